Context: an optimization exercise on an open-source flow, tuned for small area and a short achievable clock period. The choices shown serve that exercise and are no tape-out recipe.
In this exercise RTL edits were held to simulation tests only and were not proved equivalent to the original.
Runs are listed by start time; runs that overlapped did not see each other's results, and the first one shown may already differ from the original design.
Not every run is shown, and edits may drop behaviour that the tests do not exercise.
Power is estimated from default activity; no workload was simulated.

==> flow/config.mk <==
export PLATFORM = sky130hd
export DESIGN_NAME = piano_top
export DESIGN_NICKNAME = piano_top
export VERILOG_FILES = /design/flow/design.v
export SDC_FILE = /design/flow/constraint.sdc
export NUM_CORES = 4
export LEC_CHECK = 0
export CAP_MARGIN = 20
export CORE_MARGIN = 2
export CORE_UTILIZATION = 40
export SLEW_MARGIN = 20
==> flow/constraint.sdc <==
create_clock -name core_clock -period 100.0 [get_ports {CP}]
set_input_delay 20.0000 -clock core_clock [delete_from_list [all_inputs] [get_ports {CP}]]
set_output_delay 20.0000 -clock core_clock [all_outputs]
set_load 0.01 [all_outputs]
==> flow/design.v <==
module Clkdiv (
    input CP_100MHz,
    input clr,
    output CP_25MHz,       
    output reg CP_20ms,    
    output reg CP_rhythm,  
    output CP_381Hz        
);
    parameter N20=1999;       
    parameter NRHY=3333;      
    reg[1:0] count1;
    reg[31:0] count2;
    reg[31:0] count3;
    reg[23:0] count4;
    always @(posedge CP_100MHz, posedge clr) begin
        if(clr==1)
            count1<=0;
        else count1<=count1+1;
    end
    assign CP_25MHz=(count1==2'b01);
    always @(posedge CP_100MHz, posedge clr) begin
        if(clr==1) begin
            count2<=0;
            CP_20ms<=0;
        end
        else begin
            CP_20ms<=0;
            if(count2<N20)
                count2<=count2+1;
            else begin
                count2<=0;
                CP_20ms<=1;
            end
        end
    end
    always @(posedge CP_100MHz, posedge clr) begin
        if(clr==1) begin
            count3<=0;
            CP_rhythm<=0;
        end
        else begin
            CP_rhythm<=0;
            if(count3<NRHY)
                count3<=count3+1;
            else begin
                count3<=0;
                CP_rhythm<=1;
            end
        end
    end
    always@(posedge CP_100MHz, posedge clr) begin
        if(clr==1)
            count4<=0;
        else
            count4<=count4+1;
    end
    assign CP_381Hz=(count4[17:0]==18'h1ffff);
endmodule
module Key_dejitter (
    input CP,
    input clr,
    input[4:0] Button,
    input CP_20ms,
    output reg[4:0] X
);
    wire[2:0] invalid;
    assign invalid=Button[4]+Button[3]+Button[2]+Button[1]+Button[0];  
    always @(posedge CP, posedge clr) begin
        if(clr==1) X<=5'b00000;
        else if(CP_20ms) begin
            if(invalid>1) X<=5'b00000;  
            else X<=Button;
        end
    end
endmodule
module Free_play (
    input CP,
    input clr,
    input CP_20ms,
    input[2:0] sw,  
    input[4:0] Button,
    output reg[10:0] frequency
);
    parameter key_do=5'b10000, re=5'b01000, mi=5'b00100, so=5'b00010, la=5'b00001;  
    parameter low_origin=3'b100, low_up=3'b101,
                middle_origin=3'b000, middle_up=3'b001,
                high_origin=3'b010, high_up=3'b011;
    parameter low_do=262, middle_do=523, high_do=1046,
              low_re=294, middle_re=587, high_re=1175,
              low_mi=330, middle_mi=659, high_mi=1318,
              low_fa=349, middle_fa=699, high_fa=1398,
              low_so=392, middle_so=784, high_so=1569,
              low_la=440, middle_la=880, high_la=1762,
              low_xi=494, middle_xi=988, high_xi=1977,
              silence=1;
    wire[4:0] key;
    Key_dejitter U(.CP(CP),
                   .clr(clr),
                   .CP_20ms(CP_20ms),
                   .Button(Button),
                   .X(key));
    always @(*) begin
        case (key)
            key_do: case (sw)
                low_origin: frequency=low_do;
                low_up: frequency=low_do;
                middle_origin: frequency=middle_do;
                middle_up: frequency=middle_do;
                high_origin: frequency=high_do;
                high_up: frequency=high_do;
                default: frequency=middle_do;
            endcase
            re: case (sw)
                low_origin: frequency=low_re;
                low_up: frequency=low_re;
                middle_origin: frequency=middle_re;
                middle_up: frequency=middle_re;
                high_origin: frequency=high_re;
                high_up: frequency=high_re;
                default: frequency=middle_re;
            endcase
            mi: case (sw)
                low_origin: frequency=low_mi;
                low_up: frequency=low_fa;
                middle_origin: frequency=middle_mi;
                middle_up: frequency=middle_fa;
                high_origin: frequency=high_mi;
                high_up: frequency=high_fa;
                default: frequency=middle_mi;
            endcase
            so: case (sw)
                low_origin: frequency=low_so;
                low_up: frequency=low_so;
                middle_origin: frequency=middle_so;
                middle_up: frequency=middle_so;
                high_origin: frequency=high_so;
                high_up: frequency=high_so;
                default: frequency=middle_so;
            endcase
            la: case (sw)
                low_origin: frequency=low_la;
                low_up: frequency=low_xi;
                middle_origin: frequency=middle_la;
                middle_up: frequency=middle_xi;
                high_origin: frequency=high_la;
                high_up: frequency=high_xi;
                default: frequency=middle_la;
            endcase
            default: frequency=silence;
            endcase
    end
endmodule
module Auto_play (
    input CP,
    input clr,
    input CP_rhythm,
    input[1:0] sw,
    output reg[10:0] frequency
);
    reg[10:0] rhythm;
    parameter low_do=262, middle_do=523, high_do=1046,
              low_re=294, middle_re=587, high_re=1175,
              low_mi=330, middle_mi=659, high_mi=1318,
              low_fa=349, middle_fa=699, high_fa=1398,
              low_so=392, middle_so=784, high_so=1569,
              low_la=440, middle_la=880, high_la=1762,
              low_xi=494, middle_xi=988, high_xi=1977,
              silence=1;
    always @(posedge CP, posedge clr) begin
        if(clr==1) begin
            rhythm<=0;
            frequency<=silence;
        end
        else if(CP_rhythm) case (sw)
            2'b10: begin
               rhythm<=rhythm+1;
               case(rhythm)
               0: frequency<=silence;
               1: frequency<=middle_do;
               3: frequency<=middle_fa;
               6: frequency<=silence;
               7: frequency<=middle_so;
               8: frequency<=middle_la;
               9: frequency<=middle_xi;
               12: frequency<=silence;
               13: frequency<=middle_la;
               14: frequency<=middle_so;
               15: frequency<=middle_la;
               18: frequency<=silence;
               19: frequency<=middle_so;
               20: frequency<=middle_fa;
               21: frequency<=middle_so;
               23: frequency<=middle_re;
               26:frequency<=silence;
               27: frequency<=middle_fa;
               30: frequency<=silence;
               31: frequency<=middle_fa;
               32: frequency<=middle_so;
               33: frequency<=middle_mi;
               35: frequency<=middle_re;
               38: frequency<=middle_do;
               39: frequency<=middle_re;
               41: frequency<=middle_la;
               48: frequency<=silence;
               1+48: frequency<=middle_do;
               3+48: frequency<=middle_fa;
               6+48: frequency<=silence;
               7+48: frequency<=middle_so;
               8+48: frequency<=middle_la;
               9+48: frequency<=middle_xi;
               12+48: frequency<=silence;
               13+48: frequency<=middle_la;
               14+48: frequency<=middle_so;
               15+48: frequency<=middle_la;
               18+48: frequency<=silence;
               19+48: frequency<=middle_so;
               20+48: frequency<=middle_fa;
               21+48: frequency<=middle_so;
               23+48: frequency<=middle_re;
               26+48: frequency<=silence;
               27+48: frequency<=middle_fa;
               30+48: frequency<=silence;
               31+48: frequency<=middle_fa;
               32+48: frequency<=middle_so;
               33+48: frequency<=middle_mi;
               35+48: frequency<=middle_re;
               38+48: frequency<=middle_do;
               39+48: frequency<=middle_re;
               96: frequency<=silence;
               97: frequency<=middle_la;
               98: frequency<=middle_xi;
               99: frequency<=high_do;
               102: frequency<=silence;
               103: frequency<=high_do;
               104: frequency<=high_re;
               105: frequency<=middle_xi;
               107: frequency<=middle_la;
               109: frequency<=middle_so;
               111: frequency<=middle_la;
               114: frequency<=silence;
               115: frequency<=high_mi;
               117: frequency<=middle_xi;
               119: frequency<=middle_la;
               122: frequency<=middle_so;
               123: frequency<=middle_la;
               127: frequency<=middle_so;
               128: frequency<=middle_fa;
               129: frequency<=middle_mi;
               133: frequency<=middle_re;
               134: frequency<=middle_do;
               135: frequency<=middle_re;
               137: frequency<=middle_la;
               95+51: frequency<=silence;
               96+51: frequency<=silence;
               97+51: frequency<=middle_la;
               98+51: frequency<=middle_xi;
               99+51: frequency<=high_do;
               102+51: frequency<=silence;
               103+51: frequency<=high_do;
               104+51: frequency<=high_re;
               105+51: frequency<=middle_xi;
               107+51: frequency<=middle_la;
               109+51: frequency<=middle_so;
               111+51: frequency<=middle_la;
               114+51: frequency<=silence;
               115+51: frequency<=high_mi;
               117+51: frequency<=middle_xi;
               119+51: frequency<=middle_la;
               122+51: frequency<=middle_so;
               123+51: frequency<=middle_la;
               127+51: frequency<=middle_so;
               128+51: frequency<=middle_fa;
               129+51: frequency<=middle_mi;
               133+51: frequency<=middle_re;
               134+51: frequency<=middle_do;
               135+51: frequency<=middle_re;
               145+51: frequency<=silence;
               default :frequency<=frequency;
               endcase
            end
            2'b01: begin
                rhythm<=rhythm+1;
                case(rhythm)
                0: frequency<=silence;
                2: frequency<=middle_mi;
                4: frequency<=middle_re;
                5: frequency<=middle_do;
                7: frequency<=middle_re;
                8: frequency<=middle_mi;
                10: frequency<=middle_fa;
                11: frequency<=middle_so;
                13: frequency<=silence;
                14: frequency<=middle_mi;
                15: frequency<=middle_re;
                16: frequency<=middle_do;
                17: frequency<=low_xi;
                19: frequency<=low_la;
                20: frequency<=low_xi;
                22: frequency<=middle_do;
                23: frequency<=low_so;
                25: frequency<=silence;
                26: frequency<=low_la;
                27: frequency<=low_so;
                28: frequency<=low_fa;
                29: frequency<=low_mi;
                31: frequency<=low_so;
                32: frequency<=middle_do;
                34: frequency<=middle_mi;
                35: frequency<=middle_re;
                37: frequency<=middle_do;
                38: frequency<=middle_re;
                40: frequency<=low_la;
                41: frequency<=middle_do;
                43: frequency<=low_xi;
                44: frequency<=low_xi;
                46: frequency<=middle_do;
                47: frequency<=middle_re;
                49: frequency<=silence;
                default :frequency<=frequency;
            endcase
            end
            default: begin
                frequency<=1999;
                rhythm<=0;
            end
        endcase
    end
endmodule
module Select_frequency (
    input[1:0] sw,
    input[10:0] frequency1,frequency2,
    output reg[10:0] frequency
);
    always @(*) begin
        if((sw==0)||(sw==3))  
            frequency=frequency1;
        else  
            frequency=frequency2;
    end
endmodule
module Generate_melody (
    input CP,
    input clr,
    input[10:0] frequency,
    output reg melody
);
    reg[30:0] count;
    reg[30:0] flag;
    reg change;
    parameter N=9999_9999;
    always @(*) begin
        if(frequency==1)
            flag=1;  
        else flag=N/(2*frequency);
    end
    always @(posedge CP, posedge clr) begin
        if(clr==1) begin
            count<=0;
            change<=0;
        end
        else if(count<flag) begin
            count<=count+1;
            change<=0;
        end
        else begin
            change<=1;
            count<=0;
        end
    end
    always@(posedge CP, posedge clr) begin
        if(clr==1)
            melody<=0;
        else if(change)
            melody<=~melody;
    end
endmodule
module Display_melody (
    input[10:0] frequency,
    input[1:0] sw,
    input CP,
    input clr,
    input CP_381Hz,
    output reg[6:0] a_to_g,
    output reg[3:0] an
);
    reg s;
    reg[3:0] digit;
    reg[7:0] x;
    parameter low=2'b10, middle=2'b00, high=2'b01;
    parameter low_do=262, middle_do=523, high_do=1046,
              low_re=294, middle_re=587, high_re=1175,
              low_mi=330, middle_mi=659, high_mi=1318,
              low_fa=349, middle_fa=699, high_fa=1398,
              low_so=392, middle_so=784, high_so=1569,
              low_la=440, middle_la=880, high_la=1762,
              low_xi=494, middle_xi=988, high_xi=1977,
              silence=1;
    always @(*) begin
        case (frequency)
            low_do: x=8'b1010_0001;
            middle_do: x=8'b1011_0001;
            high_do: x=8'b1100_0001;
            low_re: x=8'b1010_0010;
            middle_re: x=8'b1011_0010;
            high_re: x=8'b1100_0010;
            low_mi: x=8'b1010_0011;
            middle_mi: x=8'b1011_0011;
            high_mi: x=8'b1100_0011;
            low_fa: x=8'b1010_0100;
            middle_fa: x=8'b1011_0100;
            high_fa: x=8'b1100_0100;
            low_so: x=8'b1010_0101;
            middle_so: x=8'b1011_0101;
            high_so: x=8'b1100_0101;
            low_la: x=8'b1010_0110;
            middle_la: x=8'b1011_0110;
            high_la: x=8'b1100_0110;
            low_xi: x=8'b1010_0111;
            middle_xi: x=8'b1011_0111;
            high_xi: x=8'b1100_0111;
            default: case (sw)
                low: x=8'b1010_0000;
                middle: x=8'b1011_0000;
                high: x=8'b1100_0000;
                default: x=8'b1011_0000;
            endcase
        endcase
    end
    always@(posedge CP, posedge clr) begin
        if(clr==1)
            s<=0;
        else if(CP_381Hz)
            s<=s+1;
    end
    always @(*)
        case(s)
        0: digit=x[3:0];
        1: digit=x[7:4];
        default digit=x[3:0];
        endcase
    always @(*) begin
        an=4'b1111;
        an[s]=0;
    end
    always @(*)
        case(digit)
            0:a_to_g=7'b000_0001;
            1:a_to_g=7'b100_1111;
            2:a_to_g=7'b001_0010;
            3:a_to_g=7'b000_0110;
            4:a_to_g=7'b100_1100;
            5:a_to_g=7'b010_0100;
            6:a_to_g=7'b010_0000;
            7:a_to_g=7'b000_1111;
            'hA:a_to_g=7'b111_0111;
            'hB:a_to_g=7'b111_1110;
            'hC:a_to_g=7'b011_1111;
            default:a_to_g=7'b000_0001;  
        endcase
endmodule
module VGA_640x480 (
    input CP,
    input clr,
    input CP_25MHz,
    output reg hsync,
    output reg vsync,
    output reg[9:0] hc,
    output reg[9:0] vc,
    output reg vidon
);
    parameter hpixels=10'b11001_00000,
              vlines=10'b10000_01001,
              hbp=10'b00100_10000,
              hfp=10'b1100010000,
              vbp=10'b00000_11111,
              vfp=10'b01111_11111;
    reg vsenable;
    always @(posedge CP, posedge clr) begin
        if(clr==1) begin
            hc<=0;
            vsenable<=0;
        end
        else if(CP_25MHz) begin
            if(hc==hpixels-1) begin
                hc<=0;
                vsenable<=1;
            end
            else begin
                hc<=hc+1;
                vsenable<=0;
            end
        end
    end
    always @(*) begin
        if(hc<96)
            hsync=0;
        else
            hsync=1;
    end
    always @(posedge CP, posedge clr) begin
        if(clr==1)
            vc<=0;
        else if(CP_25MHz)
            if(vsenable==1) begin
                if(vc==vlines-1)
                    vc<=0;
                else
                    vc<=vc+1;
            end
    end
    always @(*) begin
        if(vc<2)
            vsync=0;
        else
            vsync=1;
    end
    always @(*) begin
        if((hc<hfp)&&(hc>=hbp)&&(vc<vfp-40)&&(vc>=vbp))
            vidon=1;
        else
            vidon=0;
    end
endmodule
module Press_signal (
    input[10:0] frequency,
    output reg[9:0] press_left,
    output[9:0] press_right
);
    parameter low_do=262, middle_do=523, high_do=1046,
              low_re=294, middle_re=587, high_re=1175,
              low_mi=330, middle_mi=659, high_mi=1318,
              low_fa=349, middle_fa=699, high_fa=1398,
              low_so=392, middle_so=784, high_so=1569,
              low_la=440, middle_la=880, high_la=1762,
              low_xi=494, middle_xi=988, high_xi=1977,
              silence=1;
    parameter hbp=10'b00100_10000, hfp=10'b1100010000;
    parameter vbp=10'b00000_11111, vfp=10'b01111_11111;
    assign press_right=press_left+20;
    always @(*) begin
        case (frequency)
            low_do: press_left=149;
            middle_do: press_left=362;
            high_do: press_left=575;
            low_re: press_left=180;
            middle_re: press_left=395;
            high_re:  press_left=606;
            low_mi: press_left=210;
            middle_mi:  press_left=423;
            high_mi:  press_left=637;
            low_fa: press_left=241;
            middle_fa: press_left=454;
            high_fa: press_left=667;
            low_so: press_left=271;
            middle_so: press_left=484;
            high_so: press_left=697;
            low_la: press_left=301;
            middle_la:press_left=515;
            high_la: press_left=728;
            low_xi: press_left=332;
            middle_xi: press_left=545;
            high_xi: press_left=758;
            default: press_left=hfp;
        endcase
    end
endmodule
module Bar (
    input CP,
    input clr,
    input CP_rhythm,
    input[1:0] sw,
    input[9:0] hc,
    input[9:0] vc,
    output reg[3:0] red,green,blue
);
    reg[10:0] rhythm;
    reg[9:0] bar_bottom[28:0],bar_right[28:0];
    wire[9:0] bar_left[28:0],bar_top[28:0];
    parameter move_length=25;
    parameter vbp=10'b00000_11111, vfp=10'b01111_11111;
    integer i;
    reg[28:0] in_bar;
    parameter low_do=149, middle_do=362, high_do=575,
              low_re=180, middle_re=395, high_re=606,
              low_mi=210, middle_mi=423, high_mi=637,
              low_fa=241, middle_fa=454, high_fa=667,
              low_so=271, middle_so=484, high_so=697,
              low_la=301, middle_la=515, high_la=728,
              low_xi=332, middle_xi=545, high_xi=758;
    assign bar_left[0]=middle_so;
    assign bar_left[1]=high_mi;
    assign bar_left[2]=high_mi;
    assign bar_left[3]=high_fa;
    assign bar_left[4]=high_mi;
    assign bar_left[5]=high_re;
    assign bar_left[6]=high_do;
    assign bar_left[7]=high_do;
    assign bar_left[8]=high_do;
    assign bar_left[9]=high_fa;
    assign bar_left[10]=high_mi;
    assign bar_left[11]=high_re;
    assign bar_left[12]=high_do;
    assign bar_left[13]=high_re;
    assign bar_left[14]=middle_so;
    assign bar_left[15]=high_do;
    assign bar_left[16]=middle_so;
    assign bar_left[17]=high_do;
    assign bar_left[18]=middle_xi;
    assign bar_left[19]=middle_la;
    assign bar_left[20]=middle_xi;
    assign bar_left[21]=high_do;
    assign bar_left[22]=high_re;
    assign bar_left[23]=high_re;
    assign bar_left[24]=high_re;
    assign bar_left[25]=middle_xi;
    assign bar_left[26]=high_do;
    assign bar_left[27]=middle_la;
    assign bar_left[28]=middle_so;
    always @(*) begin
        for(i=0;i<=28;i=i+1)
            bar_right[i]=bar_left[i]+20;
    end
    assign bar_top[0]=bar_bottom[0]-move_length*2;
    assign bar_top[1]=bar_bottom[1]-move_length*3;
    assign bar_top[2]=bar_bottom[2]-move_length;
    assign bar_top[3]=bar_bottom[3]-move_length*2;
    assign bar_top[4]=bar_bottom[4]-move_length*2;
    assign bar_top[5]=bar_bottom[5]-move_length*4;
    assign bar_top[6]=bar_bottom[6]-move_length*2;
    assign bar_top[7]=bar_bottom[7]-move_length;
    assign bar_top[8]=bar_bottom[8]-move_length;
    assign bar_top[9]=bar_bottom[9]-move_length*2;
    assign bar_top[10]=bar_bottom[10]-move_length*2;
    assign bar_top[11]=bar_bottom[11]-move_length*2;
    assign bar_top[12]=bar_bottom[12]-move_length*2;
    assign bar_top[13]=bar_bottom[13]-move_length*6;
    assign bar_top[14]=bar_bottom[14]-move_length*2;
    assign bar_top[15]=bar_bottom[15]-move_length*2;
    assign bar_top[16]=bar_bottom[16]-move_length*2;
    assign bar_top[17]=bar_bottom[17]-move_length*2;
    assign bar_top[18]=bar_bottom[18]-move_length*2;
    assign bar_top[19]=bar_bottom[19]-move_length*3;
    assign bar_top[20]=bar_bottom[20]-move_length;
    assign bar_top[21]=bar_bottom[21]-move_length*2;
    assign bar_top[22]=bar_bottom[22]-move_length;
    assign bar_top[23]=bar_bottom[23]-move_length;
    assign bar_top[24]=bar_bottom[24]-move_length*3;
    assign bar_top[25]=bar_bottom[25]-move_length;
    assign bar_top[26]=bar_bottom[26]-move_length*2;
    assign bar_top[27]=bar_bottom[27]-move_length*2;
    assign bar_top[28]=bar_bottom[28]-move_length*6;
    always @(posedge CP, posedge clr) begin
        if(clr==1) begin
            rhythm<=0;
            for(i=0;i<=28;i=i+1)
                bar_bottom[i]<=0;
        end
        else if(CP_rhythm) case (sw)
            2'b11: begin
                rhythm<=rhythm+1;
                case (rhythm)
                    2: begin
                        bar_bottom[0]<=vbp;
                    end
                    4: begin
                        bar_bottom[0]<=bar_bottom[0]+move_length;
                        bar_bottom[1]<=vbp;
                    end
                    7: begin
                        for(i=0;i<=1;i=i+1)
                            if(bar_bottom[i])
                                bar_bottom[i]<=bar_bottom[i]+move_length;
                            else bar_bottom[i]<=0;
                        bar_bottom[2]<=vbp;
                    end
                    8: begin
                        for(i=0;i<=2;i=i+1)
                            if(bar_bottom[i])
                                bar_bottom[i]<=bar_bottom[i]+move_length;
                            else bar_bottom[i]<=0;
                        bar_bottom[3]<=vbp;
                    end
                    10: begin
                        for(i=0;i<=3;i=i+1)
                            if(bar_bottom[i])
                                bar_bottom[i]<=bar_bottom[i]+move_length;
                            else bar_bottom[i]<=0;
                        bar_bottom[4]<=vbp;
                    end
                    12: begin
                        for(i=0;i<=4;i=i+1)
                            if(bar_bottom[i])
                                bar_bottom[i]<=bar_bottom[i]+move_length;
                            else bar_bottom[i]<=0;
                        bar_bottom[5]<=vbp;
                    end
                    16: begin
                        for(i=0;i<=5;i=i+1)
                            if(bar_bottom[i])
                                bar_bottom[i]<=bar_bottom[i]+move_length;
                            else bar_bottom[i]<=0;
                        bar_bottom[6]<=vbp;
                    end
                    18: begin
                        for(i=0;i<=6;i=i+1)
                            if(bar_bottom[i])
                                bar_bottom[i]<=bar_bottom[i]+move_length;
                            else bar_bottom[i]<=0;
                        bar_bottom[7]<=vbp;
                    end
                    19: begin
                        for(i=0;i<=7;i=i+1)
                            if(bar_bottom[i])
                                bar_bottom[i]<=bar_bottom[i]+move_length;
                            else bar_bottom[i]<=0;
                        bar_bottom[8]<=vbp;
                    end
                    20: begin
                        for(i=0;i<=8;i=i+1)
                            if(bar_bottom[i])
                                bar_bottom[i]<=bar_bottom[i]+move_length;
                            else bar_bottom[i]<=0;
                        bar_bottom[9]<=vbp;
                    end
                    22: begin
                        for(i=0;i<=9;i=i+1)
                            if(bar_bottom[i])
                                bar_bottom[i]<=bar_bottom[i]+move_length;
                            else bar_bottom[i]<=0;
                        bar_bottom[10]<=vbp;
                    end
                    24: begin
                        for(i=0;i<=10;i=i+1)
                            if(bar_bottom[i])
                                bar_bottom[i]<=bar_bottom[i]+move_length;
                            else bar_bottom[i]<=0;
                        bar_bottom[11]<=vbp;
                    end
                    26: begin
                        for(i=0;i<=11;i=i+1)
                            if(bar_bottom[i])
                                bar_bottom[i]<=bar_bottom[i]+move_length;
                            else bar_bottom[i]<=0;
                        bar_bottom[12]<=vbp;
                    end
                    28: begin
                        for(i=0;i<=12;i=i+1)
                            if(bar_bottom[i])
                                bar_bottom[i]<=bar_bottom[i]+move_length;
                            else bar_bottom[i]<=0;
                        bar_bottom[13]<=vbp;
                    end
                    34: begin
                        for(i=0;i<=13;i=i+1)
                            if(bar_bottom[i])
                                bar_bottom[i]<=bar_bottom[i]+move_length;
                            else bar_bottom[i]<=0;
                        bar_bottom[14]<=vbp;
                    end
                    36: begin
                        for(i=0;i<=14;i=i+1)
                            if(bar_bottom[i])
                                bar_bottom[i]<=bar_bottom[i]+move_length;
                            else bar_bottom[i]<=0;
                        bar_bottom[15]<=vbp;
                    end
                    38: begin
                        for(i=0;i<=15;i=i+1)
                            if(bar_bottom[i])
                                bar_bottom[i]<=bar_bottom[i]+move_length;
                            else bar_bottom[i]<=0;
                        bar_bottom[16]<=vbp;
                    end
                    40: begin
                        for(i=0;i<=16;i=i+1)
                            if(bar_bottom[i])
                                bar_bottom[i]<=bar_bottom[i]+move_length;
                            else bar_bottom[i]<=0;
                        bar_bottom[17]<=vbp;
                    end
                    42: begin
                        for(i=0;i<=17;i=i+1)
                            if(bar_bottom[i])
                                bar_bottom[i]<=bar_bottom[i]+move_length;
                            else bar_bottom[i]<=0;
                        bar_bottom[18]<=vbp;
                    end
                    44: begin
                        for(i=0;i<=18;i=i+1)
                            if(bar_bottom[i])
                                bar_bottom[i]<=bar_bottom[i]+move_length;
                            else bar_bottom[i]<=0;
                        bar_bottom[19]<=vbp;
                    end
                    47: begin
                        for(i=0;i<=19;i=i+1)
                            if(bar_bottom[i])
                                bar_bottom[i]<=bar_bottom[i]+move_length;
                            else bar_bottom[i]<=0;
                        bar_bottom[20]<=vbp;
                    end
                    48: begin
                        for(i=0;i<=20;i=i+1)
                            if(bar_bottom[i])
                                bar_bottom[i]<=bar_bottom[i]+move_length;
                            else bar_bottom[i]<=0;
                        bar_bottom[21]<=vbp;
                    end
                    50: begin
                        for(i=0;i<=21;i=i+1)
                            if(bar_bottom[i])
                                bar_bottom[i]<=bar_bottom[i]+move_length;
                            else bar_bottom[i]<=0;
                        bar_bottom[22]<=vbp;
                    end
                    51: begin
                        for(i=0;i<=22;i=i+1)
                            if(bar_bottom[i])
                                bar_bottom[i]<=bar_bottom[i]+move_length;
                            else bar_bottom[i]<=0;
                        bar_bottom[23]<=vbp;
                    end
                    52: begin
                        for(i=0;i<=23;i=i+1)
                            if(bar_bottom[i])
                                bar_bottom[i]<=bar_bottom[i]+move_length;
                            else bar_bottom[i]<=0;
                        bar_bottom[24]<=vbp;
                    end
                    55: begin
                        for(i=0;i<=24;i=i+1)
                            if(bar_bottom[i])
                                bar_bottom[i]<=bar_bottom[i]+move_length;
                            else bar_bottom[i]<=0;
                        bar_bottom[25]<=vbp;
                    end
                    56: begin
                        for(i=0;i<=25;i=i+1)
                            if(bar_bottom[i])
                                bar_bottom[i]<=bar_bottom[i]+move_length;
                            else bar_bottom[i]<=0;
                        bar_bottom[26]<=vbp;
                    end
                    58: begin
                        for(i=0;i<=26;i=i+1)
                            if(bar_bottom[i])
                                bar_bottom[i]<=bar_bottom[i]+move_length;
                            else bar_bottom[i]<=0;
                        bar_bottom[27]<=vbp;
                    end
                    60: begin
                        for(i=0;i<=27;i=i+1)
                            if(bar_bottom[i])
                                bar_bottom[i]<=bar_bottom[i]+move_length;
                            else bar_bottom[i]<=0;
                        bar_bottom[28]<=vbp;
                    end
                    default: begin
                        for(i=0;i<=28;i=i+1)
                            if((bar_bottom[i]>0)&&(bar_bottom[i]<=vfp))
                                bar_bottom[i]<=bar_bottom[i]+move_length;
                            else bar_bottom[i]<=0;
                    end
                endcase
            end
            default: begin
                rhythm<=0;
                for(i=0;i<=28;i=i+1)
                    bar_bottom[i]<=0;
            end
        endcase
    end
    always @(*) begin
        for(i=0;i<=28;i=i+1)
            in_bar[i]=(hc<bar_right[i])&(hc>bar_left[i])&(vc>bar_top[i])&(vc<bar_bottom[i]);
    end
    always @(*) begin
        red=0; green=0; blue=0;
        if(in_bar) begin
            red=4'b1001;
            green=4'b1111;
            blue=4'b1111;
        end
    end
endmodule
module VGA_picture (
    input CP,
    input clr,
    input vidon,
    input CP_rhythm,
    input CP_25MHz,
    input[11:0] rom_data,
    output[16:0] rom_addr,
    input[1:0] sw,
    input[9:0] hc,
    input[9:0] vc,
    input[10:0] frequency,
    output reg[3:0] red,green,blue
);
    parameter hbp=10'b00100_10000, hfp=10'b1100010000;
    parameter vbp=10'b00000_11111, vfp=10'b01111_11111;
    parameter W=640, H=189;
    wire[10:0] xpix,ypix;
    wire[18:0] rom_addr1, rom_addr2;
    wire[16:0] rom_addr17;
    reg sprite_on,R,G,B;
    wire[11:0] M;
    wire[9:0] press_left;
    wire[9:0] press_right;
    parameter press_top=vfp-80, press_bottom=vfp-60;
    wire[3:0] red_bar,green_bar,blue_bar;
    reg[11:0] M_q;
    assign ypix=vc-(vfp-H-40);
    assign xpix=hc-hbp;
    assign rom_addr17=ypix*640+xpix;
    assign rom_addr=rom_addr17;
    always @(posedge CP, posedge clr) begin
        if(clr==1)
            M_q<=0;
        else if(CP_25MHz)
            M_q<=rom_data;
    end
    assign M=M_q;
    always @(*) begin
        if((hc>=hbp)&&(hc<hbp+W)&&
           (vc>=vfp-H-40)&&(vc<vfp-40))
           sprite_on=1;
        else
           sprite_on=0;
    end
    Press_signal U2(.frequency(frequency),
                    .press_left(press_left),
                    .press_right(press_right));
    Bar U3(.CP(CP),
          .clr(clr),
          .CP_rhythm(CP_rhythm),
          .sw(sw),
          .hc(hc),
          .vc(vc),
          .red(red_bar),
          .green(green_bar),
          .blue(blue_bar));
    always @(*) begin
        red=0; green=0; blue=0;
        if(sprite_on==1) begin
            if((hc>=press_left)&&(hc<press_right)&&
                (vc>=press_top)&&(vc<press_bottom)) begin
                    red=4'b1111;
                    green=0;
                    blue=0;
                end
            else begin
            red=M[11:8];
            green=M[7:4];
            blue=M[3:0];
            end
        end
        else if(vidon==1) begin
            red=red_bar;
            green=green_bar;
            blue=blue_bar;
        end
        else begin
            red=0;
            green=0;
            blue=0;
        end
    end
endmodule
module piano_top (
    input CP,
    input clr,
    input[4:0] sw,
    input[4:0] Button,
    input[11:0] rom_data,
    output[16:0] rom_addr,
    output melody,
    output[4:0] led,
    output[6:0] a_to_g,
    output[3:0] an,
    output hsync,vsync,
    output[3:0] red,green,blue
);
    wire[10:0] frequency1, frequency2, frequency;
    wire CP_25MHz, CP_20ms,CP_rhythm,CP_381Hz;
    wire vidon;
    wire[9:0] hc,vc;
    assign led=sw;
    Clkdiv U1(.CP_100MHz(CP),
              .clr(clr),
              .CP_25MHz(CP_25MHz),
              .CP_rhythm(CP_rhythm),
              .CP_20ms(CP_20ms),
              .CP_381Hz(CP_381Hz));
    Free_play U2(.CP(CP),
                 .clr(clr),
                 .CP_20ms(CP_20ms),
                 .sw(sw[4:2]),
                 .Button(Button),
                 .frequency(frequency1));
    Auto_play U3(.CP(CP),
                 .clr(clr),
                 .CP_rhythm(CP_rhythm),
                 .sw(sw[1:0]),
                 .frequency(frequency2));
    Select_frequency U4(.sw(sw[1:0]),
              .frequency1(frequency1),
              .frequency2(frequency2),
              .frequency(frequency));
    Generate_melody U5(.CP(CP),
                       .clr(clr),
                       .frequency(frequency),
                       .melody(melody));
    Display_melody U6(.CP(CP),
                      .clr(clr),
                      .CP_381Hz(CP_381Hz),
                      .frequency(frequency),
                      .sw(sw[4:3]),
                      .a_to_g(a_to_g),
                      .an(an));
    VGA_640x480 U7(.CP(CP),
                   .clr(clr),
                   .CP_25MHz(CP_25MHz),
                   .hsync(hsync),
                   .vsync(vsync),
                   .hc(hc),
                   .vc(vc),
                   .vidon(vidon));
    VGA_picture U8(.CP(CP),
                   .clr(clr),
                   .vidon(vidon),
                   .CP_25MHz(CP_25MHz),
                   .CP_rhythm(CP_rhythm),
                   .rom_data(rom_data),
                   .rom_addr(rom_addr),
                   .sw(sw[1:0]),
                   .hc(hc),
                   .vc(vc),
                   .frequency(frequency),
                   .red(red),
                   .green(green),
                   .blue(blue));
endmodule
==> flow/run.sh <==
#!/bin/bash
# synth_recipe.tcl (not shown) runs the flow's synth.tcl, then flattens the netlist and writes it again
# the make line also repeats each setting of config.mk as NAME=value (left out here)
make -C /OpenROAD-flow-scripts/flow DESIGN_CONFIG=/design/flow/config.mk WORK_HOME=/design/flow/orfs CLKGATE_MAP_FILE= SYNTH_SCRIPT=/design/flow/synth_recipe.tcl finish
==> impl_metrics.yaml, run 1 <==
die:
  dieWidth_um: 418
  die_h_um: 418
  num_io_pins: 72
  start_util_pct: 40.1
  coreArea_sq_mm: 0.171
  die_area_sq_mm: 0.175
  row_count: 152
logic_synthesis:
  yosysSeqAreaShare_pct: 17.5
  syn_area_sq_mm: 0.0687
  ys_top_cells_by_count: "1016 x ha_1, 837 x nor2_1, 811 x nand2_1, 761 x o21ai_0, 690 x a21oi_1"
  syn-instance-count: 9095
  yosysMostFrequentCell: "ha_1"
  synthTopCellsByArea: "ha_1 19%, dfrtp_1 17%, xnor2_1 5.9%"
  synth-edff-count: 0
  yosys_warnings: 13
  ys_types: 142
  ys_seq_elements: 481
  synthArstFlopShare_pct: 100
  synth_top_area_share_pct: 18.5
  yosys.area.top_type: "ha_1"
  synth_ff_type: "dfrtp_1"
  avgSynthCellArea_sq_um: 7.55
place:
  postPlaceCellArea_sq_mm: 0.0721
  portBuffers: 69
  dp_hpwl_mm: 168
  place.gp.congestion: 0.963
critical_path:
  cp.required_ps: 100550
  rr_startpoint: "U2.U.X[3]"
  critPathMaxFanout: 28
  crit_type: "in2reg"
  cp_common_cell: "o21a_1"
  r2r-end: "U5.count[25]"
  cp_top_family: "compound AO/OA/AOI/OAI gates"
  critPathBufInv: 24
  crit_path_start_kind: "input port"
  reg2regPathDepth: 400
  slowest_stage: "a2111o_2"
  r2r_slack_ps: 24650
  critPathMaxStageDelay_ps: 490
  cp-end-kind: "register"
  worstPathArrival_ps: 94960
finish:
  multiInputGateArea_sq_mm: 0.0541
  final-seq-area_sq_mm: 0.0121
  area_delta_synth_final_pct: 9.42
  fillCellCount: 17321
  final_area_sq_mm: 0.0751
  num-nets-final: 10208
  drive_gt1_share_pct: 6.84
  final_core_util_pct: 43.9
timing:
  skew_ps: 39.6
  fin_crit_ps: 94400
  setup_viol: 0
  timing.hold.ws_ps: 432
  worst_pin_slew_ps: 1230
  slew_headroom_pct: 17.5
  period_share_pct: 94.4
  hold_viol: 0
  report.final.slew_viol_count: 0
  max_freq_mhz: 10.6
global_route:
  grt-ovfl-total: 0
  grt_pass1_vias: 65547
  grt_max_degree: 142
  grt_pass1_wl_mm: 356
  antenna_found_initial: 6
  grt_usage_pct: 24.6
cts:
  numCtsBuffers: 61
  h-tree-depth: 2
  cts_hold_buf: 0
  clock_path_buffers: 3
  cts_tree: "done"
  clockRootBuffer: "clkbuf_16"
  clk_latency_ps: 700
  cts_sinks: 481
  cts.clk_slew.worst_paths_ps: 60
route:
  drt-vias-per-instance: 6.04
  firstDrtPassIters: 6
  drt_iter0_drc: 5801
  wire_per_inst_um: 19.6
  ant_nets: 0
  vias: 69131
  wl_mm: 224
  post-route-drc-count: 0
worst_hold_path:
  min_from: "U1.count1[0]"
  hp-class: "reg2reg"
  hold_path_end: "U1.count1[0]"
  holdPathStages: 1
outcome:
  outcome: "finished clean"
run:
  maxCapViolCount: 0
-- state kept, by name (all words and copies together) (netlist names), 2 cells and up --
register          cells
U3.frequency         11
U7.hc                10
U8.U3.rhythm         11
U1.count1             2
U1.count3            32
U7.vc                10
U2.U.X                5
U1.count4            18
U8.M_q               12
U8.U3.bar_bottom    290
U5.count             31
U1.count2            32
U3.rhythm            11
-- worst register-to-register path, delay by kind of cell (launching register included) --
| family | cells | cell delay (ps) |
|---|---|---|
| DFF | 1 | 560 |
| buffers and inverters | 20 | 3540 |
| xor gates and xnor gates | 1 | 220 |
| adders and majority gates | 29 | 9140 |
| AOI/OAI and AO/OA | 210 | 37610 |
| and+or+nand+nor | 132 | 21740 |
| muxes | 8 | 2390 |
-- per-stage QoR --
| stage | cells | setup WS [ps] | setup TNS, ps |
|---|---|---|---|
| finish | 11448 | 5600 | 0 |
| global placement | 11280 | 1410 | 0 |
| CTS | 11393 | 210 | 0 |
| global route | 11446 | -269 | -7680 |
| floorplan | 9137 | 3590 | 0 |
| detailed placement | 11281 | -581 | -17690 |
-- cell usage in the layout, fill, tap and decap left out, types with 29 or more instances in the layout --
cell,instances
nor2b_1,171
o21ai_1,63
o22ai_1,44
clkbuf_16,63
nor3b_1,30
a21o_1,178
mux2i_1,32
and3_1,95
o21bai_1,38
nand2b_1,228
and2_1,70
a21oi_1,673
or3_1,77
conb_1,44
inv_1,465
o31ai_1,104
clkdlybuf4s50_1,65
mux2_2,66
a2111oi_0,32
nor4_1,105
a31oi_1,147
nand2_1,805
nor2_1,827
ha_1,1012
xor2_1,133
nand3_1,286
nand4_1,167
o41ai_1,29
o21a_1,158
a211oi_1,58
nor3_1,261
dfrtp_1,470
buf_4,177
o211ai_1,81
xnor2_1,460
or2_2,36
o21ai_0,740
-- timing repair --
item,in CTS,in global routing
resized for setup,3,123
pin swaps,0,25
hold endpoints to repair,0,0
setup endpoints to repair,32,32
gates cloned,0,3
setup buffers,0,49
-- worst max path at each step --
stage,end,slack [ps],start,depth (start not counted)
2_1_floorplan,U5.count[19],3590,sw[0],431
3_3_place_gp,U5.count[17],1410,sw[0],396
3_5_place_dp,U5.count[17],-580,sw[0],395
4_1_cts,U5.count[17],210,sw[0],396
5_1_grt,U5.count[25],-270,sw[1],405
6_report,U5.count[25],5600,sw[0],405
-- cell families (layout without fill, tap and decap cells) --
group / after synthesis / after routing / synth area share (%)
adder cells (fa/ha/maj): 1020 / 1020 / 18.6
AO/OA/AOI/OAI: 2726 / 2726 / 25.1
buffers and inverters: 771 / 846 / 4.65
AND/OR/NAND/NOR: 3394 / 3395 / 24.7
multiplexers: 104 / 104 / 1.67
flip-flops: 481 / 481 / 17.5
XOR/XNOR: 597 / 597 / 7.66
other: 2 / 46 / 0.0109
-- routing by layer --
metal	track usage [%]	share of wire (%)
met1	34.1	46
met2	39.6	45
met3	2.76	6.5
met4	8.06	3.3
met5	0	0.0062
-- area by class of cell --
class	count	share of cell area, %
Multi-Input combinational cell	7886	72.0
Sequential cell	481	16.1
Tap cell	2233	3.72
Timing Repair Buffer	258	2.89
Inverter	476	2.39
Clock buffer	82	2.34
Clock inverter	30	0.573
Antenna cell	2	0.00666
Power of run 1 is not shown: default switching activity piles up to over one toggle a cycle in this logic, so the estimate is an artifact.
==> inputs of run 2 (changes only) <==
==> flow/design.v (replaced) <==
module Clkdiv (
    input CP,
    input clr,
    output pix_en,    
    output s,         
    output key_en,    
    output beat       
);
    reg[18:0] c4;
    always @(posedge CP, posedge clr)
        if (clr) c4 <= 19'h20000;
        else c4 <= c4 + 1'b1;
    assign pix_en = (c4[1:0] == 2'b01);
    assign s = c4[18];
    reg[6:0] kd;
    wire kd_top = kd[6] & kd[5] & kd[4] & kd[3] & kd[2] & kd[0];  
    always @(posedge CP, posedge clr)
        if (clr) kd <= 0;
        else if (c4[3:0] == 4'hf) kd <= kd_top ? 7'd1 : kd + 1'b1;
    assign key_en = kd_top & (c4[3:0] == 4'h0);
    reg[10:0] bd;
    wire bd_top = bd[10] & bd[9] & bd[7] & bd[1] & bd[0];  
    always @(posedge CP, posedge clr)
        if (clr) bd <= 0;
        else if (c4[0]) bd <= bd_top ? 11'd1 : bd + 1'b1;
    assign beat = bd_top & ~c4[0];
endmodule
module Key_dejitter (
    input CP,
    input clr,
    input key_en,
    input[4:0] Button,
    output reg[2:0] k
);
    wire[2:0] nkeys = Button[4] + Button[3] + Button[2] + Button[1] + Button[0];
    always @(posedge CP, posedge clr)
        if (clr) k <= 0;
        else if (key_en) begin
            if (nkeys > 1) k <= 0;
            else k <= {Button[1] | Button[0], Button[3] | Button[2] | Button[0],
                       Button[4] | Button[2] | Button[1]};
        end
endmodule
module Free_play (
    input[2:0] sw,
    input[2:0] k,
    output[1:0] o,
    output[2:0] t
);
    wire up = sw[0] & ~(sw[2] & sw[1]);
    assign o = {sw[2] & ~sw[1], sw[1] & ~sw[2]};
    assign t = (up && (k == 3'd3)) ? 3'd4 : (up && (k == 3'd6)) ? 3'd7 : k;
endmodule
module Auto_play (
    input CP,
    input clr,
    input beat,
    input[1:0] sw,
    output reg[4:0] auto_note,
    output[10:0] rb         
);
    reg[10:0] rc;
    reg rm;
    wire[10:0] ar = rm ? rc : 11'd0;    
    assign rb = rm ? 11'd0 : rc;
    wire auto_sw = sw[1] ^ sw[0];
    always @(posedge CP, posedge clr)
        if (clr) begin
            rc <= 0;
            rm <= 0;
        end else if (beat) begin
            if (auto_sw) begin
                rc <= ar + 1'b1;
                rm <= 1'b1;
            end else if (sw[1]) begin
                rc <= rb + 1'b1;
                rm <= 1'b0;
            end else
                rc <= 0;
        end
    reg song1_set, song2_set;
    reg[4:0] song1_note, song2_note;
    always @(*) begin
        song1_set=1'b1; song1_note=5'd0;
        case (ar)
            11'd0: song1_note=5'd0;
            11'd1: song1_note=5'd1;
            11'd3: song1_note=5'd4;
            11'd6: song1_note=5'd0;
            11'd7: song1_note=5'd5;
            11'd8: song1_note=5'd6;
            11'd9: song1_note=5'd7;
            11'd12: song1_note=5'd0;
            11'd13: song1_note=5'd6;
            11'd14: song1_note=5'd5;
            11'd15: song1_note=5'd6;
            11'd18: song1_note=5'd0;
            11'd19: song1_note=5'd5;
            11'd20: song1_note=5'd4;
            11'd21: song1_note=5'd5;
            11'd23: song1_note=5'd2;
            11'd26: song1_note=5'd0;
            11'd27: song1_note=5'd4;
            11'd30: song1_note=5'd0;
            11'd31: song1_note=5'd4;
            11'd32: song1_note=5'd5;
            11'd33: song1_note=5'd3;
            11'd35: song1_note=5'd2;
            11'd38: song1_note=5'd1;
            11'd39: song1_note=5'd2;
            11'd41: song1_note=5'd6;
            11'd48: song1_note=5'd0;
            11'd49: song1_note=5'd1;
            11'd51: song1_note=5'd4;
            11'd54: song1_note=5'd0;
            11'd55: song1_note=5'd5;
            11'd56: song1_note=5'd6;
            11'd57: song1_note=5'd7;
            11'd60: song1_note=5'd0;
            11'd61: song1_note=5'd6;
            11'd62: song1_note=5'd5;
            11'd63: song1_note=5'd6;
            11'd66: song1_note=5'd0;
            11'd67: song1_note=5'd5;
            11'd68: song1_note=5'd4;
            11'd69: song1_note=5'd5;
            11'd71: song1_note=5'd2;
            11'd74: song1_note=5'd0;
            11'd75: song1_note=5'd4;
            11'd78: song1_note=5'd0;
            11'd79: song1_note=5'd4;
            11'd80: song1_note=5'd5;
            11'd81: song1_note=5'd3;
            11'd83: song1_note=5'd2;
            11'd86: song1_note=5'd1;
            11'd87: song1_note=5'd2;
            11'd96: song1_note=5'd0;
            11'd97: song1_note=5'd6;
            11'd98: song1_note=5'd7;
            11'd99: song1_note=5'd9;
            11'd102: song1_note=5'd0;
            11'd103: song1_note=5'd9;
            11'd104: song1_note=5'd10;
            11'd105: song1_note=5'd7;
            11'd107: song1_note=5'd6;
            11'd109: song1_note=5'd5;
            11'd111: song1_note=5'd6;
            11'd114: song1_note=5'd0;
            11'd115: song1_note=5'd11;
            11'd117: song1_note=5'd7;
            11'd119: song1_note=5'd6;
            11'd122: song1_note=5'd5;
            11'd123: song1_note=5'd6;
            11'd127: song1_note=5'd5;
            11'd128: song1_note=5'd4;
            11'd129: song1_note=5'd3;
            11'd133: song1_note=5'd2;
            11'd134: song1_note=5'd1;
            11'd135: song1_note=5'd2;
            11'd137: song1_note=5'd6;
            11'd146: song1_note=5'd0;
            11'd147: song1_note=5'd0;
            11'd148: song1_note=5'd6;
            11'd149: song1_note=5'd7;
            11'd150: song1_note=5'd9;
            11'd153: song1_note=5'd0;
            11'd154: song1_note=5'd9;
            11'd155: song1_note=5'd10;
            11'd156: song1_note=5'd7;
            11'd158: song1_note=5'd6;
            11'd160: song1_note=5'd5;
            11'd162: song1_note=5'd6;
            11'd165: song1_note=5'd0;
            11'd166: song1_note=5'd11;
            11'd168: song1_note=5'd7;
            11'd170: song1_note=5'd6;
            11'd173: song1_note=5'd5;
            11'd174: song1_note=5'd6;
            11'd178: song1_note=5'd5;
            11'd179: song1_note=5'd4;
            11'd180: song1_note=5'd3;
            11'd184: song1_note=5'd2;
            11'd185: song1_note=5'd1;
            11'd186: song1_note=5'd2;
            11'd196: song1_note=5'd0;
            default: song1_set=1'b0;
        endcase
    end
    always @(*) begin
        song2_set=1'b1; song2_note=5'd0;
        case (ar)
            11'd0: song2_note=5'd0;
            11'd2: song2_note=5'd3;
            11'd4: song2_note=5'd2;
            11'd5: song2_note=5'd1;
            11'd7: song2_note=5'd2;
            11'd8: song2_note=5'd3;
            11'd10: song2_note=5'd4;
            11'd11: song2_note=5'd5;
            11'd13: song2_note=5'd0;
            11'd14: song2_note=5'd3;
            11'd15: song2_note=5'd2;
            11'd16: song2_note=5'd1;
            11'd17: song2_note=5'd23;
            11'd19: song2_note=5'd22;
            11'd20: song2_note=5'd23;
            11'd22: song2_note=5'd1;
            11'd23: song2_note=5'd21;
            11'd25: song2_note=5'd0;
            11'd26: song2_note=5'd22;
            11'd27: song2_note=5'd21;
            11'd28: song2_note=5'd20;
            11'd29: song2_note=5'd19;
            11'd31: song2_note=5'd21;
            11'd32: song2_note=5'd1;
            11'd34: song2_note=5'd3;
            11'd35: song2_note=5'd2;
            11'd37: song2_note=5'd1;
            11'd38: song2_note=5'd2;
            11'd40: song2_note=5'd22;
            11'd41: song2_note=5'd1;
            11'd43: song2_note=5'd23;
            11'd44: song2_note=5'd23;
            11'd46: song2_note=5'd1;
            11'd47: song2_note=5'd2;
            11'd49: song2_note=5'd0;
            default: song2_set=1'b0;
        endcase
    end
    always @(posedge CP, posedge clr)
        if (clr) auto_note <= 0;
        else if (beat) begin
            if (sw == 2'b10) begin
                if (song1_set) auto_note <= song1_note;
            end else if (sw == 2'b01) begin
                if (song2_set) auto_note <= song2_note;
            end else
                auto_note <= 5'b11000;
        end
endmodule
module Select_frequency (
    input[1:0] sw,
    input[1:0] free_o,
    input[2:0] free_t,
    input[4:0] auto_note,
    output[1:0] o,
    output[2:0] t,
    output idle       
);
    wire auto_sw = sw[1] ^ sw[0];
    assign o = auto_sw ? auto_note[4:3] : free_o;
    assign t = auto_sw ? auto_note[2:0] : free_t;
    assign idle = auto_sw & (auto_note == 5'b11000);
endmodule
module Generate_melody (
    input CP,
    input clr,
    input[1:0] o,
    input[2:0] t,
    input idle,
    output reg melody
);
    reg[17:0] half;
    always @(*)
        case ({o, t})
            5'b10001: half = 190839;
            5'b10010: half = 170068;
            5'b10011: half = 151515;
            5'b10100: half = 143266;
            5'b10101: half = 127551;
            5'b10110: half = 113636;
            5'b10111: half = 101214;
            5'b00001: half = 95602;
            5'b00010: half = 85178;
            5'b00011: half = 75872;
            5'b00100: half = 71530;
            5'b00101: half = 63775;
            5'b00110: half = 56818;
            5'b00111: half = 50607;
            5'b01001: half = 47801;
            5'b01010: half = 42553;
            5'b01011: half = 37936;
            5'b01100: half = 35765;
            5'b01101: half = 31867;
            5'b01110: half = 28376;
            5'b01111: half = 25290;
            default: half = idle ? 18'd25012 : 18'd1;
        endcase
    reg[17:0] count;
    reg change;
    always @(posedge CP, posedge clr)
        if (clr) begin
            count <= 0;
            change <= 0;
        end else if (count < half) begin
            count <= count + 1'b1;
            change <= 0;
        end else begin
            count <= 0;
            change <= 1;
        end
    always @(posedge CP, posedge clr)
        if (clr) melody <= 0;
        else if (change) melody <= ~melody;
endmodule
module Display_melody (
    input s,
    input[1:0] sw,       
    input auto_sw,
    input[1:0] auto_o,
    input[2:0] t,
    output reg[6:0] a_to_g,
    output[3:0] an
);
    wire[1:0] dig_o = (auto_sw && t != 0) ? auto_o : sw;
    wire[3:0] digit = !s ? {1'b0, t} : (dig_o == 2'b01) ? 4'hC : (dig_o == 2'b10) ? 4'hA : 4'hB;
    assign an = s ? 4'b1101 : 4'b1110;
    always @(*)
        case (digit)
            4'h1: a_to_g = 7'b100_1111;
            4'h2: a_to_g = 7'b001_0010;
            4'h3: a_to_g = 7'b000_0110;
            4'h4: a_to_g = 7'b100_1100;
            4'h5: a_to_g = 7'b010_0100;
            4'h6: a_to_g = 7'b010_0000;
            4'h7: a_to_g = 7'b000_1111;
            4'hA: a_to_g = 7'b111_0111;
            4'hB: a_to_g = 7'b111_1110;
            4'hC: a_to_g = 7'b011_1111;
            default: a_to_g = 7'b000_0001;
        endcase
endmodule
module VGA_640x480 (
    input CP,
    input clr,
    input pix_en,
    output hsync,
    output vsync,
    output reg[9:0] hc,
    output reg[9:0] vc
);
    reg vsenable;
    always @(posedge CP, posedge clr)
        if (clr) begin
            hc <= 0;
            vsenable <= 0;
        end else if (pix_en) begin
            if (hc == 10'd799) begin
                hc <= 0;
                vsenable <= 1;
            end else begin
                hc <= hc + 1'b1;
                vsenable <= 0;
            end
        end
    always @(posedge CP, posedge clr)
        if (clr) vc <= 0;
        else if (pix_en && vsenable) vc <= (vc == 10'd520) ? 10'd0 : vc + 1'b1;
    assign hsync = (hc >= 10'd96);
    assign vsync = (vc >= 10'd2);
endmodule
module Press_signal (
    input[9:0] hc,
    output reg[4:0] pcol
);
    always @(*) begin
        if (hc >= 10'd149 && hc < 10'd169) pcol = 5'd17;
        else if (hc >= 10'd180 && hc < 10'd200) pcol = 5'd18;
        else if (hc >= 10'd210 && hc < 10'd230) pcol = 5'd19;
        else if (hc >= 10'd241 && hc < 10'd261) pcol = 5'd20;
        else if (hc >= 10'd271 && hc < 10'd291) pcol = 5'd21;
        else if (hc >= 10'd301 && hc < 10'd321) pcol = 5'd22;
        else if (hc >= 10'd332 && hc < 10'd352) pcol = 5'd23;
        else if (hc >= 10'd362 && hc < 10'd382) pcol = 5'd1;
        else if (hc >= 10'd395 && hc < 10'd415) pcol = 5'd2;
        else if (hc >= 10'd423 && hc < 10'd443) pcol = 5'd3;
        else if (hc >= 10'd454 && hc < 10'd474) pcol = 5'd4;
        else if (hc >= 10'd484 && hc < 10'd504) pcol = 5'd5;
        else if (hc >= 10'd515 && hc < 10'd535) pcol = 5'd6;
        else if (hc >= 10'd545 && hc < 10'd565) pcol = 5'd7;
        else if (hc >= 10'd575 && hc < 10'd595) pcol = 5'd9;
        else if (hc >= 10'd606 && hc < 10'd626) pcol = 5'd10;
        else if (hc >= 10'd637 && hc < 10'd657) pcol = 5'd11;
        else if (hc >= 10'd667 && hc < 10'd687) pcol = 5'd12;
        else if (hc >= 10'd697 && hc < 10'd717) pcol = 5'd13;
        else if (hc >= 10'd728 && hc < 10'd748) pcol = 5'd14;
        else if (hc >= 10'd758 && hc < 10'd778) pcol = 5'd15;
        else pcol = 5'b11111;
    end
endmodule
module Bar (
    input[10:0] rb,
    input[9:0] hc,
    input[9:0] vc,
    output in_bar
);
    reg[3:0] a;
    reg bf;
    always @(*) begin
        if (vc >= 10'd281) a = 11;
        else if (vc >= 10'd256) a = 10;
        else if (vc >= 10'd231) a = 9;
        else if (vc >= 10'd206) a = 8;
        else if (vc >= 10'd181) a = 7;
        else if (vc >= 10'd156) a = 6;
        else if (vc >= 10'd131) a = 5;
        else if (vc >= 10'd106) a = 4;
        else if (vc >= 10'd81) a = 3;
        else if (vc >= 10'd56) a = 2;
        else a = 1;
        bf = !(vc == 10'd31 || vc == 10'd56 || vc == 10'd81 || vc == 10'd106 ||
               vc == 10'd131 || vc == 10'd156 || vc == 10'd181 || vc == 10'd206 ||
               vc == 10'd231 || vc == 10'd256 || vc == 10'd281);
    end
    wire[10:0] tau = rb - a;
    wire[6:0] cov, bcol;
    assign cov[0] = ((tau >= 11'd3) && (tau <= (bf ? 11'd4 : 11'd3))) ||
                      ((tau >= 11'd35) && (tau <= (bf ? 11'd36 : 11'd35))) ||
                      ((tau >= 11'd39) && (tau <= (bf ? 11'd40 : 11'd39))) ||
                      ((tau >= 11'd61) && (tau <= (bf ? 11'd66 : 11'd65)) && (rb >= 11'd66));
    assign cov[1] = ((tau >= 11'd45) && (tau <= (bf ? 11'd47 : 11'd46)) && (rb >= 11'd47)) ||
                      ((tau >= 11'd59) && (tau <= (bf ? 11'd60 : 11'd59)));
    assign cov[2] = ((tau >= 11'd43) && (tau <= (bf ? 11'd44 : 11'd43))) ||
                      ((tau >= 11'd48) && (tau <= (bf ? 11'd48 : 11'd47))) ||
                      ((tau >= 11'd56) && (tau <= (bf ? 11'd56 : 11'd55)));
    assign cov[3] = ((tau >= 11'd17) && (tau <= (bf ? 11'd18 : 11'd17))) ||
                      ((tau >= 11'd19) && (tau <= (bf ? 11'd19 : 11'd18))) ||
                      ((tau >= 11'd20) && (tau <= (bf ? 11'd20 : 11'd19))) ||
                      ((tau >= 11'd27) && (tau <= (bf ? 11'd28 : 11'd27))) ||
                      ((tau >= 11'd37) && (tau <= (bf ? 11'd38 : 11'd37))) ||
                      ((tau >= 11'd41) && (tau <= (bf ? 11'd42 : 11'd41))) ||
                      ((tau >= 11'd49) && (tau <= (bf ? 11'd50 : 11'd49))) ||
                      ((tau >= 11'd57) && (tau <= (bf ? 11'd58 : 11'd57)));
    assign cov[4] = ((tau >= 11'd13) && (tau <= (bf ? 11'd16 : 11'd15)) && (rb >= 11'd16)) ||
                      ((tau >= 11'd25) && (tau <= (bf ? 11'd26 : 11'd25))) ||
                      ((tau >= 11'd29) && (tau <= (bf ? 11'd34 : 11'd33)) && (rb >= 11'd34)) ||
                      ((tau >= 11'd51) && (tau <= (bf ? 11'd51 : 11'd50))) ||
                      ((tau >= 11'd52) && (tau <= (bf ? 11'd52 : 11'd51))) ||
                      ((tau >= 11'd53) && (tau <= (bf ? 11'd55 : 11'd54)) && (rb >= 11'd55));
    assign cov[5] = ((tau >= 11'd5) && (tau <= (bf ? 11'd7 : 11'd6)) && (rb >= 11'd7)) ||
                      ((tau >= 11'd8) && (tau <= (bf ? 11'd8 : 11'd7))) ||
                      ((tau >= 11'd11) && (tau <= (bf ? 11'd12 : 11'd11))) ||
                      ((tau >= 11'd23) && (tau <= (bf ? 11'd24 : 11'd23)));
    assign cov[6] = ((tau >= 11'd9) && (tau <= (bf ? 11'd10 : 11'd9))) ||
                      ((tau >= 11'd21) && (tau <= (bf ? 11'd22 : 11'd21)));
    assign bcol[0] = (hc > 10'd484) && (hc < 10'd504);
    assign bcol[1] = (hc > 10'd515) && (hc < 10'd535);
    assign bcol[2] = (hc > 10'd545) && (hc < 10'd565);
    assign bcol[3] = (hc > 10'd575) && (hc < 10'd595);
    assign bcol[4] = (hc > 10'd606) && (hc < 10'd626);
    assign bcol[5] = (hc > 10'd637) && (hc < 10'd657);
    assign bcol[6] = (hc > 10'd667) && (hc < 10'd687);
    assign in_bar = |(cov & bcol);
endmodule
module VGA_picture (
    input CP,
    input pix_en,
    input[9:0] hc,
    input[9:0] vc,
    input[11:0] rom_data,
    output[16:0] rom_addr,
    input[4:0] note,
    input[4:0] pcol,
    input in_bar,
    output reg[3:0] red,green,blue
);
    wire[10:0] xpix = {1'b0, hc} - 11'd144;
    assign rom_addr = {vc, 7'd0} + {vc, 9'd0} + {6'd0, xpix} + 17'd81664;
    reg[11:0] M;
    always @(posedge CP)
        if (pix_en) M <= rom_data;
    wire hvis = (hc >= 10'd144) && (hc < 10'd784);
    wire sprite_on = hvis && (vc >= 10'd282) && (vc < 10'd471);
    wire vidon = hvis && (vc >= 10'd31) && (vc < 10'd471);
    wire press = (note == pcol) && (vc >= 10'd431) && (vc < 10'd451);
    always @(*) begin
        if (sprite_on) begin
            if (press) begin
                red = 4'hf; green = 0; blue = 0;
            end else begin
                red = M[11:8]; green = M[7:4]; blue = M[3:0];
            end
        end else if (vidon && in_bar) begin
            red = 4'b1001; green = 4'hf; blue = 4'hf;
        end else begin
            red = 0; green = 0; blue = 0;
        end
    end
endmodule
module piano_top (
    input CP,
    input clr,
    input[4:0] sw,
    input[4:0] Button,
    input[11:0] rom_data,
    output[16:0] rom_addr,
    output melody,
    output[4:0] led,
    output[6:0] a_to_g,
    output[3:0] an,
    output hsync,vsync,
    output[3:0] red,green,blue
);
    wire pix_en, s, key_en, beat;
    wire[2:0] k;
    wire[1:0] free_o, o;
    wire[2:0] free_t, t;
    wire[4:0] auto_note, pcol;
    wire[10:0] rb;
    wire idle, in_bar;
    wire[9:0] hc, vc;
    assign led = sw;
    Clkdiv U1(.CP(CP), .clr(clr), .pix_en(pix_en), .s(s), .key_en(key_en), .beat(beat));
    Key_dejitter U2(.CP(CP), .clr(clr), .key_en(key_en), .Button(Button), .k(k));
    Free_play U3(.sw(sw[4:2]), .k(k), .o(free_o), .t(free_t));
    Auto_play U4(.CP(CP), .clr(clr), .beat(beat), .sw(sw[1:0]), .auto_note(auto_note), .rb(rb));
    Select_frequency U5(.sw(sw[1:0]), .free_o(free_o), .free_t(free_t), .auto_note(auto_note),
                        .o(o), .t(t), .idle(idle));
    Generate_melody U6(.CP(CP), .clr(clr), .o(o), .t(t), .idle(idle), .melody(melody));
    Display_melody U7(.s(s), .sw(sw[4:3]), .auto_sw(sw[1] ^ sw[0]), .auto_o(auto_note[4:3]),
                      .t(t), .a_to_g(a_to_g), .an(an));
    VGA_640x480 U8(.CP(CP), .clr(clr), .pix_en(pix_en), .hsync(hsync), .vsync(vsync),
                   .hc(hc), .vc(vc));
    Press_signal U9(.hc(hc), .pcol(pcol));
    Bar U10(.rb(rb), .hc(hc), .vc(vc), .in_bar(in_bar));
    VGA_picture U11(.CP(CP), .pix_en(pix_en), .hc(hc), .vc(vc), .rom_data(rom_data),
                    .rom_addr(rom_addr), .note({o, t}), .pcol(pcol), .in_bar(in_bar),
                    .red(red), .green(green), .blue(blue));
endmodule
==> run 2 against run 1 <==
  * Synthesized area decreased by 81%
  * Cell count decreased by 82%
  * Via count decreased by 81%
  * Global-route usage about the same
  * First-iteration DRC count decreased by 67%
  * Die area decreased by 81%
  * Clock-buffer cell count decreased by 71
  * Hold slack improved by 34 ps
==> impl_metrics.yaml, run 2 <==
outcome:
  outcome: "finished clean"
die:
  start_util_pct: 40.7
  coreArea_sq_mm: 0.0316
  dieWidth_um: 183
  row_count: 65
  num_io_pins: 72
  die_area_sq_mm: 0.0336
  die_h_um: 183
finish:
  num-nets-final: 1823
  fillCellCount: 3133
  regMostFlops: "U1.c4"
  instances_no_fill: 2106
  layout_commonest_cell: "nand2_1"
  multiInputGateArea_sq_mm: 0.00919
  largest_reg_flops: 19
  final-seq-area_sq_mm: 0.00281
  area_delta_synth_final_pct: 8.41
  layout_common_cells: "202 x nand2_1, 155 x nor2_1, 128 x o21ai_0, 97 x dfrtp_1, 95 x a21oi_1"
  antenna_cells: 0
  reg_top3: "U1.c4 x19, U6.count x18, U11.M x12"
  drive_gt1_share_pct: 5.99
critical_path:
  r2r-end: "U6.count[13]"
  endpoint: "red[3]"
  critPathMaxFanout: 21
  reg2regPathDepth: 18
  crit_path_start_kind: "input port"
  worstPathArrival_ps: 24500
  cp-end-kind: "output port"
  cp-startpoint: "sw[1]"
  rr_startpoint: "U2.k[1]"
  r2r_slack_ps: 95260
  cp.required_ps: 80000
  crit_type: "in2out"
place:
  place_inst: 2090
  dp_hpwl_mm: 30.2
  portBuffers: 69
  pre_cts_slack_ps: 55420
  place.gp.congestion: 0.957
route:
  wire_per_inst_um: 19.9
  drt-vias-per-instance: 6.35
  drt_iter0_drc: 1940
  post-route-drc-count: 0
  wl_mm: 41.8
  vias: 13375
  met3WireLength_mm: 3.46
  routedLengthMet1_mm: 18.4
  ant_nets: 0
  routed.top_layer: "met4"
  firstDrtPassIters: 8
  met2WireLength_mm: 19.2
timing:
  worst_slack_ps: 55500
  setup_viol: 0
  skew_ps: 7.51
  max_freq_mhz: 22.5
  fin_tns_setup_ps: 0
  worst_pin_slew_ps: 1080
  slew_headroom_pct: 27.4
  period_share_pct: 44.5
  hold_viol: 0
  rsz0062_at_grt: "false"
  report.final.slew_viol_count: 0
  fin_crit_ps: 44500
logic_synthesis:
  yosysSeqAreaShare_pct: 21.9
  synth-edff-count: 12
  syn-instance-count: 1723
  syn_area_sq_mm: 0.0129
  ys_top_cells_by_count: "202 x nand2_1, 155 x nor2_1, 128 x o21ai_0, 97 x dfrtp_1, 95 x a21oi_1"
  avgSynthCellArea_sq_um: 7.47
  synth_ff_type: "dfrtp_1"
  synth_top_area_share_pct: 18.9
  yosysMostFrequentCell: "nand2_1"
  synthTopCellsByArea: "dfrtp_1 19%, ha_1 9.1%, nand2_1 5.9%"
  ys_types: 100
  yosys.area.top_type: "dfrtp_1"
  synthArstFlopShare_pct: 89.1
  ys_seq_elements: 110
  yosys_warnings: 9
cts:
  cts_hold_buf: 0
  numCtsBuffers: 9
  clockRootBuffer: "clkbuf_16"
  h-tree-depth: 3
  cts_tree: "done"
  cts.clk_slew.worst_paths_ps: 80
  cts_setup_buffers: 0
  ctsResizeCount: 0
  clock_path_buffers: 2
  cts_sinks: 110
  clk_latency_ps: 370
global_route:
  grt-ovfl-total: 0
  antenna_found_initial: 0
  grt_pass1_vias: 12358
  grt_max_degree: 63
  grt_usage_pct: 24.6
  grt_pass1_wl_mm: 67.5
worst_hold_path:
  hp-class: "reg2reg"
  min_from: "U6.change"
run:
  maxCapViolCount: 0
power_and_ir_drop:
  power.leakage_nw: 5.56
  peakVddDrop_mv: 0.00954
  p_per_area_mw_per_mm2: 10.1
## run 2: final cells by class
cell class	instances	area share, %
multi-input cells	1413	65.9
flip-flops and latches	110	20.2
repair buffers	90	6.08
well taps	402	3.61
inverters	75	2.04
clock buffers	11	1.82
clock inverters	5	0.422
## run 2: worst min path at each step
| stage | endpoint | slack, ps | cells after the start |
|---|---|---|---|
| 6_report | U6.melody | 470 | 1 |
| 5_1_grt | U6.melody | 490 | 1 |
| 4_1_cts | U1.c4[16] | 470 | 1 |
| 3_5_place_dp | U1.c4[16] | 460 | 1 |
| 3_3_place_gp | U1.c4[16] | 450 | 1 |
| 2_1_floorplan | U6.melody | 420 | 1 |
## run 2: critical path: stages
cell	delay (ps)
clkdlybuf4s50_1	530
inv_1	100
ha_1	740
clkinv_1	470
mux2_2	550
and3_1	210
mux2_2	260
nor4_1	790
o21ai_0	190
nand2_1	120
clkdlybuf4s50_1	530
## run 2: report_power, final
group	total (mW)	internal (mW)	switching (mW)
logic	0.0535	0.0198	0.0337
registers	0.0489	0.0469	0.00206
clock network	0.0381	0.0193	0.0189
total	0.141	0.0859	0.0547
## run 2: metrics by stage
step / hold slack (ps) / power, mW / area [sq um] / util, %
finish: 466 / 0.141 / 13900 / 44.1
global placement: 455 / 0.102 / 13600 / 43.1
global route: 488 / 0.149 / 13900 / 44.1
CTS: 473 / 0.141 / 13900 / 44.1
floorplan: 417 / 0.0880 / 12900 / -
detailed placement: 458 / 0.102 / 13600 / 43.1
## run 2: cell families (layout without fill, tap and decap cells)
family | Yosys count | after routing | synth area share [%]
muxes | 21 | 21 | 1.94
adders and majority gates | 100 | 100 | 10.1
xor gates and xnor gates | 88 | 88 | 6.11
AOI/OAI and AO/OA | 508 | 508 | 26.8
other | 1 | 2 | 0.0291
buffers and inverters | 201 | 181 | 6.81
and+or+nand+nor | 694 | 694 | 26.3
DFF | 110 | 110 | 21.9
## run 2: routing by layer
metal | track usage (%) | up-vias
li1 | - | 6274
met4 | 7.33 | 0
met3 | 4.05 | 84
met1 | 34.6 | 6340
met5 | 0 | -
met2 | 38.7 | 677
==> inputs of run 3 (changes only) <==
--- a/flow/design.v
+++ b/flow/design.v
@@ -2,28 +2,33 @@
     input CP,
     input clr,
     output pix_en,    
-    output s,         
+    output reg s,     
     output key_en,    
     output beat       
 );
-    reg[18:0] c4;
+    reg[1:0] p;
     always @(posedge CP, posedge clr)
-        if (clr) c4 <= 19'h20000;
-        else c4 <= c4 + 1'b1;
-    assign pix_en = (c4[1:0] == 2'b01);
-    assign s = c4[18];
-    reg[6:0] kd;
-    wire kd_top = kd[6] & kd[5] & kd[4] & kd[3] & kd[2] & kd[0];  
-    always @(posedge CP, posedge clr)
-        if (clr) kd <= 0;
-        else if (c4[3:0] == 4'hf) kd <= kd_top ? 7'd1 : kd + 1'b1;
-    assign key_en = kd_top & (c4[3:0] == 4'h0);
-    reg[10:0] bd;
-    wire bd_top = bd[10] & bd[9] & bd[7] & bd[1] & bd[0];  
-    always @(posedge CP, posedge clr)
-        if (clr) bd <= 0;
-        else if (c4[0]) bd <= bd_top ? 11'd1 : bd + 1'b1;
-    assign beat = bd_top & ~c4[0];
+        if (clr) p <= 0;
+        else p <= p + 1'b1;
+    assign pix_en = (p == 2'b01);
+    reg[10:0] kq;
+    assign key_en = (kq == 11'h4ff);
+    always @(posedge CP, posedge clr)
+        if (clr) kq <= 11'h0ff;
+        else kq <= {kq[9:0], kq[10] ^ kq[8] ^ key_en};
+    reg[11:0] bq;
+    assign beat = (bq == 12'hf55);
+    always @(posedge CP, posedge clr)
+        if (clr) bq <= 12'h755;
+        else bq <= {bq[10:0], bq[11] ^ bq[10] ^ bq[9] ^ bq[3] ^ beat};
+    reg[18:0] sq;
+    wire s_flip = (sq == 19'h555fe);
+    always @(posedge CP, posedge clr)
+        if (clr) sq <= 19'h003e6;
+        else sq <= {sq[17:0], sq[18] ^ sq[17] ^ sq[16] ^ sq[13] ^ s_flip};
+    always @(posedge CP, posedge clr)
+        if (clr) s <= 0;
+        else if (s_flip) s <= ~s;
 endmodule
 module Key_dejitter (
     input CP,
@@ -305,30 +310,44 @@
 endmodule
 module Display_melody (
     input s,
-    input[1:0] sw,       
-    input auto_sw,
-    input[1:0] auto_o,
-    input[2:0] t,
-    output reg[6:0] a_to_g,
+    input[4:0] sw,
+    input[2:0] k,            
+    input[4:0] auto_note,
+    output[6:0] a_to_g,
     output[3:0] an
 );
-    wire[1:0] dig_o = (auto_sw && t != 0) ? auto_o : sw;
-    wire[3:0] digit = !s ? {1'b0, t} : (dig_o == 2'b01) ? 4'hC : (dig_o == 2'b10) ? 4'hA : 4'hB;
-    assign an = s ? 4'b1101 : 4'b1110;
-    always @(*)
-        case (digit)
-            4'h1: a_to_g = 7'b100_1111;
-            4'h2: a_to_g = 7'b001_0010;
-            4'h3: a_to_g = 7'b000_0110;
-            4'h4: a_to_g = 7'b100_1100;
-            4'h5: a_to_g = 7'b010_0100;
-            4'h6: a_to_g = 7'b010_0000;
-            4'h7: a_to_g = 7'b000_1111;
-            4'hA: a_to_g = 7'b111_0111;
-            4'hB: a_to_g = 7'b111_1110;
-            4'hC: a_to_g = 7'b011_1111;
-            default: a_to_g = 7'b000_0001;
+    function [6:0] seg;
+        input[3:0] d;
+        case (d)
+            4'h1: seg = 7'b100_1111;
+            4'h2: seg = 7'b001_0010;
+            4'h3: seg = 7'b000_0110;
+            4'h4: seg = 7'b100_1100;
+            4'h5: seg = 7'b010_0100;
+            4'h6: seg = 7'b010_0000;
+            4'h7: seg = 7'b000_1111;
+            4'hA: seg = 7'b111_0111;
+            4'hB: seg = 7'b111_1110;
+            4'hC: seg = 7'b011_1111;
+            default: seg = 7'b000_0001;
         endcase
+    endfunction
+    function [6:0] mark;
+        input[1:0] o;
+        mark = (o == 2'b01) ? seg(4'hC) : (o == 2'b10) ? seg(4'hA) : seg(4'hB);
+    endfunction
+    wire auto_sw = sw[1] ^ sw[0];
+    wire up = sw[2] & ~(sw[4] & sw[3]);
+    wire[2:0] kup = (k == 3'd3) ? 3'd4 : (k == 3'd6) ? 3'd7 : k;
+    wire[6:0] seg_k = seg({1'b0, k});
+    wire[6:0] seg_kup = seg({1'b0, kup});
+    wire[6:0] seg_auto = seg({1'b0, auto_note[2:0]});
+    wire[6:0] mark_auto = mark(auto_note[4:3]);
+    wire auto_tone = auto_note[2:0] != 3'd0;
+    wire[6:0] mark_sw = mark(sw[4:3]);
+    assign a_to_g = s ? ((auto_sw & auto_tone) ? mark_auto : mark_sw)
+                      : (auto_sw ? seg_auto : (up ? seg_kup : seg_k));
+    assign an = s ? 4'b1101 : 4'b1110;
 endmodule
 module VGA_640x480 (
     input CP,
@@ -413,36 +432,100 @@
                vc == 10'd231 || vc == 10'd256 || vc == 10'd281);
     end
     wire[10:0] tau = rb - a;
-    wire[6:0] cov, bcol;
-    assign cov[0] = ((tau >= 11'd3) && (tau <= (bf ? 11'd4 : 11'd3))) ||
-                      ((tau >= 11'd35) && (tau <= (bf ? 11'd36 : 11'd35))) ||
-                      ((tau >= 11'd39) && (tau <= (bf ? 11'd40 : 11'd39))) ||
-                      ((tau >= 11'd61) && (tau <= (bf ? 11'd66 : 11'd65)) && (rb >= 11'd66));
-    assign cov[1] = ((tau >= 11'd45) && (tau <= (bf ? 11'd47 : 11'd46)) && (rb >= 11'd47)) ||
-                      ((tau >= 11'd59) && (tau <= (bf ? 11'd60 : 11'd59)));
-    assign cov[2] = ((tau >= 11'd43) && (tau <= (bf ? 11'd44 : 11'd43))) ||
-                      ((tau >= 11'd48) && (tau <= (bf ? 11'd48 : 11'd47))) ||
-                      ((tau >= 11'd56) && (tau <= (bf ? 11'd56 : 11'd55)));
-    assign cov[3] = ((tau >= 11'd17) && (tau <= (bf ? 11'd18 : 11'd17))) ||
-                      ((tau >= 11'd19) && (tau <= (bf ? 11'd19 : 11'd18))) ||
-                      ((tau >= 11'd20) && (tau <= (bf ? 11'd20 : 11'd19))) ||
-                      ((tau >= 11'd27) && (tau <= (bf ? 11'd28 : 11'd27))) ||
-                      ((tau >= 11'd37) && (tau <= (bf ? 11'd38 : 11'd37))) ||
-                      ((tau >= 11'd41) && (tau <= (bf ? 11'd42 : 11'd41))) ||
-                      ((tau >= 11'd49) && (tau <= (bf ? 11'd50 : 11'd49))) ||
-                      ((tau >= 11'd57) && (tau <= (bf ? 11'd58 : 11'd57)));
-    assign cov[4] = ((tau >= 11'd13) && (tau <= (bf ? 11'd16 : 11'd15)) && (rb >= 11'd16)) ||
-                      ((tau >= 11'd25) && (tau <= (bf ? 11'd26 : 11'd25))) ||
-                      ((tau >= 11'd29) && (tau <= (bf ? 11'd34 : 11'd33)) && (rb >= 11'd34)) ||
-                      ((tau >= 11'd51) && (tau <= (bf ? 11'd51 : 11'd50))) ||
-                      ((tau >= 11'd52) && (tau <= (bf ? 11'd52 : 11'd51))) ||
-                      ((tau >= 11'd53) && (tau <= (bf ? 11'd55 : 11'd54)) && (rb >= 11'd55));
-    assign cov[5] = ((tau >= 11'd5) && (tau <= (bf ? 11'd7 : 11'd6)) && (rb >= 11'd7)) ||
-                      ((tau >= 11'd8) && (tau <= (bf ? 11'd8 : 11'd7))) ||
-                      ((tau >= 11'd11) && (tau <= (bf ? 11'd12 : 11'd11))) ||
-                      ((tau >= 11'd23) && (tau <= (bf ? 11'd24 : 11'd23)));
-    assign cov[6] = ((tau >= 11'd9) && (tau <= (bf ? 11'd10 : 11'd9))) ||
-                      ((tau >= 11'd21) && (tau <= (bf ? 11'd22 : 11'd21)));
+    wire[6:0] bcol;
+    reg[6:0] cov;
+    always @(*)
+        case (tau[6:0])
+            7'd3: cov[0] = 1'b1;
+            7'd4: cov[0] = (bf ? 1'b1 : 1'b0);
+            7'd35: cov[0] = 1'b1;
+            7'd36: cov[0] = (bf ? 1'b1 : 1'b0);
+            7'd39: cov[0] = 1'b1;
+            7'd40: cov[0] = (bf ? 1'b1 : 1'b0);
+            7'd61: cov[0] = (a >= 4'd5);
+            7'd62: cov[0] = (a >= 4'd4);
+            7'd63: cov[0] = (a >= 4'd3);
+            7'd64: cov[0] = (a >= 4'd2);
+            7'd65: cov[0] = 1'b1;
+            7'd66: cov[0] = (bf ? 1'b1 : 1'b0);
+            default: cov[0] = 1'b0;
+        endcase
+    always @(*)
+        case (tau[6:0])
+            7'd45: cov[1] = (a >= 4'd2);
+            7'd46: cov[1] = 1'b1;
+            7'd47: cov[1] = (bf ? 1'b1 : 1'b0);
+            7'd59: cov[1] = 1'b1;
+            7'd60: cov[1] = (bf ? 1'b1 : 1'b0);
+            default: cov[1] = 1'b0;
+        endcase
+    always @(*)
+        case (tau[6:0])
+            7'd43: cov[2] = 1'b1;
+            7'd44: cov[2] = (bf ? 1'b1 : 1'b0);
+            7'd48: cov[2] = (bf ? 1'b1 : 1'b0);
+            7'd56: cov[2] = (bf ? 1'b1 : 1'b0);
+            default: cov[2] = 1'b0;
+        endcase
+    always @(*)
+        case (tau[6:0])
+            7'd17: cov[3] = 1'b1;
+            7'd18: cov[3] = (bf ? 1'b1 : 1'b0);
+            7'd19: cov[3] = (bf ? 1'b1 : 1'b0);
+            7'd20: cov[3] = (bf ? 1'b1 : 1'b0);
+            7'd27: cov[3] = 1'b1;
+            7'd28: cov[3] = (bf ? 1'b1 : 1'b0);
+            7'd37: cov[3] = 1'b1;
+            7'd38: cov[3] = (bf ? 1'b1 : 1'b0);
+            7'd41: cov[3] = 1'b1;
+            7'd42: cov[3] = (bf ? 1'b1 : 1'b0);
+            7'd49: cov[3] = 1'b1;
+            7'd50: cov[3] = (bf ? 1'b1 : 1'b0);
+            7'd57: cov[3] = 1'b1;
+            7'd58: cov[3] = (bf ? 1'b1 : 1'b0);
+            default: cov[3] = 1'b0;
+        endcase
+    always @(*)
+        case (tau[6:0])
+            7'd13: cov[4] = (a >= 4'd3);
+            7'd14: cov[4] = (a >= 4'd2);
+            7'd15: cov[4] = 1'b1;
+            7'd16: cov[4] = (bf ? 1'b1 : 1'b0);
+            7'd25: cov[4] = 1'b1;
+            7'd26: cov[4] = (bf ? 1'b1 : 1'b0);
+            7'd29: cov[4] = (a >= 4'd5);
+            7'd30: cov[4] = (a >= 4'd4);
+            7'd31: cov[4] = (a >= 4'd3);
+            7'd32: cov[4] = (a >= 4'd2);
+            7'd33: cov[4] = 1'b1;
+            7'd34: cov[4] = (bf ? 1'b1 : 1'b0);
+            7'd51: cov[4] = (bf ? 1'b1 : 1'b0);
+            7'd52: cov[4] = (bf ? 1'b1 : 1'b0);
+            7'd53: cov[4] = (a >= 4'd2);
+            7'd54: cov[4] = 1'b1;
+            7'd55: cov[4] = (bf ? 1'b1 : 1'b0);
+            default: cov[4] = 1'b0;
+        endcase
+    always @(*)
+        case (tau[6:0])
+            7'd5: cov[5] = (a >= 4'd2);
+            7'd6: cov[5] = 1'b1;
+            7'd7: cov[5] = (bf ? 1'b1 : 1'b0);
+            7'd8: cov[5] = (bf ? 1'b1 : 1'b0);
+            7'd11: cov[5] = 1'b1;
+            7'd12: cov[5] = (bf ? 1'b1 : 1'b0);
+            7'd23: cov[5] = 1'b1;
+            7'd24: cov[5] = (bf ? 1'b1 : 1'b0);
+            default: cov[5] = 1'b0;
+        endcase
+    always @(*)
+        case (tau[6:0])
+            7'd9: cov[6] = 1'b1;
+            7'd10: cov[6] = (bf ? 1'b1 : 1'b0);
+            7'd21: cov[6] = 1'b1;
+            7'd22: cov[6] = (bf ? 1'b1 : 1'b0);
+            default: cov[6] = 1'b0;
+        endcase
     assign bcol[0] = (hc > 10'd484) && (hc < 10'd504);
     assign bcol[1] = (hc > 10'd515) && (hc < 10'd535);
     assign bcol[2] = (hc > 10'd545) && (hc < 10'd565);
@@ -450,7 +533,7 @@
     assign bcol[4] = (hc > 10'd606) && (hc < 10'd626);
     assign bcol[5] = (hc > 10'd637) && (hc < 10'd657);
     assign bcol[6] = (hc > 10'd667) && (hc < 10'd687);
-    assign in_bar = |(cov & bcol);
+    assign in_bar = (tau[10:7] == 0) && |(cov & bcol);
 endmodule
 module VGA_picture (
     input CP,
@@ -459,10 +542,12 @@
     input[9:0] vc,
     input[11:0] rom_data,
     output[16:0] rom_addr,
-    input[4:0] note,
-    input[4:0] pcol,
+    input[4:0] sw,
+    input[2:0] k,
+    input[4:0] auto_note,
+    input[4:0] pcol,         
     input in_bar,
-    output reg[3:0] red,green,blue
+    output[3:0] red,green,blue
 );
     wire[10:0] xpix = {1'b0, hc} - 11'd144;
     assign rom_addr = {vc, 7'd0} + {vc, 9'd0} + {6'd0, xpix} + 17'd81664;
@@ -472,20 +557,21 @@
     wire hvis = (hc >= 10'd144) && (hc < 10'd784);
     wire sprite_on = hvis && (vc >= 10'd282) && (vc < 10'd471);
     wire vidon = hvis && (vc >= 10'd31) && (vc < 10'd471);
-    wire press = (note == pcol) && (vc >= 10'd431) && (vc < 10'd451);
-    always @(*) begin
-        if (sprite_on) begin
-            if (press) begin
-                red = 4'hf; green = 0; blue = 0;
-            end else begin
-                red = M[11:8]; green = M[7:4]; blue = M[3:0];
-            end
-        end else if (vidon && in_bar) begin
-            red = 4'b1001; green = 4'hf; blue = 4'hf;
-        end else begin
-            red = 0; green = 0; blue = 0;
-        end
-    end
+    wire mark_row = sprite_on && (vc >= 10'd431) && (vc < 10'd451);
+    wire[11:0] base = sprite_on ? M : (vidon && in_bar) ? 12'h9ff : 12'h000;
+    wire auto_sw = sw[1] ^ sw[0];
+    wire up = sw[2] & ~(sw[4] & sw[3]);
+    wire[2:0] kup = (k == 3'd3) ? 3'd4 : (k == 3'd6) ? 3'd7 : k;
+    wire hit_auto = (auto_note == pcol);
+    wire hit_k = (k == pcol[2:0]);
+    wire hit_kup = (kup == pcol[2:0]);
+    wire oct_ok = (sw[4:3] == 2'b10) ? (pcol[4:3] == 2'b10) :
+                  (sw[4:3] == 2'b01) ? (pcol[4:3] == 2'b01) : (pcol[4:3] == 2'b00);
+    wire hit = auto_sw ? hit_auto : (oct_ok & (up ? hit_kup : hit_k));
+    wire mark = mark_row & hit;
+    assign red = base[11:8] | {4{mark}};
+    assign green = base[7:4] & ~{4{mark}};
+    assign blue = base[3:0] & ~{4{mark}};
 endmodule
 module piano_top (
     input CP,
@@ -517,13 +603,12 @@
     Select_frequency U5(.sw(sw[1:0]), .free_o(free_o), .free_t(free_t), .auto_note(auto_note),
                         .o(o), .t(t), .idle(idle));
     Generate_melody U6(.CP(CP), .clr(clr), .o(o), .t(t), .idle(idle), .melody(melody));
-    Display_melody U7(.s(s), .sw(sw[4:3]), .auto_sw(sw[1] ^ sw[0]), .auto_o(auto_note[4:3]),
-                      .t(t), .a_to_g(a_to_g), .an(an));
+    Display_melody U7(.s(s), .sw(sw), .k(k), .auto_note(auto_note), .a_to_g(a_to_g), .an(an));
     VGA_640x480 U8(.CP(CP), .clr(clr), .pix_en(pix_en), .hsync(hsync), .vsync(vsync),
                    .hc(hc), .vc(vc));
     Press_signal U9(.hc(hc), .pcol(pcol));
     Bar U10(.rb(rb), .hc(hc), .vc(vc), .in_bar(in_bar));
     VGA_picture U11(.CP(CP), .pix_en(pix_en), .hc(hc), .vc(vc), .rom_data(rom_data),
-                    .rom_addr(rom_addr), .note({o, t}), .pcol(pcol), .in_bar(in_bar),
-                    .red(red), .green(green), .blue(blue));
+                    .rom_addr(rom_addr), .sw(sw), .k(k), .auto_note(auto_note), .pcol(pcol),
+                    .in_bar(in_bar), .red(red), .green(green), .blue(blue));
 endmodule
==> flow/flow/run.sh (new file) <==
#!/bin/bash
# The standard layout, with two changes: synthesis maps arithmetic to plain
# gates (no Kogge-Stone carry map, no full-adder cells) with an area-oriented ABC
# script (flow/my_synth.tcl), and the
# port buffers are the smallest buffer cell. Output goes to standard.log.
set -euo pipefail
here=$(pwd)
bash standard.sh SYNTH_SCRIPT=$here/flow/my_synth.tcl \
  "BUFFER_PORTS_ARGS=-buffer_cell sky130_fd_sc_hd__buf_1" ADDER_MAP_FILE= \
  finish > standard.log 2>&1
==> flow/flow/area.abc (new file) <==
strash; ifraig; dc2; dc2; dc2; &get -n; &st; &dch -f; &nf -a -R 1000; &put; topo
==> flow/flow/my_synth.tcl (new file) <==
# The standard flow's synthesis (ORFS synth.tcl, without Yosys's fsm and share passes), with
# ripple arithmetic instead of the Kogge-Stone carry map and an area-oriented
# ABC script.
set my_dir [file dirname [file normalize [info script]]]
proc synth {args} {
  set out {}
  set skip 0
  foreach a $args {
    if {$skip} { set skip 0; continue }
    if {$a eq "-extra-map"} { set skip 1; continue }
    lappend out $a
  }
  yosys synth -nofsm -noshare {*}$out
}
proc abc {args} {
  global my_dir
  set out {}
  set skip 0
  foreach a $args {
    if {$skip} { set skip 0; continue }
    if {$a eq "-script"} { set skip 1; continue }
    lappend out $a
  }
  yosys abc -script $my_dir/area.abc {*}$out
}
source $::env(SCRIPTS_DIR)/synth.tcl
# left out here: clear keep_hierarchy, flatten, clean up, hide names made inside functions, write 1_2_yosys.v
==> flow/standard.sh (new file) <==
#!/bin/bash
# synth_recipe.tcl (not shown) runs the flow's synth.tcl, then flattens the netlist and writes it again
# the make line also repeats each setting of config.mk as NAME=value (left out here)
make -C /OpenROAD-flow-scripts/flow DESIGN_CONFIG=/design/flow/config.mk WORK_HOME=/design/flow/orfs CLKGATE_MAP_FILE= SYNTH_SCRIPT=/design/flow/synth_recipe.tcl "${@:-finish}"
removed: flow/run.sh
==> run 3 against run 2 <==
  * Via count fell by 25%
  * Hold slack got worse by 100 ps
  * Wire length shrank 29%
  * Largest cell class unchanged
  * Largest power group is now the clock network
  * Highest routed layer unchanged
==> impl_metrics.yaml, run 3 <==
outcome:
  outcome: "finished clean"
critical_path:
  rr_startpoint: "U2.k[2]"
  critPathMaxFanout: 11
  r2r-end: "U6.count[13]"
  reg2regPathDepth: 24
  r2r_slack_ps: 94440
  crit_path_start_kind: "input port"
  cp.required_ps: 80000
  worstPathArrival_ps: 22850
  crit_type: "in2out"
  cp-end-kind: "output port"
timing:
  worst_pin_slew_ps: 951
  period_share_pct: 42.8
  timing.hold.ws_ps: 364
  fin_crit_ps: 42850
  fin_tns_setup_ps: 0
  hold_viol: 0
  report.final.slew_viol_count: 0
  worst_slack_ps: 57150
  slew_headroom_pct: 35.7
  max_freq_mhz: 23.3
  skew_ps: 10.0
  rsz0062_at_grt: "false"
  setup_viol: 0
logic_synthesis:
  synth_top_area_share_pct: 22.7
  yosysSeqAreaShare_pct: 32.8
  synthArstFlopShare_pct: 89.8
  yosys.area.top_type: "dfrtp_1"
  syn-instance-count: 1223
  synthTopCellsByArea: "dfrtp_1 23%, nor2_1 7.8%, nand2_1 6.3%"
  ys_types: 63
  yosysMostFrequentCell: "nor2_1"
  ys_top_cells_by_count: "192 x nor2_1, 155 x nand2_1, 97 x a21oi_1, 84 x dfrtp_1, 74 x o21ai_0"
  yosys_warnings: 9
  synth-edff-count: 12
  synth_ff_type: "dfrtp_1"
  ys_seq_elements: 118
  avgSynthCellArea_sq_um: 7.57
  syn_area_sq_mm: 0.00926
cts:
  clk_latency_ps: 430
  ctsResizeCount: 0
  cts.clk_slew.worst_paths_ps: 60
  h-tree-depth: 4
  cts_tree: "done"
  clock_path_buffers: 2
  cts_sinks: 118
  numCtsBuffers: 17
  cts_setup_buffers: 0
  cts_hold_buf: 0
  clockRootBuffer: "clkbuf_16"
worst_hold_path:
  hold_path_end: "U1.kq[1]"
  min_from: "U1.kq[0]"
  holdPathStages: 0
  hp-class: "reg2reg"
die:
  die_area_sq_mm: 0.0244
  dieWidth_um: 156
  coreArea_sq_mm: 0.0227
  die_h_um: 156
  row_count: 55
  start_util_pct: 40.8
  num_io_pins: 72
global_route:
  grt_pass1_wl_mm: 47.6
  grt_usage_pct: 24.1
  grt-ovfl-total: 0
  grt_max_degree: 59
  grt_pass1_vias: 9091
  antenna_found_initial: 0
finish:
  instances_no_fill: 1608
  drive_gt1_share_pct: 4.99
  area_delta_synth_final_pct: 12.9
  layout_common_cells: "192 x nor2_1, 155 x nand2_1, 97 x a21oi_1, 84 x dfrtp_1, 74 x o21ai_0"
  layout_commonest_cell: "nor2_1"
  num-nets-final: 1334
  reg_top3: "U1.sq x19, U6.count x18"
  largest_reg_flops: 19
  fillCellCount: 2279
  antenna_cells: 0
  regMostFlops: "U1.sq"
route:
  wire_per_inst_um: 18.4
  ant_nets: 0
  wl_mm: 29.5
  drt_iter0_drc: 1268
  vias: 10077
  drt-vias-per-instance: 6.27
  firstDrtPassIters: 7
  post-route-drc-count: 0
power_and_ir_drop:
  p_switching_mw: 0.0404
  peakVddDrop_mv: 0.00901
  combPwrFrac_pct: 13.5
  p_per_area_mw_per_mm2: 12.5
  p_clk_share_pct: 45.8
  p_int_mw: 0.0905
  pwr-share-seq_pct: 40.6
  power.leakage_nw: 4.16
  finalPower_mw: 0.131
  swShare_pct: 30.9
run:
  maxCapViolCount: 0
place:
  place.gp.congestion: 0.967
  pre_cts_slack_ps: 57300
  dp_hpwl_mm: 21.4
  place_inst: 1576
  portBuffers: 69
run 3: routing by layer:
| metal | global-route usage [%] | wire length, um |
|---|---|---|
| met1 | 35.3 | 13500 |
| met2 | 35.9 | 12700 |
| met3 | 3.58 | 2420 |
| met4 | 8.74 | 933 |
| met5 | 0 | 0 |
run 3: layout make-up:
cell class / instances / area (sq um) / area share [%]
Tap cell: 285 / 357 / 3.41
Clock buffer: 17 / 425 / 4.07
Clock inverter: 15 / 155 / 1.48
Timing Repair Buffer: 79 / 334 / 3.19
Multi-Input combinational cell: 1077 / 6080 / 58.1
Sequential cell: 118 / 3040 / 29.1
Inverter: 17 / 66.3 / 0.634
run 3: worst max path at each step:
stage	cells after the start	from	end	slack, ps
after global placement	9	sw[0]	red[0]	57350
after global routing	9	sw[0]	red[3]	57090
after CTS	9	sw[0]	red[3]	57290
after detailed placement	9	sw[0]	red[3]	57300
after floorplan	9	sw[3]	red[0]	58420
final	9	sw[0]	red[3]	57150
run 3: cell families (layout without fill, tap and decap cells):
group,count (synthesis),after routing,share of synthesized area (%)
simple gates,639,639,33.0
flops,118,118,32.8
buf+inv,29,128,1.66
mux,3,3,0.338
compound gates,347,347,23.9
other cells,1,2,0.0405
xor+xnor,78,78,7.37
fa+ha+maj,8,8,0.864
run 3: power groups by stage:
stage	clock network [mW]	registers [mW]	logic (mW)
after floorplan	0	0.0534	0.0131
after global placement	0	0.0541	0.0174
after detailed placement	0	0.0540	0.0174
after CTS	0.0613	0.0532	0.0175
after global routing	0.0636	0.0538	0.0203
final	0.0600	0.0532	0.0177
run 3: stage by stage:
stage,utilization [%],area [sq um]
2_1_floorplan,-,9270
6_report,46.0,10500
3_5_place_dp,43.5,9870
4_1_cts,46.0,10500
5_1_grt,46.0,10500
3_3_place_gp,43.5,9870
run 3: critical path, cell delays in order:
cell      delay [ps]
buf_1            180
nand2b_1         220
and2_0           560
o211ai_1         170
o41ai_1          800
and3_1           490
nand2b_1         180
a21o_1           100
buf_1            140
==> inputs of run 4 (changes only) <==
--- a/flow/design.v
+++ b/flow/design.v
@@ -62,183 +62,507 @@
     input beat,
     input[1:0] sw,
     output reg[4:0] auto_note,
-    output[10:0] rb         
+    output reg[10:0] rc,
+    output reg rm
 );
-    reg[10:0] rc;
-    reg rm;
-    wire[10:0] ar = rm ? rc : 11'd0;    
-    assign rb = rm ? 11'd0 : rc;
     wire auto_sw = sw[1] ^ sw[0];
+    wire[10:0] base = (auto_sw == rm) ? rc : 11'd0;
     always @(posedge CP, posedge clr)
         if (clr) begin
             rc <= 0;
             rm <= 0;
         end else if (beat) begin
-            if (auto_sw) begin
-                rc <= ar + 1'b1;
-                rm <= 1'b1;
-            end else if (sw[1]) begin
-                rc <= rb + 1'b1;
-                rm <= 1'b0;
-            end else
-                rc <= 0;
+            rc <= (sw == 2'b00) ? 11'd0 : base + 1'b1;
+            rm <= auto_sw;
         end
     reg song1_set, song2_set;
     reg[4:0] song1_note, song2_note;
+    reg song1_hit;
     always @(*) begin
-        song1_set=1'b1; song1_note=5'd0;
-        case (ar)
-            11'd0: song1_note=5'd0;
-            11'd1: song1_note=5'd1;
-            11'd3: song1_note=5'd4;
-            11'd6: song1_note=5'd0;
-            11'd7: song1_note=5'd5;
-            11'd8: song1_note=5'd6;
-            11'd9: song1_note=5'd7;
-            11'd12: song1_note=5'd0;
-            11'd13: song1_note=5'd6;
-            11'd14: song1_note=5'd5;
-            11'd15: song1_note=5'd6;
-            11'd18: song1_note=5'd0;
-            11'd19: song1_note=5'd5;
-            11'd20: song1_note=5'd4;
-            11'd21: song1_note=5'd5;
-            11'd23: song1_note=5'd2;
-            11'd26: song1_note=5'd0;
-            11'd27: song1_note=5'd4;
-            11'd30: song1_note=5'd0;
-            11'd31: song1_note=5'd4;
-            11'd32: song1_note=5'd5;
-            11'd33: song1_note=5'd3;
-            11'd35: song1_note=5'd2;
-            11'd38: song1_note=5'd1;
-            11'd39: song1_note=5'd2;
-            11'd41: song1_note=5'd6;
-            11'd48: song1_note=5'd0;
-            11'd49: song1_note=5'd1;
-            11'd51: song1_note=5'd4;
-            11'd54: song1_note=5'd0;
-            11'd55: song1_note=5'd5;
-            11'd56: song1_note=5'd6;
-            11'd57: song1_note=5'd7;
-            11'd60: song1_note=5'd0;
-            11'd61: song1_note=5'd6;
-            11'd62: song1_note=5'd5;
-            11'd63: song1_note=5'd6;
-            11'd66: song1_note=5'd0;
-            11'd67: song1_note=5'd5;
-            11'd68: song1_note=5'd4;
-            11'd69: song1_note=5'd5;
-            11'd71: song1_note=5'd2;
-            11'd74: song1_note=5'd0;
-            11'd75: song1_note=5'd4;
-            11'd78: song1_note=5'd0;
-            11'd79: song1_note=5'd4;
-            11'd80: song1_note=5'd5;
-            11'd81: song1_note=5'd3;
-            11'd83: song1_note=5'd2;
-            11'd86: song1_note=5'd1;
-            11'd87: song1_note=5'd2;
-            11'd96: song1_note=5'd0;
-            11'd97: song1_note=5'd6;
-            11'd98: song1_note=5'd7;
-            11'd99: song1_note=5'd9;
-            11'd102: song1_note=5'd0;
-            11'd103: song1_note=5'd9;
-            11'd104: song1_note=5'd10;
-            11'd105: song1_note=5'd7;
-            11'd107: song1_note=5'd6;
-            11'd109: song1_note=5'd5;
-            11'd111: song1_note=5'd6;
-            11'd114: song1_note=5'd0;
-            11'd115: song1_note=5'd11;
-            11'd117: song1_note=5'd7;
-            11'd119: song1_note=5'd6;
-            11'd122: song1_note=5'd5;
-            11'd123: song1_note=5'd6;
-            11'd127: song1_note=5'd5;
-            11'd128: song1_note=5'd4;
-            11'd129: song1_note=5'd3;
-            11'd133: song1_note=5'd2;
-            11'd134: song1_note=5'd1;
-            11'd135: song1_note=5'd2;
-            11'd137: song1_note=5'd6;
-            11'd146: song1_note=5'd0;
-            11'd147: song1_note=5'd0;
-            11'd148: song1_note=5'd6;
-            11'd149: song1_note=5'd7;
-            11'd150: song1_note=5'd9;
-            11'd153: song1_note=5'd0;
-            11'd154: song1_note=5'd9;
-            11'd155: song1_note=5'd10;
-            11'd156: song1_note=5'd7;
-            11'd158: song1_note=5'd6;
-            11'd160: song1_note=5'd5;
-            11'd162: song1_note=5'd6;
-            11'd165: song1_note=5'd0;
-            11'd166: song1_note=5'd11;
-            11'd168: song1_note=5'd7;
-            11'd170: song1_note=5'd6;
-            11'd173: song1_note=5'd5;
-            11'd174: song1_note=5'd6;
-            11'd178: song1_note=5'd5;
-            11'd179: song1_note=5'd4;
-            11'd180: song1_note=5'd3;
-            11'd184: song1_note=5'd2;
-            11'd185: song1_note=5'd1;
-            11'd186: song1_note=5'd2;
-            11'd196: song1_note=5'd0;
-            default: song1_set=1'b0;
+        song1_hit = 1'b1;
+        case (rc[7:0])
+            8'd0: ;
+            8'd1: ;
+            8'd3: ;
+            8'd6: ;
+            8'd7: ;
+            8'd8: ;
+            8'd9: ;
+            8'd12: ;
+            8'd13: ;
+            8'd14: ;
+            8'd15: ;
+            8'd18: ;
+            8'd19: ;
+            8'd20: ;
+            8'd21: ;
+            8'd23: ;
+            8'd26: ;
+            8'd27: ;
+            8'd30: ;
+            8'd31: ;
+            8'd32: ;
+            8'd33: ;
+            8'd35: ;
+            8'd38: ;
+            8'd39: ;
+            8'd41: ;
+            8'd48: ;
+            8'd49: ;
+            8'd51: ;
+            8'd54: ;
+            8'd55: ;
+            8'd56: ;
+            8'd57: ;
+            8'd60: ;
+            8'd61: ;
+            8'd62: ;
+            8'd63: ;
+            8'd66: ;
+            8'd67: ;
+            8'd68: ;
+            8'd69: ;
+            8'd71: ;
+            8'd74: ;
+            8'd75: ;
+            8'd78: ;
+            8'd79: ;
+            8'd80: ;
+            8'd81: ;
+            8'd83: ;
+            8'd86: ;
+            8'd87: ;
+            8'd96: ;
+            8'd97: ;
+            8'd98: ;
+            8'd99: ;
+            8'd102: ;
+            8'd103: ;
+            8'd104: ;
+            8'd105: ;
+            8'd107: ;
+            8'd109: ;
+            8'd111: ;
+            8'd114: ;
+            8'd115: ;
+            8'd117: ;
+            8'd119: ;
+            8'd122: ;
+            8'd123: ;
+            8'd127: ;
+            8'd128: ;
+            8'd129: ;
+            8'd133: ;
+            8'd134: ;
+            8'd135: ;
+            8'd137: ;
+            8'd146: ;
+            8'd147: ;
+            8'd148: ;
+            8'd149: ;
+            8'd150: ;
+            8'd153: ;
+            8'd154: ;
+            8'd155: ;
+            8'd156: ;
+            8'd158: ;
+            8'd160: ;
+            8'd162: ;
+            8'd165: ;
+            8'd166: ;
+            8'd168: ;
+            8'd170: ;
+            8'd173: ;
+            8'd174: ;
+            8'd178: ;
+            8'd179: ;
+            8'd180: ;
+            8'd184: ;
+            8'd185: ;
+            8'd186: ;
+            8'd196: ;
+            default: song1_hit = 1'b0;
         endcase
     end
+    always @(*)
+        case (rc[7:0])
+            8'd0: song1_note = 5'd0;
+            8'd1: song1_note = 5'd1;
+            8'd2: song1_note = 5'd1;
+            8'd3: song1_note = 5'd4;
+            8'd4: song1_note = 5'd4;
+            8'd5: song1_note = 5'd4;
+            8'd6: song1_note = 5'd0;
+            8'd7: song1_note = 5'd5;
+            8'd8: song1_note = 5'd6;
+            8'd9: song1_note = 5'd7;
+            8'd10: song1_note = 5'd7;
+            8'd11: song1_note = 5'd7;
+            8'd12: song1_note = 5'd0;
+            8'd13: song1_note = 5'd6;
+            8'd14: song1_note = 5'd5;
+            8'd15: song1_note = 5'd6;
+            8'd16: song1_note = 5'd6;
+            8'd17: song1_note = 5'd6;
+            8'd18: song1_note = 5'd0;
+            8'd19: song1_note = 5'd5;
+            8'd20: song1_note = 5'd4;
+            8'd21: song1_note = 5'd5;
+            8'd22: song1_note = 5'd5;
+            8'd23: song1_note = 5'd2;
+            8'd24: song1_note = 5'd2;
+            8'd25: song1_note = 5'd2;
+            8'd26: song1_note = 5'd0;
+            8'd27: song1_note = 5'd4;
+            8'd28: song1_note = 5'd4;
+            8'd29: song1_note = 5'd4;
+            8'd30: song1_note = 5'd0;
+            8'd31: song1_note = 5'd4;
+            8'd32: song1_note = 5'd5;
+            8'd33: song1_note = 5'd3;
+            8'd34: song1_note = 5'd3;
+            8'd35: song1_note = 5'd2;
+            8'd36: song1_note = 5'd2;
+            8'd37: song1_note = 5'd2;
+            8'd38: song1_note = 5'd1;
+            8'd39: song1_note = 5'd2;
+            8'd40: song1_note = 5'd2;
+            8'd41: song1_note = 5'd6;
+            8'd42: song1_note = 5'd6;
+            8'd43: song1_note = 5'd6;
+            8'd44: song1_note = 5'd6;
+            8'd45: song1_note = 5'd6;
+            8'd46: song1_note = 5'd6;
+            8'd47: song1_note = 5'd6;
+            8'd48: song1_note = 5'd0;
+            8'd49: song1_note = 5'd1;
+            8'd50: song1_note = 5'd1;
+            8'd51: song1_note = 5'd4;
+            8'd52: song1_note = 5'd4;
+            8'd53: song1_note = 5'd4;
+            8'd54: song1_note = 5'd0;
+            8'd55: song1_note = 5'd5;
+            8'd56: song1_note = 5'd6;
+            8'd57: song1_note = 5'd7;
+            8'd58: song1_note = 5'd7;
+            8'd59: song1_note = 5'd7;
+            8'd60: song1_note = 5'd0;
+            8'd61: song1_note = 5'd6;
+            8'd62: song1_note = 5'd5;
+            8'd63: song1_note = 5'd6;
+            8'd64: song1_note = 5'd6;
+            8'd65: song1_note = 5'd6;
+            8'd66: song1_note = 5'd0;
+            8'd67: song1_note = 5'd5;
+            8'd68: song1_note = 5'd4;
+            8'd69: song1_note = 5'd5;
+            8'd70: song1_note = 5'd5;
+            8'd71: song1_note = 5'd2;
+            8'd72: song1_note = 5'd2;
+            8'd73: song1_note = 5'd2;
+            8'd74: song1_note = 5'd0;
+            8'd75: song1_note = 5'd4;
+            8'd76: song1_note = 5'd4;
+            8'd77: song1_note = 5'd4;
+            8'd78: song1_note = 5'd0;
+            8'd79: song1_note = 5'd4;
+            8'd80: song1_note = 5'd5;
+            8'd81: song1_note = 5'd3;
+            8'd82: song1_note = 5'd3;
+            8'd83: song1_note = 5'd2;
+            8'd84: song1_note = 5'd2;
+            8'd85: song1_note = 5'd2;
+            8'd86: song1_note = 5'd1;
+            8'd87: song1_note = 5'd2;
+            8'd88: song1_note = 5'd2;
+            8'd89: song1_note = 5'd2;
+            8'd90: song1_note = 5'd2;
+            8'd91: song1_note = 5'd2;
+            8'd92: song1_note = 5'd2;
+            8'd93: song1_note = 5'd2;
+            8'd94: song1_note = 5'd2;
+            8'd95: song1_note = 5'd2;
+            8'd96: song1_note = 5'd0;
+            8'd97: song1_note = 5'd6;
+            8'd98: song1_note = 5'd7;
+            8'd99: song1_note = 5'd9;
+            8'd100: song1_note = 5'd9;
+            8'd101: song1_note = 5'd9;
+            8'd102: song1_note = 5'd0;
+            8'd103: song1_note = 5'd9;
+            8'd104: song1_note = 5'd10;
+            8'd105: song1_note = 5'd7;
+            8'd106: song1_note = 5'd7;
+            8'd107: song1_note = 5'd6;
+            8'd108: song1_note = 5'd6;
+            8'd109: song1_note = 5'd5;
+            8'd110: song1_note = 5'd5;
+            8'd111: song1_note = 5'd6;
+            8'd112: song1_note = 5'd6;
+            8'd113: song1_note = 5'd6;
+            8'd114: song1_note = 5'd0;
+            8'd115: song1_note = 5'd11;
+            8'd116: song1_note = 5'd11;
+            8'd117: song1_note = 5'd7;
+            8'd118: song1_note = 5'd7;
+            8'd119: song1_note = 5'd6;
+            8'd120: song1_note = 5'd6;
+            8'd121: song1_note = 5'd6;
+            8'd122: song1_note = 5'd5;
+            8'd123: song1_note = 5'd6;
+            8'd124: song1_note = 5'd6;
+            8'd125: song1_note = 5'd6;
+            8'd126: song1_note = 5'd6;
+            8'd127: song1_note = 5'd5;
+            8'd128: song1_note = 5'd4;
+            8'd129: song1_note = 5'd3;
+            8'd130: song1_note = 5'd3;
+            8'd131: song1_note = 5'd3;
+            8'd132: song1_note = 5'd3;
+            8'd133: song1_note = 5'd2;
+            8'd134: song1_note = 5'd1;
+            8'd135: song1_note = 5'd2;
+            8'd136: song1_note = 5'd2;
+            8'd137: song1_note = 5'd6;
+            8'd138: song1_note = 5'd6;
+            8'd139: song1_note = 5'd6;
+            8'd140: song1_note = 5'd6;
+            8'd141: song1_note = 5'd6;
+            8'd142: song1_note = 5'd6;
+            8'd143: song1_note = 5'd6;
+            8'd144: song1_note = 5'd6;
+            8'd145: song1_note = 5'd6;
+            8'd146: song1_note = 5'd0;
+            8'd147: song1_note = 5'd0;
+            8'd148: song1_note = 5'd6;
+            8'd149: song1_note = 5'd7;
+            8'd150: song1_note = 5'd9;
+            8'd151: song1_note = 5'd9;
+            8'd152: song1_note = 5'd9;
+            8'd153: song1_note = 5'd0;
+            8'd154: song1_note = 5'd9;
+            8'd155: song1_note = 5'd10;
+            8'd156: song1_note = 5'd7;
+            8'd157: song1_note = 5'd7;
+            8'd158: song1_note = 5'd6;
+            8'd159: song1_note = 5'd6;
+            8'd160: song1_note = 5'd5;
+            8'd161: song1_note = 5'd5;
+            8'd162: song1_note = 5'd6;
+            8'd163: song1_note = 5'd6;
+            8'd164: song1_note = 5'd6;
+            8'd165: song1_note = 5'd0;
+            8'd166: song1_note = 5'd11;
+            8'd167: song1_note = 5'd11;
+            8'd168: song1_note = 5'd7;
+            8'd169: song1_note = 5'd7;
+            8'd170: song1_note = 5'd6;
+            8'd171: song1_note = 5'd6;
+            8'd172: song1_note = 5'd6;
+            8'd173: song1_note = 5'd5;
+            8'd174: song1_note = 5'd6;
+            8'd175: song1_note = 5'd6;
+            8'd176: song1_note = 5'd6;
+            8'd177: song1_note = 5'd6;
+            8'd178: song1_note = 5'd5;
+            8'd179: song1_note = 5'd4;
+            8'd180: song1_note = 5'd3;
+            8'd181: song1_note = 5'd3;
+            8'd182: song1_note = 5'd3;
+            8'd183: song1_note = 5'd3;
+            8'd184: song1_note = 5'd2;
+            8'd185: song1_note = 5'd1;
+            8'd186: song1_note = 5'd2;
+            8'd187: song1_note = 5'd2;
+            8'd188: song1_note = 5'd2;
+            8'd189: song1_note = 5'd2;
+            8'd190: song1_note = 5'd2;
+            8'd191: song1_note = 5'd2;
+            8'd192: song1_note = 5'd2;
+            8'd193: song1_note = 5'd2;
+            8'd194: song1_note = 5'd2;
+            8'd195: song1_note = 5'd2;
+            8'd196: song1_note = 5'd0;
+            8'd197: song1_note = 5'd0;
+            8'd198: song1_note = 5'd0;
+            8'd199: song1_note = 5'd0;
+            8'd200: song1_note = 5'd0;
+            8'd201: song1_note = 5'd0;
+            8'd202: song1_note = 5'd0;
+            8'd203: song1_note = 5'd0;
+            8'd204: song1_note = 5'd0;
+            8'd205: song1_note = 5'd0;
+            8'd206: song1_note = 5'd0;
+            8'd207: song1_note = 5'd0;
+            8'd208: song1_note = 5'd0;
+            8'd209: song1_note = 5'd0;
+            8'd210: song1_note = 5'd0;
+            8'd211: song1_note = 5'd0;
+            8'd212: song1_note = 5'd0;
+            8'd213: song1_note = 5'd0;
+            8'd214: song1_note = 5'd0;
+            8'd215: song1_note = 5'd0;
+            8'd216: song1_note = 5'd0;
+            8'd217: song1_note = 5'd0;
+            8'd218: song1_note = 5'd0;
+            8'd219: song1_note = 5'd0;
+            8'd220: song1_note = 5'd0;
+            8'd221: song1_note = 5'd0;
+            8'd222: song1_note = 5'd0;
+            8'd223: song1_note = 5'd0;
+            8'd224: song1_note = 5'd0;
+            8'd225: song1_note = 5'd0;
+            8'd226: song1_note = 5'd0;
+            8'd227: song1_note = 5'd0;
+            8'd228: song1_note = 5'd0;
+            8'd229: song1_note = 5'd0;
+            8'd230: song1_note = 5'd0;
+            8'd231: song1_note = 5'd0;
+            8'd232: song1_note = 5'd0;
+            8'd233: song1_note = 5'd0;
+            8'd234: song1_note = 5'd0;
+            8'd235: song1_note = 5'd0;
+            8'd236: song1_note = 5'd0;
+            8'd237: song1_note = 5'd0;
+            8'd238: song1_note = 5'd0;
+            8'd239: song1_note = 5'd0;
+            8'd240: song1_note = 5'd0;
+            8'd241: song1_note = 5'd0;
+            8'd242: song1_note = 5'd0;
+            8'd243: song1_note = 5'd0;
+            8'd244: song1_note = 5'd0;
+            8'd245: song1_note = 5'd0;
+            8'd246: song1_note = 5'd0;
+            8'd247: song1_note = 5'd0;
+            8'd248: song1_note = 5'd0;
+            8'd249: song1_note = 5'd0;
+            8'd250: song1_note = 5'd0;
+            8'd251: song1_note = 5'd0;
+            8'd252: song1_note = 5'd0;
+            8'd253: song1_note = 5'd0;
+            8'd254: song1_note = 5'd0;
+            8'd255: song1_note = 5'd0;
+        endcase
+    always @(*) song1_set = song1_hit && rc[10:8] == 0;
+    reg song2_hit;
     always @(*) begin
-        song2_set=1'b1; song2_note=5'd0;
-        case (ar)
-            11'd0: song2_note=5'd0;
-            11'd2: song2_note=5'd3;
-            11'd4: song2_note=5'd2;
-            11'd5: song2_note=5'd1;
-            11'd7: song2_note=5'd2;
-            11'd8: song2_note=5'd3;
-            11'd10: song2_note=5'd4;
-            11'd11: song2_note=5'd5;
-            11'd13: song2_note=5'd0;
-            11'd14: song2_note=5'd3;
-            11'd15: song2_note=5'd2;
-            11'd16: song2_note=5'd1;
-            11'd17: song2_note=5'd23;
-            11'd19: song2_note=5'd22;
-            11'd20: song2_note=5'd23;
-            11'd22: song2_note=5'd1;
-            11'd23: song2_note=5'd21;
-            11'd25: song2_note=5'd0;
-            11'd26: song2_note=5'd22;
-            11'd27: song2_note=5'd21;
-            11'd28: song2_note=5'd20;
-            11'd29: song2_note=5'd19;
-            11'd31: song2_note=5'd21;
-            11'd32: song2_note=5'd1;
-            11'd34: song2_note=5'd3;
-            11'd35: song2_note=5'd2;
-            11'd37: song2_note=5'd1;
-            11'd38: song2_note=5'd2;
-            11'd40: song2_note=5'd22;
-            11'd41: song2_note=5'd1;
-            11'd43: song2_note=5'd23;
-            11'd44: song2_note=5'd23;
-            11'd46: song2_note=5'd1;
-            11'd47: song2_note=5'd2;
-            11'd49: song2_note=5'd0;
-            default: song2_set=1'b0;
+        song2_hit = 1'b1;
+        case (rc[5:0])
+            6'd0: ;
+            6'd2: ;
+            6'd4: ;
+            6'd5: ;
+            6'd7: ;
+            6'd8: ;
+            6'd10: ;
+            6'd11: ;
+            6'd13: ;
+            6'd14: ;
+            6'd15: ;
+            6'd16: ;
+            6'd17: ;
+            6'd19: ;
+            6'd20: ;
+            6'd22: ;
+            6'd23: ;
+            6'd25: ;
+            6'd26: ;
+            6'd27: ;
+            6'd28: ;
+            6'd29: ;
+            6'd31: ;
+            6'd32: ;
+            6'd34: ;
+            6'd35: ;
+            6'd37: ;
+            6'd38: ;
+            6'd40: ;
+            6'd41: ;
+            6'd43: ;
+            6'd44: ;
+            6'd46: ;
+            6'd47: ;
+            6'd49: ;
+            default: song2_hit = 1'b0;
         endcase
     end
+    always @(*)
+        case (rc[5:0])
+            6'd0: song2_note = 5'd0;
+            6'd1: song2_note = 5'd0;
+            6'd2: song2_note = 5'd3;
+            6'd3: song2_note = 5'd3;
+            6'd4: song2_note = 5'd2;
+            6'd5: song2_note = 5'd1;
+            6'd6: song2_note = 5'd1;
+            6'd7: song2_note = 5'd2;
+            6'd8: song2_note = 5'd3;
+            6'd9: song2_note = 5'd3;
+            6'd10: song2_note = 5'd4;
+            6'd11: song2_note = 5'd5;
+            6'd12: song2_note = 5'd5;
+            6'd13: song2_note = 5'd0;
+            6'd14: song2_note = 5'd3;
+            6'd15: song2_note = 5'd2;
+            6'd16: song2_note = 5'd1;
+            6'd17: song2_note = 5'd23;
+            6'd18: song2_note = 5'd23;
+            6'd19: song2_note = 5'd22;
+            6'd20: song2_note = 5'd23;
+            6'd21: song2_note = 5'd23;
+            6'd22: song2_note = 5'd1;
+            6'd23: song2_note = 5'd21;
+            6'd24: song2_note = 5'd21;
+            6'd25: song2_note = 5'd0;
+            6'd26: song2_note = 5'd22;
+            6'd27: song2_note = 5'd21;
+            6'd28: song2_note = 5'd20;
+            6'd29: song2_note = 5'd19;
+            6'd30: song2_note = 5'd19;
+            6'd31: song2_note = 5'd21;
+            6'd32: song2_note = 5'd1;
+            6'd33: song2_note = 5'd1;
+            6'd34: song2_note = 5'd3;
+            6'd35: song2_note = 5'd2;
+            6'd36: song2_note = 5'd2;
+            6'd37: song2_note = 5'd1;
+            6'd38: song2_note = 5'd2;
+            6'd39: song2_note = 5'd2;
+            6'd40: song2_note = 5'd22;
+            6'd41: song2_note = 5'd1;
+            6'd42: song2_note = 5'd1;
+            6'd43: song2_note = 5'd23;
+            6'd44: song2_note = 5'd23;
+            6'd45: song2_note = 5'd23;
+            6'd46: song2_note = 5'd1;
+            6'd47: song2_note = 5'd2;
+            6'd48: song2_note = 5'd2;
+            6'd49: song2_note = 5'd0;
+            6'd50: song2_note = 5'd0;
+            6'd51: song2_note = 5'd0;
+            6'd52: song2_note = 5'd0;
+            6'd53: song2_note = 5'd0;
+            6'd54: song2_note = 5'd0;
+            6'd55: song2_note = 5'd0;
+            6'd56: song2_note = 5'd0;
+            6'd57: song2_note = 5'd0;
+            6'd58: song2_note = 5'd0;
+            6'd59: song2_note = 5'd0;
+            6'd60: song2_note = 5'd0;
+            6'd61: song2_note = 5'd0;
+            6'd62: song2_note = 5'd0;
+            6'd63: song2_note = 5'd0;
+        endcase
+    always @(*) song2_set = song2_hit && rc[10:6] == 0;
     always @(posedge CP, posedge clr)
         if (clr) auto_note <= 0;
         else if (beat) begin
             if (sw == 2'b10) begin
-                if (song1_set) auto_note <= song1_note;
+                if (!rm) auto_note <= 0;
+                else if (song1_set) auto_note <= song1_note;
             end else if (sw == 2'b01) begin
-                if (song2_set) auto_note <= song2_note;
+                if (!rm) auto_note <= 0;
+                else if (song2_set) auto_note <= song2_note;
             end else
                 auto_note <= 5'b11000;
         end
@@ -408,8 +732,10 @@
     end
 endmodule
 module Bar (
-    input[10:0] rb,
+    input[10:0] rc,      
+    input rm,            
     input[9:0] hc,
+    input[4:0] pcol,
     input[9:0] vc,
     output in_bar
 );
@@ -431,7 +757,7 @@
                vc == 10'd131 || vc == 10'd156 || vc == 10'd181 || vc == 10'd206 ||
                vc == 10'd231 || vc == 10'd256 || vc == 10'd281);
     end
-    wire[10:0] tau = rb - a;
+    wire[10:0] tau = rc - a;
     wire[6:0] bcol;
     reg[6:0] cov;
     always @(*)
@@ -526,14 +852,15 @@
             7'd22: cov[6] = (bf ? 1'b1 : 1'b0);
             default: cov[6] = 1'b0;
         endcase
-    assign bcol[0] = (hc > 10'd484) && (hc < 10'd504);
-    assign bcol[1] = (hc > 10'd515) && (hc < 10'd535);
-    assign bcol[2] = (hc > 10'd545) && (hc < 10'd565);
-    assign bcol[3] = (hc > 10'd575) && (hc < 10'd595);
-    assign bcol[4] = (hc > 10'd606) && (hc < 10'd626);
-    assign bcol[5] = (hc > 10'd637) && (hc < 10'd657);
-    assign bcol[6] = (hc > 10'd667) && (hc < 10'd687);
-    assign in_bar = (tau[10:7] == 0) && |(cov & bcol);
+    assign bcol[0] = (pcol == 5'd5);
+    assign bcol[1] = (pcol == 5'd6);
+    assign bcol[2] = (pcol == 5'd7);
+    assign bcol[3] = (pcol == 5'd9);
+    assign bcol[4] = (pcol == 5'd10);
+    assign bcol[5] = (pcol == 5'd11);
+    assign bcol[6] = (pcol == 5'd12);
+    wire first_px = (hc == 10'd484) || (hc == 10'd515) || (hc == 10'd545) || (hc == 10'd575) || (hc == 10'd606) || (hc == 10'd637) || (hc == 10'd667);
+    assign in_bar = !rm && (tau[10:7] == 0) && |(cov & bcol) && !first_px;
 endmodule
 module VGA_picture (
     input CP,
@@ -592,14 +919,15 @@
     wire[1:0] free_o, o;
     wire[2:0] free_t, t;
     wire[4:0] auto_note, pcol;
-    wire[10:0] rb;
+    wire[10:0] rc;
+    wire rm;
     wire idle, in_bar;
     wire[9:0] hc, vc;
     assign led = sw;
     Clkdiv U1(.CP(CP), .clr(clr), .pix_en(pix_en), .s(s), .key_en(key_en), .beat(beat));
     Key_dejitter U2(.CP(CP), .clr(clr), .key_en(key_en), .Button(Button), .k(k));
     Free_play U3(.sw(sw[4:2]), .k(k), .o(free_o), .t(free_t));
-    Auto_play U4(.CP(CP), .clr(clr), .beat(beat), .sw(sw[1:0]), .auto_note(auto_note), .rb(rb));
+    Auto_play U4(.CP(CP), .clr(clr), .beat(beat), .sw(sw[1:0]), .auto_note(auto_note), .rc(rc), .rm(rm));
     Select_frequency U5(.sw(sw[1:0]), .free_o(free_o), .free_t(free_t), .auto_note(auto_note),
                         .o(o), .t(t), .idle(idle));
     Generate_melody U6(.CP(CP), .clr(clr), .o(o), .t(t), .idle(idle), .melody(melody));
@@ -607,7 +935,7 @@
     VGA_640x480 U8(.CP(CP), .clr(clr), .pix_en(pix_en), .hsync(hsync), .vsync(vsync),
                    .hc(hc), .vc(vc));
     Press_signal U9(.hc(hc), .pcol(pcol));
-    Bar U10(.rb(rb), .hc(hc), .vc(vc), .in_bar(in_bar));
+    Bar U10(.rc(rc), .rm(rm), .hc(hc), .pcol(pcol), .vc(vc), .in_bar(in_bar));
     VGA_picture U11(.CP(CP), .pix_en(pix_en), .hc(hc), .vc(vc), .rom_data(rom_data),
                     .rom_addr(rom_addr), .sw(sw), .k(k), .auto_note(auto_note), .pcol(pcol),
                     .in_bar(in_bar), .red(red), .green(green), .blue(blue));
==> flow/flow/run.sh (replaced) <==
#!/bin/bash
# The standard layout (standard.sh), with these changes:
# - synthesis (flow/my_synth.tcl): arithmetic maps to plain gates (no
#   Kogge-Stone carry map, no full-adder cells) and ABC runs an area-oriented
#   script (flow/area.abc); registers and their names are as standard;
# - port buffers are the smallest buffer cell;
# - the clock tree uses clkbuf_4 cells and no dummy loads.
# make's output goes to standard.log; each step's log is under orfs/logs.
set -euo pipefail
here=$(pwd)
bash standard.sh SYNTH_SCRIPT=$here/flow/my_synth.tcl ADDER_MAP_FILE= \
  "BUFFER_PORTS_ARGS=-buffer_cell sky130_fd_sc_hd__buf_1" \
  "CTS_ARGS=-sink_clustering_enable -repair_clock_nets -buf_list sky130_fd_sc_hd__clkbuf_4 -sink_clustering_size 20 -sink_clustering_max_diameter 300 -sink_buffer_max_cap_derate 1.0 -dont_use_dummy_load" \
  finish > standard.log 2>&1
--- a/flow/config.mk
+++ b/flow/config.mk
@@ -7,5 +7,6 @@
 export LEC_CHECK = 0
 export CAP_MARGIN = 20
 export CORE_MARGIN = 2
-export CORE_UTILIZATION = 40
+export CORE_UTILIZATION = 65
+export PLACE_DENSITY = 0.75
 export SLEW_MARGIN = 20
==> run 4 against run 3 <==
  * Combinational power shrank 15%
  * Clock power shrank about 60%
  * Maximum frequency shrank 0.37%
  * Critical endpoint is now red[0]
  * Power shrank 30%
  * Synthesized cell count shrank 4.6%
  * Hold slack lost 32 ps
  * Die area shrank 40%
==> impl_metrics.yaml, run 4 <==
outcome:
  outcome: "finished clean"
finish:
  drive_gt1_share_pct: 3.92
  regMostFlops: "U1.sq"
  largest_reg_flops: 19
  layout_common_cells: "164 x nand2_1, 155 x nor2_1, 92 x a21oi_1, 84 x dfrtp_1, 76 x o21ai_0"
  final_area_sq_mm: 0.00953
  antenna_cells: 0
  layout_commonest_cell: "nand2_1"
  area_delta_synth_final_pct: 6.54
  fillCellCount: 1035
  num-nets-final: 1276
  reg_top3: "U1.sq x19, U6.count x18"
route:
  ant_nets: 0
  vias: 10043
  wire_per_inst_um: 19.7
  drt_iter0_drc: 1684
  post-route-drc-count: 0
  drt-vias-per-instance: 7.04
  firstDrtPassIters: 7
  wl_mm: 28.1
global_route:
  grt_usage_pct: 38.0
  use_met3_pct: 8.74
  grt-ovfl-total: 0
  grtUsageMet2_pct: 59.3
  grt_pass1_wl_mm: 44.9
  antenna_found_initial: 0
  grt_pass1_vias: 9063
  gr-usage-met1_pct: 51.0
  busiest_layer: "met2"
  grt_max_degree: 76
logic_synthesis:
  synth_ff_type: "dfrtp_1"
  yosysSeqAreaShare_pct: 34.0
  syn_area_sq_mm: 0.00895
  ys_types: 63
  synthTopCellsByArea: "dfrtp_1 23%, nand2_1 6.9%, nor2_1 6.5%"
  ys_top_cells_by_count: "164 x nand2_1, 156 x nor2_1, 92 x a21oi_1, 84 x dfrtp_1, 76 x o21ai_0"
  synth_top_area_share_pct: 23.5
  avgSynthCellArea_sq_um: 7.67
  yosys_warnings: 9
  syn-instance-count: 1167
  synthArstFlopShare_pct: 89.8
  yosysMostFrequentCell: "nand2_1"
  synth-edff-count: 12
  ys_seq_elements: 118
  yosys.area.top_type: "dfrtp_1"
power_and_ir_drop:
  finalPower_mw: 0.0912
  power.leakage_nw: 3.84
  p_per_area_mw_per_mm2: 9.57
  peakVddDrop_mv: 0.0119
die:
  row_count: 42
  dieWidth_um: 121
  die_area_sq_mm: 0.0147
  die_h_um: 121
  num_io_pins: 72
  coreArea_sq_mm: 0.0133
  start_util_pct: 67.0
cts:
  clock_path_buffers: 2
  cts_hold_buf: 0
  ctsResizeCount: 0
  numCtsBuffers: 17
  cts_sinks: 118
  cts_setup_buffers: 0
  cts_tree: "done"
  clockRootBuffer: "clkbuf_4"
  h-tree-depth: 4
  cts.clk_slew.worst_paths_ps: 120
  clk_latency_ps: 560
critical_path:
  crit_type: "in2out"
  worstPathArrival_ps: 23010
  crit_path_start_kind: "input port"
  rr_startpoint: "U2.k[2]"
  r2r-end: "U6.count[13]"
  slowest_stage: "o41ai_1"
  critPathMaxStageDelay_ps: 640
  critPathMaxFanout: 11
  reg2regPathDepth: 21
  cp.required_ps: 80000
  cp-end-kind: "output port"
  r2r_slack_ps: 93800
  cp_cell_sequence: "buf_1 -> a21boi_0 -> and3_1 -> o22a_1 -> xor2_1 -> o2111ai_1 -> o41ai_1 -> and3_1 -> nor2b_1 -> nand2_1 -> buf_1"
place:
  postPlaceCellArea_sq_mm: 0.00940
  place.gp.congestion: 1.00
  portBuffers: 69
  dp_hpwl_mm: 20.1
worst_hold_path:
  min_from: "U1.kq[0]"
  hold_path_end: "U1.kq[1]"
  holdPathStages: 0
  hp-class: "reg2reg"
timing:
  worst_pin_slew_ps: 1110
  max_freq_mhz: 23.3
  report.final.slew_viol_count: 0
  skew_ps: 31.3
  setup_viol: 0
  slew_headroom_pct: 25.1
  fin_crit_ps: 43010
  fin_tns_setup_ps: 0
  period_share_pct: 43.0
  hold_viol: 0
  rsz0062_at_grt: "false"
run:
  maxCapViolCount: 0
[run 4: changes by cell type after synthesis, sizes merged, moves of 9 or more]
cell and delta:
nand2 +9, nand3 -17, nand4 -15, and3 +16, nor2 -36
[run 4: logic make-up after synthesis]
logic type	count (synthesis)	share of synthesized area, %
buffers and inverters	33	1.89
AO/OA/AOI/OAI	334	23.6
XOR/XNOR	71	6.95
flip-flops	118	34.0
other	1	0.0419
AND/OR/NAND/NOR	601	32.5
multiplexers	3	0.364
adder cells (fa/ha/maj)	6	0.671
[run 4: through the flow]
| step | hold WS (ps) | utilization (%) | std cells | setup slack (ps) |
|---|---|---|---|---|
| 2_1_floorplan | 345 | - | 1168 | 58140 |
| 3_3_place_gp | 351 | 70.4 | 1408 | 57180 |
| 3_5_place_dp | 355 | 70.5 | 1409 | 57030 |
| 4_1_cts | 330 | 71.4 | 1426 | 57030 |
| 5_1_grt | 331 | 71.4 | 1426 | 56850 |
| 6_report | 332 | 71.4 | 1426 | 56990 |
[run 4: how the worst max path moves through the flow]
stage | endpoint | from | cells past startpoint
final | red[0] | sw[3] | 11
after global routing | red[0] | sw[3] | 11
after CTS | red[0] | sw[3] | 11
after detailed placement | red[0] | sw[3] | 11
after global placement | red[0] | sw[3] | 11
after floorplan | red[0] | sw[2] | 9
[run 4: power by group]
group          total, mW  internal [mW]  switching, mW
logic             0.0150        0.00555        0.00949
registers         0.0522         0.0501        0.00209
clock network     0.0240        0.00773         0.0163
total             0.0912         0.0634         0.0279
[run 4: routing by layer]
layer | up-vias | wire (um)
li1 | 4521 | -
met2 | 789 | 12600
met1 | 4590 | 11000
met3 | 143 | 3320
met4 | 0 | 1130
met5 | - | 0
[run 4: layout make-up]
| type | instances | area (sq um) | share of cell area (%) |
|---|---|---|---|
| multi-input combinational | 1017 | 5750 | 60.3 |
| sequential | 118 | 3040 | 31.9 |
| timing repair buffer | 77 | 319 | 3.35 |
| tap | 176 | 220 | 2.31 |
| clock buffer | 17 | 128 | 1.34 |
| inverter | 21 | 81.3 | 0.853 |
[run 4: worst max-delay path: cells and delay by family]
| kind | cells | cell delay, ps |
|---|---|---|
| AOI/OAI and AO/OA | 4 | 1600 |
| xor gates and xnor gates | 1 | 150 |
| buffers and inverters | 2 | 260 |
| and+or+nand+nor | 4 | 1010 |
==> inputs of run 5 (changes only) <==
--- a/flow/design.v
+++ b/flow/design.v
@@ -757,7 +757,7 @@
                vc == 10'd131 || vc == 10'd156 || vc == 10'd181 || vc == 10'd206 ||
                vc == 10'd231 || vc == 10'd256 || vc == 10'd281);
     end
-    wire[10:0] tau = rc - a;
+    wire[6:0] tau = rc[6:0] - {3'd0, a};
     wire[6:0] bcol;
     reg[6:0] cov;
     always @(*)
@@ -860,7 +860,7 @@
     assign bcol[5] = (pcol == 5'd11);
     assign bcol[6] = (pcol == 5'd12);
     wire first_px = (hc == 10'd484) || (hc == 10'd515) || (hc == 10'd545) || (hc == 10'd575) || (hc == 10'd606) || (hc == 10'd637) || (hc == 10'd667);
-    assign in_bar = !rm && (tau[10:7] == 0) && |(cov & bcol) && !first_px;
+    assign in_bar = !rm && (rc[10:7] == 0) && |(cov & bcol) && !first_px;
 endmodule
 module VGA_picture (
     input CP,
==> flow/flow/run.sh (replaced) <==
#!/bin/bash
# The standard layout (standard.sh), with these changes:
# - synthesis (flow/my_synth.tcl): arithmetic maps to plain gates (no
#   Kogge-Stone carry map, no full-adder cells) and ABC runs an area-oriented
#   script with deep logic resynthesis (flow/area.abc); registers and their
#   names are as in the standard synthesis;
# - port buffers are the smallest buffer cell;
# - the clock tree uses clkbuf_4 cells and no dummy loads;
# - repair_timing works on paths with less than 57.7 ns of slack: the paths
#   from the switch inputs to the outputs, which set the period reached.
# make's output goes to standard.log; each step's log is under orfs/logs.
set -euo pipefail
here=$(pwd)
bash standard.sh SYNTH_SCRIPT=$here/flow/my_synth.tcl ADDER_MAP_FILE= \
  "BUFFER_PORTS_ARGS=-buffer_cell sky130_fd_sc_hd__buf_1" \
  "CTS_ARGS=-sink_clustering_enable -repair_clock_nets -buf_list sky130_fd_sc_hd__clkbuf_4 -sink_clustering_size 20 -sink_clustering_max_diameter 300 -sink_buffer_max_cap_derate 1.0 -dont_use_dummy_load" \
  SETUP_SLACK_MARGIN=57.7 \
  finish > standard.log 2>&1
==> flow/flow/area.abc (replaced) <==
strash; ifraig; dc2; dc2; dc2; &get -n; &deepsyn -T 300; &put; strash; &get -n; &st; &dch -f; &nf -R 1000; &put; topo
--- a/flow/flow/my_synth.tcl
+++ b/flow/flow/my_synth.tcl
@@ -1,6 +1,6 @@
 # The standard flow's synthesis (ORFS synth.tcl, without Yosys's fsm and share passes), with
 # ripple arithmetic instead of the Kogge-Stone carry map and an area-oriented
-# ABC script.
+# ABC script (flow/area.abc).
 set my_dir [file dirname [file normalize [info script]]]
 proc synth {args} {
   set out {}
==> run 5 against run 4 <==
  * Power is 1.0% lower
  * Clock skew grew 6.7 ps
  * Clock power shrank 5%
  * Critical endpoint is now blue[2]
  * Sequential power about the same
  * Non-clock buffer count is 1 lower
  * First-iteration DRC count down 39%
==> impl_metrics.yaml, run 5 <==
outcome:
  outcome: "finished clean"
global_route:
  gr-usage-met1_pct: 46.3
  grt_usage_pct: 33.8
  grt_pass1_vias: 7500
  antenna_found_initial: 0
  grtUsageMet2_pct: 54.2
  grt_max_degree: 63
  grt_pass1_wl_mm: 36.3
  busiest_layer: "met2"
  use_met3_pct: 5.91
  grt-ovfl-total: 0
logic_synthesis:
  synthTopCellsByArea: "dfrtp_1 26%, nand2_1 7.4%, dfstp_2 7.2%"
  ys_types: 64
  yosys_warnings: 9
  yosys.area.top_type: "dfrtp_1"
  ys_seq_elements: 118
  yosysMostFrequentCell: "nand2_1"
  syn_area_sq_mm: 0.00808
  ys_top_cells_by_count: "159 x nand2_1, 130 x nor2_1, 84 x dfrtp_1, 83 x a21oi_1, 67 x o21ai_0"
  synthArstFlopShare_pct: 89.8
  synth-edff-count: 12
  synth_top_area_share_pct: 26.0
  synth_ff_type: "dfrtp_1"
  avgSynthCellArea_sq_um: 7.98
  yosysSeqAreaShare_pct: 37.6
  syn-instance-count: 1013
timing:
  rsz0062_at_grt: "false"
  max_freq_mhz: 23.7
  fin_tns_setup_ps: 0
  slew_headroom_pct: 36.3
  skew_ps: 38.0
  report.final.slew_viol_count: 0
  setup_viol: 0
  hold_viol: 0
  worst_pin_slew_ps: 947
  fin_crit_ps: 42180
  period_share_pct: 42.2
critical_path:
  critPathMaxFanout: 8
  cp_common_cell: "nand2_1"
  crit_type: "in2out"
  worstPathArrival_ps: 22180
  cp-end-kind: "output port"
  cp_cell_sequence: "buf_1 -> nand2_1 -> a21oi_2 -> mux2i_2 -> and2_1 -> nor3_1 -> a21oi_1 -> nand2_1 -> o21ai_1 -> o21ai_1 -> and2_2 -> nand2_1 -> nand2_1 -> buf_1"
  cp.required_ps: 80000
  crit_path_start_kind: "input port"
  critPathMaxStageDelay_ps: 310
  slowest_stage: "mux2i_2"
route:
  wl_mm: 22.1
  vias: 8247
  ant_nets: 0
  drt_iter0_drc: 1028
  wire_per_inst_um: 17.5
  post-route-drc-count: 0
  drt-vias-per-instance: 6.53
  firstDrtPassIters: 5
power_and_ir_drop:
  peakVddDrop_mv: 0.00945
  p_per_area_mw_per_mm2: 10.4
  power.leakage_nw: 3.51
place:
  place.gp.congestion: 1.01
  portBuffers: 69
  dp_hpwl_mm: 16.0
cts:
  cts.clk_slew.worst_paths_ps: 110
  clockRootBuffer: "clkbuf_4"
  cts_sinks: 118
  numCtsBuffers: 17
  clock_path_buffers: 2
  h-tree-depth: 4
  clk_latency_ps: 540
  cts_tree: "done"
finish:
  drive_gt1_share_pct: 5.11
  largest_reg_flops: 19
  layout_commonest_cell: "nand2_1"
  antenna_cells: 0
  final_core_util_pct: 72.0
  regMostFlops: "U1.sq"
  num-nets-final: 1121
  area_delta_synth_final_pct: 7.56
  fillCellCount: 992
  layout_common_cells: "159 x nand2_1, 130 x nor2_1, 84 x dfrtp_1, 81 x a21oi_1, 68 x buf_1"
  reg_top3: "U1.sq x19, U6.count x18"
die:
  die_h_um: 115
  start_util_pct: 67.0
  row_count: 40
  die_area_sq_mm: 0.0133
  dieWidth_um: 115
  num_io_pins: 72
  coreArea_sq_mm: 0.0121
run:
  maxCapViolCount: 0
worst_hold_path:
  hp-class: "reg2reg"
-- run 5: repair_timing --
item                       4_1_cts  5_1_grt
setup endpoints to repair       18       15
gates resized for setup          8        5
buffers inserted                 0        1
gates cloned                     0        0
hold buffers                     0        0
-- run 5: worst paths after layout --
path / startpoint / end / slack, ps / cells after the start
min in group asynchronous: clr / U1.sq[3] / 19480 / 2
setup / recovery: sw[2] / blue[2] / 57820 / 14
hold reg to reg: U1.kq[4] / U1.kq[5] / 350 / 0
hold / removal: U1.kq[4] / U1.kq[5] / 350 / 0
setup reg to reg: U2.k[1] / U6.count[4] / 94020 / 26
max in group asynchronous: clr / U6.count[7] / 79310 / 3
-- run 5: routing by layer --
metal  vias up  wire length [um]
li1       3879                 -
met5         -                 0
met4         0               669
met1      3851              9380
met3        71              1770
met2       446             10300
-- run 5: area by class of cell --
type,instances,area (sq um),area share (%)
Clock buffer,17,128,1.47
Inverter,23,88.8,1.02
Multi-Input combinational cell,861,4910,56.5
Sequential cell,118,3040,35.0
Tap cell,168,210,2.42
Timing Repair Buffer,76,313,3.60
-- run 5: critical path, delay by kind of cell --
kind	cells	cell delay (ps)
buf+inv	2	260
mux	1	310
compound gates	4	760
simple gates	7	850
-- run 5: per-stage QoR --
stage	std cells	power, mW	setup slack, ps	hold slack (ps)	cell area (sq um)
floorplan	1014	0.0638	58010	346	8080
global route	1263	0.0949	57710	354	8690
global placement	1245	0.0678	57270	353	8510
finish	1263	0.0903	57820	354	8690
detailed placement	1245	0.0681	57110	358	8510
CTS	1262	0.0903	57710	352	8660
-- run 5: kinds of logic (layout without fill, tap and decap cells) --
logic type,Yosys count,after routing,synth area share [%]
AND/OR/NAND/NOR,496,496,29.2
AO/OA/AOI/OAI,286,286,22.3
flip-flops,118,118,37.6
XOR/XNOR,63,63,6.83
buffers and inverters,35,116,2.18
adder cells (fa/ha/maj),7,7,0.867
multiplexers,7,7,0.929
other,1,2,0.0464
-- run 5: report_power, final --
part           switching (mW)  internal (mW)  leakage (nW)
clock                  0.0149        0.00774        0.0782
combinational         0.00955        0.00600          2.01
sequential            0.00191         0.0502          1.42
total                  0.0264         0.0639          3.51
==> inputs of run 6 (changes only) <==
--- a/flow/design.v
+++ b/flow/design.v
@@ -757,7 +757,7 @@
                vc == 10'd131 || vc == 10'd156 || vc == 10'd181 || vc == 10'd206 ||
                vc == 10'd231 || vc == 10'd256 || vc == 10'd281);
     end
-    wire[6:0] tau = rc[6:0] - {3'd0, a};
+    wire[10:0] tau = rc - a;
     wire[6:0] bcol;
     reg[6:0] cov;
     always @(*)
@@ -860,7 +860,7 @@
     assign bcol[5] = (pcol == 5'd11);
     assign bcol[6] = (pcol == 5'd12);
     wire first_px = (hc == 10'd484) || (hc == 10'd515) || (hc == 10'd545) || (hc == 10'd575) || (hc == 10'd606) || (hc == 10'd637) || (hc == 10'd667);
-    assign in_bar = !rm && (rc[10:7] == 0) && |(cov & bcol) && !first_px;
+    assign in_bar = !rm && (tau[10:7] == 0) && |(cov & bcol) && !first_px;
 endmodule
 module VGA_picture (
     input CP,
==> run 6 against run 5 <==
  * Critical path depth is the same
  * Non-clock buffer count grew 10
  * Critical endpoint is now green[2]
  * Die area shrank 3.1%
  * Maximum frequency is essentially flat
  * Worst setup slack lost 16 ps
==> impl_metrics.yaml, run 6 <==
power_and_ir_drop:
  p_switching_mw: 0.0222
  power.leakage_nw: 3.41
  finalPower_mw: 0.0833
  p_per_area_mw_per_mm2: 9.72
  p_int_mw: 0.0611
  p_clk_share_pct: 27.2
  pwr-share-seq_pct: 61.7
  peakVddDrop_mv: 0.00933
  combPwrFrac_pct: 11.0
  swShare_pct: 26.6
timing:
  fin_crit_ps: 42200
  report.final.slew_viol_count: 0
  setup_viol: 0
  skew_ps: 24.9
  period_share_pct: 42.2
  worst_pin_slew_ps: 922
  max_freq_mhz: 23.7
  fin_tns_setup_ps: 0
  hold_viol: 0
  slew_headroom_pct: 36.9
  worst_slack_ps: 57800
  rsz0062_at_grt: "true"
finish:
  layout_common_cells: "147 x nand2_1, 115 x nor2_1, 85 x a21oi_1, 84 x dfrtp_1, 80 x o21ai_0"
  regMostFlops: "U1.sq"
  largest_reg_flops: 19
  layout_commonest_cell: "nand2_1"
  num-nets-final: 1097
  reg_top3: "U1.sq x19, U6.count x18"
  area_delta_synth_final_pct: 9.55
  fillCellCount: 943
  multiInputGateArea_sq_mm: 0.00470
  drive_gt1_share_pct: 7.19
  instances_no_fill: 1219
  final-seq-area_sq_mm: 0.00304
critical_path:
  cp-end-kind: "output port"
  worstPathArrival_ps: 22200
  critPathMaxFanout: 9
  slowest_stage: "nor3_2"
  cp_top_family: "simple AND/OR/NAND/NOR gates"
  crit_path_start_kind: "input port"
  critPathMaxStageDelay_ps: 330
  cp_common_cell: "nand2_1"
  cp.required_ps: 80000
  cp_cell_sequence: "clkbuf_4 -> xor2_2 -> nor3_2 -> nand2_2 -> nand2_1 -> o21ai_0 -> buf_4 -> xnor2_2 -> a211oi_4 -> buf_4 -> nor2b_4 -> nand2_1 -> nand2_1 -> buf_1"
  critPathBufInv: 4
  crit_type: "in2out"
logic_synthesis:
  ys_seq_elements: 118
  yosys.area.top_type: "dfrtp_1"
  avgSynthCellArea_sq_um: 8.00
  synthArstFlopShare_pct: 89.8
  synth_top_area_share_pct: 26.9
  yosysSeqAreaShare_pct: 38.9
  yosys_warnings: 9
  syn_area_sq_mm: 0.00782
  yosysMostFrequentCell: "nand2_1"
  syn-instance-count: 978
  synthTopCellsByArea: "dfrtp_1 27%, dfstp_2 7.4%, nand2_1 7.1%"
  synth_ff_type: "dfrtp_1"
  synth-edff-count: 12
  ys_types: 64
  ys_top_cells_by_count: "148 x nand2_1, 115 x nor2_1, 86 x a21oi_1, 84 x dfrtp_1, 81 x o21ai_0"
run:
  maxCapViolCount: 0
route:
  met2WireLength_mm: 9.28
  routedLengthMet1_mm: 8.88
  wl_mm: 20.8
  firstDrtPassIters: 9
  ant_nets: 0
  post-route-drc-count: 0
  vias: 8113
  wire_per_inst_um: 17.1
  met3WireLength_mm: 1.97
  routed.top_layer: "met4"
  drt-vias-per-instance: 6.66
  drt_iter0_drc: 888
global_route:
  grt_pass1_wl_mm: 34.6
  grt_max_degree: 66
  grt-ovfl-total: 0
  grt_usage_pct: 32.7
  antenna_found_initial: 1
  grt_pass1_vias: 7298
die:
  dieWidth_um: 114
  die_area_sq_mm: 0.0129
  start_util_pct: 65.9
  num_io_pins: 72
  coreArea_sq_mm: 0.0119
  die_h_um: 114
  row_count: 40
cts:
  numCtsBuffers: 17
  cts_hold_buf: 0
  clk_latency_ps: 510
  clock_path_buffers: 2
  clockRootBuffer: "clkbuf_4"
  cts_tree: "done"
  h-tree-depth: 4
  cts_sinks: 118
  cts.clk_slew.worst_paths_ps: 100
place:
  dp_hpwl_mm: 14.6
  place.gp.congestion: 0.999
  pre_cts_slack_ps: 56590
  portBuffers: 69
  place_inst: 1191
worst_hold_path:
  hp-class: "reg2reg"
outcome:
  outcome: "finished clean"
## run 6: layout make-up
cell class / instances / area share [%]
sequential: 118 / 35.5
clock buffer: 17 / 1.49
inverter: 31 / 1.39
tap: 147 / 2.15
multi-input combinational: 819 / 54.9
antenna: 1 / 0.0292
timing repair buffer: 86 / 4.61
## run 6: routing by layer
layer,global-route usage (%),vias to the layer above
met5,0,-
met4,11.5,0
met3,7.60,82
met2,50.2,480
met1,45.9,3755
li1,-,3796
## run 6: path summary, 6_finish.rpt
| path | start | slack [ps] | depth (start not counted) | to |
|---|---|---|---|---|
| worst max-delay path | sw[0] | 57800 | 14 | green[2] |
| worst min-delay path | U1.kq[1] | 360 | 0 | U1.kq[2] |
| worst max register to register | U2.k[1] | 94990 | 24 | U6.count[2] |
| worst min register to register | U1.kq[1] | 360 | 0 | U1.kq[2] |
| max in group asynchronous | clr | 79310 | 3 | U8.vc[1] |
| min in group asynchronous | clr | 19510 | 2 | U1.bq[5] |
## run 6: cells by family (layout without fill, tap and decap cells)
group	count (synthesis)	after routing	synth area share, %
and+or+nand+nor	441	441	26.4
muxes	5	5	0.656
adders and majority gates	4	4	0.512
AOI/OAI and AO/OA	310	310	24.6
xor gates and xnor gates	56	57	6.27
buffers and inverters	43	134	2.64
DFF	118	118	38.9
other	1	3	0.0479
## run 6: power by group through the flow
stage | logic, mW | clock network (mW) | registers (mW)
after floorplan | 0.00641 | 0 | 0.0518
after global placement | 0.00843 | 0 | 0.0523
after detailed placement | 0.00859 | 0 | 0.0522
after CTS | 0.00886 | 0.0232 | 0.0514
after global routing | 0.0104 | 0.0253 | 0.0517
final | 0.00920 | 0.0227 | 0.0514
## run 6: per-stage QoR
| stage | utilization (%) | area (sq um) | hold WS, ps |
|---|---|---|---|
| 6_report | 72.2 | 8570 | 356 |
| 5_1_grt | 72.2 | 8570 | 356 |
| 2_1_floorplan | - | 7840 | 346 |
| 4_1_cts | 71.3 | 8450 | 354 |
| 3_5_place_dp | 69.6 | 8250 | 356 |
| 3_3_place_gp | 69.6 | 8250 | 351 |
## run 6: what timing repair did
item                                    CTS  global route
cloned                                    0             1
pin swaps                                 1             2
endpoints found under the setup margin   19            12
setup buffers                             4             5
gates resized for setup                  13            13
## run 6: worst reg2reg max path, cell delays in order, from the launching register on
cell and delay (ps):
dfrtp_1 380, nand3_1 160, nor3_2 280, buf_4 170, a211o_1 230, nand2_1 150
nand2_1 200, nor2_1 90, a2111oi_0 800, a21oi_1 130, a31o_1 220, a21oi_1 100
o21ai_0 80, o21ai_0 90, a21oi_1 90, a221oi_1 200, o21ai_0 150, o21ai_0 90
a21oi_1 80, a221oi_1 180, o21ai_0 130, a222oi_1 280, o22ai_1 190, buf_4 230
nor3_1 220
==> inputs of run 7 (changes only) <==
--- a/flow/flow/run.sh
+++ b/flow/flow/run.sh
@@ -2,7 +2,8 @@
 # The standard layout (standard.sh), with these changes:
 # - synthesis (flow/my_synth.tcl): arithmetic maps to plain gates (no
 #   Kogge-Stone carry map, no full-adder cells) and ABC runs an area-oriented
-#   script with deep logic resynthesis (flow/area.abc); registers and their
+#   script with two rounds of deep logic resynthesis (flow/area.abc);
+#   registers and their
 #   names are as in the standard synthesis;
 # - port buffers are the smallest buffer cell;
 # - the clock tree uses clkbuf_4 cells and no dummy loads;
==> flow/flow/area.abc (replaced) <==
strash; ifraig; dc2; dc2; dc2; &get -n; &deepsyn -T 300; &put; strash; dc2; &get -n; &deepsyn -T 200 -S 2; &put; strash; &get -n; &st; &dch -f; &nf -R 1000; &put; topo
==> run 7 against run 6 <==
  * Still clean
  * Sequential cell count unchanged
  * Critical path depth unchanged
  * Global-route usage up 1.6 points
  * Largest cell class unchanged
==> impl_metrics.yaml, run 7 <==
outcome:
  outcome: "finished clean"
power_and_ir_drop:
  finalPower_mw: 0.0950
  swShare_pct: 31.1
  p_clk_share_pct: 24.1
  p_per_area_mw_per_mm2: 11.1
  peakVddDrop_mv: 0.0106
  pwr-share-seq_pct: 56.5
  p_switching_mw: 0.0295
  power.leakage_nw: 3.39
  p_int_mw: 0.0655
  combPwrFrac_pct: 19.4
route:
  wire_per_inst_um: 18.3
  firstDrtPassIters: 7
  drt-vias-per-instance: 6.77
  wl_mm: 22.3
  vias: 8261
  post-route-drc-count: 0
  ant_nets: 0
  drt_iter0_drc: 1017
cts:
  cts.clk_slew.worst_paths_ps: 110
  cts_sinks: 118
  clk_latency_ps: 560
  clock_path_buffers: 2
  cts_hold_buf: 0
  cts_tree: "done"
  numCtsBuffers: 17
  h-tree-depth: 4
  clockRootBuffer: "clkbuf_4"
critical_path:
  cp-startpoint: "sw[0]"
  slowest_stage: "nor3_4"
  cp-end-kind: "output port"
  rr_startpoint: "U2.k[1]"
  worstSetupPathDepth: 14
  r2r_slack_ps: 95300
  critPathMaxFanout: 8
  endpoint: "blue[1]"
  r2r-end: "U6.count[7]"
  cp_top_family: "simple AND/OR/NAND/NOR gates"
  crit_path_start_kind: "input port"
  worstPathArrival_ps: 22200
  cp.required_ps: 80000
  crit_type: "in2out"
  cp_cell_sequence: "buf_12 -> nor2b_4 -> or2_4 -> buf_6 -> nor3_4 -> nand2_2 -> a22oi_2 -> xnor2_1 -> o211ai_1 -> nor3_4 -> nor2b_4 -> nand2_1 -> nand2_1 -> buf_1"
  critPathBufInv: 3
  critPathMaxStageDelay_ps: 300
  reg2regPathDepth: 24
die:
  row_count: 40
  start_util_pct: 65.9
  coreArea_sq_mm: 0.0119
  num_io_pins: 72
  die_h_um: 114
  die_area_sq_mm: 0.0129
  dieWidth_um: 114
timing:
  report.final.slew_viol_count: 0
  fin_crit_ps: 42200
  rsz0062_at_grt: "true"
  skew_ps: 41.3
  max_freq_mhz: 23.7
  hold_viol: 0
  fin_tns_setup_ps: 0
  period_share_pct: 42.2
  setup_viol: 0
  slew_headroom_pct: 37.6
  worst_slack_ps: 57800
  worst_pin_slew_ps: 936
logic_synthesis:
  syn_area_sq_mm: 0.00781
  ys_top_cells_by_count: "151 x nand2_1, 129 x nor2_1, 84 x dfrtp_1, 82 x o21ai_0, 76 x a21oi_1"
  ys_seq_elements: 118
  yosys.area.top_type: "dfrtp_1"
  synth-edff-count: 12
  yosysMostFrequentCell: "nand2_1"
  synth_ff_type: "dfrtp_1"
  syn-instance-count: 982
  synthArstFlopShare_pct: 89.8
  avgSynthCellArea_sq_um: 7.96
  synthTopCellsByArea: "dfrtp_1 27%, dfstp_2 7.4%, nand2_1 7.3%"
  synth_top_area_share_pct: 26.9
  yosys_warnings: 9
  yosysSeqAreaShare_pct: 38.9
  ys_types: 63
place:
  place_inst: 1192
  dp_hpwl_mm: 15.7
  portBuffers: 69
  pre_cts_slack_ps: 56890
  place.gp.congestion: 1.01
finish:
  regMostFlops: "U1.sq"
  multiInputGateArea_sq_mm: 0.00472
  layout_commonest_cell: "nand2_1"
  drive_gt1_share_pct: 7.18
  num-nets-final: 1098
  final-seq-area_sq_mm: 0.00304
  largest_reg_flops: 19
  reg_top3: "U1.sq x19, U6.count x18"
  area_delta_synth_final_pct: 9.58
  instances_no_fill: 1220
  layout_common_cells: "148 x nand2_1, 128 x nor2_1, 84 x dfrtp_1, 79 x o21ai_0, 75 x a21oi_1"
  final_core_util_pct: 72.2
  fillCellCount: 954
run:
  maxCapViolCount: 0
global_route:
  grt_usage_pct: 34.3
  grt_pass1_wl_mm: 35.5
  grt_max_degree: 62
  grt-ovfl-total: 0
  antenna_found_initial: 1
  grt_pass1_vias: 7390
worst_hold_path:
  hp-class: "reg2reg"
-- run 7: cell types whose count changed after synthesis, sizes merged, moves of 7 or more --
cell,before,now
a211oi,9,21
nor2,115,129
o21a,14,7
a31oi,28,15
a21oi,86,76
-- run 7: final cells by class --
type / count / area share (%)
inverters: 25 / 1.13
multi-input cells: 829 / 55.1
repair buffers: 83 / 4.60
well taps: 147 / 2.15
clock buffers: 17 / 1.49
flip-flops and latches: 118 / 35.5
diodes: 1 / 0.0292
-- run 7: power groups by stage --
| stage | clock network [mW] | logic, mW | registers, mW |
|---|---|---|---|
| after global placement | 0 | 0.0169 | 0.0543 |
| final | 0.0229 | 0.0184 | 0.0536 |
| after detailed placement | 0 | 0.0170 | 0.0544 |
| after CTS | 0.0233 | 0.0173 | 0.0535 |
| after global routing | 0.0251 | 0.0204 | 0.0539 |
| after floorplan | 0 | 0.0130 | 0.0537 |
-- run 7: worst min-delay path by stage --
stage,startpoint,end,slack [ps],depth (start not counted)
6_report,U1.sq[8],U1.sq[9],350,0
5_1_grt,U1.sq[8],U1.sq[9],340,0
4_1_cts,U1.sq[8],U1.sq[9],350,0
3_5_place_dp,U1.sq[1],U1.sq[2],360,0
2_1_floorplan,U1.bq[7],U1.bq[8],350,0
3_3_place_gp,U1.bq[7],U1.bq[8],350,0
-- run 7: through the flow --
| step | cell area (sq um) | hold slack [ps] |
|---|---|---|
| 3_5_place_dp | 8230 | 356 |
| 3_3_place_gp | 8230 | 349 |
| 4_1_cts | 8420 | 345 |
| 6_report | 8560 | 353 |
| 2_1_floorplan | 7830 | 346 |
| 5_1_grt | 8560 | 344 |
-- run 7: layer usage --
layer	GRT usage, %	vias up	part of all wire, %
met5	0	-	0
met4	14.1	0	3.3
met3	6.48	87	10
met2	53.3	573	45
met1	47.8	3810	41
li1	-	3791	-
-- run 7: cell families after synthesis --
kind of cell | Yosys count | share of synthesized area, %
mux | 4 | 0.544
other cells | 1 | 0.0480
simple gates | 474 | 28.4
fa+ha+maj | 1 | 0.128
xor+xnor | 54 | 6.05
compound gates | 293 | 23.6
buf+inv | 37 | 2.35
flops | 118 | 38.9
-- run 7: what timing repair did --
action,CTS,global route
endpoints found under the hold margin,0,0
pin swaps,2,10
cloned,0,1
endpoints found under the setup margin,19,16
buffers inserted,1,8
gates resized for setup,17,26
==> inputs of run 8 (changes only) <==
==> flow/flow/area.abc (replaced) <==
strash; ifraig; dc2; dc2; dc2; &get -n; &deepsyn -T 300; &put; strash; dc2; &get -n; &deepsyn -T 200 -S 2; &put; strash; dch -f; amap; topo
==> run 8 against run 7 <==
  * Largest cell class unchanged
  * Synthesized area increased by 0.21%
  * Non-clock buffer count grew 18
  * Via count rose by 5.8%
  * Die area is 0.20% higher
  * Power up 5.5%
  * Sequential power down 2%
  * Maximum frequency is 1.0% lower
  * Still clean on timing, DRC and antenna
  * Register-to-register slack got worse by 530 ps
  * Critical endpoint is now green[2]
==> impl_metrics.yaml, run 8 <==
outcome:
  outcome: "finished clean"
route:
  wire_per_inst_um: 17.6
  firstDrtPassIters: 10
  drt-vias-per-instance: 6.54
  ant_nets: 0
  wl_mm: 23.5
  post-route-drc-count: 0
  drt_iter0_drc: 1210
  vias: 8737
place:
  dp_hpwl_mm: 16.8
  pre_cts_slack_ps: 56450
  portBuffers: 69
  place.gp.congestion: 1.12
  place_inst: 1290
run:
  maxCapViolCount: 0
logic_synthesis:
  yosysSeqAreaShare_pct: 38.8
  syn_area_sq_mm: 0.00783
  avgSynthCellArea_sq_um: 7.24
  ys_top_cells_by_count: "260 x nor2_1, 147 x clkinv_1, 110 x o21ai_0, 101 x nand2_1, 84 x dfrtp_1"
  yosys.area.top_type: "dfrtp_1"
  syn-instance-count: 1081
  ys_seq_elements: 118
  synthArstFlopShare_pct: 89.8
  yosys_warnings: 9
  synth_ff_type: "dfrtp_1"
  synth_top_area_share_pct: 26.8
  synthTopCellsByArea: "dfrtp_1 27%, nor2_1 12%, dfstp_2 7.4%"
  synth-edff-count: 12
  yosysMostFrequentCell: "nor2_1"
  ys_types: 54
cts:
  numCtsBuffers: 17
  clk_latency_ps: 540
  cts_tree: "done"
  clockRootBuffer: "clkbuf_4"
  cts.clk_slew.worst_paths_ps: 120
  clock_path_buffers: 2
  h-tree-depth: 4
  cts_sinks: 118
finish:
  instances_no_fill: 1335
  antenna_cells: 0
  drive_gt1_share_pct: 10.9
  layout_common_cells: "244 x nor2_1, 137 x clkinv_1, 108 x o21ai_0, 101 x nand2_1, 84 x dfrtp_1"
  num-nets-final: 1214
  area_delta_synth_final_pct: 13.6
  reg_top3: "U1.sq x19, U6.count x18"
  regMostFlops: "U1.sq"
  largest_reg_flops: 19
  layout_commonest_cell: "nor2_1"
  fillCellCount: 928
  final_core_util_pct: 75.0
global_route:
  grt_usage_pct: 36.5
  grt_max_degree: 55
  antenna_found_initial: 0
  grt-ovfl-total: 0
  grt_pass1_wl_mm: 38.0
  grt_pass1_vias: 8075
timing:
  worst_pin_slew_ps: 1070
  fin_tns_setup_ps: 0
  worst_slack_ps: 57360
  report.final.slew_viol_count: 0
  rsz0062_at_grt: "true"
  period_share_pct: 42.6
  max_freq_mhz: 23.5
  hold_viol: 0
  slew_headroom_pct: 27.9
  skew_ps: 44.4
  timing.hold.ws_ps: 353
  setup_viol: 0
  fin_crit_ps: 42640
die:
  num_io_pins: 72
  start_util_pct: 66.0
  coreArea_sq_mm: 0.0119
  dieWidth_um: 114
  die_area_sq_mm: 0.0129
  die_h_um: 114
  row_count: 40
power_and_ir_drop:
  swShare_pct: 33.1
  power.leakage_nw: 3.41
  peakVddDrop_mv: 0.0121
  p_per_area_mw_per_mm2: 11.3
  p_int_mw: 0.0671
  pwr-share-seq_pct: 52.4
  p_switching_mw: 0.0331
  combPwrFrac_pct: 24.3
  p_clk_share_pct: 23.3
worst_hold_path:
  hp-class: "reg2reg"
critical_path:
  cp-end-kind: "output port"
  worstPathArrival_ps: 22640
  cp.required_ps: 80000
  critPathMaxFanout: 8
  crit_type: "in2out"
  crit_path_start_kind: "input port"
  r2r_slack_ps: 94770
[run 8: cell types whose count changed in the layout (fill, tap and decap cells not counted), sizes merged, moves of 14 or more]
cell    previous run  this run
and3              17         3
nand3             31         8
o21ai             82       110
clkinv            24       143
xnor2             38         0
o22ai             16        33
buf               83        97
nor3              52        38
a21oi             76        56
nand2            151       101
xor2              16         2
nor2             129       260
[run 8: worst max-delay path, stage by stage]
cell and delay [ps]:
buf_12 130, clkinv_16 40, nor2_4 30, nor2_4 200, clkinv_4 90, or3_4 370, nor2_4 160, o32ai_4 100
a2111oi_2 310, o21ai_1 170, a2111oi_4 480, or2_4 280, o22ai_2 90, buf_2 190
[run 8: final timing paths]
path	startpoint	cells past startpoint	endpoint
max	sw[0]	14	green[2]
min	U1.sq[7]	0	U1.sq[8]
max reg2reg	U2.k[1]	30	U6.count[4]
min reg2reg	U1.sq[7]	0	U1.sq[8]
max in group asynchronous	clr	3	U1.p[0]
min in group asynchronous	clr	2	U1.sq[0]
[run 8: layer usage]
layer	up-vias	GRT usage, %	part of all wire (%)
met5	-	0	0
met1	3969	48.4	40
met3	131	9.30	10
met2	583	56.2	46
met4	0	17.9	4.4
li1	4054	-	-
[run 8: final cells by class]
type / count / area [sq um] / area share [%]
multi-input combinational: 805 / 4370 / 49.2
sequential: 118 / 3040 / 34.2
inverter: 147 / 621 / 6.98
timing repair buffer: 101 / 548 / 6.16
tap: 147 / 184 / 2.07
clock buffer: 17 / 128 / 1.44
[run 8: cell families (layout without fill, tap and decap cells)]
logic type | count (synthesis) | count (layout) | synth area share [%]
buf+inv | 159 | 265 | 8.20
xor+xnor | 2 | 2 | 0.224
flops | 118 | 118 | 38.8
simple gates | 461 | 461 | 24.9
other cells | 1 | 2 | 0.0479
compound gates | 340 | 340 | 27.8
[run 8: timing repair]
action	in CTS	in global routing
pin swaps	12	14
hold buffers	0	0
setup endpoints to repair	19	18
setup buffers	16	12
gates resized for setup	38	24
[run 8: power by group through the flow]
| stage | Clock [mW] | Combinational [mW] | Sequential [mW] |
|---|---|---|---|
| 6_report | 0.0234 | 0.0244 | 0.0525 |
| 5_1_grt | 0.0254 | 0.0268 | 0.0527 |
| 4_1_cts | 0.0236 | 0.0225 | 0.0524 |
| 3_5_place_dp | 0 | 0.0215 | 0.0533 |
| 3_3_place_gp | 0 | 0.0213 | 0.0533 |
| 2_1_floorplan | 0 | 0.0164 | 0.0528 |
[run 8: stage by stage]
| stage | area, sq um | total power [mW] |
|---|---|---|
| after floorplan | 7980 | 0.0691 |
| after global placement | 8370 | 0.0746 |
| after detailed placement | 8370 | 0.0748 |
| after CTS | 8740 | 0.0985 |
| after global routing | 8890 | 0.105 |
| final | 8890 | 0.100 |

afterwards: timing with drivers on the ports:
The flow's constraints put no driver on any port. The routed layouts listed below were extracted and timed again, unchanged, in two steps.
Step 1 (the two cells are an assumption about what drives the block):
set clk [get_ports {CP}]
set_driving_cell -lib_cell sky130_fd_sc_hd__clkbuf_16 $clk
set_driving_cell -lib_cell sky130_fd_sc_hd__buf_2 [delete_from_list [all_inputs] $clk]
Step 2, shift: input delay + t, output delay - t, t = (earliest + latest rising clock arrival at the registers) / 2. This alone moves slack from input paths to output paths.
Three values: ideal ports, drivers, drivers and shift; two values: the first two.
run | shift t [ns] | setup WS [ns] | clock arrival spread, ns
run 1 | 0.744 | 5.596 / 5.642 / 4.898 | 0.041 / 0.041
run 2 | 0.415 | 55.501 / 55.472 / 55.472 | 0.011 / 0.011
run 3 | 0.470 | 57.154 / 57.132 / 57.132 | 0.016 / 0.016
run 4 | 0.582 | 56.994 / 56.972 / 56.972 | 0.039 / 0.039
run 5 | 0.557 | 57.816 / 57.793 / 57.793 | 0.043 / 0.044
run 6 | 0.534 | 57.799 / 57.777 / 57.777 | 0.025 / 0.025
run 7 | 0.570 | 57.796 / 57.748 / 57.748 | 0.045 / 0.046
run 8 | 0.559 | 57.359 / 57.299 / 57.299 | 0.051 / 0.051
After both steps setup and hold are still met in every run listed. For run 1, which loses most, drivers alone change the setup slack by +0.046 ns; drivers and shift together by -0.698 ns.
